This is an optimization exercise on Yosys and OpenROAD, whose aim is small area and a short achievable clock period, not a production implementation. RTL that was checked went through simulation tests only; none was proved equivalent to the original. Order is by start time. A run may have started before the one above it ended, and the first run may already hold edits. Not every run is shown, and edits may drop behaviour that the tests do not exercise. No functional check of the RTL was part of runs 1, 2 and 4. Power figures rest on the tool's default switching activity, not on a simulated workload.

==> flow/design.v <==
module  ALU(data1, data2, operation, result, flags, AluWritebackTest, reset, clk);
	input wire [31:0] data1, data2;
	input wire [4:0] operation;
	input wire reset,clk;
	output reg [31:0] result;   
	output reg [3:0] flags;
	output reg AluWritebackTest;
	reg [31:0] unsignedData1, unsignedData2, unsignedResult;
	reg [1:0] negativeData; 
	reg Z, C, N, V;  
	always @* begin
		if (data1[31] == 1) 
			begin
				unsignedData1 = ((~data1) + 1);
				negativeData[1] = 1;
			end
		else
			begin
				unsignedData1 = data1;
				negativeData[1] = 0;
			end
		if (data2[31] == 1) 
			begin
				unsignedData2 = ((~data2) + 1);
				negativeData[0] = 1;
			end
		else
			begin
				unsignedData2 = data2;
				negativeData[0] = 0;
			end
		case (operation)
			5'b00000:  	begin
							unsignedResult = (data1 & data2);			 
							AluWritebackTest = 1;
							end
			5'b00001:	begin
							unsignedResult = (data1 ^ data2);			 
							AluWritebackTest = 1;
							end
			5'b00010:	begin
							AluWritebackTest = 1;							 
							if ((negativeData == 2'b10)|(negativeData == 2'b01))
								unsignedResult = (unsignedData1 + unsignedData2);
							else if (unsignedData2 > unsignedData1)
								unsignedResult = (unsignedData2 - unsignedData1);
							else unsignedResult = (unsignedData1 - unsignedData2);
							end
			5'b00011:	begin
							AluWritebackTest = 1;
							unsignedResult = (unsignedData2 - unsignedData1);	
							end                                                       
			5'b00100:	begin
							AluWritebackTest = 1;												 
							if ((negativeData == 2'b10)|(negativeData == 2'b01))
								if (unsignedData1 > unsignedData2)
									unsignedResult = (unsignedData1 - unsignedData2);
								else
									unsignedResult = (unsignedData2 - unsignedData1);
							else
								unsignedResult = (unsignedData1 + unsignedData2);			
							end
			5'b01000:	begin
								AluWritebackTest = 0;
								unsignedResult =	(data1 & data2);	
							end
			5'b01001:	begin
								AluWritebackTest = 0;
								unsignedResult =	(data1 ^ data2);										 
							end
			5'b01010:	begin
							AluWritebackTest = 0;
							if ((negativeData == 2'b10)|(negativeData == 2'b01))				 
								unsignedResult = (unsignedData1 + unsignedData2);
							else if (unsignedData2 > unsignedData1)
								unsignedResult = (unsignedData2 - unsignedData1);
							else 
								unsignedResult = (unsignedData1 - unsignedData2);
							end
			5'b01011:	begin
							AluWritebackTest = 0;														 
							if ((negativeData == 2'b10)|(negativeData == 2'b01))
								if (unsignedData1 > unsignedData2)
									unsignedResult = (unsignedData1 - unsignedData2);
								else
									unsignedResult = (unsignedData2 - unsignedData1);
							else
								unsignedResult = (unsignedData1 + unsignedData2);			
							end
			5'b01100:	begin
								AluWritebackTest = 1;
								unsignedResult = (data1 | data2);
							end													 
			5'b01101:	begin
								AluWritebackTest = 1;
								unsignedResult = (data2);						 
							end
			5'b01110:	begin
								AluWritebackTest = 1;
								unsignedResult = (data1 & ~data2);			 
							end
			5'b01111:	begin
								AluWritebackTest = 1;
								unsignedResult = (~data2);					 
							end
			5'b11111: begin
								AluWritebackTest = 0;
								unsignedResult = 0;					 
							end
			default:
				begin
					unsignedResult = 0;
					AluWritebackTest = 0;
				end
			endcase
			if (unsignedResult == 0) Z = 1; else Z = 0;
			if ((operation == 5'b00100) | (operation == 5'b01011))
				if ((unsignedData1 > unsignedData2) && (negativeData == 2'b10 ))
					N = 1;
				else if ((unsignedData1 < unsignedData2) && (negativeData == 2'b01 ))
					N = 1;
				else if (negativeData == 2'b11 )
					N = 1;
				else
					N = 0;
			else if ((operation == 5'b00010) |  (operation == 5'b00011) | (operation == 5'b01010))
				if ((unsignedData1 > unsignedData2) && (negativeData == 2'b11 ))
					N = 1;
				else if ((unsignedData1 < unsignedData2) && (negativeData == 2'b00 ))
					N = 1;
				else if ((unsignedData1 <= unsignedData2) && (negativeData == 2'b10 ))
					N = 1;
				else
					N = 0;
			else N = 0;
			if (N == 1)
					result = ~(unsignedResult-1);
				else 
					result = unsignedResult;
			if ((operation == 5'b00100) | (operation == 5'b01011))
					if(((negativeData == 2'b00) && (result[31] == 1)) | ((negativeData == 2'b11) && (result[31] == 0)))
						begin
						V = 1;
						C = 0;
						end
					else
						begin
						V = 0;
						C = 0;
						end
			else if ((operation == 5'b00010) |  (operation == 5'b00011) | (operation == 5'b01010))
					if(((negativeData == 2'b01) && (result[31] == 1)) | ((negativeData == 2'b10) && (result[31] == 0))) 
						begin
						V = 1;
						C = 0;
						end
					else
						begin
						V = 0;
						C = 0;
						end
			else
				begin
				V = 0;
				C = 0;
				end
		flags[0] = Z;
		flags[1] = C;
		flags[2] = N;
		flags[3] = V;
		end
endmodule
module conditionTest (cond, CPSRIn, conditionalExecute, reset, clk);
	input wire [3:0] cond, CPSRIn;
	input wire reset, clk;
	output reg conditionalExecute;
	reg Z,C,N,V;
	always @* begin
		Z = CPSRIn[0];
		C = CPSRIn[1];
		N = CPSRIn[2];
		V = CPSRIn[3];
		case (cond)	
			4'b0000: if (Z == 1)						 
							conditionalExecute = 1; else conditionalExecute = 0;
			4'b0001: if (Z == 0)						 
							conditionalExecute = 1; else conditionalExecute = 0;
			4'b0010: if (C == 1)						 
							conditionalExecute = 1; else conditionalExecute = 0;
			4'b0011: if (C == 0)						 
							conditionalExecute = 1; else conditionalExecute = 0;
			4'b0100: if (N == 1)						 
							conditionalExecute = 1; else conditionalExecute = 0;
			4'b0101:	if (N == 0)						 
							conditionalExecute = 1; else conditionalExecute = 0;
			4'b0110: if (V == 1)						 
							conditionalExecute = 1; else conditionalExecute = 0;
			4'b0111: if (V == 0)						 
							conditionalExecute = 1; else conditionalExecute = 0;
			4'b1000: if ((C == 1) && (Z == 0))	 
							conditionalExecute = 1; else conditionalExecute = 0;
			4'b1001: if ((C == 0) | (Z == 1))	 
							conditionalExecute = 1; else conditionalExecute = 0;
			4'b1010: if (N == V)						 
							conditionalExecute = 1; else conditionalExecute = 0;
			4'b1011: if (N != V)						 
							conditionalExecute = 1; else conditionalExecute = 0;
			4'b1100: if ((Z == 0) && (N == V))	 
							conditionalExecute = 1; else conditionalExecute = 0;
			4'b1101: if ((Z == 1) | (N != V))	 
							conditionalExecute = 1; else conditionalExecute = 0;
			4'b1110: 									 
							conditionalExecute = 1;
			default: 	conditionalExecute = 1;
		endcase
	end
endmodule
module addrInputMux(preCheck, ALUInput, d0Input, dataOut);
	input wire preCheck;
	input wire [31:0] ALUInput, d0Input;
	output reg [31:0] dataOut;
	always @* begin
		if (preCheck)  
			dataOut = ALUInput;
		else  
			dataOut = d0Input;
	end
endmodule
module aluOutputMux(opcode, ALUresult, branchImmediate, conditionalExecute, aluMuxout, aluWritebackTest, writebackEnable, noop);
input wire [4:0] opcode;
input wire [31:0] ALUresult, branchImmediate;
input wire conditionalExecute, aluWritebackTest;
output reg [31:0] aluMuxout;
output reg writebackEnable;
output reg noop;
always @* begin
	writebackEnable = (aluWritebackTest && conditionalExecute);
	if (opcode == 5'b10001)
		aluMuxout = branchImmediate;
	else 
		aluMuxout = ALUresult;
	if ((opcode == 5'b10001) && conditionalExecute)
		noop = 1;
	else 
		noop =0;
	end
endmodule
module noopMux(opcodeIN, opcodeOUT, noop);
input wire [4:0] opcodeIN;
input wire noop;
output reg [4:0] opcodeOUT;
always @* begin
if (noop)
	opcodeOUT = 5'b11111;
	else
	opcodeOUT = opcodeIN;
	end
endmodule
module WriteDataMux(dMemIn, ALUIn, isDataAccess, regWriteDataOut);
	input wire [31:0] dMemIn, ALUIn;
	input wire isDataAccess;
	output reg [31:0] regWriteDataOut;
	always @* begin
		if (isDataAccess)
			regWriteDataOut = dMemIn;
		else
			regWriteDataOut = ALUIn;
	end
endmodule
module shifter(opcode, data12In, branchOffset, rmData, shiftedData, immediateOperand);
	input wire immediateOperand;
	input wire [4:0]  opcode;
	input wire [11:0] data12In;
	input wire [23:0] branchOffset;
	input wire [31:0] rmData;
	output reg [31:0] shiftedData;
	reg [7:0] rm_shift;
	reg [1:0] shiftType;
	reg [31:0] immediateData;
	always @* begin
			rm_shift = 0;
			shiftType = 0;
			immediateData = {24'b000000000000000000000000, data12In[7:0]};
			if (opcode == 5'b10001) begin  
				if (branchOffset[23] == 1'b1)
					shiftedData = {6'b111111, branchOffset, 2'b00};
				else 
					shiftedData = {6'b000000, branchOffset, 2'b00};
			end
			else if ((opcode == 5'b10000 && immediateOperand == 1) || (opcode != 5'b10000 &&  immediateOperand == 0)) begin 
				rm_shift = data12In[11:7];
				shiftType = data12In[6:5];
				case (shiftType)
						2'b00: 	shiftedData = rmData << rm_shift;  
						2'b01:	shiftedData = rmData >> rm_shift;  
						2'b10: 	shiftedData = rmData >>> rm_shift;  
						2'b11: 	case(rm_shift)
										5'b00000:	shiftedData = rmData;
										5'b00001:	shiftedData = {rmData[0], rmData[31:1]};
										5'b00010:	shiftedData = {rmData[1:0], rmData[31:2]};
										5'b00011:	shiftedData = {rmData[2:0], rmData[31:3]};
										5'b00100:	shiftedData = {rmData[3:0], rmData[31:4]};
										5'b00101:	shiftedData = {rmData[4:0], rmData[31:5]};
										5'b00110:	shiftedData = {rmData[5:0], rmData[31:6]};
										5'b00111:	shiftedData = {rmData[6:0], rmData[31:7]};
										5'b01000:	shiftedData = {rmData[7:0], rmData[31:8]};
										5'b01001:	shiftedData = {rmData[8:0], rmData[31:9]};
										5'b01010:	shiftedData = {rmData[9:0], rmData[31:10]};
										5'b01011:	shiftedData = {rmData[10:0], rmData[31:11]};
										5'b01100:	shiftedData = {rmData[11:0], rmData[31:12]};
										5'b01101:	shiftedData = {rmData[12:0], rmData[31:13]};
										5'b01110:	shiftedData = {rmData[13:0], rmData[31:14]};
										5'b01111:	shiftedData = {rmData[14:0], rmData[31:15]};
										5'b10000:	shiftedData = {rmData[15:0], rmData[31:16]};
										5'b10001:	shiftedData = {rmData[16:0], rmData[31:17]};
										5'b10010:	shiftedData = {rmData[17:0], rmData[31:18]};
										5'b10011:	shiftedData = {rmData[18:0], rmData[31:19]};
										5'b10100:	shiftedData = {rmData[19:0], rmData[31:20]};
										5'b10101:	shiftedData = {rmData[20:0], rmData[31:21]};
										5'b10110:	shiftedData = {rmData[21:0], rmData[31:22]};
										5'b10111:	shiftedData = {rmData[22:0], rmData[31:23]};
										5'b11000:	shiftedData = {rmData[23:0], rmData[31:24]};
										5'b11001:	shiftedData = {rmData[24:0], rmData[31:25]};
										5'b11010:	shiftedData = {rmData[25:0], rmData[31:26]};
										5'b11011:	shiftedData = {rmData[26:0], rmData[31:27]};
										5'b11100:	shiftedData = {rmData[27:0], rmData[31:28]};
										5'b11101:	shiftedData = {rmData[28:0], rmData[31:29]};
										5'b11110:	shiftedData = {rmData[29:0], rmData[31:30]};
										5'b11111:	shiftedData = {rmData[30:0], rmData[31]};
										default:		shiftedData = 32'b0;
									endcase
					endcase
			end
			else if (immediateOperand == 1) begin  
				rm_shift = {data12In[11:8], 1'b0};
				case(rm_shift)
					5'b00000:	shiftedData = immediateData;
					5'b00010:	shiftedData = {immediateData[1:0], immediateData[31:2]};
					5'b00100:	shiftedData = {immediateData[3:0], immediateData[31:4]};
					5'b00110:	shiftedData = {immediateData[5:0], immediateData[31:6]};
					5'b01000:	shiftedData = {immediateData[7:0], immediateData[31:8]};
					5'b01010:	shiftedData = {immediateData[9:0], immediateData[31:10]};
					5'b01100:	shiftedData = {immediateData[11:0], immediateData[31:12]};
					5'b01110:	shiftedData = {immediateData[13:0], immediateData[31:14]};
					5'b10000:	shiftedData = {immediateData[15:0], immediateData[31:16]};
					5'b10010:	shiftedData = {immediateData[17:0], immediateData[31:18]};
					5'b10100:	shiftedData = {immediateData[19:0], immediateData[31:20]};
					5'b10110:	shiftedData = {immediateData[21:0], immediateData[31:22]};
					5'b11000:	shiftedData = {immediateData[23:0], immediateData[31:24]};
					5'b11010:	shiftedData = {immediateData[25:0], immediateData[31:26]};
					5'b11100:	shiftedData = {immediateData[27:0], immediateData[31:28]};
					5'b11110:	shiftedData = {immediateData[29:0], immediateData[31:30]};
					default:		shiftedData = 32'b0;
				endcase
			end
			else begin
				shiftedData = rmData;
			end
	end	
endmodule
module  sortInstruction(instruction, noop,linkBit, prePostAddOffset, upDownOffset, shifterVals,
												byteOrWord, writeBack, loadStore, rd, rn, rm, opcode,
												cond, branchImmediate, reset, clk, CPSRwrite, immediateOperand);
	input wire [31:0] instruction;
	input wire reset, clk, noop;
	output reg linkBit, prePostAddOffset, upDownOffset, byteOrWord, writeBack,
							 loadStore, CPSRwrite, immediateOperand;
	output reg [3:0] rd, rn, rm, cond;
	output reg [4:0] opcode;
	output reg [23:0] branchImmediate;
	output reg [11:0] shifterVals;
	always @* begin
		cond = instruction [31:28];
		opcode = 5'b11111;  
		rn = 0;
		rd = 0;
		rm = 0;
		CPSRwrite = 0;
		immediateOperand = 0;
		linkBit = 0;
		branchImmediate = 0;
		prePostAddOffset = 0;
		upDownOffset = 0;
		byteOrWord = 0;
		writeBack = 0;
		loadStore = 0;
		shifterVals = 0;
		if (instruction [27:26] == 2'b00)   
		begin
			rn = instruction[19:16];
			rd = instruction[15:12];
			rm = instruction[3:0];
			immediateOperand = instruction[25];
			shifterVals = instruction[11:0];
			CPSRwrite = instruction [20]; 		 
			case (instruction [24:21])  
			4'b0000: opcode = 5'b00000;   
			4'b0001: opcode = 5'b00001;   
			4'b0010: opcode = 5'b00010;   
			4'b0011: opcode = 5'b00011;   
			4'b0100: opcode = 5'b00100;   
			4'b0101: opcode = 5'b00101;   
			4'b0110: opcode = 5'b00110;   
			4'b0111: opcode = 5'b00111;   
			4'b1000: opcode = 5'b01000;   
			4'b1001: opcode = 5'b01001;   
			4'b1010: opcode = 5'b01010;   
			4'b1011: opcode = 5'b01011;   
			4'b1100: opcode = 5'b01100;   
			4'b1101: opcode = 5'b01101;   
			4'b1110: opcode = 5'b01110;   
			4'b1111: opcode = 5'b01111;   
			endcase
		end
		else if (instruction [27:26] == 2'b01)   
			begin 
			opcode = 5'b10000;  
			prePostAddOffset = instruction[24];
			upDownOffset = instruction[23];
			byteOrWord = instruction[22];
			writeBack = instruction[21];
			loadStore = instruction[20];
			rn = instruction[19:16];
			rd = instruction[15:12];
			rm = instruction[3:0];
			immediateOperand = instruction[25];
			shifterVals = instruction[11:0];
			end
		else if (instruction [27:25] == 3'b101)  
			begin
			opcode = 5'b10001;  
			linkBit = instruction[24];
			branchImmediate = instruction[23:0];
			end
			if (noop == 1)
				opcode = 5'b11111;
	end
endmodule
module registerFile(writeDestination, writeEnable, readReg1, readReg2,
	 										writeData, readData1, readData2, reset, clk,
											writeToPC, oldPCVal, linkBit);
	input wire writeEnable, reset, clk, linkBit;
	input wire [31:0] writeData, oldPCVal;
	input wire [3:0] writeDestination, readReg1, readReg2;
	output reg [31:0] readData1, readData2;
	output reg writeToPC;
	reg [31:0] internalDataHold, resetVal;
	reg [31:0] regFile [0:15];
	always @* begin
			internalDataHold = regFile[writeDestination];
			if((writeEnable == 1) && (writeDestination == 4'b1111))
				writeToPC = 1;
			else 
				writeToPC = 0;
			if (readReg1 == 4'b1111)
				readData1 = oldPCVal;
			else
				readData1 = regFile[readReg1];
			if (readReg2 == 4'b1111)
				readData2 = oldPCVal;
			else
				readData2 = regFile[readReg2];
		end
	always @(posedge clk) begin
		if (reset) begin
			regFile[0] <= 0;
			regFile[1] <= 0;
			regFile[2] <= 0;
			regFile[3] <= 0;
			regFile[4] <= 0;
			regFile[5] <= 0;
			regFile[6] <= 0;
			regFile[7] <= 0;
			regFile[8] <= 0;
			regFile[9] <= 0;
			regFile[10] <= 0;
			regFile[11] <= 0;
			regFile[12] <= 0;
			regFile[13] <= 0;
			regFile[14] <= 0;
			regFile[15] <= 0;
		end
		else begin
		if (writeEnable)
			regFile[writeDestination] <= writeData;	
		else
			regFile[writeDestination] <= internalDataHold;
			if (linkBit)
				regFile[14] <= regFile[15];  
		end
	end
endmodule
module programCounter(Branch, currData, branchImmediate, clk, writeEnable, writeData, reset);
  input wire Branch, clk, writeEnable, reset;
  input wire [31:0] writeData, branchImmediate;
  output reg [31:0] currData;
  reg [31:0] nextData, temp;
  always @* begin
	 if (Branch == 1'b1) begin
		if (branchImmediate[31] == 1'b1) 
			nextData = currData - (~branchImmediate + 1'b1) - 4'b1000;
		else
			nextData = currData + branchImmediate + 4'b1000;
	 end
    else if (writeEnable)
		nextData = writeData;
	 else
      nextData = currData + 3'b100;
  end
  always @(posedge clk) begin
	if (reset)
		currData <= 0;
	else begin
		if (nextData[31] == 1'b0)
			currData <= nextData;
		else 
			currData <= (~nextData + 1'b1);
		end
	end
endmodule
module instructionFetchRegister(instructionIN, pcValIN, CPSRFlags_In, noopIN, writeBackEnable_In,
										  instructionOUT, pcValOUT, CPSRFlags_INST_OUT, noopOUT, writeBackEnable_INST_OUT,
										  reset, clk);
output reg [31:0] instructionOUT, pcValOUT;
output reg [3:0] CPSRFlags_INST_OUT;
output reg writeBackEnable_INST_OUT, noopOUT;
input wire reset, clk, writeBackEnable_In, noopIN;
input wire [3:0] CPSRFlags_In;
input wire [31:0] instructionIN, pcValIN;
 always @(posedge clk)
	if (reset) 
	begin
		instructionOUT <= 0;  
		pcValOUT <= 0;
		CPSRFlags_INST_OUT <= 0;
		writeBackEnable_INST_OUT <= 0;
		noopOUT <= 0;
	end
	else
	begin
		instructionOUT <= instructionIN;
		pcValOUT <= pcValIN;
		CPSRFlags_INST_OUT <= CPSRFlags_In;
		writeBackEnable_INST_OUT <= writeBackEnable_In;
		noopOUT <= noopIN;
	end
endmodule
module registerFetchRegister(Data1IN, Data2IN, linkBitIN, prePostAddOffsetIN, upDownOffsetIN,
												byteOrWordIN, writeBackIN, loadStoreIN, rdIN, rmIN, opcodeIN,
												condIN, CPSRwriteIN, immediateOperandIN,
												Data1OUT, Data2OUT, linkBitOUT, prePostAddOffsetOUT, upDownOffsetOUT,
												byteOrWordOUT, writeBackOUT, loadStoreOUT, rdOUT, rmOUT, opcodeOUT,
												condOUT, CPSRwriteOUT, immediateOperandOUT, 
												reset, clk);
	input wire [31:0] Data1IN;
	input wire [31:0] Data2IN;
	input wire linkBitIN, prePostAddOffsetIN, upDownOffsetIN, byteOrWordIN, writeBackIN, loadStoreIN, CPSRwriteIN, immediateOperandIN, reset, clk;
	input wire [3:0] rdIN, rmIN;
	input wire [4:0] opcodeIN;
	input wire [3:0] condIN;
   output reg [31:0] Data1OUT;
	output reg [31:0] Data2OUT;
	output reg linkBitOUT, prePostAddOffsetOUT, upDownOffsetOUT, byteOrWordOUT, writeBackOUT, loadStoreOUT, CPSRwriteOUT, immediateOperandOUT;
	output reg [3:0] rdOUT, rmOUT;
	output reg [4:0] opcodeOUT;
	output reg [3:0] condOUT;
	 always @(posedge clk) begin
		 if (reset) begin
			Data1OUT <= 0;
			Data2OUT <= 0;
			linkBitOUT <= 0;
			prePostAddOffsetOUT <= 0;
			upDownOffsetOUT <= 0;
			byteOrWordOUT <= 0;
			writeBackOUT <= 0;
			loadStoreOUT <= 0;
			rdOUT <= 0;
			rmOUT <= 0;
			opcodeOUT <= 0;
			condOUT <= 0;
			CPSRwriteOUT <= 0;
			immediateOperandOUT <= 0;
		 end
		 else begin
			Data1OUT <= Data1IN;
			Data2OUT <= Data2IN;
			linkBitOUT <= linkBitIN;
			prePostAddOffsetOUT <= prePostAddOffsetIN;
			upDownOffsetOUT <= upDownOffsetIN;
			byteOrWordOUT <= byteOrWordIN;
			writeBackOUT <= writeBackIN;
			loadStoreOUT <= loadStoreIN;
			rdOUT <= rdIN;
			rmOUT <= rmIN;
			opcodeOUT <= opcodeIN;
			condOUT <= condIN;
			CPSRwriteOUT <= CPSRwriteIN;
			immediateOperandOUT <= immediateOperandIN;							
		end			
	 end
endmodule
module executeRegister (Data1_EX, Data2_EX, linkBit_EX, prePostAddOffset_EX,
								upDownOffset_EX, byteOrWord_EX, writeBack_EX, loadStore_EX,
								rd_EX, rm_EX, opcode_EX, writebackEnable_EX,
								writeData_EX, addrFinalWire_EX, ALUResult_EX, CPSRFlags_EX_In,
								Data1_EX_OUT, Data2_EX_OUT, linkBit_EX_OUT, prePostAddOffset_EX_OUT,
								upDownOffset_EX_OUT, byteOrWord_EX_OUT, writeBack_EX_OUT, loadStore_EX_OUT,
								rd_EX_OUT, rm_EX_OUT, opcode_EX_OUT, writebackEnable_EX_OUT,
								writeData_EX_OUT, addrFinalWire_EX_OUT, ALUResult_EX_OUT,
								CPSRFlags_EX_OUT,
								reset, clk);
	input wire [31:0] Data1_EX;
	input wire [31:0] Data2_EX;
	input wire linkBit_EX, prePostAddOffset_EX, upDownOffset_EX, byteOrWord_EX, writeBack_EX, loadStore_EX, writebackEnable_EX, reset, clk;
	input wire [3:0] rd_EX;
	input wire [3:0] rm_EX;
	input wire [4:0]opcode_EX;
	input wire [31:0] writeData_EX;
	input wire [31:0] addrFinalWire_EX;
	input wire [31:0] ALUResult_EX;
	input wire [3:0] CPSRFlags_EX_In;
	output reg [31:0] Data1_EX_OUT;
	output reg [31:0] Data2_EX_OUT;
	output reg linkBit_EX_OUT, prePostAddOffset_EX_OUT, upDownOffset_EX_OUT, byteOrWord_EX_OUT, writeBack_EX_OUT, loadStore_EX_OUT, writebackEnable_EX_OUT;
	output reg [3:0] rd_EX_OUT;
	output reg [3:0] rm_EX_OUT;
	output reg [4:0]opcode_EX_OUT;
	output reg [31:0] writeData_EX_OUT;
	output reg [31:0] addrFinalWire_EX_OUT;
	output reg [31:0] ALUResult_EX_OUT;
	output reg [3:0] CPSRFlags_EX_OUT;
	 always @(posedge clk) begin
		 if (reset) begin
	Data1_EX_OUT <= 0;
	Data2_EX_OUT <= 0;
	linkBit_EX_OUT <= 0;
	prePostAddOffset_EX_OUT <= 0;
	upDownOffset_EX_OUT <= 0;
	byteOrWord_EX_OUT <= 0;
	writeBack_EX_OUT <= 0;
	loadStore_EX_OUT <= 0;
	writebackEnable_EX_OUT <= 0;
	rd_EX_OUT <= 0;
	rm_EX_OUT <= 0;
	opcode_EX_OUT <= 0;
	writeData_EX_OUT <= 0;
	addrFinalWire_EX_OUT <= 0;
	ALUResult_EX_OUT <= 0;
	CPSRFlags_EX_OUT <= 0;
		 end
		 else begin
	Data1_EX_OUT <= Data1_EX;
	Data2_EX_OUT <= Data2_EX;
	linkBit_EX_OUT <= linkBit_EX;
	prePostAddOffset_EX_OUT <= prePostAddOffset_EX;
	upDownOffset_EX_OUT <= upDownOffset_EX;
	byteOrWord_EX_OUT <= byteOrWord_EX;
	writeBack_EX_OUT <= writeBack_EX;
	loadStore_EX_OUT <= loadStore_EX;
	writebackEnable_EX_OUT <= writebackEnable_EX;
	rd_EX_OUT <= rd_EX;
	rm_EX_OUT <= rm_EX;
	opcode_EX_OUT <= opcode_EX;
	writeData_EX_OUT <= writeData_EX;	
	addrFinalWire_EX_OUT <= addrFinalWire_EX;
	ALUResult_EX_OUT <= ALUResult_EX;
	CPSRFlags_EX_OUT <= CPSRFlags_EX_In;
		end			
	 end
endmodule
module DataMemoryRegister(dataMemOut_DMR, rd_DMR, linkBit,writebackEnable, 
								  CPSRStatus_In, writeData_DMR, opcode, data2In,
								  dataMemOut_DMR_OUT,  rd_DMR_OUT, linkBit_DMR_OUT, 
								  writebackEnable_DMR_OUT, CPSRStatus_DMR_OUT,
								  writeData_DMR_OUT, opcode_DMR_OUT, data2_DMR_OUT,
								  reset, clk);
input wire linkBit, writebackEnable, reset, clk;	
input wire [31:0] dataMemOut_DMR, writeData_DMR, data2In;
input wire [3:0] rd_DMR, CPSRStatus_In;
input wire [4:0] opcode;
output reg [31:0] dataMemOut_DMR_OUT, writeData_DMR_OUT, data2_DMR_OUT;
output reg [3:0] rd_DMR_OUT, CPSRStatus_DMR_OUT;
output reg linkBit_DMR_OUT, writebackEnable_DMR_OUT;
output reg [4:0] opcode_DMR_OUT;
	 always @(posedge clk) begin
		 if (reset) begin
		dataMemOut_DMR_OUT <= 0;
		rd_DMR_OUT <= 0;
		linkBit_DMR_OUT <= 0;
		writebackEnable_DMR_OUT <= 0;
		CPSRStatus_DMR_OUT <= 0;
		writeData_DMR_OUT <= 0;
		opcode_DMR_OUT <= 0;
		data2_DMR_OUT <= 0;
		 end
		 else begin
		dataMemOut_DMR_OUT <= dataMemOut_DMR;
		rd_DMR_OUT <= rd_DMR;
		linkBit_DMR_OUT <= linkBit;
		writebackEnable_DMR_OUT <= writebackEnable;
		CPSRStatus_DMR_OUT <= CPSRStatus_In;
		writeData_DMR_OUT <= writeData_DMR;
		opcode_DMR_OUT <= opcode;
		data2_DMR_OUT <= data2In;
		end			
end
endmodule
module dataMemory(addr, dataIn, dataOut, memoryEnable, readNotWrite, reset, clk,
                  memRead, memWrite, memReadData);
	input wire [31:0] addr, dataIn;
	input wire readNotWrite, memoryEnable, reset, clk;  
	input wire [31:0] memReadData;  
	output reg [31:0] dataOut;
	output wire memRead, memWrite;
	reg [31:0] internalDataHold;
	assign memWrite = (readNotWrite == 0) && (memoryEnable == 1);
	assign memRead = (readNotWrite == 1) && (memoryEnable == 1);
	always @* begin
		if ((readNotWrite == 0) && (memoryEnable == 1))
			internalDataHold = dataIn;
		else
			internalDataHold = memReadData;
	end
	always @(posedge clk) begin
		if (memoryEnable == 1)
			dataOut <= internalDataHold;
		else
			dataOut <= 0;
	end
endmodule
module cpu(
  input wire clk,
  input wire nreset,
  output wire led,
  output wire [7:0] debug_port1,
  output wire [7:0] debug_port2,
  output wire [7:0] debug_port3,
  output wire [7:0] debug_port4,
  output wire [7:0] debug_port5,
  output wire [7:0] debug_port6,
  output wire [7:0] debug_port7,
  output wire [31:0] imem_addr,
  input wire [31:0] imem_data,
  output wire [31:0] dmem_addr,
  output wire [31:0] dmem_wdata,
  output wire dmem_we,
  output wire dmem_re,
  input wire [31:0] dmem_rdata
  );
	reg [31:0] instrLocReg;
	wire [31:0] nextInstrWire;
	reg  [31:0] nextInstrReg;
	wire [31:0] nextInstr_INSTfetch_Wire, pcVal_INST_Wire;
	wire [3:0] CPSRStatus_INST_Wire;
	wire writeBackEnable_INST_Wire;
	wire noopINSTWire;
	reg [3:0] CPSRStatus_INST_Reg;
	reg writeBackEnable_INST_Reg;
	reg noopINSTReg;
	reg [31:0] nextInstr_INSTfetch_Reg;
	wire linkBitWire, prePostAddOffsetWire, upDownOffsetWire, byteOrWordWire, writeBackWire, loadStoreWire, CPSRwritewire, immediateOperandWire;
	wire [1:0] shiftTypeWire;
	wire [3:0] rdWire, rnWire, rmWire, condWire, rotateValWire;
	wire [4:0] opcodeWire;
	wire [7:0] immediateValWire;
	wire [23:0] branchImmediateWire;
	wire [11:0] shifterValsWire;
	reg linkBitReg, prePostAddOffsetReg, upDownOffsetReg, byteOrWordReg, writeBackReg, loadStoreReg, CPSRwriteReg, immediateOperandReg;
	reg [1:0] shiftTypeReg;
	reg [3:0] rdReg, rnReg, rmReg, condReg, rotateValReg;
	reg [4:0] opcodeReg;
	reg [7:0] immediateValReg;
	reg [23:0] branchImmediateReg;
	reg [11:0] shifterValsReg;
	reg readWrite;
	reg [3:0] rd,rm,rn;
	reg [31:0] writeData, pcVal_INST_Reg;
	wire [31:0] rmDataWire, rnDataWire;
	wire WriteToPCWire;
	reg [31:0] rnDataReg, rmDataReg;
	reg WriteToPCReg;
	wire [31:0] shiftedDataWire;
	reg [31:0] shiftedDataReg;
	wire [4:0] noopCheckOpcodeWire;
	reg [4:0] noopCheckOpcodeReg;
	reg [3:0] CPSRStatusReg;	
	wire conditionalExecuteWire;
	reg conditionalExecuteReg;
	wire [31:0] Data1_RFR;
	wire [31:0] Data2_RFR;
	wire linkBit_RFR, prePostAddOffset_RFR, upDownOffset_RFR, byteOrWord_RFR, writeBack_RFR, loadStore_RFR, CPSRwrite_RFR, immediateOperand_RFR;
	wire [3:0] rd_RFR, rm_RFR;
	wire [4:0] opcode_RFR;
	wire [3:0] cond_RFR;
	reg [31:0] Data1_RFR_Reg;
	reg [31:0] Data2_RFR_Reg;
	reg linkBit_RFR_Reg, prePostAddOffset_RFR_Reg, upDownOffset_RFR_Reg, byteOrWord_RFR_Reg, writeBack_RFR_Reg, loadStore_RFR_Reg, CPSRwrite_RFR_Reg, immediateOperand_RFR_Reg;
	reg [3:0] rd_RFR_Reg, rm_RFR_Reg;
	reg [4:0] opcode_RFR_Reg;
	reg [3:0] cond_RFR_Reg;
	wire [31:0] resultWire;
	wire [3:0] CPSRStatusWire;
	wire AluWritebackTestWire;
	reg  [31:0] ALUResultReg;
	reg AluWritebackTestReg;
	wire [31:0] ALUMuxWire;
	wire writebackEnableWire;
	wire noopWire;
	reg writebackEnableReg;
	reg [31:0] ALUMuxReg;
	reg noopReg;
	wire [31:0] addrFinalWire;
	reg [31:0] addrFinalReg;
	wire [31:0] Data1_EX_Wire;
	wire [31:0] Data2_EX_Wire;
	wire [31:0] ALUResult_EX_Wire;
	wire linkBit_EX_Wire, prePostAddOffset_EX_Wire, upDownOffset_EX_Wire, byteOrWord_EX_Wire, writeBack_EX_Wire, loadStore_EX_Wire, writebackEnable_EX_Wire;
	wire [3:0] rd_EX_Wire, rm_EX_Wire, CPSRStatus_EX_Wire;
	wire [4:0]opcode_EX_Wire;
	wire [31:0] writeData_EX_Wire;
	wire [31:0] addrFinal_EX_Wire;
	reg [31:0] Data1_EX_Reg;	
	reg [31:0] Data2_EX_Reg;
	reg [31:0] ALUResult_EX_Reg;
	reg linkBit_EX_Reg, prePostAddOffset_EX_Reg, upDownOffset_EX_Reg, byteOrWord_EX_Reg, writeBack_EX_Reg, loadStore_EX_Reg, writebackEnable_EX_Reg;
	reg [3:0] rd_EX_Reg, rm_EX_Reg, CPSRStatus_EX_Reg;
	reg [4:0] opcode_EX_Reg;
	reg [31:0] writeData_EX_Reg;
	reg [31:0] addrFinal_EX_Reg;
	wire [31:0] dataMemOutWire;
	reg [31:0] dataMemOutReg;
	wire [31:0] writeDataWire;
	reg [31:0] writeDataReg;
	wire [31:0] dataMemOut_DMR_Wire, writeData_DMR_Wire, data2_DMR_Wire;
	wire [3:0] rd_DMR_Wire;
	wire linkBit_DMR_Wire;
	wire writebackEnable_DMR_Wire;
	wire [3:0] CPSRStatus_DMR_Wire;
	wire [4:0] opcode_DMR_Wire;
	reg [3:0] rd_DMR_Reg;
	reg readWrite_DMR_Reg;
	reg linkBit_DMR_Reg;									  
	reg writebackEnable_DMR_Reg;
	reg [3:0] CPSRStatus_DMR_Reg;
	reg [31:0] writeData_DMR_Reg, data2_DMR_Reg;
	reg [4:0] opcode_DMR_Reg;
	reg isBranch;
	reg [23:0] branchImmediate;
	wire [31:0] instrLocWire;
	reg writeToPC;
	reg instructionFetchGo, registerFetchGo, executeGo, dataMemoryGo, PCGo;
  assign led = 1'b1;
	reg dataResetReg, dataResetReg_ns;
	programCounter PC (.Branch(opcode_DMR_Reg == 5'b10001), .currData(instrLocWire),
                    .branchImmediate(data2_DMR_Reg), .clk(clk), .writeEnable((rd_DMR_Reg == 4'b1111 && writebackEnable_DMR_Reg)), 
						  .writeData(writeData_DMR_Reg), .reset(nreset || dataResetReg));
	assign imem_addr = instrLocWire;
	assign nextInstrWire = imem_data;
	instructionFetchRegister instFetch (.instructionIN(nextInstrReg), .pcValIN(instrLocReg), .CPSRFlags_In(CPSRStatus_DMR_Reg), .noopIN(noopReg), .writeBackEnable_In(1'b0),
													.instructionOUT(nextInstr_INSTfetch_Wire), .pcValOUT(pcVal_INST_Wire), .CPSRFlags_INST_OUT(CPSRStatus_INST_Wire), .noopOUT(noopINSTWire),
													.reset(nreset || dataResetReg), .clk(clk)); 
	sortInstruction sortInstr (.instruction(nextInstr_INSTfetch_Reg), .noop(noopINSTReg), .linkBit(linkBitWire), .prePostAddOffset(prePostAddOffsetWire), .upDownOffset(upDownOffsetWire),
  												.byteOrWord(byteOrWordWire), .writeBack(writeBackWire),
												.loadStore(loadStoreWire), .rd(rdWire), .rn(rnWire), .rm(rmWire), .opcode(opcodeWire),
  												.cond(condWire), .branchImmediate(branchImmediateWire), .reset(nreset || dataResetReg), .clk(clk), .CPSRwrite(CPSRwritewire), 
												.immediateOperand(immediateOperandWire), .shifterVals(shifterValsWire));		
	registerFile reg_file (.writeDestination(rd_DMR_Reg), .writeEnable(writebackEnable_DMR_Reg), .readReg1(rn), .readReg2(rm),
                          .writeData(writeData_DMR_Reg), .readData1(rnDataWire), .readData2(rmDataWire), .reset(nreset || dataResetReg), .clk(clk), 
								  .oldPCVal(pcVal_INST_Reg), .writeToPC(WriteToPCWire),
								  .linkBit(linkBit_DMR_Reg));
	shifter shifty(.opcode(opcodeReg), .data12In(shifterValsReg), .branchOffset(branchImmediateReg), .rmData(rmDataReg), 
						.shiftedData(shiftedDataWire), .immediateOperand(immediateOperandReg));  
	noopMux noopCheck (.opcodeIN(opcodeReg), .opcodeOUT(noopCheckOpcodeWire), .noop(noopReg));
	registerFetchRegister regFetch (.Data1IN(rnDataReg), .Data2IN(shiftedDataReg), .linkBitIN(linkBitReg), .prePostAddOffsetIN(prePostAddOffsetReg), .upDownOffsetIN(upDownOffsetReg),
												.byteOrWordIN(byteOrWordReg), .writeBackIN(writeBackReg), .loadStoreIN(loadStoreReg), .rdIN(rdReg), .rmIN(rm), .opcodeIN(noopCheckOpcodeReg),
												.condIN(condReg),
												.CPSRwriteIN(CPSRwriteReg), .immediateOperandIN(immediateOperandReg), 
												.Data1OUT(Data1_RFR), .Data2OUT(Data2_RFR), .linkBitOUT(linkBit_RFR), .prePostAddOffsetOUT( prePostAddOffset_RFR), .upDownOffsetOUT(upDownOffset_RFR),
												.byteOrWordOUT(byteOrWord_RFR), .writeBackOUT(writeBack_RFR), .loadStoreOUT(loadStore_RFR), .rdOUT(rd_RFR), .rmOUT(rm_RFR), .opcodeOUT(opcode_RFR),
												.condOUT(cond_RFR),
												.CPSRwriteOUT(CPSRwrite_RFR), .immediateOperandOUT(immediateOperand_RFR),
												.reset(nreset || dataResetReg), .clk(clk));	 
	conditionTest condTest (.cond(cond_RFR_Reg), .CPSRIn(CPSRStatus_EX_Reg), .conditionalExecute(conditionalExecuteWire), .reset(nreset || dataResetReg), .clk(clk));
	ALU numberCrunch (.data1(Data1_RFR_Reg), .data2(Data2_RFR_Reg), .operation(opcode_RFR_Reg), .result(resultWire), 
							.flags(CPSRStatusWire), .AluWritebackTest(AluWritebackTestWire), .reset(nreset || dataResetReg), .clk(clk));
	aluOutputMux aluOutMux (.opcode(opcode_RFR_Reg), .ALUresult(ALUResultReg), .branchImmediate(Data2_RFR_Reg), 
									.aluWritebackTest(AluWritebackTestReg), .conditionalExecute(conditionalExecuteReg),
									.writebackEnable(writebackEnableWire), .aluMuxout(ALUMuxWire), .noop(noopWire));
	addrInputMux addrMux (.preCheck(prePostAddOffset_RFR), .ALUInput(ALUResultReg), .dataOut(addrFinalWire), .d0Input(Data1_RFR));
	executeRegister ex (.Data1_EX(Data1_RFR_Reg), .Data2_EX(Data2_RFR_Reg), .linkBit_EX(linkBit_RFR_Reg), .prePostAddOffset_EX(prePostAddOffset_RFR_Reg),
								.upDownOffset_EX(upDownOffset_RFR_Reg), .byteOrWord_EX(byteOrWord_RFR_Reg), .writeBack_EX(writeBack_RFR_Reg), .loadStore_EX(loadStore_RFR_Reg),
								.rd_EX(rd_RFR_Reg), .rm_EX(rm_RFR_Reg), .opcode_EX(opcode_RFR_Reg), .writebackEnable_EX(writebackEnableReg), 
								.writeData_EX(ALUMuxReg), .addrFinalWire_EX(addrFinalReg), .ALUResult_EX(ALUResultReg), .CPSRFlags_EX_In(CPSRStatusReg), 
								.Data1_EX_OUT(Data1_EX_Wire), .Data2_EX_OUT(Data2_EX_Wire), .linkBit_EX_OUT(linkBit_EX_Wire), .prePostAddOffset_EX_OUT(prePostAddOffset_EX_Wire),
								.upDownOffset_EX_OUT(upDownOffset_EX_Wire), .byteOrWord_EX_OUT(byteOrWord_EX_Wire), .writeBack_EX_OUT(writeBack_EX_Wire), .loadStore_EX_OUT(loadStore_EX_Wire),
								.rd_EX_OUT(rd_EX_Wire), .rm_EX_OUT(rm_EX_Wire), .opcode_EX_OUT(opcode_EX_Wire), .writebackEnable_EX_OUT(writebackEnable_EX_Wire),
								.writeData_EX_OUT(writeData_EX_Wire), .addrFinalWire_EX_OUT(addrFinal_EX_Wire), .ALUResult_EX_OUT(ALUResult_EX_Wire),
								.CPSRFlags_EX_OUT(CPSRStatus_EX_Wire),
								.reset(nreset || dataResetReg), .clk(clk));   
	dataMemory dataMem (.addr(addrFinal_EX_Reg), .dataIn(Data2_EX_Reg), .dataOut(dataMemOutWire), .memoryEnable(opcode_EX_Reg == 5'b10000), 
							  .readNotWrite(loadStore_EX_Reg), .reset(nreset || dataResetReg), .clk(clk),
							  .memRead(dmem_re), .memWrite(dmem_we), .memReadData(dmem_rdata));
	assign dmem_addr = addrFinal_EX_Reg;
	assign dmem_wdata = Data2_EX_Reg;
	WriteDataMux whatWrite (.dMemIn(dataMemOutReg), .ALUIn(writeData_EX_Reg), .isDataAccess(opcode_EX_Reg == 5'b10000), .regWriteDataOut(writeDataWire));
	DataMemoryRegister DataMemReg ( .dataMemOut_DMR(dataMemOutReg), .rd_DMR(rd_EX_Reg), .writeData_DMR(writeDataReg), 
											  .linkBit(linkBit_EX_Reg), .writebackEnable(writebackEnable_EX_Reg), .CPSRStatus_In(CPSRStatus_EX_Reg),
											  .opcode(opcode_EX_Reg), .data2In(Data2_EX_Reg), 
											  .dataMemOut_DMR_OUT(dataMemOut_DMR_Wire), .rd_DMR_OUT(rd_DMR_Wire), .writeData_DMR_OUT(writeData_DMR_Wire),
											  .linkBit_DMR_OUT(linkBit_DMR_Wire), .writebackEnable_DMR_OUT(writebackEnable_DMR_Wire), .CPSRStatus_DMR_OUT(CPSRStatus_DMR_Wire),
											  .opcode_DMR_OUT(opcode_DMR_Wire), .data2_DMR_OUT(data2_DMR_Wire),
											  .reset(nreset || dataResetReg), .clk(clk));  
parameter 	instructionFetch = 3'b000,
				registerFetch = 3'b001,
				execute = 3'b010,
				dataMemoryParam = 3'b011,
				PCUpdate = 3'b100;
reg [2:0] ps, ns;
always @* begin
	instrLocReg = instrLocWire;
	nextInstrReg = nextInstrWire;
	nextInstr_INSTfetch_Reg = nextInstr_INSTfetch_Wire;
	pcVal_INST_Reg = pcVal_INST_Wire;
	CPSRStatus_INST_Reg = CPSRStatus_INST_Wire;
	writeBackEnable_INST_Reg = writeBackEnable_INST_Wire;
	noopINSTReg = noopINSTWire;
	linkBitReg = linkBitWire;
	prePostAddOffsetReg = prePostAddOffsetWire;
	upDownOffsetReg = upDownOffsetWire;
	byteOrWordReg = byteOrWordWire;
	writeBackReg = writeBackWire;
	loadStoreReg = loadStoreWire;
	CPSRwriteReg = CPSRwritewire;
	immediateOperandReg = immediateOperandWire;
	shiftTypeReg = shiftTypeWire;
	rdReg = rdWire;
	rnReg = rnWire;
	rmReg = rmWire;
	condReg = condWire;
	rotateValReg = rotateValWire;
	opcodeReg = opcodeWire;
	immediateValReg = immediateValWire;
	branchImmediateReg = branchImmediateWire;
	shifterValsReg = shifterValsWire;
	rd = rdWire; 
	rn = rnWire;
	rm = rmWire;
	rmDataReg = rmDataWire;
	rnDataReg = rnDataWire;
	shiftedDataReg = shiftedDataWire;
	noopCheckOpcodeReg = noopCheckOpcodeWire;
	CPSRStatusReg = CPSRStatusWire;
	conditionalExecuteReg = conditionalExecuteWire;
	Data1_RFR_Reg = Data1_RFR;
	Data2_RFR_Reg = Data2_RFR;
	linkBit_RFR_Reg = linkBit_RFR; 
	prePostAddOffset_RFR_Reg = prePostAddOffset_RFR;
	upDownOffset_RFR_Reg = upDownOffset_RFR;
	byteOrWord_RFR_Reg = byteOrWord_RFR; 
	writeBack_RFR_Reg = writeBack_RFR;
	loadStore_RFR_Reg = loadStore_RFR;
	CPSRwrite_RFR_Reg = CPSRwrite_RFR;
	immediateOperand_RFR_Reg = immediateOperand_RFR;
	rd_RFR_Reg = rd_RFR; 
	rm_RFR_Reg = rm_RFR; 
	opcode_RFR_Reg = opcode_RFR; 
	cond_RFR_Reg = cond_RFR;
	ALUResultReg = resultWire;
	AluWritebackTestReg = AluWritebackTestWire;
	ALUMuxReg = ALUMuxWire;
	writebackEnableReg = writebackEnableWire;
	noopReg =  noopWire;
	Data1_EX_Reg = Data1_EX_Wire;
	Data2_EX_Reg = Data2_EX_Wire;
	linkBit_EX_Reg = linkBit_EX_Wire;
	prePostAddOffset_EX_Reg = prePostAddOffset_EX_Wire;
	upDownOffset_EX_Reg = upDownOffset_EX_Wire;
	byteOrWord_EX_Reg = byteOrWord_EX_Wire;
	writeBack_EX_Reg = writeBack_EX_Wire;
	loadStore_EX_Reg = loadStore_EX_Wire;
	writebackEnable_EX_Reg = writebackEnable_EX_Wire;
	rd_EX_Reg = rd_EX_Wire;
	rm_EX_Reg = rm_EX_Wire;
	opcode_EX_Reg = opcode_EX_Wire;
	writeData_EX_Reg = writeData_EX_Wire;
	addrFinal_EX_Reg = addrFinal_EX_Wire;
	CPSRStatus_EX_Reg = CPSRStatus_EX_Wire;
	addrFinalReg = addrFinalWire;
	ALUResult_EX_Reg = ALUResult_EX_Wire;
	dataMemOutReg = dataMemOutWire;
	writeDataReg = writeDataWire;
	writebackEnable_DMR_Reg = writebackEnable_DMR_Wire;
	linkBit_DMR_Reg = linkBit_DMR_Wire; 
	CPSRStatus_DMR_Reg = CPSRStatus_DMR_Wire;
	rd_DMR_Reg = rd_DMR_Wire;
	writeData_DMR_Reg = writeData_DMR_Wire;
	opcode_DMR_Reg = opcode_DMR_Wire;
	data2_DMR_Reg = data2_DMR_Wire;
	if (opcodeReg == 5'b10001) begin
		isBranch = 1; 
	end
	else begin
		isBranch = 0;
	end
	case (ps)
		instructionFetch: 	begin
			instructionFetchGo = 1'b1; 
			registerFetchGo = 1'b0;
			executeGo = 1'b0;
			dataMemoryGo = 1'b0;
			PCGo = 1'b0;
			ns = registerFetch;
			dataResetReg_ns = dataResetReg;
		end
		registerFetch: 		begin
			instructionFetchGo = 1'b0; 
			registerFetchGo = 1'b1;
			executeGo = 1'b0;
			dataMemoryGo = 1'b0;
			PCGo = 1'b0;
			ns = execute;
			dataResetReg_ns = dataResetReg;
		end
		execute:					begin 
			instructionFetchGo = 1'b0; 
			registerFetchGo = 1'b0;
			executeGo = 1'b1;
			dataMemoryGo = 1'b0;
			PCGo = 1'b0;
			ns = dataMemoryParam;
			dataResetReg_ns = dataResetReg;
		end
		dataMemoryParam: 			begin
			instructionFetchGo = 1'b0; 
			registerFetchGo = 1'b0;
			executeGo = 1'b0;
			dataMemoryGo = 1'b1;
			PCGo = 1'b0;
			ns = PCUpdate;
			dataResetReg_ns = dataResetReg;
		end
		PCUpdate: 				begin
			instructionFetchGo = 1'b0; 
			registerFetchGo = 1'b0;
			executeGo = 1'b0;
			dataMemoryGo = 1'b0;
			PCGo = 1'b1;
			ns = 3'b000;
			dataResetReg_ns = 1'b0;
		end
		default:	begin
			instructionFetchGo = 1'b0;
			registerFetchGo = 1'b0;
			executeGo = 1'b0;
			dataMemoryGo = 1'b0;
			PCGo = 1'b0;
			ns = instructionFetch;
			dataResetReg_ns = dataResetReg;
		end
	endcase
 end
 always @(posedge clk) begin
	if (nreset) begin
		ps <= 3'b100;  
		dataResetReg <= 1'b1;
	end
	else begin
		dataResetReg <= dataResetReg_ns;
		ps <= ns;
	end
 end
		assign debug_port1 = instrLocReg[9:2];
		assign debug_port2 = {rd, rm};
		assign debug_port3 = {rn[2:0]	, opcodeReg};
		assign debug_port4 = ALUResultReg[7:0];
		assign debug_port5 = ALUResultReg[15:8];
		assign debug_port6 = dataMemOutReg[7:0];
		assign debug_port7 = dataMemOutReg[15:8];
endmodule
==> flow/run.sh <==
#!/bin/bash
# synth_recipe.tcl (not shown) runs the flow's synth.tcl, then flattens the netlist and writes it again
# the make line also repeats each setting of config.mk as NAME=value (left out here)
make -C /OpenROAD-flow-scripts/flow DESIGN_CONFIG=/design/flow/config.mk WORK_HOME=/design/flow/orfs CLKGATE_MAP_FILE= SYNTH_SCRIPT=/design/flow/synth_recipe.tcl finish
==> flow/config.mk <==
export PLATFORM = sky130hd
export DESIGN_NAME = cpu
export DESIGN_NICKNAME = cpu
export VERILOG_FILES = /design/flow/design.v
export SDC_FILE = /design/flow/constraint.sdc
export NUM_CORES = 8
export LEC_CHECK = 0
export CAP_MARGIN = 20
export CORE_MARGIN = 2
export CORE_UTILIZATION = 30
export CTS_CLUSTER_DIAMETER = 60
export CTS_CLUSTER_SIZE = 12
export PLACE_DENSITY = 0.45
export SLEW_MARGIN = 20
==> flow/constraint.sdc <==
create_clock -name core_clock -period 12.0 [get_ports {clk}]
set_input_delay 2.4000 -clock core_clock [delete_from_list [all_inputs] [get_ports {clk}]]
set_output_delay 2.4000 -clock core_clock [all_outputs]
set_load 0.01 [all_outputs]
==> results of run 1 <==
## power breakdown
| part | switching (mW) | internal [mW] | leakage (nW) | total [mW] |
|---|---|---|---|---|
| registers | 0.0876 | 3.39 | 9.17 | 3.48 |
| clock network | 1.52 | 1.95 | 1.80 | 3.47 |
| logic | 1.88 | 0.768 | 16.6 | 2.64 |
## worst paths after layout
check / startpoint / cells after the start / end / slack [ns]
worst min register to register: instFetch.instructionOUT[28]$_SDFF_PP0_ / 1 / regFetch.condOUT[0]$_SDFF_PP0_ / 0.42
worst max register to register: regFetch.Data1OUT[4]$_SDFF_PP0_ / 25 / ex.CPSRFlags_EX_OUT[3]$_SDFF_PP0_ / 2.90
worst max-delay path: regFetch.Data1OUT[4]$_SDFF_PP0_ / 23 / debug_port5[7] / 0.28
worst min-delay path: instFetch.instructionOUT[28]$_SDFF_PP0_ / 1 / regFetch.condOUT[0]$_SDFF_PP0_ / 0.42
## Yosys cell counts, types with 66 or more instances
library cell / n
nand3_1: 87
nand2_1: 574
nor2_1: 578
a21oi_1: 509
inv_1: 303
mux4_2: 184
nor2b_1: 66
a211oi_1: 98
buf_1: 95
o22ai_1: 507
o21ai_0: 378
clkbuf_1: 589
dfxtp_1: 399
xor2_1: 69
o221ai_1: 126
mux2i_1: 225
edfxtp_1: 512
nor4_1: 83
ha_1: 251
xnor2_1: 190
nor3_1: 147
and2_1: 605
## critical path: cells and delay by family (launching register included)
family	cells	cell delay, ns
and+or+nand+nor	12	4.02
buffers and inverters	1	0.70
xor gates and xnor gates	2	0.72
AOI/OAI and AO/OA	6	1.99
muxes	1	0.33
adders and majority gates	1	0.42
DFF	1	0.38
## through the flow
step | area [µm²] | hold WS [ns]
floorplan | 67200 | 0.406
detailed placement | 72800 | 0.412
global placement | 72700 | 0.413
global route | 76500 | 0.435
finish | 76500 | 0.422
CTS | 76500 | 0.426
## cells by family after synthesis
group	after synthesis	share of synthesized area, %
other	1	0.00558
flip-flops	911	34.8
AND/OR/NAND/NOR	2435	18.3
buffers and inverters	1046	6.06
adder cells (fa/ha/maj)	255	4.79
AO/OA/AOI/OAI	2311	22.7
multiplexers	436	9.97
XOR/XNOR	260	3.40
## per-layer routing
metal,share of wire [%],vias up
met5,0.020,-
met4,4.8,12
met3,10,987
met2,43,4614
met1,42,33500
li1,-,28100
## final cells by class
cell class / count / share of cell area [%]
multi-input cells: 5698 / 53.0
flip-flops and latches: 911 / 30.5
repair buffers: 446 / 5.20
well taps: 2975 / 4.86
clock buffers: 148 / 4.06
inverters: 311 / 1.53
clock inverters: 49 / 0.732
diodes: 10 / 0.0327
## timing repair
| action | in CTS | in global routing |
|---|---|---|
| endpoints found under the setup margin | 0 | 1 |
| buffers inserted | 0 | 0 |
| resized for setup | 0 | 3 |
==> impl_metrics.tcl, run 1 <==
set metrics [dict create \
    hold_class "reg -> reg" \
    fin_crit_ns 11.72 \
    hold_viol 0 \
    viasPerCell 6.37 \
    antenna_found_initial 44 \
    coreArea_um2 223000 \
    p_leak_nw 27.5 \
    final_cell_mix "and2_1, nand2_1, nor2_1, edfxtp_1, o22ai_1" \
    syn-cell-area_um2 67200 \
    syn-num-nets 7976 \
    cts_root_buf "clkbuf_16" \
    status "no timing/DRC/antenna violations" \
    gr-usage-met3_pct 7.07 \
    power.total_mw 9.59 \
    wirelength_mm 378 \
    use_met1_pct 43.5 \
    clockBufferDepth 3 \
    start_kind "flip-flop" \
    holdBufCountCts 0 \
    seqCellArea_um2 23400 \
    pre_cts_ws_ns 1.23 \
    syn_inst 7655 \
    grt_util_met2_pct 48.7 \
    synth-seq-cells 911 \
    cts_buffers 110 \
    fin_nets 7799 \
    slew_headroom_pct 15.1 \
    rsz0062_at_grt "false" \
    skew_ns 0.0755 \
    fin_cells 10500 \
    cp-end-kind "output port" \
    area_growth_syn_to_layout_pct 13.9 \
    yosysWarnings 16 \
    synth_top_area_share_pct 22.9 \
    drc 0 \
    grt_overflow 0 \
    synth_enable_flop_cells 512 \
    dpl.hpwl_mm 256 \
    utilization_pct 34.4 \
    io_buffer_count 219 \
    syn_area_per_cell_um2 8.78 \
    cts_tree "yes" \
    die_area_um2 228000 \
    grt_start_max_net_pins 83 \
    dp_cells 10300 \
    powerDensity_nw_per_um2 125 \
    fp.dieW_um 477 \
    fin_ws_ns 0.277 \
    path_clk_slew_ns 0.06 \
    period_share_pct 97.7 \
    ys.flop_type "edfxtp_1" \
    yosys-top-cells-area "edfxtp_1, dfxtp_1, mux4_2" \
    timing.fmax_mhz 85.3 \
    ant_nets 0 \
    ios 221 \
    setup_violations 0 \
    tightest_slew_ns 1.27 \
    drv_slew 0 \
    grt.busiest_layer "met2" \
    wire_per_inst_um 35.9 \
    cp_slowest_stage_delay_ns 0.70 \
    crit_fanout 14 \
    layout_commonest_cell "and2_1" \
    multi_input_area_um2 40600 \
    yosysTopAreaCell "edfxtp_1" \
    first_global_vias 63400 \
    synth-seq-area-share_pct 34.8 \
    gp_congestion 0.990 \
    ir_drop_mv 0.107 \
    initial_core_util_pct 30.2 \
    final.setup.tns_ns 0 \
    ys_types 115 \
    grt_pass1_wl_mm 522 \
    maxCapViolCount 0 \
    largest_reg_flops 512 \
    htree_levels 3 \
    rows 173 \
    crit_type "reg -> out" \
    drt_iter0_drc 10300 \
    fillers 23000 \
    critPathArrivalTime_ns 9.32 \
    ys_async_sr_fraction_pct 0 \
    die_h_um 477 \
    cp_cell_sequence "nor4_2 -> nand4_1 -> or4_1 -> or3_1 -> nand2b_1 -> nor3_1 -> nor2_1 -> xnor2_1 -> ha_1 -> a21oi_1 -> nand2_1 -> a32oi_1 -> a31o_2 -> nand2_2 -> mux2i_1 -> o221ai_1 -> a21oi_1 -> nor2b_1 -> nor2b_1 -> nand2_1 -> o21ai_0 -> xnor2_1 -> clkdlybuf4s50_1" \
    crit_required_ns 9.60 \
    grt.total_usage_pct 31.8 \
    clock-sinks 911 \
    insertion_delay_ns 0.80 \
    drive_above_1_share_pct 11.3 \
    top_register "reg_file.regFile" \
    vias 67200 \
    crit_path_top_delay_cell "clkdlybuf4s50_1" \
    drt-pass1-iter-count 9 \
]
==> run 2, diff against run 1 <==
==> flow/design.v (replaced) <==
module cpu(
  input wire clk,
  input wire nreset,
  output wire led,
  output wire [7:0] debug_port1,
  output wire [7:0] debug_port2,
  output wire [7:0] debug_port3,
  output wire [7:0] debug_port4,
  output wire [7:0] debug_port5,
  output wire [7:0] debug_port6,
  output wire [7:0] debug_port7,
  output wire [31:0] imem_addr,
  input wire [31:0] imem_data,
  output wire [31:0] dmem_addr,
  output wire [31:0] dmem_wdata,
  output wire dmem_we,
  output wire dmem_re,
  input wire [31:0] dmem_rdata
  );
  assign led = 1'b1;
  reg rstd;
  always @(posedge clk) rstd <= nreset;
  wire rst = nreset | rstd;
  reg [31:0] pc;
  reg [31:0] ir, pcv;
  reg        noopF;
  reg [31:0] ea, eb;
  reg [3:0]  ett;                
  reg        eadd, esub, ersb;   
  reg        ewbt, els, ebr, elink, ep, el;
  reg [3:0]  econd, erd;
  reg        fz, fn, fv;         
  reg [31:0] mdata, maddr;
  reg [3:0]  mrd;
  reg        mwe, mlink, mls, ml, mbr;
  reg [31:0] dout;
  reg [31:0] wd;
  reg [3:0]  wrd;
  reg        wwe, wlink, wbr;
  wire [31:0] rf [0:15];
  reg cex;
  always @* begin
    case (econd)
      4'b0000: cex = fz;
      4'b0001: cex = ~fz;
      4'b0010: cex = 1'b0;
      4'b0011: cex = 1'b1;
      4'b0100: cex = fn;
      4'b0101: cex = ~fn;
      4'b0110: cex = fv;
      4'b0111: cex = ~fv;
      4'b1000: cex = 1'b0;
      4'b1001: cex = 1'b1;
      4'b1010: cex = (fn == fv);
      4'b1011: cex = (fn != fv);
      4'b1100: cex = ~fz & (fn == fv);
      4'b1101: cex = fz | (fn != fv);
      default: cex = 1'b1;
    endcase
  end
  wire noopE = ebr & cex;
  wire weE   = ewbt & cex;
  wire isDP  = (ir[27:26] == 2'b00);
  wire isLSf = (ir[27:26] == 2'b01);
  wire isBRf = (ir[27:25] == 3'b101);
  wire immI  = ir[25];
  wire [3:0] dop = ir[24:21];
  wire [3:0] f_rn = (isDP | isLSf) ? ir[19:16] : 4'd0;
  wire [3:0] f_rd = (isDP | isLSf) ? ir[15:12] : 4'd0;
  wire [3:0] f_rm = (isDP | isLSf) ? ir[3:0]   : 4'd0;
  wire [4:0] opD = noopF ? 5'b11111 :
                   isDP  ? {1'b0, dop} :
                   isLSf ? 5'b10000 :
                   isBRf ? 5'b10001 : 5'b11111;
  assign debug_port2 = {f_rd, f_rm};
  assign debug_port3 = {f_rn[2:0], opD};
  wire [3:0] rnI = ir[19:16];
  wire [3:0] rmI = ir[3:0];
  reg [31:0] rnV, rmV;
  integer k;
  always @* begin
    rnV = 32'd0;
    rmV = 32'd0;
    for (k = 0; k < 15; k = k + 1) begin
      rnV = rnV | ({32{rnI == k}} & rf[k]);
      rmV = rmV | ({32{rmI == k}} & rf[k]);
    end
    rnV = rnV | ({32{rnI == 4'd15}} & pcv);
    rmV = rmV | ({32{rmI == 4'd15}} & pcv);
  end
  wire [4:0] samt = (isLSf & ~immI) ? 5'd0 : ir[11:7];
  wire [1:0] styp = ir[6:5];
  wire [4:0] rot  = (styp == 2'b00) ? (5'd0 - samt) : samt;
  wire [31:0] r0 = rot[0] ? {rmV[0],    rmV[31:1]}  : rmV;
  wire [31:0] r1 = rot[1] ? {r0[1:0],   r0[31:2]}   : r0;
  wire [31:0] r2 = rot[2] ? {r1[3:0],   r1[31:4]}   : r1;
  wire [31:0] r3 = rot[3] ? {r2[7:0],   r2[31:8]}   : r2;
  wire [31:0] r4 = rot[4] ? {r3[15:0],  r3[31:16]}  : r3;
  wire [31:0] smask = (styp == 2'b00) ? (32'hffffffff << samt) :
                      (styp == 2'b11) ? 32'hffffffff : (32'hffffffff >> samt);
  wire [31:0] shv = r4 & smask;
  wire [63:0] immd = {24'd0, ir[7:0], 24'd0, ir[7:0]} >> {ir[11:8], 1'b0};
  wire [31:0] immv = immd[31:0];
  wire [29:0] boff = {{6{ir[23]}}, ir[23:0]};
  wire [29:0] boff8 = boff + (ir[23] ? 30'h3ffffffe : 30'd2);
  wire [31:0] brv = {boff8, 2'b00};
  wire [31:0] bD = isBRf ? brv : (isDP & immI) ? immv : shv;
  wire [4:0] opE = noopE ? 5'b11111 : opD;
  wire dpE = ~opE[4];
  wire [3:0] fE = opE[3:0];
  reg [3:0] tt;
  always @* begin
    tt = 4'b0000;
    if (dpE) case (fE)
      4'b0000, 4'b1000: tt = 4'b1000;   
      4'b0001, 4'b1001: tt = 4'b0110;   
      4'b1100:          tt = 4'b1110;   
      4'b1101:          tt = 4'b1010;   
      4'b1110:          tt = 4'b0100;   
      4'b1111:          tt = 4'b0101;   
      default:          tt = 4'b0000;
    endcase
  end
  wire wbtD = dpE & (fE[3:2] == 2'b11 || fE == 4'b0000 || fE == 4'b0001 ||
                     fE == 4'b0010 || fE == 4'b0011 || fE == 4'b0100);
  wire sa = ea[31];
  wire sb = eb[31];
  wire [32:0] s1x = {ea[31], ea} + {eb[31], eb};
  wire [32:0] s2x = {ea[31], ea} - {eb[31], eb};
  wire [31:0] s1 = s1x[31:0];
  wire [31:0] s2 = s2x[31:0];
  wire [31:0] s3 = eb - ea;
  wire [31:0] nx = ~ea, ny = ~eb;
  wire [31:0] cs = nx ^ ny ^ 32'd2;
  wire [31:0] cc = ((nx & ny) | ((nx | ny) & 32'd2)) << 1;
  wire [31:0] s4 = cs + cc;       
  wire cadd = s1x[32];            
  wire csub = s2x[32];            
  wire sub10 = sa & ~sb;
  wire sub01 = ~sa & sb;
  wire sel1 = eadd | (ersb & sub10 & cadd);
  wire sel2 = (esub & ~(sub10 & cadd)) | (ersb & (sa == sb) & (csub ^ sa));
  wire sel3 = (esub & sub10 & cadd) | (ersb & (sa == sb) & ~(csub ^ sa));
  wire sel4 = ersb & (sub01 | (sub10 & ~cadd));
  wire [31:0] lres = (~ea & ~eb & {32{ett[0]}}) | (~ea & eb & {32{ett[1]}}) |
                     (ea & ~eb & {32{ett[2]}}) | (ea & eb & {32{ett[3]}});
  wire [31:0] res = lres | ({32{sel1}} & s1) | ({32{sel2}} & s2) |
                    ({32{sel3}} & s3) | ({32{sel4}} & s4);
  wire nflag = (eadd & cadd) |
               (esub & ~(sub10 & cadd) & csub) |
               (ersb & (((sa == sb) & csub) | (sub10 & ~cadd)));
  wire vflag = (eadd & (sa == sb) & (res[31] != sa)) |
               ((esub | ersb) & (sa != sb) & (res[31] != sa));
  wire zflag = (res == 32'd0);
  assign debug_port4 = res[7:0];
  assign debug_port5 = res[15:8];
  assign dmem_we = mls & ~ml;
  assign dmem_re = mls & ml;
  assign dmem_addr = maddr;
  assign dmem_wdata = mdata;
  assign debug_port6 = dout[7:0];
  assign debug_port7 = dout[15:8];
  wire [31:0] pcn = wbr ? (pc + wd) : (wwe && wrd == 4'd15) ? wd : (pc + 32'd4);
  assign imem_addr = pc;
  assign debug_port1 = pc[9:2];
  always @(posedge clk) begin
    pc  <= rst ? 32'd0 : (pcn[31] ? (32'd0 - pcn) : pcn);
    ir  <= rst ? 32'd0 : imem_data;
    pcv <= pc;
    noopF <= ~rst & noopE;
    ea <= rnV;
    eb <= bD;
    eadd <= ~rst & dpE & (fE == 4'b0100 || fE == 4'b1011);
    esub <= ~rst & dpE & (fE == 4'b0010 || fE == 4'b1010);
    ersb <= ~rst & dpE & (fE == 4'b0011);
    ett  <= rst ? 4'b0000 : tt;
    ewbt <= rst | wbtD;
    els  <= ~rst & (opE == 5'b10000);
    ebr  <= ~rst & (opE == 5'b10001);
    elink <= ~rst & isBRf & ir[24];
    econd <= rst ? 4'd0 : ir[31:28];
    erd <= ir[15:12];
    ep  <= ir[24];
    el  <= ir[20];
    fz <= ~rst & zflag;
    fn <= ~rst & nflag;
    fv <= ~rst & vflag;
    mdata <= (els | ebr) ? eb : res;
    maddr <= ep ? 32'd0 : ea;
    mrd  <= erd;
    mwe  <= ~rst & weE;
    mlink <= ~rst & elink;
    mls  <= ~rst & els;
    ml   <= el;
    mbr  <= ~rst & ebr;
    dout <= mls ? (ml ? dmem_rdata : mdata) : 32'd0;
    wd   <= mls ? dout : mdata;
    wrd  <= mrd;
    wwe  <= ~rst & mwe;
    wlink <= ~rst & mlink;
    wbr  <= ~rst & mbr;
  end
  genvar g;
  generate
    for (g = 0; g < 16; g = g + 1) begin : regs
      reg [31:0] q;
      assign rf[g] = q;
      if (g == 14) begin : r14
        always @(posedge clk)
          if (rst | wlink | (wwe & (wrd == 4'd14)))
            q <= rst ? 32'd0 : (wlink ? rf[15] : wd);
      end else begin : rx
        always @(posedge clk)
          if (rst | (wwe & (wrd == g)))
            q <= rst ? 32'd0 : wd;
      end
    end
  endgenerate
endmodule
==> run 2 against run 1 <==
  * Count of clock-buffer cells in the layout down 16
  * Clock power shrank 18%
  * Worst hold slack worse by 0.099 ns
  * Power grew 8.4%
  * Utilization rose by 0.63 points
  * Sequential share of layout area grew 8.6 points
  * Via count fell by 36%
  * Register-to-register slack better by 2.3 ns
  * Synthesized cell count shrank 38%
  * Critical endpoint is now debug_port4[3]
==> impl_metrics.tcl, run 2 <==
set metrics [dict create \
    layout_commonest_cell "edfxtp_1" \
    clockBufferDepth 3 \
    slew_headroom_pct 11.7 \
    largest_reg_flops 512 \
    grt_pass1_wl_mm 329 \
    ys.flop_type "edfxtp_1" \
    hold_viol 0 \
    antenna_found_initial 31 \
    drc 0 \
    crit_required_ns 9.60 \
    combPwrFrac_pct 35.9 \
    yosys-top-cells-area "edfxtp_1, dfxtp_1, ha_1" \
    viasPerCell 6.04 \
    timing.fmax_mhz 119 \
    hold_depth 0 \
    cts-resized-gates 0 \
    gr-usage-met3_pct 6.77 \
    area_growth_syn_to_layout_pct 16.1 \
    holdBufCountCts 0 \
    initial_core_util_pct 30.2 \
    fin_nets 5138 \
    cp-end-kind "output port" \
    powerDensity_nw_per_um2 185 \
    crit_type "reg -> out" \
    use_met1_pct 37.7 \
    skew_ns 0.0776 \
    syn_area_per_cell_um2 10.2 \
    insertion_delay_ns 0.76 \
    fin_crit_ns 8.43 \
    top_register "regs.q" \
    intPower_mw 6.30 \
    crit_fanout 14 \
    crit_end "debug_port4[3]" \
    post_cts_buffers 0 \
    r2r_cells 12 \
    path_clk_slew_ns 0.06 \
    ir_drop_mv 0.122 \
    final.setup.tns_ns 0 \
    maxCapViolCount 0 \
    syn-cell-area_um2 48500 \
    hold_class "reg -> reg" \
    synth-seq-cells 842 \
    grt_overflow 0 \
    ant_nets 0 \
    tightest_slew_ns 1.32 \
    rsz0062_at_grt "false" \
    die_area_um2 165000 \
    synth_top_area_share_pct 31.7 \
    yosysTopAreaCell "edfxtp_1" \
    rows 147 \
    setup_violations 0 \
    fp.dieW_um 406 \
    grt_start_max_net_pins 65 \
    cts_root_buf "clkbuf_16" \
    yosysWarnings 1 \
    critPathLaunch "ea[0]$_DFF_P_" \
    reg2reg_slack_ns 5.19 \
    start_kind "flip-flop" \
    ios 221 \
    timing.rr.end "eb[18]$_DFF_P_" \
    final_cell_mix "edfxtp_1, nor2_1, dfxtp_1, a21oi_1, nand2_1" \
    vias 42800 \
    synth-seq-area-share_pct 45.4 \
    synth_enable_flop_cells 512 \
    yosysMostFrequentCell "edfxtp_1" \
    period_share_pct 70.3 \
    drt-pass1-iter-count 10 \
    wire_per_inst_um 33.8 \
    grt.busiest_layer "met2" \
    die_h_um 406 \
    syn_inst 4735 \
    fin_ws_ns 3.57 \
    drt_iter0_drc 6134 \
    clock-sinks 842 \
    seqPwrFrac_pct 36.8 \
    power.total_mw 10.4 \
    netSwitchingFraction_pct 39.4 \
    drv_slew 0 \
    critPathArrivalTime_ns 6.03 \
    cts_buffers 92 \
    coreArea_um2 161000 \
    wirelength_mm 239 \
    min_from "mrd[1]$_DFF_P_" \
    grt_util_met2_pct 42.2 \
    io_buffer_count 219 \
    r2r-start "ir[2]$_SDFF_PN0_" \
    utilization_pct 35.0 \
    pre_cts_ws_ns 4.34 \
    htree_levels 3 \
    p_leak_nw 21.1 \
    grt.total_usage_pct 28.3 \
    syn-num-nets 5025 \
    dpl.hpwl_mm 165 \
    fillers 16100 \
    status "no timing/DRC/antenna violations" \
    pwr-share-clk_pct 27.3 \
    ys_types 111 \
    gp_congestion 0.944 \
    p_sw_mw 4.10 \
    first_global_vias 40700 \
    ys_async_sr_fraction_pct 0 \
    synth_common_cells "edfxtp_1, nor2_1, dfxtp_1" \
    drive_above_1_share_pct 9.56 \
    cts_tree "yes" \
]
[run 2: cell types whose count changed after synthesis, sizes merged, moves of 183 or more]
cell	previous run	this run
o21ai	389	206
clkbuf	589	211
and2	608	102
a21oi	509	280
o22ai	507	40
nand2	576	231
[run 2: worst min path at each step]
stage / endpoint / slack (ns)
2_1_floorplan: ml$_DFF_P_ / 0.31
3_3_place_gp: mrd[2]$_DFF_P_ / 0.31
3_5_place_dp: wrd[0]$_DFF_P_ / 0.31
4_1_cts: wrd[1]$_DFF_P_ / 0.33
5_1_grt: wrd[2]$_DFF_P_ / 0.33
6_report: wrd[1]$_DFF_P_ / 0.32
[run 2: critical path, stage by stage, from the launching register on]
cell             delay [ns]
dfxtp_1                0.34
inv_1                  0.13
ha_1                   0.19
inv_1                  0.06
fa_1                   0.41
nor2b_1                0.17
o311ai_2               0.36
a211oi_2               0.20
a2111oi_4              0.56
o21ai_2                0.15
and3_1                 0.25
o21ai_1                0.30
nand2_1                0.52
buf_4                  0.39
a221o_1                0.34
a211o_1                0.43
clkdlybuf4s50_1        0.53
[run 2: layer usage]
| metal | share of wire [%] | vias up | routed length [µm] |
|---|---|---|---|
| met5 | 0.097 | - | 232 |
| met4 | 6.0 | 26 | 14300 |
| met3 | 9.7 | 569 | 23300 |
| met2 | 43 | 2472 | 102000 |
| met1 | 41 | 21300 | 99300 |
| li1 | - | 18400 | - |
[run 2: cell families (layout without fill, tap and decap cells)]
kind of cell | count (synthesis) | in the layout | share of synthesized area, %
buffers and inverters | 480 | 659 | 4.09
other | 1 | 16 | 0.00774
multiplexers | 311 | 311 | 6.72
adder cells (fa/ha/maj) | 228 | 228 | 5.96
XOR/XNOR | 151 | 151 | 2.73
AO/OA/AOI/OAI | 1533 | 1533 | 23.2
flip-flops | 842 | 842 | 45.4
AND/OR/NAND/NOR | 1189 | 1189 | 11.9
[run 2: power by group through the flow]
stage | Combinational (mW) | Sequential, mW | Clock [mW]
floorplan | 2.23 | 3.72 | 0
global placement | 3.71 | 3.87 | 0
global route | 3.98 | 3.86 | 2.99
detailed placement | 3.64 | 3.88 | 0
finish | 3.74 | 3.83 | 2.84
CTS | 3.67 | 3.82 | 2.88
[run 2: per-stage QoR]
stage	hold WS, ns	instances	cell area [µm²]
after global routing	0.334	7079	56200
final	0.324	7089	56200
after global placement	0.314	6913	53300
after CTS	0.325	7073	56200
after detailed placement	0.312	6913	53300
after floorplan	0.310	4735	48500
[run 2: final cells by class]
| class | instances | area (µm²) | area share (%) |
|---|---|---|---|
| Sequential cell | 842 | 22000 | 39.1 |
| Timing Repair Buffer | 337 | 3080 | 5.47 |
| Clock buffer | 132 | 2520 | 4.49 |
| Tap cell | 2160 | 2700 | 4.80 |
| Multi-Input combinational cell | 3413 | 24900 | 44.3 |
| Clock inverter | 28 | 382 | 0.678 |
| Antenna cell | 15 | 37.5 | 0.0667 |
| Inverter | 162 | 608 | 1.08 |
==> run 3, diff against run 2 <==
==> flow/design.v (replaced) <==
module cpu(
  input wire clk,
  input wire nreset,
  output wire led,
  output wire [7:0] debug_port1,
  output wire [7:0] debug_port2,
  output wire [7:0] debug_port3,
  output wire [7:0] debug_port4,
  output wire [7:0] debug_port5,
  output wire [7:0] debug_port6,
  output wire [7:0] debug_port7,
  output wire [31:0] imem_addr,
  input wire [31:0] imem_data,
  output wire [31:0] dmem_addr,
  output wire [31:0] dmem_wdata,
  output wire dmem_we,
  output wire dmem_re,
  input wire [31:0] dmem_rdata
  );
  assign led = 1'b1;
  reg rstd;
  always @(posedge clk) rstd <= nreset;
  wire rst = nreset | rstd;
  reg [31:0] pc;
  reg [31:0] ir;                 
  reg [31:0] da, dm;             
  reg [4:0]  drot;               
  reg        noopF;              
  reg        dzero;              
  reg [31:0] ex;                 
  reg [31:0] eaddr;              
  reg        exz;                
  reg        en, evs, esa;       
  reg        ewbt, els, ebr, elink, el;
  reg [3:0]  econd, erd;
  reg        fz, fn, fv;         
  reg [31:0] mdata, maddr;
  reg [3:0]  mrd;
  reg        mwe, mlink, mls, ml, mbr;
  reg [31:0] dout;
  reg [31:0] wd;
  reg [3:0]  wrd;
  reg        wwe, wlink, wbr;
  wire [31:0] rf [0:15];
  wire zE = exz | (ex == 32'd0);
  wire vE = evs & (ex[31] != esa);
  reg cex;
  always @* begin
    case (econd)
      4'b0000: cex = fz;
      4'b0001: cex = ~fz;
      4'b0010: cex = 1'b0;
      4'b0011: cex = 1'b1;
      4'b0100: cex = fn;
      4'b0101: cex = ~fn;
      4'b0110: cex = fv;
      4'b0111: cex = ~fv;
      4'b1000: cex = 1'b0;
      4'b1001: cex = 1'b1;
      4'b1010: cex = (fn == fv);
      4'b1011: cex = (fn != fv);
      4'b1100: cex = ~fz & (fn == fv);
      4'b1101: cex = fz | (fn != fv);
      default: cex = 1'b1;
    endcase
  end
  wire noopE = ebr & cex;
  wire weE   = ewbt & cex;
  assign debug_port4 = ex[7:0] & {8{~exz}};
  assign debug_port5 = ex[15:8] & {8{~exz}};
  wire [31:0] wdb = wlink ? rf[15] : wd;
  wire [14:0] bw;
  genvar g;
  generate
    for (g = 0; g < 15; g = g + 1) begin : bwg
      assign bw[g] = (wwe & (wrd == g)) | ((g == 14) & wlink);
    end
  endgenerate
  wire [3:0] fn_i = imem_data[19:16];
  wire [3:0] fm_i = imem_data[3:0];
  wire fisDP = (imem_data[27:26] == 2'b00);
  wire fisLS = (imem_data[27:26] == 2'b01);
  wire fisBR = (imem_data[27:25] == 3'b101);
  wire fimm  = imem_data[25];
  wire fimmop = fisDP & fimm;                    
  wire fusereg = ~fisBR & ~fimmop;               
  wire fregsh = fusereg & ~(fisLS & ~fimm);      
  wire [1:0] fstyp = imem_data[6:5];
  wire [4:0] famt  = imem_data[11:7];
  wire flsl = fregsh & (fstyp == 2'b00);
  wire flsr = fregsh & (fstyp[1] != fstyp[0]);
  wire [31:0] pmask = {32{fusereg}} & (flsl ? (32'hffffffff >> famt) :
                                       flsr ? (32'hffffffff << famt) : 32'hffffffff);
  wire [4:0] frot  = fimmop ? {imem_data[11:8], 1'b0} :
                     ~fregsh ? 5'd0 :
                     (fstyp == 2'b00) ? (5'd0 - famt) : famt;
  wire [31:0] fconst = fisBR ? {{6{imem_data[23]}}, imem_data[23:0], 2'b00} :
                       fimmop ? {24'd0, imem_data[7:0]} : 32'd0;
  reg [31:0] fa, fmr;
  reg ba, bm;
  integer k;
  always @* begin
    fa  = 32'd0;
    fmr = 32'd0;
    ba  = 1'b0;
    bm  = 1'b0;
    for (k = 0; k < 15; k = k + 1) begin
      fa  = fa  | ({32{(fn_i == k) & ~bw[k]}} & rf[k]);
      fmr = fmr | ({32{(fm_i == k) & ~bw[k]}} & rf[k]);
      ba  = ba | ((fn_i == k) & bw[k]);
      bm  = bm | ((fm_i == k) & bw[k]);
    end
    fa  = fa  | ({32{fn_i == 4'd15}} & pc) | ({32{ba}} & wdb);
    fmr = fmr | ({32{fm_i == 4'd15}} & pc) | ({32{bm}} & wdb);
  end
  wire [31:0] fm = (fmr & pmask) | fconst;
  wire isDP  = (ir[27:26] == 2'b00);
  wire isLSf = (ir[27:26] == 2'b01);
  wire isBRf = (ir[27:25] == 3'b101);
  wire [3:0] dop = ir[24:21];
  wire [3:0] f_rn = (isDP | isLSf) ? ir[19:16] : 4'd0;
  wire [3:0] f_rd = (isDP | isLSf) ? ir[15:12] : 4'd0;
  wire [3:0] f_rm = (isDP | isLSf) ? ir[3:0]   : 4'd0;
  wire [4:0] opD = noopF ? 5'b11111 :
                   isDP  ? {1'b0, dop} :
                   isLSf ? 5'b10000 :
                   isBRf ? 5'b10001 : 5'b11111;
  assign debug_port2 = {f_rd, f_rm};
  assign debug_port3 = {f_rn[2:0], opD};
  wire [31:0] r0 = drot[0] ? {dm[0],     dm[31:1]}   : dm;
  wire [31:0] r1 = drot[1] ? {r0[1:0],   r0[31:2]}   : r0;
  wire [31:0] r2 = drot[2] ? {r1[3:0],   r1[31:4]}   : r1;
  wire [31:0] r3 = drot[3] ? {r2[7:0],   r2[31:8]}   : r2;
  wire [31:0] b  = drot[4] ? {r3[15:0],  r3[31:16]}  : r3;
  wire [31:0] a = da;
  wire sq = noopE | noopF;
  wire dpE = isDP & ~sq;
  wire [3:0] fE = dop;
  wire lsbr = isLSf | isBRf;
  reg [3:0] tt;                  
  always @* begin
    tt = 4'b0000;
    if (isDP & ~dzero) case (fE)
      4'b0000, 4'b1000: tt = 4'b1000;   
      4'b0001, 4'b1001: tt = 4'b0110;   
      4'b1100:          tt = 4'b1110;   
      4'b1101:          tt = 4'b1010;   
      4'b1110:          tt = 4'b0100;   
      4'b1111:          tt = 4'b0101;   
      default:          tt = 4'b0000;
    endcase
  end
  wire oadd = isDP & ((fE == 4'b0100) | (fE == 4'b1011));    
  wire osub = isDP & ((fE == 4'b0010) | (fE == 4'b1010));    
  wire orsb = isDP & (fE == 4'b0011);                        
  wire wbtD = dpE & ((fE[3:2] == 2'b11) | (fE[3] == 1'b0 && fE[2:0] <= 3'd4));
  wire lsD = isLSf & ~sq;
  wire brD = isBRf & ~sq;
  wire sa = a[31];
  wire sb = b[31];
  wire [31:0] na = 32'd0 - a;
  wire [32:0] s1x = {a[31], a} + {b[31], b};
  wire [32:0] s2x = {a[31], a} - {b[31], b};
  wire [31:0] s1 = s1x[31:0];     
  wire [31:0] s2 = s2x[31:0];     
  wire [31:0] s3 = b + na;        
  wire [31:0] s4 = na - b;        
  wire cadd = s1x[32];            
  wire csub = s2x[32];            
  wire same  = (sa == sb);
  wire sub10 = sa & ~sb;
  wire late = (cadd & sub10 & (osub | orsb)) | (orsb & same & (csub ^ sa));
  wire [31:0] lres = (~a & ~b & {32{tt[0]}}) | (~a & b & {32{tt[1]}}) |
                     (a & ~b & {32{tt[2]}}) | (a & b & {32{tt[3]}});
  wire [31:0] rx = ({32{osub}} & s3) | ({32{orsb & same}} & s2) | ({32{orsb & sub10}} & s1);
  wire [31:0] ry = lres | ({32{lsbr}} & b) | ({32{oadd}} & s1) | ({32{osub}} & s2) |
                   ({32{orsb & same}} & s3) | ({32{orsb & ~same}} & s4);
  wire [31:0] res = late ? rx : ry;
  wire nflag = (oadd & cadd) |
               (osub & ~(sub10 & cadd) & csub) |
               (orsb & ((same & csub) | (sub10 & ~cadd)));
  wire vsel = (oadd & same) | ((osub | orsb) & ~same);
  wire arith0 = (fE == 4'b0101) | (fE == 4'b0110) | (fE == 4'b0111);
  assign dmem_we = mls & ~ml;
  assign dmem_re = mls & ml;
  assign dmem_addr = maddr;
  assign dmem_wdata = mdata;
  assign debug_port6 = dout[7:0];
  assign debug_port7 = dout[15:8];
  wire [31:0] pcs = pc + (wbr ? wd : 32'd4);
  wire [31:0] pcn = (wwe && wrd == 4'd15) ? wd : pcs;
  assign imem_addr = pc;
  assign debug_port1 = pc[9:2];
  always @(posedge clk) begin
    pc  <= rst ? 32'd0 : (pcn[31] ? (32'd0 - pcn) : pcn);
    ir  <= rst ? 32'd0 : imem_data;
    da  <= fa;
    dm  <= fm;
    drot <= frot;
    noopF <= ~rst & noopE;
    dzero <= rst;
    ex    <= res;
    eaddr <= ir[24] ? 32'd0 : a;
    exz   <= rst | ~dpE | arith0;
    en    <= ~rst & dpE & nflag;
    evs   <= ~rst & dpE & vsel;
    esa   <= sa;
    ewbt  <= rst | wbtD;
    els   <= ~rst & lsD;
    ebr   <= ~rst & brD;
    elink <= ~rst & isBRf & ir[24];
    econd <= rst ? 4'd0 : ir[31:28];
    erd   <= ir[15:12];
    el    <= ir[20];
    fz <= ~rst & zE;
    fn <= ~rst & en;
    fv <= ~rst & vE;
    mdata <= ex;
    maddr <= eaddr;
    mrd   <= erd;
    mwe   <= ~rst & weE;
    mlink <= ~rst & elink;
    mls   <= ~rst & els;
    ml    <= el;
    mbr   <= ~rst & ebr;
    dout <= mls ? (ml ? dmem_rdata : mdata) : 32'd0;
    wd    <= mbr ? (mdata + (mdata[31] ? 32'hfffffff8 : 32'd8)) : mls ? dout : mdata;
    wrd   <= mrd;
    wwe   <= ~rst & mwe;
    wlink <= ~rst & mlink;
    wbr   <= ~rst & mbr;
  end
  generate
    for (g = 0; g < 16; g = g + 1) begin : regs
      reg [31:0] q;
      assign rf[g] = q;
      if (g == 14) begin : r14
        always @(posedge clk)
          if (rst | wlink | (wwe & (wrd == 4'd14)))
            q <= rst ? 32'd0 : wdb;
      end else begin : rx
        always @(posedge clk)
          if (rst | (wwe & (wrd == g)))
            q <= rst ? 32'd0 : wd;
      end
    end
  endgenerate
endmodule
--- a/flow/config.mk
+++ b/flow/config.mk
@@ -9,6 +9,7 @@
 export CORE_MARGIN = 2
-export CORE_UTILIZATION = 30
+export CORE_UTILIZATION = 60
 export CTS_CLUSTER_DIAMETER = 60
 export CTS_CLUSTER_SIZE = 12
-export PLACE_DENSITY = 0.45
+export PLACE_DENSITY = 0.75
+export SETUP_SLACK_MARGIN = 5
 export SLEW_MARGIN = 20
==> run 3 against run 2 <==
  * Still clean
  * Sequential cell count is 29 higher
  * First-iteration DRC count is 11% higher
  * Sequential power is 3% higher
  * Via count is 4.4% higher
  * Critical path type is now reg -> reg
  * Largest cell class unchanged
==> impl_metrics.tcl, run 3 <==
set metrics [dict create \
    vias 44700 \
    r2r-start "drot[1]$_DFF_P_" \
    insertion_delay_ns 0.70 \
    first_global_vias 42500 \
    yosys-top-cells-area "edfxtp_1, dfxtp_1, ha_1" \
    gp_congestion 1.01 \
    synth_top_area_share_pct 30.7 \
    cp_slowest_stage_delay_ns 0.58 \
    antenna_found_initial 11 \
    fin_nets 5329 \
    ant_nets 0 \
    slew_headroom_pct 11.2 \
    die_h_um 293 \
    rows 105 \
    reg2reg_slack_ns 5.31 \
    fin_hold_ws_ns 0.306 \
    drc 0 \
    clockBufferDepth 3 \
    yosysWarnings 1 \
    yosysMostFrequentCell "edfxtp_1" \
    fin_crit_ns 6.69 \
    skew_ns 0.0615 \
    grt_start_max_net_pins 61 \
    path_buf_inv 3 \
    coreArea_um2 82200 \
    largest_reg_flops 512 \
    multi_input_area_um2 25700 \
    syn_area_per_cell_um2 10.2 \
    htree_levels 3 \
    syn_inst 4915 \
    cts_buffers 92 \
    top_register "regs.q" \
    whs_endpoint "maddr[28]$_DFF_P_" \
    ys.flop_type "edfxtp_1" \
    crit_top_cell "mux2i_1" \
    drt-pass1-iter-count 12 \
    grt_pass1_wl_mm 282 \
    synth-seq-area-share_pct 45.1 \
    powerDensity_nw_per_um2 179 \
    p_leak_nw 21.3 \
    ios 221 \
    min_from "eaddr[28]$_SDFF_PP0_" \
    hold_depth 0 \
    ys_async_sr_fraction_pct 0 \
    wire_per_inst_um 32.2 \
    fin_cells 6126 \
    tightest_slew_ns 1.32 \
    syn-num-nets 5259 \
    crit_required_ns 12.52 \
    drt_iter0_drc 6810 \
    hold_viol 0 \
    yosysTopAreaCell "edfxtp_1" \
    critical_path.top_delay_family "compound AO/OA/AOI/OAI gates" \
    initial_core_util_pct 60.8 \
    grt_overflow 0 \
    area_growth_syn_to_layout_pct 12.0 \
    seqCellArea_um2 22600 \
    critPathLaunch "drot[1]$_DFF_P_" \
    clock-sinks 871 \
    start_kind "flip-flop" \
    path_clk_slew_ns 0.06 \
    viasPerCell 7.30 \
    setup_violations 0 \
    crit_fanout 51 \
    crit_path_top_delay_cell "a211oi_1" \
    io_buffer_count 219 \
    synth-seq-cells 871 \
    fp.dieW_um 293 \
    drv_slew 0 \
    cts_tree "yes" \
    syn-cell-area_um2 50000 \
    ir_drop_mv 0.191 \
    r2r_cells 19 \
    fillers 6353 \
    dp_cells 5958 \
    wirelength_mm 197 \
    critPathArrivalTime_ns 7.21 \
    final_cell_mix "edfxtp_1, dfxtp_1, nor2_1, a21oi_1, ha_1" \
    timing.fmax_mhz 149 \
    utilization_pct 68.1 \
    cts_root_buf "clkbuf_16" \
    hold_class "reg -> reg" \
    timing.rr.end "ex[8]$_DFF_P_" \
    dpl.hpwl_mm 127 \
    cp-end-kind "flip-flop" \
    drive_above_1_share_pct 7.85 \
    maxCapViolCount 0 \
    synth_enable_flop_cells 512 \
    rsz0062_at_grt "false" \
    crit_type "reg -> reg" \
    cp_cell_sequence "buf_4 -> mux2i_1 -> mux2_2 -> mux4_2 -> mux2i_1 -> inv_1 -> ha_1 -> nor2_1 -> o221ai_1 -> a211oi_2 -> a211oi_1 -> o31ai_2 -> a31oi_1 -> o31ai_2 -> xnor2_1 -> a21boi_4 -> buf_8 -> mux2i_1 -> o221ai_1" \
    period_share_pct 55.8 \
    final.setup.tns_ns 0 \
    status "no timing/DRC/antenna violations" \
    ys_types 96 \
    die_area_um2 85700 \
    synth_common_cells "edfxtp_1, dfxtp_1, nor2_1" \
    layout_commonest_cell "edfxtp_1" \
    grt.total_usage_pct 44.7 \
]
run 3: changes by cell type in the layout (fill, tap and decap cells not counted), moves of 31 or more:
cell | before | now
nor2_1 | 391 | 343
a222oi_1 | 13 | 70
mux2i_1 | 224 | 171
xnor2_1 | 94 | 165
nand4_1 | 54 | 85
a21oi_1 | 274 | 318
a22o_1 | 177 | 209
a22oi_1 | 128 | 59
mux2_2 | 83 | 43
o21ai_0 | 166 | 233
ha_1 | 218 | 272
dfxtp_1 | 322 | 354
run 3: what timing repair did:
| item | CTS | global route |
|---|---|---|
| setup endpoints to repair | 0 | 26 |
| hold buffers | 0 | 0 |
| resized for setup | 0 | 9 |
| setup buffers | 0 | 2 |
run 3: logic make-up (layout without fill, tap and decap cells):
family          count (synthesis)  count (layout)  synth area share, %
buf+inv                       519             651                 4.15
fa+ha+maj                     278             278                 7.05
other cells                     1              10              0.00750
xor+xnor                      205             205                 3.59
flops                         871             871                 45.1
mux                           235             235                 5.31
compound gates               1551            1551                 22.3
simple gates                 1255            1255                 12.5
run 3: through the flow:
step           instance area [µm²]  power [mW]  setup slack [ns]
2_1_floorplan                50000        6.04              6.58
3_3_place_gp                 53100        7.19              5.22
3_5_place_dp                 53100        7.20              5.12
4_1_cts                      56000        9.90              5.07
5_1_grt                      56000        10.4              5.04
6_report                     56000        10.1              5.31
run 3: area by class of cell:
cell class	instances	share of cell area [%]
multi-input combinational	3525	45.8
sequential	871	40.3
timing repair buffer	318	5.25
clock buffer	130	4.46
tap	1070	2.39
inverter	176	1.19
clock inverter	26	0.558
antenna	9	0.0402
timing repair inverter	1	0.0134
run 3: how the worst max path moves through the flow:
stage | end | slack, ns | cells past startpoint
floorplan | ex[30]$_DFF_P_ | 6.58 | 21
global placement | ex[8]$_DFF_P_ | 5.22 | 17
detailed placement | ex[8]$_DFF_P_ | 5.12 | 17
CTS | ex[31]$_DFF_P_ | 5.07 | 17
global route | ex[8]$_DFF_P_ | 5.04 | 20
finish | ex[8]$_DFF_P_ | 5.31 | 19
run 3: worst register-to-register path: cells and delay by family, from the launching register on:
kind            cells  cell delay, ns
flops               1            0.31
simple gates        1            0.10
compound gates      8            2.48
xor+xnor            1            0.21
buf+inv             3            1.01
mux                 5            1.91
fa+ha+maj           1            0.53
run 3: routing by layer:
metal	up-vias	global-route usage (%)	wire, µm
met4	8	34.5	18300
li1	19000	-	-
met5	-	0	55
met2	3605	67.4	84400
met3	1036	12.1	26200
met1	21100	54.6	68000
run 3: power breakdown:
group,switching [mW],leakage (nW),internal [mW]
combinational,2.14,11.3,1.25
sequential,0.408,8.64,3.53
clock,1.24,1.35,1.49
==> run 4, diff against run 3 <==
--- a/flow/design.v
+++ b/flow/design.v
@@ -26,3 +26,4 @@
   reg [31:0] da, dm;             
-  reg [4:0]  drot;               
+  reg [7:0]  drh;                
+  reg [3:0]  drl;                
   reg        noopF;              
@@ -129,7 +130,12 @@
   assign debug_port3 = {f_rn[2:0], opD};
-  wire [31:0] r0 = drot[0] ? {dm[0],     dm[31:1]}   : dm;
-  wire [31:0] r1 = drot[1] ? {r0[1:0],   r0[31:2]}   : r0;
-  wire [31:0] r2 = drot[2] ? {r1[3:0],   r1[31:4]}   : r1;
-  wire [31:0] r3 = drot[3] ? {r2[7:0],   r2[31:8]}   : r2;
-  wire [31:0] b  = drot[4] ? {r3[15:0],  r3[31:16]}  : r3;
+  reg [31:0] rt, b;
+  integer j;
+  always @* begin
+    rt = 32'd0;
+    for (j = 0; j < 8; j = j + 1)
+      rt = rt | ({32{drh[j]}} & ((dm >> (4*j)) | (dm << (32 - 4*j))));
+    b = 32'd0;
+    for (j = 0; j < 4; j = j + 1)
+      b = b | ({32{drl[j]}} & ((rt >> j) | (rt << (32 - j))));
+  end
   wire [31:0] a = da;
@@ -161,10 +167,12 @@
   wire [31:0] na = 32'd0 - a;
-  wire [32:0] s1x = {a[31], a} + {b[31], b};
-  wire [32:0] s2x = {a[31], a} - {b[31], b};
-  wire [31:0] s1 = s1x[31:0];     
-  wire [31:0] s2 = s2x[31:0];     
-  wire [31:0] s3 = b + na;        
-  wire [31:0] s4 = na - b;        
-  wire cadd = s1x[32];            
-  wire csub = s2x[32];            
+  wire [31:0] nb = ~b;
+  wire [31:0] u0, u1, v0, v1;
+  addc2 AU(.x(a), .y(nb), .s0(u0), .s1(u1));
+  addc2 AV(.x(na), .y(nb), .s0(v0), .s1(v1));
+  wire [31:0] s1 = ~v0;           
+  wire [31:0] s2 = u1;            
+  wire [31:0] s3 = ~u0;           
+  wire [31:0] s4 = v1;            
+  wire cadd = (sa & sb) | ((sa ^ sb) & s1[31]);     
+  wire csub = (sa & ~sb) | (~(sa ^ sb) & s2[31]);   
   wire same  = (sa == sb);
@@ -198,3 +206,4 @@
     dm  <= fm;
-    drot <= frot;
+    drh <= 8'd1 << frot[4:2];
+    drl <= 4'd1 << frot[1:0];
     noopF <= ~rst & noopE;
@@ -248 +257,20 @@
 endmodule
+module addc2(input [31:0] x, input [31:0] y, output [31:0] s0, output [31:0] s1);
+  wire [31:0] g0 = x & y;
+  wire [31:0] p0 = x ^ y;
+  reg [31:0] G, P, Gn, Pn;
+  integer i, d;
+  always @* begin
+    G = g0; P = p0;
+    for (d = 1; d < 32; d = d * 2) begin
+      Gn = G; Pn = P;
+      for (i = d; i < 32; i = i + 1) begin
+        Gn[i] = G[i] | (P[i] & G[i-d]);
+        Pn[i] = P[i] & P[i-d];
+      end
+      G = Gn; P = Pn;
+    end
+  end
+  assign s0 = p0 ^ {G[30:0], 1'b0};
+  assign s1 = p0 ^ {G[30:0] | P[30:0], 1'b1};
+endmodule
==> flow/flow/run.sh (new file) <==
#!/bin/bash
# Own layout flow: the standard ORFS flow (standard synthesis unchanged), with
# timing repair asked to aim for more setup slack than the 12 ns clock needs.
set -euo pipefail
bash standard.sh SETUP_SLACK_MARGIN=8 finish > flow_standard.log 2>&1
==> flow/standard.sh (new file) <==
#!/bin/bash
# synth_recipe.tcl (not shown) runs the flow's synth.tcl, then flattens the netlist and writes it again
# the make line also repeats each setting of config.mk as NAME=value (left out here)
make -C /OpenROAD-flow-scripts/flow DESIGN_CONFIG=/design/flow/config.mk WORK_HOME=/design/flow/orfs CLKGATE_MAP_FILE= SYNTH_SCRIPT=/design/flow/synth_recipe.tcl "${@:-finish}"
--- a/flow/config.mk
+++ b/flow/config.mk
@@ -13,3 +13,2 @@
 export PLACE_DENSITY = 0.75
-export SETUP_SLACK_MARGIN = 5
 export SLEW_MARGIN = 20
removed: flow/run.sh
==> run 4 against run 3 <==
  * Worst hold slack got worse by 0.0081 ns
  * Critical endpoint is now ex[19]$_DFF_P_
  * Area after synthesis down 1.6%
  * Non-clock buffer count grew 191
  * Sequential share of layout area down 1.8 points
==> impl_metrics.tcl, run 4 <==
set metrics [dict create \
    drc 0 \
    die_area_um2 84400 \
    fin_crit_ns 5.17 \
    antenna_found_initial 16 \
    crit_fanout 16 \
    synth-seq-area-share_pct 46.1 \
    skew_ns 0.0727 \
    insertion_delay_ns 0.74 \
    layout_commonest_cell "edfxtp_1" \
    wirelength_mm 217 \
    place_area_um2 52600 \
    top_register "regs.q" \
    largest_reg_flops 512 \
    period_share_pct 43.1 \
    drt-pass1-iter-count 13 \
    ys_types 104 \
    m1WireLength_mm 70.8 \
    stdcell_area_um2 59800 \
    powerDensity_nw_per_um2 194 \
    drv_slew 0 \
    final.setup.tns_ns 0 \
    fp.dieW_um 290 \
    ys_async_sr_fraction_pct 0 \
    min_from "ir[20]$_SDFF_PN0_" \
    crit_type "reg -> reg" \
    path_clk_slew_ns 0.06 \
    tightest_slew_ns 1.22 \
    cts_tree "yes" \
    fin_ws_ns 6.83 \
    grt_pass1_wl_mm 305 \
    io_buffer_count 219 \
    r2r_cells 21 \
    yosysMostFrequentCell "edfxtp_1" \
    syn-cell-area_um2 49200 \
    ir_drop_mv 0.156 \
    clock-sinks 878 \
    dr_wl_met2_mm 88.6 \
    whs_endpoint "el$_DFF_P_" \
    initial_core_util_pct 60.2 \
    yosysWarnings 2 \
    vias 48000 \
    cts_buffers 93 \
    dpl.hpwl_mm 130 \
    timing.fmax_mhz 193 \
    holdBufCountCts 0 \
    grt_start_max_net_pins 53 \
    ios 221 \
    fillers 5753 \
    fin_nets 5358 \
    start_kind "flip-flop" \
    cts_root_buf "clkbuf_16" \
    rows 105 \
    reg2reg_slack_ns 6.83 \
    yosys-top-cells-area "edfxtp_1, dfxtp_1, ha_1" \
    hold_depth 0 \
    grt.total_usage_pct 49.0 \
    synth_enable_flop_cells 512 \
    first_global_vias 44600 \
    syn_area_per_cell_um2 10.1 \
    htree_levels 3 \
    yosysTopAreaCell "edfxtp_1" \
    maxCapViolCount 0 \
    hold_viol 0 \
    coreArea_um2 81700 \
    clockBufferDepth 3 \
    hold_class "reg -> reg" \
    crit_required_ns 12.59 \
    final_cell_mix "edfxtp_1, nor2_1, dfxtp_1, a21oi_1, nand2_1" \
    grt_overflow 0 \
    cp-end-kind "flip-flop" \
    slew_headroom_pct 18.7 \
    critPathArrivalTime_ns 5.76 \
    syn_inst 4864 \
    power.total_mw 11.6 \
    synth-seq-cells 878 \
    die_h_um 290 \
    synth_common_cells "edfxtp_1, dfxtp_1, clkbuf_1" \
    wire_per_inst_um 35.0 \
    crit_path_top_delay_cell "fa_2" \
    timing.rr.end "ex[19]$_DFF_P_" \
    area_growth_syn_to_layout_pct 21.6 \
    p_leak_nw 22.8 \
    ys.flop_type "edfxtp_1" \
    gp_congestion 1.05 \
    setup_violations 0 \
    rsz0062_at_grt "true" \
    status "no timing/DRC/antenna violations" \
    met3_length_mm 34.6 \
    synth_top_area_share_pct 31.2 \
    r2r-start "drh[3]$_SDFF_PP0_" \
    syn-num-nets 5159 \
    cp_cell_sequence "buf_6 -> a22oi_1 -> nand4_1 -> a22oi_1 -> nand2_2 -> ha_4 -> and3_1 -> nand2_1 -> or2_2 -> o21ai_4 -> a21oi_4 -> inv_2 -> a21oi_4 -> fa_2 -> xor2_2 -> a32oi_2 -> a21bo_4 -> buf_12 -> a211oi_4 -> a22oi_2 -> o221a_1" \
    drive_above_1_share_pct 19.4 \
    ant_nets 0 \
    maxUsedRoutingLayer "met5" \
    cp_slowest_stage_delay_ns 0.44 \
    viasPerCell 7.75 \
    drt_iter0_drc 9219 \
    pre_cts_ws_ns 5.77 \
]
-- run 4: changes by cell type in the layout (fill, tap and decap cells not counted), moves of 69 or more --
cell             before  now
a22oi_1              59  215
dfxtp_1             354  251
clkdlybuf4s50_1     219   81
a21oi_1             318  249
ha_1                272  177
dlygate4sd2_1         0   96
buf_4                98  197
-- run 4: kinds of logic after synthesis --
| logic type | after synthesis | synth area share [%] |
|---|---|---|
| XOR/XNOR | 168 | 3.04 |
| flip-flops | 878 | 46.1 |
| AND/OR/NAND/NOR | 1215 | 12.6 |
| AO/OA/AOI/OAI | 1730 | 25.8 |
| other | 1 | 0.00762 |
| multiplexers | 113 | 2.31 |
| adder cells (fa/ha/maj) | 229 | 5.90 |
| buffers and inverters | 530 | 4.30 |
-- run 4: critical path: cells and delay by family, from the launching register on --
family	cells	cell delay, ns
simple gates	5	1.20
fa+ha+maj	2	0.81
xor+xnor	1	0.16
buf+inv	3	0.39
compound gates	10	2.09
flops	1	0.40
-- run 4: power by group --
part | switching, mW | internal [mW] | leakage (nW)
Sequential | 0.604 | 3.70 | 8.75
Clock | 1.29 | 1.51 | 1.37
Combinational | 2.82 | 1.70 | 12.7
Total | 4.72 | 6.91 | 22.8
-- run 4: final cells by class --
type | instances | area [µm²] | area share (%)
clock buffer | 124 | 2440 | 4.08
sequential | 878 | 23000 | 38.4
clock inverter | 28 | 407 | 0.679
multi-input combinational | 3457 | 27100 | 45.3
antenna | 8 | 20.0 | 0.0334
tap | 1070 | 1340 | 2.24
timing repair buffer | 509 | 5050 | 8.43
inverter | 124 | 489 | 0.817
-- run 4: stage by stage --
step | cells | hold WS (ns) | util [%]
finish | 6198 | 0.298 | 73.2
global route | 6190 | 0.319 | 73.2
CTS | 6134 | 0.303 | 71.6
detailed placement | 5836 | 0.312 | 64.3
global placement | 5836 | 0.310 | 64.3
floorplan | 4864 | 0.310 | -
-- run 4: worst max-delay path by stage --
stage                                 start              to  slack, ns  depth (start not counted)
after floorplan           drh[1]$_SDFF_PP0_  ex[20]$_DFF_P_       7.22                         26
after global placement    drh[0]$_SDFF_PP0_  ex[23]$_DFF_P_       5.90                         22
after detailed placement  drh[0]$_SDFF_PP0_  ex[23]$_DFF_P_       5.77                         22
after CTS                 drh[0]$_SDFF_PP0_  ex[19]$_DFF_P_       7.07                         24
after global routing      drh[6]$_SDFF_PN0_  ex[19]$_DFF_P_       6.67                         22
final                     drh[3]$_SDFF_PP0_  ex[19]$_DFF_P_       6.83                         21
-- run 4: what timing repair did --
| item | 4_1_cts | 5_1_grt |
|---|---|---|
| endpoints found under the setup margin | 583 | 355 |
| cloned | 9 | 7 |
| pin swaps | 96 | 71 |
| gates resized for setup | 717 | 238 |
| buffers inserted | 137 | 49 |
-- run 4: per-layer routing --
layer,GRT usage [%],vias up
met5,0,-
met4,39.1,8
met3,18.4,1356
met2,70.8,4743
met1,58.8,22600
li1,-,19300
==> run 5, diff against run 4 <==
--- a/flow/design.v
+++ b/flow/design.v
@@ -30,3 +30,4 @@
   reg        dzero;              
-  reg [31:0] ex;                 
+  reg [31:0] erx, ery;           
+  reg        elate;
   reg [31:0] eaddr;              
@@ -45,2 +46,3 @@
   wire [31:0] rf [0:15];
+  wire [31:0] ex = elate ? erx : ery;
   wire zE = exz | (ex == 32'd0);
@@ -166,7 +168,6 @@
   wire sb = b[31];
-  wire [31:0] na = 32'd0 - a;
-  wire [31:0] nb = ~b;
-  wire [31:0] u0, u1, v0, v1;
-  addc2 AU(.x(a), .y(nb), .s0(u0), .s1(u1));
-  addc2 AV(.x(na), .y(nb), .s0(v0), .s1(v1));
+  wire [31:0] u0, u1, v0, v1, na;
+  neg32 NA(.x(a), .s(na));                         
+  addc2 AU(.x(a), .y(~b), .s0(u0), .s1(u1));
+  addc2 AV(.x(na), .y(~b), .s0(v0), .s1(v1));
   wire [31:0] s1 = ~v0;           
@@ -185,3 +186,2 @@
                    ({32{orsb & same}} & s3) | ({32{orsb & ~same}} & s4);
-  wire [31:0] res = late ? rx : ry;
   wire nflag = (oadd & cadd) |
@@ -210,18 +210,20 @@
     dzero <= rst;
-    ex    <= res;
+    erx   <= rx;
+    ery   <= ry;
+    elate <= late;
     eaddr <= ir[24] ? 32'd0 : a;
     exz   <= rst | ~dpE | arith0;
-    en    <= ~rst & dpE & nflag;
-    evs   <= ~rst & dpE & vsel;
+    en    <= ~rstd & dpE & nflag;
+    evs   <= ~rstd & dpE & vsel;
     esa   <= sa;
-    ewbt  <= rst | wbtD;
-    els   <= ~rst & lsD;
-    ebr   <= ~rst & brD;
-    elink <= ~rst & isBRf & ir[24];
-    econd <= rst ? 4'd0 : ir[31:28];
+    ewbt  <= rstd | wbtD;
+    els   <= ~rstd & lsD;
+    ebr   <= ~rstd & brD;
+    elink <= ~rstd & isBRf & ir[24];
+    econd <= rstd ? 4'd0 : ir[31:28];
     erd   <= ir[15:12];
     el    <= ir[20];
-    fz <= ~rst & zE;
-    fn <= ~rst & en;
-    fv <= ~rst & vE;
+    fz <= ~rstd & zE;
+    fn <= ~rstd & en;
+    fv <= ~rstd & vE;
     mdata <= ex;
@@ -229,7 +231,7 @@
     mrd   <= erd;
-    mwe   <= ~rst & weE;
-    mlink <= ~rst & elink;
+    mwe   <= ~rstd & weE;
+    mlink <= ~rstd & elink;
     mls   <= ~rst & els;
     ml    <= el;
-    mbr   <= ~rst & ebr;
+    mbr   <= ~rstd & ebr;
     dout <= mls ? (ml ? dmem_rdata : mdata) : 32'd0;
@@ -237,5 +239,5 @@
     wrd   <= mrd;
-    wwe   <= ~rst & mwe;
-    wlink <= ~rst & mlink;
-    wbr   <= ~rst & mbr;
+    wwe   <= ~rstd & mwe;
+    wlink <= ~rstd & mlink;
+    wbr   <= ~rstd & mbr;
   end
@@ -247,8 +249,8 @@
         always @(posedge clk)
-          if (rst | wlink | (wwe & (wrd == 4'd14)))
-            q <= rst ? 32'd0 : wdb;
+          if (rstd | wlink | (wwe & (wrd == 4'd14)))
+            q <= rstd ? 32'd0 : wdb;
       end else begin : rx
         always @(posedge clk)
-          if (rst | (wwe & (wrd == g)))
-            q <= rst ? 32'd0 : wd;
+          if (rstd | (wwe & (wrd == g)))
+            q <= rstd ? 32'd0 : wd;
       end
@@ -276 +278,4 @@
 endmodule
+module neg32(input [31:0] x, output [31:0] s);
+  assign s = 32'd0 - x;
+endmodule
==> flow/flow/run.sh (replaced) <==
#!/bin/bash
# Own layout flow: the standard ORFS flow, with the standard synthesis unchanged
# (SYNTH_HIERARCHICAL comes from config.mk). Two differences in how the layout is made:
#  - timing repair aims for 8 ns of setup slack instead of 0, so it keeps sizing up
#    the critical paths well past what the 12 ns clock needs;
#  - ports are buffered with buf_4 cells (still one buffer per port), which the
#    resizer can size, instead of the delay cells buffer_ports picks by default.
set -euo pipefail
bash standard.sh SETUP_SLACK_MARGIN=8 "BUFFER_PORTS_ARGS=-buffer_cell sky130_fd_sc_hd__buf_4" finish > flow_standard.log 2>&1
--- a/flow/config.mk
+++ b/flow/config.mk
@@ -14 +14,2 @@
 export SLEW_MARGIN = 20
+export SYNTH_HIERARCHICAL = 1
==> run 5 against run 4 <==
  * Combinational power increased by 44%
  * Final cell count up 4.4%
  * Via count increased by 2.9%
  * Power up 21%
  * Global-route usage shrank 1.8 points
  * Sequential cell count is 33 higher
  * First-iteration DRC count increased by 0.63%
  * Wire length up 0.49%
  * Area after synthesis increased by 1.4%
  * Design area is 5.1% higher
==> impl_metrics.tcl, run 5 <==
set metrics [dict create \
    clock-sinks 911 \
    multi_input_area_um2 28600 \
    synth-seq-area-share_pct 46.8 \
    drt_iter0_drc 9277 \
    syn_area_per_cell_um2 9.98 \
    grt.total_usage_pct 47.2 \
    ys_async_sr_fraction_pct 0 \
    syn_inst 5002 \
    die_h_um 292 \
    ys.flop_type "edfxtp_1" \
    yosysWarnings 8 \
    cts_buffers 94 \
    io_buffer_count 219 \
    fin_nets 5540 \
    cts_root_buf "clkbuf_16" \
    hold_class "reg -> reg" \
    fillers 5239 \
    top_register "regs.q" \
    antenna_found_initial 20 \
    stdcell_area_um2 62900 \
    viasPerCell 7.64 \
    reg2reg_slack_ns 7.53 \
    fin_hold_ws_ns 0.324 \
    clockBufferDepth 3 \
    whs_endpoint "maddr[14]$_DFF_P_" \
    synth_top_area_share_pct 30.8 \
    synth_enable_flop_cells 512 \
    hold_depth 0 \
    fp.dieW_um 292 \
    period_share_pct 37.3 \
    area_growth_syn_to_layout_pct 26.0 \
    critPathArrivalTime_ns 5.09 \
    path_clk_slew_ns 0.06 \
    drc 0 \
    cp-end-kind "flip-flop" \
    grt_overflow 0 \
    yosysTopAreaCell "edfxtp_1" \
    setup_violations 0 \
    dpl.hpwl_mm 128 \
    grt_pass1_wl_mm 299 \
    crit_fanout 8 \
    synth-seq-cells 911 \
    drive_above_1_share_pct 26.2 \
    layout_commonest_cell "buf_4" \
    crit_type "reg -> reg" \
    fin_cells 6473 \
    slew_headroom_pct 19.4 \
    wire_per_inst_um 33.7 \
    timing.rr.end "en$_DFF_P_" \
    status "no timing/DRC/antenna violations" \
    r2r-start "da[0]$_DFF_P_" \
    largest_reg_flops 512 \
    min_from "eaddr[14]$_SDFF_PP0_" \
    die_area_um2 85600 \
    htree_levels 3 \
    first_global_vias 44500 \
    timing.fmax_mhz 224 \
    wirelength_mm 218 \
    yosysMostFrequentCell "edfxtp_1" \
    ant_nets 0 \
    powerDensity_nw_per_um2 224 \
    crit_required_ns 12.62 \
    ios 221 \
    ir_drop_mv 0.145 \
    cts_tree "yes" \
    rows 105 \
    ys_types 96 \
    tightest_slew_ns 1.21 \
    final.setup.tns_ns 0 \
    yosys-top-cells-area "edfxtp_1, dfxtp_1, a22o_1" \
    fin_crit_ns 4.47 \
    place_area_um2 52600 \
    syn-cell-area_um2 49900 \
    insertion_delay_ns 0.73 \
    hold_viol 0 \
    coreArea_um2 82200 \
    skew_ns 0.0675 \
    rsz0062_at_grt "true" \
    initial_core_util_pct 60.7 \
    seqCellArea_um2 23500 \
    grt_start_max_net_pins 55 \
    final_cell_mix "buf_4, edfxtp_1, dfxtp_1, nand2_1, nor2_1" \
    syn-num-nets 5205 \
    maxCapViolCount 0 \
    r2r_cells 19 \
    vias 49400 \
    utilization_pct 76.5 \
    drt-pass1-iter-count 13 \
    p_leak_nw 23.4 \
    dp_cells 5980 \
    synth_common_cells "edfxtp_1, dfxtp_1, nand2_1" \
    start_kind "flip-flop" \
    gp_congestion 1.10 \
    drv_slew 0 \
]
run 5: where the power goes:
group,internal [mW],switching (mW),leakage (nW)
registers,4.02,0.683,8.57
logic,2.66,3.86,13.4
clock network,1.58,1.30,1.40
run 5: per-stage QoR:
step / setup slack, ns / power [mW]
after floorplan: 7.87 / 7.38
after CTS: 7.61 / 12.7
after global routing: 7.41 / 14.4
after global placement: 6.41 / 8.98
final: 7.53 / 14.1
after detailed placement: 6.36 / 9.01
run 5: modules after synthesis (local to each module, per instance):
module | times used | cells inside | cell area (µm²) | flip-flops and latches
addc2 | 2 | 416 | 2670 | 0
cpu | 1 | 4086 | 44000 | 911
neg32 | 1 | 84 | 632 | 0
run 5: timing repair:
item,in CTS,in global routing
hold buffers,0,0
cloned,11,5
pin swaps,132,174
setup buffers,160,155
gates resized for setup,488,416
endpoints found under the setup margin,172,140
endpoints found under the hold margin,0,0
run 5: layer usage:
metal	track usage [%]	share of wire [%]	routed length (µm)
met2	68.8	41	90000
met3	14.6	16	34100
met5	0	0.032	70
met4	38.1	10	22900
met1	57.8	33	71100
run 5: how the worst max path moves through the flow:
stage                  start             end  depth (start not counted)
2_1_floorplan   imem_data[1]   dm[1]$_DFF_P_                         12
3_3_place_gp    imem_data[2]  dm[10]$_DFF_P_                         10
4_1_cts        elate$_DFF_P_  debug_port4[3]                          5
3_5_place_dp    imem_data[2]  dm[10]$_DFF_P_                         10
6_report       da[0]$_DFF_P_      en$_DFF_P_                         19
5_1_grt        da[8]$_DFF_P_      en$_DFF_P_                         20
run 5: critical path: stages, from the launching register on:
cell,delay [ns]
dfxtp_4,0.35
buf_6,0.11
or4_4,0.57
nor3_2,0.38
nand2_1,0.16
xor2_1,0.18
ha_1,0.59
nand2_4,0.08
o21a_4,0.25
nor4_4,0.23
nor3_2,0.08
a21oi_2,0.16
buf_6,0.18
a21oi_4,0.05
xnor2_2,0.24
nor2_2,0.07
o21ai_1,0.15
a21oi_1,0.08
o32a_1,0.38
nor3_2,0.10
run 5: cell type report:
cell class,instances,area share [%]
Antenna cell,11,0.0437
Clock buffer,129,4.03
Clock inverter,22,0.605
Inverter,141,0.863
Multi-Input combinational cell,3542,45.5
Sequential cell,911,37.3
Tap cell,1070,2.13
Timing Repair Buffer,647,9.54
run 5: cells by family after synthesis:
family / count (synthesis) / share of synthesized area (%)
AND/OR/NAND/NOR: 1358 / 13.9
AO/OA/AOI/OAI: 1675 / 24.3
buffers and inverters: 551 / 4.46
XOR/XNOR: 188 / 3.30
adder cells (fa/ha/maj): 137 / 3.49
flip-flops: 911 / 46.8
multiplexers: 181 / 3.70
other: 1 / 0.00751
==> run 6, diff against run 5 <==
--- a/flow/design.v
+++ b/flow/design.v
@@ -31,4 +31,3 @@
   reg [31:0] erx, ery;           
-  reg        elate;
-  reg [31:0] eaddr;              
+  reg        elate;              
   reg        exz;                
@@ -116,2 +115,3 @@
     fa  = fa  | ({32{fn_i == 4'd15}} & pc) | ({32{ba}} & wdb);
+    fa  = fisBR ? {{28{imem_data[23]}}, 4'b1000} : fa;
     fmr = fmr | ({32{fm_i == 4'd15}} & pc) | ({32{bm}} & wdb);
@@ -183,4 +183,5 @@
                      (a & ~b & {32{tt[2]}}) | (a & b & {32{tt[3]}});
-  wire [31:0] rx = ({32{osub}} & s3) | ({32{orsb & same}} & s2) | ({32{orsb & sub10}} & s1);
-  wire [31:0] ry = lres | ({32{lsbr}} & b) | ({32{oadd}} & s1) | ({32{osub}} & s2) |
+  wire [31:0] rx = ({32{osub}} & s3) | ({32{orsb & same}} & s2) | ({32{orsb & sub10}} & s1) |
+                   ({32{isLSf & ~ir[24]}} & a);
+  wire [31:0] ry = lres | ({32{isLSf}} & b) | ({32{oadd | isBRf}} & s1) | ({32{osub}} & s2) |
                    ({32{orsb & same}} & s3) | ({32{orsb & ~same}} & s4);
@@ -213,3 +214,2 @@
     elate <= late;
-    eaddr <= ir[24] ? 32'd0 : a;
     exz   <= rst | ~dpE | arith0;
@@ -229,3 +229,3 @@
     mdata <= ex;
-    maddr <= eaddr;
+    maddr <= erx;
     mrd   <= erd;
@@ -237,3 +237,3 @@
     dout <= mls ? (ml ? dmem_rdata : mdata) : 32'd0;
-    wd    <= mbr ? (mdata + (mdata[31] ? 32'hfffffff8 : 32'd8)) : mls ? dout : mdata;
+    wd    <= mls ? dout : mdata;
     wrd   <= mrd;
--- a/flow/config.mk
+++ b/flow/config.mk
@@ -10,4 +10,4 @@
 export CORE_UTILIZATION = 60
-export CTS_CLUSTER_DIAMETER = 60
-export CTS_CLUSTER_SIZE = 12
+export CTS_CLUSTER_DIAMETER = 100
+export CTS_CLUSTER_SIZE = 30
 export PLACE_DENSITY = 0.75
==> run 6 against run 5 <==
  * Power is 9.2% lower
  * Setup slack worse by 0.10 ns
  * Critical endpoint is now ery[31]$_DFF_P_
  * Count of clock-buffer cells in the layout is 73 lower
  * Largest power group unchanged
  * Sequential cell count is 32 lower
  * Still clean on timing, DRC and antenna
  * Sequential power is 1% higher
  * Synthesized cell count is 5.0% lower
  * Combinational power is 3% lower
  * Wire length is 3.2% higher
  * Largest cell class unchanged
  * Die area is 3.9% lower
  * Sequential share of layout area is 1.2 points higher
==> impl_metrics.tcl, run 6 <==
set metrics [dict create \
    setup_violations 0 \
    seqPwrFrac_pct 37.3 \
    crit_type "reg -> reg" \
    period_share_pct 38.1 \
    reg2reg_slack_ns 7.42 \
    crit_top_cell "buf_4" \
    p_leak_nw 21.6 \
    first_global_vias 42800 \
    power.total_mw 12.8 \
    yosysWarnings 8 \
    ys_types 99 \
    fin_nets 5213 \
    dpl.hpwl_mm 136 \
    yosys-top-cells-area "edfxtp_1, dfxtp_1, a221oi_1" \
    ir_drop_mv 0.274 \
    synth-seq-cells 879 \
    min_from "mrd[2]$_DFF_P_" \
    start_kind "flip-flop" \
    ant_nets 0 \
    layout_commonest_cell "edfxtp_1" \
    syn_inst 4751 \
    critical_path.top_delay_family "compound AO/OA/AOI/OAI gates" \
    insertion_delay_ns 0.67 \
    drc 0 \
    initial_core_util_pct 60.7 \
    whs_endpoint "wrd[2]$_DFF_P_" \
    ios 221 \
    hold_depth 0 \
    fin_crit_ns 4.58 \
    grt.total_usage_pct 50.2 \
    cp-end-kind "flip-flop" \
    intPower_mw 7.14 \
    status "no timing/DRC/antenna violations" \
    netSwitchingFraction_pct 44.2 \
    holdBufCountCts 0 \
    die_h_um 287 \
    pwr-share-clk_pct 13.1 \
    drt_iter0_drc 10500 \
    final_cell_mix "edfxtp_1, buf_4, dfxtp_1, nand2_1, nor2_1" \
    tightest_slew_ns 1.25 \
    syn_area_per_cell_um2 10.1 \
    vias 48100 \
    synth-seq-area-share_pct 47.4 \
    clockBufferDepth 3 \
    skew_ns 0.0642 \
    combPwrFrac_pct 49.6 \
    timing.rr.end "ery[31]$_DFF_P_" \
    drt-pass1-iter-count 14 \
    hold_class "reg -> reg" \
    r2r_cells 20 \
    coreArea_um2 79000 \
    yosysMostFrequentCell "edfxtp_1" \
    grt_start_max_net_pins 67 \
    synth_common_cells "edfxtp_1, dfxtp_1, clkbuf_1" \
    cts_root_buf "clkbuf_16" \
    syn-num-nets 4926 \
    slew_headroom_pct 16.2 \
    critPathArrivalTime_ns 5.05 \
    syn-cell-area_um2 47900 \
    ys.flop_type "edfxtp_1" \
    viasPerCell 7.85 \
    timing.fmax_mhz 219 \
    antenna_found_initial 23 \
    crit_required_ns 12.48 \
    area_growth_syn_to_layout_pct 23.8 \
    hold_viol 0 \
    die_area_um2 82200 \
    crit_path_top_delay_cell "dfxtp_4" \
    rows 103 \
    largest_reg_flops 512 \
    fp.dieW_um 287 \
    stdcell_area_um2 59400 \
    io_buffer_count 219 \
    rsz0062_at_grt "true" \
    p_sw_mw 5.66 \
    drive_above_1_share_pct 28.1 \
    grt_overflow 0 \
    powerDensity_nw_per_um2 216 \
    cp_slowest_stage_delay_ns 0.45 \
    grt_pass1_wl_mm 300 \
    pre_cts_ws_ns 6.55 \
    r2r-start "drh[3]$_SDFF_PP0_" \
    synth_top_area_share_pct 32.1 \
    fin_ws_ns 7.42 \
    gp_congestion 1.04 \
    synth_enable_flop_cells 512 \
    place_area_um2 50400 \
    cp_cell_sequence "buf_6 -> a22oi_1 -> nand4_1 -> buf_4 -> buf_4 -> a221oi_4 -> buf_12 -> ha_4 -> nand2_1 -> o21a_1 -> nor4_1 -> nor3_1 -> a21oi_2 -> buf_4 -> a21oi_4 -> xnor2_2 -> mux2i_1 -> a221o_1 -> a221oi_2 -> o221ai_1" \
    yosysTopAreaCell "edfxtp_1" \
    cts_tree "yes" \
    wire_per_inst_um 36.7 \
    htree_levels 2 \
    maxCapViolCount 0 \
    ys_async_sr_fraction_pct 0 \
    path_buf_inv 5 \
    clock-sinks 879 \
    drv_slew 0 \
    path_clk_slew_ns 0.12 \
    wirelength_mm 225 \
    final.setup.tns_ns 0 \
    cts_buffers 39 \
    top_register "regs.q" \
    crit_fanout 17 \
]
run 6: final cells by class:
type / instances / area [µm²]
multi-input combinational: 3340 / 27400
tap: 1050 / 1310
sequential: 879 / 22900
timing repair buffer: 644 / 6030
clock buffer: 56 / 1040
fill: 5262 / 19600
antenna: 19 / 47.5
inverter: 134 / 519
clock inverter: 10 / 178
run 6: worst max path at each step:
stage,start,end,slack (ns),cells past startpoint
after detailed placement,imem_data[16],da[4]$_DFF_P_,6.55,10
after global placement,imem_data[19],da[13]$_DFF_P_,6.51,9
after global routing,drh[3]$_SDFF_PP0_,ery[31]$_DFF_P_,7.49,20
after CTS,elate$_DFF_P_,debug_port5[6],7.73,4
after floorplan,imem_data[27],dm[1]$_DFF_P_,7.91,11
final,drh[3]$_SDFF_PP0_,ery[31]$_DFF_P_,7.42,20
run 6: logic make-up (layout without fill, tap and decap cells):
family / after synthesis / after routing / synth area share (%)
XOR/XNOR: 172 / 172 / 3.14
AO/OA/AOI/OAI: 1591 / 1591 / 24.3
multiplexers: 188 / 188 / 4.07
AND/OR/NAND/NOR: 1274 / 1279 / 13.7
flip-flops: 879 / 879 / 47.4
adder cells (fa/ha/maj): 109 / 109 / 2.89
buffers and inverters: 537 / 844 / 4.55
other: 1 / 20 / 0.00782
run 6: layer usage:
layer | global-route usage, % | vias to the layer above | share of wire, %
met1 | 60.3 | 22500 | 32
met2 | 72.4 | 4975 | 40
met4 | 36.7 | 28 | 11
li1 | - | 19100 | -
met3 | 20.8 | 1619 | 17
met5 | 0 | - | 0.19
run 6: power by group through the flow:
stage | combinational, mW | clock (mW) | sequential [mW]
floorplan | 2.97 | 0 | 4.26
global placement | 4.36 | 0 | 4.66
detailed placement | 4.36 | 0 | 4.67
CTS | 5.02 | 1.64 | 4.65
global route | 6.56 | 1.74 | 4.76
finish | 6.35 | 1.68 | 4.78
run 6: per-module statistics from Yosys, one instance, submodules excluded:
| module | area [µm²] | cells | copies in the design | flops+latches |
|---|---|---|---|---|
| neg32 | 637 | 84 | 1 | 0 |
| addc2 | 2670 | 416 | 2 | 0 |
| cpu | 42000 | 3835 | 1 | 879 |
run 6: repair_timing:
item | 4_1_cts | 5_1_grt
pin swaps | 99 | 216
gates cloned | 7 | 15
endpoints found under the setup margin | 212 | 169
hold endpoints to repair | 0 | 0
resized for setup | 506 | 489
setup buffers | 126 | 189
run 6: stage by stage:
step / instances / hold WS [ns] / util [%]
2_1_floorplan: 4751 / 0.310 / -
3_3_place_gp: 5709 / 0.312 / 63.8
3_5_place_dp: 5710 / 0.315 / 63.8
4_1_cts: 5909 / 0.340 / 69.8
5_1_grt: 6115 / 0.347 / 75.1
6_report: 6132 / 0.342 / 75.1
==> run 7, diff against run 6 <==
--- a/flow/design.v
+++ b/flow/design.v
@@ -42,4 +42,3 @@
   reg [31:0] wd;
-  reg [3:0]  wrd;
-  reg        wwe, wlink, wbr;
+  reg        wpcw, wbr;          
   wire [31:0] rf [0:15];
@@ -72,10 +71,2 @@
   assign debug_port5 = ex[15:8] & {8{~exz}};
-  wire [31:0] wdb = wlink ? rf[15] : wd;
-  wire [14:0] bw;
-  genvar g;
-  generate
-    for (g = 0; g < 15; g = g + 1) begin : bwg
-      assign bw[g] = (wwe & (wrd == g)) | ((g == 14) & wlink);
-    end
-  endgenerate
   wire [3:0] fn_i = imem_data[19:16];
@@ -101,3 +92,2 @@
   reg [31:0] fa, fmr;
-  reg ba, bm;
   integer k;
@@ -106,13 +96,9 @@
     fmr = 32'd0;
-    ba  = 1'b0;
-    bm  = 1'b0;
     for (k = 0; k < 15; k = k + 1) begin
-      fa  = fa  | ({32{(fn_i == k) & ~bw[k]}} & rf[k]);
-      fmr = fmr | ({32{(fm_i == k) & ~bw[k]}} & rf[k]);
-      ba  = ba | ((fn_i == k) & bw[k]);
-      bm  = bm | ((fm_i == k) & bw[k]);
+      fa  = fa  | ({32{fn_i == k}} & rf[k]);
+      fmr = fmr | ({32{fm_i == k}} & rf[k]);
     end
-    fa  = fa  | ({32{fn_i == 4'd15}} & pc) | ({32{ba}} & wdb);
+    fa  = fa  | ({32{fn_i == 4'd15}} & pc);
     fa  = fisBR ? {{28{imem_data[23]}}, 4'b1000} : fa;
-    fmr = fmr | ({32{fm_i == 4'd15}} & pc) | ({32{bm}} & wdb);
+    fmr = fmr | ({32{fm_i == 4'd15}} & pc);
   end
@@ -196,2 +182,3 @@
   assign dmem_wdata = mdata;
+  wire [31:0] mwd = mls ? dout : mdata;
   assign debug_port6 = dout[7:0];
@@ -199,3 +186,3 @@
   wire [31:0] pcs = pc + (wbr ? wd : 32'd4);
-  wire [31:0] pcn = (wwe && wrd == 4'd15) ? wd : pcs;
+  wire [31:0] pcn = wpcw ? wd : pcs;
   assign imem_addr = pc;
@@ -237,8 +224,7 @@
     dout <= mls ? (ml ? dmem_rdata : mdata) : 32'd0;
-    wd    <= mls ? dout : mdata;
-    wrd   <= mrd;
-    wwe   <= ~rstd & mwe;
-    wlink <= ~rstd & mlink;
+    wd    <= mwd;
+    wpcw  <= ~rstd & mwe & (mrd == 4'd15);
     wbr   <= ~rstd & mbr;
   end
+  genvar g;
   generate
@@ -249,8 +235,8 @@
         always @(posedge clk)
-          if (rstd | wlink | (wwe & (wrd == 4'd14)))
-            q <= rstd ? 32'd0 : wdb;
+          if (rstd | mlink | (mwe & (mrd == 4'd14)))
+            q <= rstd ? 32'd0 : (mlink ? rf[15] : mwd);
       end else begin : rx
         always @(posedge clk)
-          if (rstd | (wwe & (wrd == g)))
-            q <= rstd ? 32'd0 : wd;
+          if (rstd | (mwe & (mrd == g)))
+            q <= rstd ? 32'd0 : mwd;
       end
@@ -263,10 +249,13 @@
   reg [31:0] G, P, Gn, Pn;
-  integer i, d;
+  integer i, l, j;
   always @* begin
     G = g0; P = p0;
-    for (d = 1; d < 32; d = d * 2) begin
+    for (l = 0; l < 5; l = l + 1) begin
       Gn = G; Pn = P;
-      for (i = d; i < 32; i = i + 1) begin
-        Gn[i] = G[i] | (P[i] & G[i-d]);
-        Pn[i] = P[i] & P[i-d];
+      for (i = 0; i < 32; i = i + 1) begin
+        if ((i >> l) & 1) begin
+          j = ((i >> l) << l) - 1;
+          Gn[i] = G[i] | (P[i] & G[j]);
+          Pn[i] = P[i] & P[j];
+        end
       end
==> flow/flow/run.sh (replaced) <==
#!/bin/bash
# Own layout flow: the standard ORFS flow (standard.sh), with the standard synthesis
# unchanged (SYNTH_HIERARCHICAL comes from config.mk). What differs is how hard the
# layout steps work on timing:
#  - up to and including CTS, timing repair aims for 8 ns of setup slack instead of 0,
#    so it keeps sizing up the critical paths well past what the 12 ns clock needs;
#  - global routing's repair then runs with the default margin (0): it fixes hold and
#    any real violation, but adds no more area chasing the extra slack;
#  - ports are buffered with buf_1 cells (still one buffer per port), which the resizer
#    can size up where it matters, instead of the delay cells buffer_ports picks.
# Each make run's full output goes to its own log file here; ORFS's per-step logs are
# under orfs/logs/.
set -euo pipefail
PORTS="BUFFER_PORTS_ARGS=-buffer_cell sky130_fd_sc_hd__buf_1"
bash standard.sh SETUP_SLACK_MARGIN=8 "$PORTS" cts > flow_to_cts.log 2>&1
bash standard.sh SETUP_SLACK_MARGIN=0 "$PORTS" finish > flow_to_finish.log 2>&1
--- a/flow/config.mk
+++ b/flow/config.mk
@@ -10,4 +10,4 @@
 export CORE_UTILIZATION = 60
-export CTS_CLUSTER_DIAMETER = 100
-export CTS_CLUSTER_SIZE = 30
+export CTS_CLUSTER_DIAMETER = 80
+export CTS_CLUSTER_SIZE = 20
 export PLACE_DENSITY = 0.75
==> run 7 against run 6 <==
  * Count of clock-buffer cells in the layout grew 28
  * Critical path depth shrank 1
  * Design area shrank 12%
  * Global-route usage shrank 3.6 points
  * Critical path type unchanged
  * Critical endpoint is now ery[17]$_DFF_P_
  * Die area shrank 4.0%
  * Worst hold slack lost 0.012 ns
==> impl_metrics.tcl, run 7 <==
set metrics [dict create \
    status "no timing/DRC/antenna violations" \
    p_sw_mw 4.17 \
    pwr-share-clk_pct 18.5 \
    dpl.hpwl_mm 116 \
    hold_class "reg -> reg" \
    drv_slew 0 \
    period_share_pct 38.2 \
    drt-pass1-iter-count 14 \
    clock-sinks 874 \
    die_h_um 281 \
    hold_viol 0 \
    intPower_mw 6.23 \
    cp-end-kind "flip-flop" \
    fin_ws_ns 7.41 \
    ys_async_sr_fraction_pct 0 \
    crit_fanout 32 \
    grt.total_usage_pct 46.6 \
    maxCapViolCount 0 \
    drt_iter0_drc 8465 \
    r2r-start "drh[7]$_SDFF_PN0_" \
    pre_cts_ws_ns 6.34 \
    critical_path.top_delay_family "compound AO/OA/AOI/OAI gates" \
    combPwrFrac_pct 38.7 \
    wirelength_mm 189 \
    fin_crit_ns 4.59 \
    grt_overflow 0 \
    skew_ns 0.0605 \
    fin_cells 5721 \
    viasPerCell 7.54 \
    path_buf_inv 4 \
    yosys-top-cells-area "edfxtp_1, dfxtp_1, a22oi_1" \
    ios 221 \
    syn_area_per_cell_um2 10.2 \
    p_leak_nw 18.8 \
    gp_congestion 1.02 \
    top_register "regs.q" \
    synth-seq-area-share_pct 49.2 \
    cts_tree "yes" \
    slew_headroom_pct 14.5 \
    yosysWarnings 8 \
    ys_types 101 \
    drive_above_1_share_pct 13.6 \
    rows 101 \
    cp_cell_sequence "buf_8 -> a22oi_1 -> nand4_1 -> a22o_1 -> a221oi_4 -> ha_1 -> o211ai_1 -> buf_4 -> o211ai_1 -> nand3_1 -> nand2_4 -> inv_2 -> fa_1 -> o41ai_1 -> xor2_1 -> inv_1 -> mux2i_1 -> a22oi_1 -> o211ai_1" \
    final.setup.tns_ns 0 \
    synth-seq-cells 874 \
    dp_cells 5478 \
    setup_violations 0 \
    fin_nets 4824 \
    rsz0062_at_grt "false" \
    powerDensity_nw_per_um2 200 \
    htree_levels 2 \
    yosysTopAreaCell "edfxtp_1" \
    syn-cell-area_um2 46000 \
    fp.dieW_um 281 \
    stdcell_area_um2 52100 \
    place_area_um2 47800 \
    synth_common_cells "edfxtp_1, a22oi_1, dfxtp_1" \
    cp_slowest_stage_delay_ns 0.44 \
    clockBufferDepth 3 \
    crit_cells 19 \
    path_clk_slew_ns 0.09 \
    crit_end "ery[17]$_DFF_P_" \
    first_global_vias 40200 \
    syn_inst 4507 \
    vias 43100 \
    seqPwrFrac_pct 42.8 \
    reg2reg_slack_ns 7.41 \
    power.total_mw 10.4 \
    drc 0 \
    synth_top_area_share_pct 33.4 \
    crit_required_ns 12.54 \
    initial_core_util_pct 60.6 \
    grt_start_max_net_pins 66 \
    r2r_cells 19 \
    ys.flop_type "edfxtp_1" \
    ant_nets 0 \
    io_buffer_count 219 \
    grt_pass1_wl_mm 269 \
    area_growth_syn_to_layout_pct 13.3 \
    final_cell_mix "edfxtp_1, a22oi_1, dfxtp_1, nor2_1, nand2_1" \
    holdBufCountCts 0 \
    antenna_found_initial 20 \
    cts_buffers 53 \
    cts_root_buf "clkbuf_16" \
    yosysMostFrequentCell "edfxtp_1" \
    critPathArrivalTime_ns 5.12 \
    syn-num-nets 4690 \
    ir_drop_mv 0.148 \
    coreArea_um2 75900 \
    netSwitchingFraction_pct 40.1 \
    layout_commonest_cell "edfxtp_1" \
    crit_top_cell "o211ai_1" \
    largest_reg_flops 512 \
    tightest_slew_ns 1.28 \
    wire_per_inst_um 33.0 \
    die_area_um2 78900 \
    timing.rr.end "ery[17]$_DFF_P_" \
    timing.fmax_mhz 218 \
    crit_path_top_delay_cell "fa_1" \
    synth_enable_flop_cells 512 \
    critPathLaunch "drh[7]$_SDFF_PN0_" \
    start_kind "flip-flop" \
    insertion_delay_ns 0.70 \
    crit_type "reg -> reg" \
]
run 7: per-module statistics from Yosys, one instance, submodules excluded:
module,flip-flops and latches,cell area (µm²)
cpu,874,41100
neg32,0,636
addc2,0,2160
run 7: power groups by stage:
stage	logic, mW	clock network (mW)	registers, mW
final	4.03	1.92	4.45
after global routing	4.23	2.02	4.47
after CTS	3.76	1.92	4.39
after detailed placement	3.29	0	4.43
after global placement	3.24	0	4.42
after floorplan	2.30	0	4.20
run 7: per-layer routing:
| metal | vias to the layer above | GRT usage (%) | wire (µm) |
|---|---|---|---|
| met3 | 1012 | 21.9 | 33800 |
| li1 | 17700 | - | - |
| met2 | 4067 | 65.4 | 75600 |
| met1 | 20300 | 57.8 | 64200 |
| met4 | 26 | 29.1 | 14900 |
| met5 | - | 0.125 | 189 |
run 7: kinds of logic after synthesis:
family	share of synthesized area, %
flip-flops	49.2
multiplexers	3.28
adder cells (fa/ha/maj)	3.36
AND/OR/NAND/NOR	13.1
buffers and inverters	4.54
XOR/XNOR	2.55
AO/OA/AOI/OAI	24.0
other	0.00815
run 7: per-stage QoR:
step / hold slack [ns] / utilization, %
after CTS: 0.329 / 68.6
after floorplan: 0.310 / -
after detailed placement: 0.313 / 62.9
after global routing: 0.336 / 68.6
final: 0.330 / 68.6
after global placement: 0.310 / 62.9
run 7: area by class of cell:
cell class | instances | area [µm²]
fill | 5665 | 23800
multi-input combinational | 3119 | 23000
sequential | 874 | 22700
timing repair buffer | 456 | 2960
clock buffer | 84 | 1450
tap | 1030 | 1290
inverter | 137 | 519
clock inverter | 11 | 184
antenna | 10 | 25.0
run 7: worst min-delay path by stage:
stage / from / endpoint / slack (ns) / cells past startpoint
finish: el$_DFF_P_ / ml$_DFF_P_ / 0.33 / 0
CTS: el$_DFF_P_ / ml$_DFF_P_ / 0.33 / 0
detailed placement: el$_DFF_P_ / ml$_DFF_P_ / 0.31 / 0
global placement: erd[1]$_DFF_P_ / mrd[1]$_DFF_P_ / 0.31 / 0
floorplan: ir[20]$_SDFF_PN0_ / el$_DFF_P_ / 0.31 / 0
global route: el$_DFF_P_ / ml$_DFF_P_ / 0.34 / 0
run 7: timing repair:
item                                   CTS  global route
setup buffers                          131             0
setup endpoints to repair              195             0
gates resized for setup                340             0
endpoints found under the hold margin    0             0
==> run 8, diff against run 7 <==
--- a/flow/design.v
+++ b/flow/design.v
@@ -268,3 +268,17 @@
 module neg32(input [31:0] x, output [31:0] s);
-  assign s = 32'd0 - x;
+  reg [31:0] o, on;
+  integer i, l, j;
+  always @* begin
+    o = x;
+    for (l = 0; l < 5; l = l + 1) begin
+      on = o;
+      for (i = 0; i < 32; i = i + 1)
+        if ((i >> l) & 1) begin
+          j = ((i >> l) << l) - 1;
+          on[i] = o[i] | o[j];
+        end
+      o = on;
+    end
+  end
+  assign s = x ^ {o[30:0], 1'b0};
 endmodule
--- a/flow/flow/run.sh
+++ b/flow/flow/run.sh
@@ -4,3 +4,3 @@
 # layout steps work on timing:
-#  - up to and including CTS, timing repair aims for 8 ns of setup slack instead of 0,
+#  - up to and including CTS, timing repair aims for 7.75 ns of setup slack instead of 0,
 #    so it keeps sizing up the critical paths well past what the 12 ns clock needs;
@@ -14,3 +14,3 @@
 PORTS="BUFFER_PORTS_ARGS=-buffer_cell sky130_fd_sc_hd__buf_1"
-bash standard.sh SETUP_SLACK_MARGIN=8 "$PORTS" cts > flow_to_cts.log 2>&1
+bash standard.sh SETUP_SLACK_MARGIN=7.75 "$PORTS" cts > flow_to_cts.log 2>&1
 bash standard.sh SETUP_SLACK_MARGIN=0 "$PORTS" finish > flow_to_finish.log 2>&1
==> run 8 against run 7 <==
  * Final cell count decreased by 0.96%
  * Sequential share of layout area increased by 0.79 points
  * Via count decreased by 1.5%
  * Wire length decreased by 2.9%
  * Critical path type is now in -> reg
  * Sequential cell count unchanged
  * First-iteration DRC count increased by 0.22%
  * Highest routed layer unchanged
  * Area after synthesis increased by 0.32%
  * Largest cell class is now flip-flops and latches
  * Sequential power decreased by 1%
==> impl_metrics.tcl, run 8 <==
set metrics [dict create \
    ys_async_sr_fraction_pct 0 \
    synth_enable_flop_cells 512 \
    critPathArrivalTime_ns 5.10 \
    drive_above_1_share_pct 11.1 \
    final_cell_mix "edfxtp_1, a22oi_1, dfxtp_1, nor2_1, nand2_1" \
    drc 0 \
    skew_ns 0.0680 \
    grt_pass1_wl_mm 260 \
    dp_cells 5481 \
    netSwitchingFraction_pct 39.7 \
    hold_class "reg -> reg" \
    dpl.hpwl_mm 112 \
    hold_viol 0 \
    power.total_mw 10.2 \
    top_register "regs.q" \
    combPwrFrac_pct 37.4 \
    io_buffer_count 219 \
    status "no timing/DRC/antenna violations" \
    ys.flop_type "edfxtp_1" \
    seqPwrFrac_pct 43.2 \
    gp_congestion 0.985 \
    fin_crit_ns 4.63 \
    layout_commonest_cell "edfxtp_1" \
    cts_tree "yes" \
    p_leak_nw 18.5 \
    cts_root_buf "clkbuf_16" \
    start_kind "primary input" \
    reg2reg_slack_ns 7.45 \
    wire_per_inst_um 32.3 \
    ir_drop_mv 0.157 \
    slew_headroom_pct 19.5 \
    rsz0062_at_grt "false" \
    clockBufferDepth 3 \
    fin_cells 5666 \
    synth_common_cells "edfxtp_1, a22oi_1, dfxtp_1" \
    crit_required_ns 12.47 \
    crit_fanout 32 \
    pwr-share-clk_pct 19.4 \
    yosys-top-cells-area "edfxtp_1, dfxtp_1, a22oi_1" \
    grt.total_usage_pct 44.9 \
    ant_nets 0 \
    antenna_found_initial 14 \
    gr-usage-met3_pct 20.5 \
    initial_core_util_pct 60.7 \
    synth-seq-cells 874 \
    crit_type "in -> reg" \
    grt_start_max_net_pins 66 \
    first_global_vias 39500 \
    fillers 5833 \
    yosysTopAreaCell "edfxtp_1" \
    synth-seq-area-share_pct 49.0 \
    viasPerCell 7.49 \
    intPower_mw 6.13 \
    use_met1_pct 56.0 \
    yosysWarnings 9 \
    ios 221 \
    vias 42500 \
    syn-cell-area_um2 46200 \
    syn-num-nets 4696 \
    path_clk_slew_ns 0.09 \
    die_h_um 281 \
    grt_util_met2_pct 64.1 \
    area_growth_syn_to_layout_pct 10.7 \
    powerDensity_nw_per_um2 199 \
    cts_buffers 53 \
    grt.busiest_layer "met2" \
    holdBufCountCts 0 \
    wirelength_mm 183 \
    syn_inst 4509 \
    maxCapViolCount 0 \
    rows 101 \
    tightest_slew_ns 1.17 \
    die_area_um2 79200 \
    coreArea_um2 76100 \
    insertion_delay_ns 0.71 \
    fp.dieW_um 281 \
    p_sw_mw 4.03 \
    period_share_pct 38.6 \
    setup_violations 0 \
    cp-end-kind "flip-flop" \
    drt-pass1-iter-count 12 \
    grt_overflow 0 \
    drv_slew 0 \
    largest_reg_flops 512 \
    syn_area_per_cell_um2 10.2 \
    ys_types 105 \
    drt_iter0_drc 8484 \
    yosysMostFrequentCell "edfxtp_1" \
    timing.fmax_mhz 216 \
    clock-sinks 874 \
    fin_nets 4776 \
    synth_top_area_share_pct 33.3 \
    final.setup.tns_ns 0 \
    fin_hold_ws_ns 0.334 \
    htree_levels 2 \
]
## run 8: changes by cell type in the layout (fill, tap and decap cells not counted), moves of 14 or more
cell | before | now
a22oi_1 | 406 | 425
buf_4 | 196 | 166
buf_6 | 35 | 12
dfxtp_1 | 328 | 344
nor3_1 | 64 | 50
o21ai_0 | 173 | 190
xor2_1 | 53 | 38
## run 8: power by group through the flow
| stage | clock network [mW] | logic, mW | registers, mW |
|---|---|---|---|
| floorplan | 0 | 2.28 | 4.20 |
| global placement | 0 | 3.25 | 4.39 |
| detailed placement | 0 | 3.31 | 4.40 |
| CTS | 1.95 | 3.59 | 4.35 |
| global route | 2.06 | 4.01 | 4.42 |
| finish | 1.97 | 3.80 | 4.39 |
## run 8: per-stage QoR
step	setup slack [ns]	util (%)	area (µm²)
after floorplan	7.82	-	46200
after global routing	7.20	67.1	51100
after CTS	7.59	67.1	51100
after detailed placement	6.24	62.9	47900
after global placement	6.17	62.9	47900
final	7.37	67.2	51100
## run 8: cell families (layout without fill, tap and decap cells)
group	Yosys count	after routing	share of synthesized area [%]
flip-flops	874	874	49.0
buffers and inverters	522	643	4.60
adder cells (fa/ha/maj)	121	121	3.46
XOR/XNOR	132	132	2.55
AO/OA/AOI/OAI	1523	1523	24.0
other	1	7	0.00812
AND/OR/NAND/NOR	1183	1183	13.0
multiplexers	153	153	3.40
## run 8: area by class of cell
type | count | area, µm² | share of cell area, %
clock inverters | 13 | 220 | 0.431
clock buffers | 83 | 1440 | 2.82
diodes | 6 | 15.0 | 0.0294
multi-input cells | 3113 | 22600 | 44.1
inverters | 143 | 546 | 1.07
repair buffers | 404 | 2360 | 4.63
well taps | 1030 | 1290 | 2.52
flip-flops and latches | 874 | 22700 | 44.4
## run 8: layer usage
| metal | up-vias | share of wire, % |
|---|---|---|
| li1 | 17600 | - |
| met1 | 20000 | 34 |
| met2 | 3956 | 41 |
| met3 | 908 | 18 |
| met4 | 16 | 7.2 |
| met5 | - | 0.098 |
## run 8: path summary, 6_finish.rpt
check | from | endpoint | cells after the start
setup / recovery | imem_data[3] | dm[11]$_DFF_P_ | 9
hold / removal | ir[20]$_SDFF_PN0_ | el$_DFF_P_ | 0
setup reg to reg | drh[5]$_SDFF_PN0_ | erx[17]$_DFF_P_ | 18
hold reg to reg | ir[20]$_SDFF_PN0_ | el$_DFF_P_ | 0
## run 8: worst max-delay path: stages
cell and delay, ns:
buf_2 0.30, nand2b_4 0.27, nor3_2 0.05, buf_4 0.38
a22o_1 0.33, a221oi_1 0.22, nand4_1 0.53, o2111ai_1 0.35
o21ai_0 0.25
## run 8: what timing repair did
action	in CTS	in global routing
buffers inserted	81	0
resized for setup	174	0
setup endpoints to repair	128	0
## run 8: modules after synthesis, one instance, submodules excluded
module / area (µm²) / times used / flops+latches / cells
cpu: 41200 / 1 / 874 / 3834
addc2: 2150 / 2 / 0 / 297
neg32: 663 / 1 / 0 / 81

-- afterwards: timing with drivers on the ports --
The results above use ideal ports. As a check the final layouts listed here were re-extracted and re-timed, cells and wires unchanged.
Step 1 assumes that a clkbuf_16 drives the clock port and a buf_2 every other input.
Step 2 adds t to the input delays and takes it off the output delays; t is the mean of the earliest and latest rising clock arrival at the registers after step 1. Input paths then give back, and output paths get back, about the clock's delay inside the block.
a / b / c = no drivers / after step 1 / after step 2; a / b = the first two.
| run | t (ns) | setup slack, ns | clock arrival spread, ns | worst register clock-pin slew, ns | pins driven straight from the clock port |
|---|---|---|---|---|---|
| run 1 | 0.860 | 0.277 / 0.180 / 1.040 | 0.076 / 0.076 | 0.07 / 0.07 | 1 |
| run 2 | 0.806 | 3.565 / 3.481 / 4.287 | 0.077 / 0.078 | 0.07 / 0.07 | 1 |
| run 3 | 0.740 | 5.309 / 5.309 / 5.309 | 0.064 / 0.064 | 0.07 / 0.07 | 1 |
| run 4 | 0.772 | 6.827 / 6.827 / 6.827 | 0.082 / 0.082 | 0.07 / 0.07 | 1 |
| run 5 | 0.762 | 7.529 / 7.476 / 7.080 | 0.080 / 0.079 | 0.07 / 0.07 | 1 |
| run 6 | 0.709 | 7.425 / 7.425 / 6.896 | 0.064 / 0.064 | 0.12 / 0.12 | 1 |
| run 7 | 0.741 | 7.415 / 7.415 / 7.072 | 0.062 / 0.062 | 0.10 / 0.10 | 1 |
| run 8 | 0.748 | 7.369 / 7.410 / 6.662 | 0.069 / 0.070 | 0.09 / 0.09 | 1 |
After both steps every run listed still meets setup and hold. The setup slack of run 8, which loses most, moves by +0.041 ns with the drivers and by -0.707 ns with both steps.
